From an optimization exercise on the open Yosys and OpenROAD flow, aimed at small area; shortcuts taken in it are not production practice. At most, simulation tests tie the RTL to the original design; equivalence was not proved. The runs stand in the order in which they began. Some may have run side by side, so a run need not build on the results above it, and the first need not be the original design. Not every run is shown, and edits may drop behaviour that the tests do not exercise. The RTL of runs 2, 3 and 13 was laid out without a check of its function.

<file path="design/flow/run.sh">
#!/bin/bash
# synth_recipe.tcl (not shown) runs the flow's synth.tcl, then flattens the netlist and writes it again
# the make line also repeats each setting of config.mk as NAME=value (left out here)
make -C /OpenROAD-flow-scripts/flow DESIGN_CONFIG=/design/flow/config.mk WORK_HOME=/design/flow/orfs CLKGATE_MAP_FILE= SYNTH_SCRIPT=/design/flow/synth_recipe.tcl finish
</file>
<file path="design/flow/config.mk">
export PLATFORM = sky130hd
export DESIGN_NAME = bdot256
export DESIGN_NICKNAME = bdot256
export VERILOG_FILES = /design/flow/design.v
export SDC_FILE = /design/flow/constraint.sdc
export NUM_CORES = 4
export LEC_CHECK = 0
export CAP_MARGIN = 20
export CORE_MARGIN = 2
export CORE_UTILIZATION = 45
export PLACE_DENSITY = 0.6
export SLEW_MARGIN = 20
</file>
<file path="design/flow/constraint.sdc">
create_clock -name core_clock -period 5.0 [get_ports {clk}]
set_input_delay 1.0000 -clock core_clock [delete_from_list [all_inputs] [get_ports {clk}]]
set_output_delay 1.0000 -clock core_clock [all_outputs]
set_load 0.01 [all_outputs]
</file>
<file path="design/flow/design.v">
module shiftReg # ( 
  DATA_WIDTH = 16,
  MAX_FANOUT = 256
) (
  clk,
  rst,
  ena,
  in_data,
  out_data
);
  input   wire                       clk;
  input   wire                       rst;
  input   wire                       ena;
  input   wire   [DATA_WIDTH-1:0]    in_data;
  output         [DATA_WIDTH-1:0]    out_data;
  reg [DATA_WIDTH-1:0] out_data;
  always @(posedge clk) begin
    if(rst) begin
      out_data <= 0;
    end else if(ena) begin
      out_data <= in_data;
    end 
  end
endmodule
module nBit_mLength_shiftRegister #(
  DATA_WIDTH = 16,
  DELAY_LENGTH = 1,
  MAX_FANOUT = 256
) (
  clk,
  rst,
  ena,
  data_in,
  data_out
);
  input   wire                        clk;
  input   wire                        rst;
  input   wire                        ena;
  input   wire    [DATA_WIDTH-1:0]    data_in;
  output  wire    [DATA_WIDTH-1:0]    data_out;
  wire [DATA_WIDTH-1:0] shift_mem [0:DELAY_LENGTH+1];
  generate
    if(DELAY_LENGTH <= 0) begin
      assign data_out = data_in;
    end else begin
      assign data_out     = shift_mem[DELAY_LENGTH];
      assign shift_mem[0] = data_in;
    end
  endgenerate
  genvar i;
  generate
    for (i=0; i<DELAY_LENGTH; i=i+1) begin
      shiftReg # ( DATA_WIDTH, MAX_FANOUT ) PIPELINE_REG (
        .clk        (clk),
        .rst        (rst),
        .ena        (ena),
        .in_data    (shift_mem[i]),
        .out_data   (shift_mem[i+1])
      );
    end
  endgenerate
endmodule	
module bdot256 # ( 
		   DATA_WIDTH = 1,
		   ACCU_WIDTH = 32,
		   VECTOR_LENGTH = 256,
		   MULT_LATENCY = 3,
		   INPUT_DELAY = 1,
		   TREE_DELAY= 1,
		   OUT_DELAY = 1,
		   ROW_NUM = 1
		   )
   (
    clk,
    rst,
    ena,
    acc_reg,
    a_in,
    b_in,
    result
    );
   localparam TOTAL_DELAY = (MULT_LATENCY + 1) + TREE_DELAY*2 + INPUT_DELAY;
   input wire clk;
   input wire rst;
   input wire ena;
   input wire [31:0] acc_reg;
   input wire [DATA_WIDTH*VECTOR_LENGTH-1:0] a_in;
   input wire [DATA_WIDTH*VECTOR_LENGTH-1:0] b_in;
   output wire [31:0] 			     result;
   wire [DATA_WIDTH*VECTOR_LENGTH-1:0] 	     a_w;
   wire [DATA_WIDTH*VECTOR_LENGTH-1:0] 	     b_w;
   nBit_mLength_shiftRegister # (DATA_WIDTH*VECTOR_LENGTH, INPUT_DELAY) A_W_Q (clk, rst, ena, a_in, a_w);
   nBit_mLength_shiftRegister # (DATA_WIDTH*VECTOR_LENGTH, INPUT_DELAY) B_W_Q (clk, rst, ena, b_in, b_w);
   wire [31:0] 				     dot_res;
   wire [31:0] 				     acc_reg_q;
   wire [31:0] 				     res_q;
   nBit_mLength_shiftRegister #(32, TOTAL_DELAY + OUT_DELAY) acc_reg1 (clk, rst, ena, acc_reg, acc_reg_q);
   wire [(16*6)-1:0] 			     bdot16_dout; 
   genvar 				     i;
   generate 
      for(i=0; i<16; i=i+1) begin : bdot16_cluster
	 bdot16 bdot16_inst (
			     .clk  (clk),
			     .rst  (rst),
			     .ena  (ena),
			     .din0 (a_w[(i*16)+15 : (i*16)]),
			     .din1 (b_w[(i*16)+15 : (i*16)]),
			     .dout (bdot16_dout[(i*6)+5 : (i*6)])
			     );
      end
   endgenerate
   wire [(8*7)-1:0] res8;  
   wire [(8*7)-1:0] res8_q; 
   genvar 	    j;
   generate
      for(j=0; j<8; j=j+1) begin : reduce16to8
	 assign res8[(j*7)+6 : (j*7)] = 
					{ bdot16_dout [(j*6)+5],  
					  bdot16_dout [(j*6)+5: (j*6)] } + 
					{ bdot16_dout [(j*6)+(8*6)+5],  
					  bdot16_dout [(j*6)+(8*6)+5: (j*6)+(8*6)] }; 
      end
   endgenerate
   nBit_mLength_shiftRegister #(8*7, 1) RES8_PIPE (clk, rst, ena, res8, res8_q);
   wire [(4*8)-1:0] res4;  
   wire [(4*8)-1:0] res4_q; 
   genvar 	    k;
   generate
      for(k=0; k<4; k=k+1) begin : reduce8to4
	 assign res4[(k*8)+7 : (k*8)] = 
					{ res8_q [(k*7)+6],  
					  res8_q [(k*7)+6: (k*7)] } + 
					{ res8_q [(k*7)+(4*7)+6],  
					  res8_q [(k*7)+(4*7)+6: (k*7)+(4*7)] };  
      end
   endgenerate
   nBit_mLength_shiftRegister # (4*8, 1)    RES4_PIPE (clk, rst, ena, res4, res4_q);
   wire [(2*9)-1:0] res2;  
   wire [(2*9)-1:0] res2_q; 
   assign res2[8:0]  = { res4_q[7] ,res4_q[7:0]   } +
                       { res4_q[15],res4_q[15:8]  } ;
   assign res2[17:9] = { res4_q[23],res4_q[23:16] } +
                       { res4_q[31],res4_q[31:24] } ;
   nBit_mLength_shiftRegister # (2*9, 1)   RES2_PIPE (clk, rst, ena, res2, res2_q);
   wire [9:0] 	    dot256_res;
   assign dot256_res =  { res2_q[8] , res2_q[8:0]  } +
			{ res2_q[17], res2_q[17:9] } ;
   nBit_mLength_shiftRegister # (32, 3 - INPUT_DELAY)   DOT_PIPE (clk, rst, ena, {{22{dot256_res[9]}}, dot256_res}, dot_res);
   nBit_mLength_shiftRegister # ( 32, OUT_DELAY ) RES_Q (clk, rst, ena, dot_res, res_q);
   assign result = res_q + acc_reg_q;
endmodule
module bdot16 (
	       clk,
	       rst,
	       ena,
	       din0,
	       din1,
	       dout
	       );
   input wire          clk;
   input wire          rst;
   input wire          ena;
   input wire [15:0]   din0;
   input wire [15:0]   din1;
   output wire [5:0]   dout;  
   wire [15:0] 	       xnor_res;
   wire [3:0] 	       lt0_out, lt1_out, lt2_out, lt3_out;
   wire [3:0] 	       lt0_out_q, lt1_out_q, lt2_out_q, lt3_out_q;
   nBit_mLength_shiftRegister #(16, 1) XNOR_RES_Q  (clk, rst, ena, din0 ~^ din1, xnor_res);
   bcnt4 bcnt4_0 (xnor_res[3:0],   lt0_out);
   bcnt4 bcnt4_1 (xnor_res[7:4],   lt1_out);
   bcnt4 bcnt4_2 (xnor_res[11:8],  lt2_out);
   bcnt4 bcnt4_3 (xnor_res[15:12], lt3_out);
   nBit_mLength_shiftRegister #(4, 1) BCNT4_0 (clk, rst, ena, lt0_out, lt0_out_q);
   nBit_mLength_shiftRegister #(4, 1) BCNT4_1 (clk, rst, ena, lt1_out, lt1_out_q);
   nBit_mLength_shiftRegister #(4, 1) BCNT4_2 (clk, rst, ena, lt2_out, lt2_out_q);
   nBit_mLength_shiftRegister #(4, 1) BCNT4_3 (clk, rst, ena, lt3_out, lt3_out_q);
   assign dout =   { {2{lt0_out_q[3]}}, lt0_out_q } + 
                   { {2{lt1_out_q[3]}}, lt1_out_q } + 
                   { {2{lt2_out_q[3]}}, lt2_out_q } + 
                   { {2{lt3_out_q[3]}}, lt3_out_q } ; 
endmodule
module bcnt4 (
	      input [3:0]  din,
	      output [3:0] dout  
	      );
   assign dout = 
		 (din[3:0]==4'b0000) ? 4'b1100 :  
		 (din[3:0]==4'b0001) ? 4'b1110 :  
		 (din[3:0]==4'b0010) ? 4'b1110 :  
		 (din[3:0]==4'b0011) ? 4'b0000 :  
		 (din[3:0]==4'b0100) ? 4'b1110 :  
		 (din[3:0]==4'b0101) ? 4'b0000 :  
		 (din[3:0]==4'b0110) ? 4'b0000 :  
		 (din[3:0]==4'b0111) ? 4'b0010 :  
		 (din[3:0]==4'b1000) ? 4'b1110 :  
		 (din[3:0]==4'b1001) ? 4'b0000 :  
		 (din[3:0]==4'b1010) ? 4'b0000 :  
		 (din[3:0]==4'b1011) ? 4'b0010 :  
		 (din[3:0]==4'b1100) ? 4'b0000 :  
		 (din[3:0]==4'b1101) ? 4'b0010 :  
		 (din[3:0]==4'b1110) ? 4'b0010 :  
                 4'b0100 ;  
endmodule
</file>
==> metrics.md, run 1 <==
| Metric | Value |
|---|---|
| Status | no timing/DRC/antenna violations |
| Cell row count | between 100 and 150 |
| Top cells by area, synth | dfxtp_1 44%, mux2i_1 18%, nor2_1 9.0% |
| Top cell by count, worst path | inv_1 |
| Starting Density | 45.3% |
| DP Wirelength | 98.7 mm |
| Clock latency (worst-skew pair) | ~0.76 ns |
| Num CTS Buffers | roughly 150 |
| Non-filler cells, final | 8585 |
| Number of max-cap violations | 0 |
| WL met2 | 64.6 mm |
| Ys flop type | dfxtp_1 |
| Overflow after GRT | 0 |
| Syn Area/Cell | 9.84 µm² |
| Die Span X | 373 µm |
| Hold Crit Class | reg2reg |
| Cell variety after synth | 66 |
| Core area | 135000 µm² |
| Synthesis-to-layout area growth | 20.5% |
| CTS root buf | clkbuf_16 |
| Share of layout cells above drive strength 1 | 4.81% |
| FMAX | 214 MHz |
| Drt first-iter violations | 1928 |
| Nets | 7553 |
| Number of global-route vias before repair | 41700 |
| Synth top cells by count | 1473 x nor2_1, 1335 x dfxtp_1, 1106 x mux2i_1 |
| Synthesis-stage register bit count | approximately 1300 |
| DRC viols | 0 |
| RSZ-0062 raised after global routing | false |
| Sequential element share of the synthesized area | 43.7% |
| Actual slew at the worst max-slew pin | 0.947 ns |
| Total die area | 139000 µm² |
| Synthesis Warnings | 14 |
| Slowest stage delay, CP | 0.55 ns |
| Clk sinks | 1335 |
| EDFF count, synth | 0 |
| Final Hold Fails | 0 |
| WL/cell | 16.0 µm |
| Synth area leader | dfxtp_1 |
| Async SR Flop Fraction | 0% |
| Skew final | about 0.031 ns |
| GRT Total Usage | 19.5% |
| Setup TNS | 0 ns |
| Routed length on met1 | 62.6 mm |
| Initial antenna violation count | 9 |
| DR vias/cell | about 4.9 |
| Syn nets | between 7000 and 8000 |
| Hold_buf cts | 0 |
| Max Root-Sink Buffers | 3 |
| Most frequent cell after synthesis | nor2_1 |
| CP arrival | ~3.7 ns |
| Crit path launch type | register |
| Final WL | 138 mm |
| First-pass GRT wire length | 220 mm |
| Die height | 373 µm |
| Pre-Repair DR Iteration Count | 5 |
| Buf+Inv Stages, Crit Path | 3 |
| Crit path max fanout | 5 |
| Part of the cycle the worst path needs | slightly above 90% |
| Detail Route Antenna Nets | 0 |
| Crit end category | output pin |
| Met3 Routed Length | 6.45 mm |
| Mapped Area | 61200 µm² |
| # fillers | roughly 12000 |
| Slew margin rel. | a little under two fifths |
| H-tree depth | 4 |
| CP Data Required Time | 4.00 ns |
| Shortest period the worst path allows | 4.68 ns |
| Slew Viols, Final | 0 |
| Port bufs | 578 |
| Setup Viol. Count Final | 0 |
| Yosys top cell area share | 43.7% |
| Gate Count Post-Synth | a little over 6000 |
| Slowest CP cell | clkdlybuf4s50_1 |
| Finished Cell Area | 73700 µm² |
| TritonCTS clock tree | yes |
| Largest net degree at the start of global routing | between 100 and 150 |
| Placed Cells | 8312 |
| DR top layer | met5 |
| Clock transition at path regs | 0.06 ns |
| Crit path cell chain | ha_1 -> inv_1 -> fa_1 -> inv_1 -> a21oi_1 -> o221ai_2 -> o2111ai_1 -> a22o_1 -> o21ai_0 -> xor2_1 -> clkdlybuf4s50_1 |
| CP Class | reg2out |
| GP Congestion | approximately 0.86 |
| Area after DPL | 68600 µm² |
| Crit path max-delay family | compound AO/OA/AOI/OAI gates |
| Top Ports | 579 |
| Vias after detailed routing | 42300 |
## cell type report
type                            count  area [µm²]  share of cell area, %
Antenna cell                        3        7.51                 0.0102
Clock buffer                      218        4430                   6.01
Clock inverter                     52         672                  0.911
Inverter                          213         800                   1.08
Multi-Input combinational cell   4346       32300                   43.8
Sequential cell                  1335       26700                   36.2
Tap cell                         1781        2230                   3.02
Timing Repair Buffer              637        6590                   8.94
## logic make-up after synthesis
group	Yosys count	share of synthesized area (%)
xor gates and xnor gates	593	8.49
buffers and inverters	538	3.53
muxes	1106	18.1
adders and majority gates	388	9.05
DFF	1335	43.7
and+or+nand+nor	1832	12.1
AOI/OAI and AO/OA	427	5.00
## per-stage QoR
stage          setup slack (ns)  utilization [%]  hold slack [ns]
2_1_floorplan              1.45                -            0.452
3_3_place_gp              0.852             50.8            0.468
3_5_place_dp              0.827             50.8            0.467
4_1_cts                  0.0194             54.6            0.479
5_1_grt                  0.0687             54.6            0.494
6_report                  0.323             54.6            0.476
## worst reg2reg max path, stage by stage (launching register included)
cell      delay, ns
dfxtp_1        0.32
ha_1           0.22
fa_1           0.51
fa_1           0.43
ha_1           0.23
fa_1           0.44
xor2_1         0.50
ha_1           0.37
nor2b_1        0.15
nor3_1         0.17
mux2i_1        0.10
a211oi_1       0.23
## worst paths after layout
path | start | endpoint | slack (ns) | cells after the start
worst max register to register | register | RES8_PIPE.genblk2[0].PIPELINE_REG.out_data[41] | 1.25 | 11
worst min-delay path | register | register | 0.48 | 2
worst max-delay path | RES_Q.genblk2[0].PIPELINE_REG.out_data[1] | result[19] | 0.32 | 11
worst min register to register | register | register | 0.48 | 2
## per-layer routing
metal / up-vias / track usage [%]
met4: 8 / 6.16
met5: - / 0
met3: 216 / 4.54
met1: 19500 / 24.7
met2: 622 / 32.6
li1: 21900 / -
## cell usage in the layout (no fill, tap or decap), types with 5 or more instances in the layout
master,instances
a21oi_1,88
fa_1,112
o21bai_1,10
nor3_1,159
nand2b_1,21
buf_12,27
a2111oi_0,18
nor2_1,1473
xnor2_1,533
o211ai_1,5
a211oi_1,150
clkbuf_16,151
buf_4,32
inv_1,213
ha_1,212
a311oi_1,22
clkdlybuf4s50_1,576
nand4_1,66
maj3_1,64
clkbuf_8,40
dfxtp_1,1334
nand2_1,67
o21a_1,8
xor2_1,60
a21o_1,60
o21ai_0,18
o31ai_1,6
nor2b_1,11
inv_6,6
clkbuf_1,27
a31oi_1,5
clkinv_2,24
bufinv_16,10
o22ai_1,9
nand3_1,12
mux2i_1,1106
## repair_timing
| action | CTS | global route |
|---|---|---|
| setup buffers | 0 | 0 |
| hold endpoints to repair | 0 | 0 |
| gates resized for setup | 0 | 2 |
| setup endpoints to repair | 0 | 7 |
Power of run 1 is not shown: the default activity estimate is doubtful for this run.
==> inputs of run 2 (changes only) <==
==> design/flow/design.v (replaced) <==
module shiftReg # ( 
  parameter DATA_WIDTH = 16,
  parameter MAX_FANOUT = 256
) (
  clk,
  rst,
  ena,
  in_data,
  out_data
);
  input   wire                       clk;
  input   wire                       rst;
  input   wire                       ena;
  input   wire   [DATA_WIDTH-1:0]    in_data;
  output         [DATA_WIDTH-1:0]    out_data;
  reg [DATA_WIDTH-1:0] out_data;
  always @(posedge clk) begin
    if(rst) begin
      out_data <= 0;
    end else if(ena) begin
      out_data <= in_data;
    end 
  end
endmodule
module nBit_mLength_shiftRegister #(
  parameter DATA_WIDTH = 16,
  parameter DELAY_LENGTH = 1,
  parameter MAX_FANOUT = 256
) (
  clk,
  rst,
  ena,
  data_in,
  data_out
);
  input   wire                        clk;
  input   wire                        rst;
  input   wire                        ena;
  input   wire    [DATA_WIDTH-1:0]    data_in;
  output  wire    [DATA_WIDTH-1:0]    data_out;
  wire [DATA_WIDTH-1:0] shift_mem [0:DELAY_LENGTH+1];
  generate
    if(DELAY_LENGTH <= 0) begin
      assign data_out = data_in;
    end else begin
      assign data_out     = shift_mem[DELAY_LENGTH];
      assign shift_mem[0] = data_in;
    end
  endgenerate
  genvar i;
  generate
    for (i=0; i<DELAY_LENGTH; i=i+1) begin
      shiftReg # ( DATA_WIDTH, MAX_FANOUT ) PIPELINE_REG (
        .clk        (clk),
        .rst        (rst),
        .ena        (ena),
        .in_data    (shift_mem[i]),
        .out_data   (shift_mem[i+1])
      );
    end
  endgenerate
endmodule	
module bdot256 #(
  parameter DATA_WIDTH = 1,
  parameter ACCU_WIDTH = 32,
  parameter VECTOR_LENGTH = 256,
  parameter MULT_LATENCY = 3,
  parameter INPUT_DELAY = 1,
  parameter TREE_DELAY = 1,
  parameter OUT_DELAY = 1,
  parameter ROW_NUM = 1
) (
  input  wire         clk,
  input  wire         rst,
  input  wire         ena,
  input  wire [31:0]  acc_reg,
  input  wire [255:0] a_in,
  input  wire [255:0] b_in,
  output wire [31:0]  result
);
  wire en = ena & ~rst;
  wire [255:0] x = a_in ~^ b_in;
  wire fs0 = x[0] ^ x[100] ^ x[101];
  wire fc0 = (x[0] & x[100]) | (x[0] & x[101]) | (x[100] & x[101]);
  wire fs1 = x[102] ^ x[103] ^ x[104];
  wire fc1 = (x[102] & x[103]) | (x[102] & x[104]) | (x[103] & x[104]);
  wire fs2 = x[105] ^ x[106] ^ x[107];
  wire fc2 = (x[105] & x[106]) | (x[105] & x[107]) | (x[106] & x[107]);
  wire fs3 = x[108] ^ x[109] ^ x[10];
  wire fc3 = (x[108] & x[109]) | (x[108] & x[10]) | (x[109] & x[10]);
  wire fs4 = x[110] ^ x[111] ^ x[112];
  wire fc4 = (x[110] & x[111]) | (x[110] & x[112]) | (x[111] & x[112]);
  wire fs5 = x[113] ^ x[114] ^ x[115];
  wire fc5 = (x[113] & x[114]) | (x[113] & x[115]) | (x[114] & x[115]);
  wire fs6 = x[116] ^ x[117] ^ x[118];
  wire fc6 = (x[116] & x[117]) | (x[116] & x[118]) | (x[117] & x[118]);
  wire fs7 = x[119] ^ x[11] ^ x[120];
  wire fc7 = (x[119] & x[11]) | (x[119] & x[120]) | (x[11] & x[120]);
  wire fs8 = x[121] ^ x[122] ^ x[123];
  wire fc8 = (x[121] & x[122]) | (x[121] & x[123]) | (x[122] & x[123]);
  wire fs9 = x[124] ^ x[125] ^ x[126];
  wire fc9 = (x[124] & x[125]) | (x[124] & x[126]) | (x[125] & x[126]);
  wire fs10 = x[127] ^ x[128] ^ x[129];
  wire fc10 = (x[127] & x[128]) | (x[127] & x[129]) | (x[128] & x[129]);
  wire fs11 = x[12] ^ x[130] ^ x[131];
  wire fc11 = (x[12] & x[130]) | (x[12] & x[131]) | (x[130] & x[131]);
  wire fs12 = x[132] ^ x[133] ^ x[134];
  wire fc12 = (x[132] & x[133]) | (x[132] & x[134]) | (x[133] & x[134]);
  wire fs13 = x[135] ^ x[136] ^ x[137];
  wire fc13 = (x[135] & x[136]) | (x[135] & x[137]) | (x[136] & x[137]);
  wire fs14 = x[138] ^ x[139] ^ x[13];
  wire fc14 = (x[138] & x[139]) | (x[138] & x[13]) | (x[139] & x[13]);
  wire fs15 = x[140] ^ x[141] ^ x[142];
  wire fc15 = (x[140] & x[141]) | (x[140] & x[142]) | (x[141] & x[142]);
  wire fs16 = x[143] ^ x[144] ^ x[145];
  wire fc16 = (x[143] & x[144]) | (x[143] & x[145]) | (x[144] & x[145]);
  wire fs17 = x[146] ^ x[147] ^ x[148];
  wire fc17 = (x[146] & x[147]) | (x[146] & x[148]) | (x[147] & x[148]);
  wire fs18 = x[149] ^ x[14] ^ x[150];
  wire fc18 = (x[149] & x[14]) | (x[149] & x[150]) | (x[14] & x[150]);
  wire fs19 = x[151] ^ x[152] ^ x[153];
  wire fc19 = (x[151] & x[152]) | (x[151] & x[153]) | (x[152] & x[153]);
  wire fs20 = x[154] ^ x[155] ^ x[156];
  wire fc20 = (x[154] & x[155]) | (x[154] & x[156]) | (x[155] & x[156]);
  wire fs21 = x[157] ^ x[158] ^ x[159];
  wire fc21 = (x[157] & x[158]) | (x[157] & x[159]) | (x[158] & x[159]);
  wire fs22 = x[15] ^ x[160] ^ x[161];
  wire fc22 = (x[15] & x[160]) | (x[15] & x[161]) | (x[160] & x[161]);
  wire fs23 = x[162] ^ x[163] ^ x[164];
  wire fc23 = (x[162] & x[163]) | (x[162] & x[164]) | (x[163] & x[164]);
  wire fs24 = x[165] ^ x[166] ^ x[167];
  wire fc24 = (x[165] & x[166]) | (x[165] & x[167]) | (x[166] & x[167]);
  wire fs25 = x[168] ^ x[169] ^ x[16];
  wire fc25 = (x[168] & x[169]) | (x[168] & x[16]) | (x[169] & x[16]);
  wire fs26 = x[170] ^ x[171] ^ x[172];
  wire fc26 = (x[170] & x[171]) | (x[170] & x[172]) | (x[171] & x[172]);
  wire fs27 = x[173] ^ x[174] ^ x[175];
  wire fc27 = (x[173] & x[174]) | (x[173] & x[175]) | (x[174] & x[175]);
  wire fs28 = x[176] ^ x[177] ^ x[178];
  wire fc28 = (x[176] & x[177]) | (x[176] & x[178]) | (x[177] & x[178]);
  wire fs29 = x[179] ^ x[17] ^ x[180];
  wire fc29 = (x[179] & x[17]) | (x[179] & x[180]) | (x[17] & x[180]);
  wire fs30 = x[181] ^ x[182] ^ x[183];
  wire fc30 = (x[181] & x[182]) | (x[181] & x[183]) | (x[182] & x[183]);
  wire fs31 = x[184] ^ x[185] ^ x[186];
  wire fc31 = (x[184] & x[185]) | (x[184] & x[186]) | (x[185] & x[186]);
  wire fs32 = x[187] ^ x[188] ^ x[189];
  wire fc32 = (x[187] & x[188]) | (x[187] & x[189]) | (x[188] & x[189]);
  wire fs33 = x[18] ^ x[190] ^ x[191];
  wire fc33 = (x[18] & x[190]) | (x[18] & x[191]) | (x[190] & x[191]);
  wire fs34 = x[192] ^ x[193] ^ x[194];
  wire fc34 = (x[192] & x[193]) | (x[192] & x[194]) | (x[193] & x[194]);
  wire fs35 = x[195] ^ x[196] ^ x[197];
  wire fc35 = (x[195] & x[196]) | (x[195] & x[197]) | (x[196] & x[197]);
  wire fs36 = x[198] ^ x[199] ^ x[19];
  wire fc36 = (x[198] & x[199]) | (x[198] & x[19]) | (x[199] & x[19]);
  wire fs37 = x[1] ^ x[200] ^ x[201];
  wire fc37 = (x[1] & x[200]) | (x[1] & x[201]) | (x[200] & x[201]);
  wire fs38 = x[202] ^ x[203] ^ x[204];
  wire fc38 = (x[202] & x[203]) | (x[202] & x[204]) | (x[203] & x[204]);
  wire fs39 = x[205] ^ x[206] ^ x[207];
  wire fc39 = (x[205] & x[206]) | (x[205] & x[207]) | (x[206] & x[207]);
  wire fs40 = x[208] ^ x[209] ^ x[20];
  wire fc40 = (x[208] & x[209]) | (x[208] & x[20]) | (x[209] & x[20]);
  wire fs41 = x[210] ^ x[211] ^ x[212];
  wire fc41 = (x[210] & x[211]) | (x[210] & x[212]) | (x[211] & x[212]);
  wire fs42 = x[213] ^ x[214] ^ x[215];
  wire fc42 = (x[213] & x[214]) | (x[213] & x[215]) | (x[214] & x[215]);
  wire fs43 = x[216] ^ x[217] ^ x[218];
  wire fc43 = (x[216] & x[217]) | (x[216] & x[218]) | (x[217] & x[218]);
  wire fs44 = x[219] ^ x[21] ^ x[220];
  wire fc44 = (x[219] & x[21]) | (x[219] & x[220]) | (x[21] & x[220]);
  wire fs45 = x[221] ^ x[222] ^ x[223];
  wire fc45 = (x[221] & x[222]) | (x[221] & x[223]) | (x[222] & x[223]);
  wire fs46 = x[224] ^ x[225] ^ x[226];
  wire fc46 = (x[224] & x[225]) | (x[224] & x[226]) | (x[225] & x[226]);
  wire fs47 = x[227] ^ x[228] ^ x[229];
  wire fc47 = (x[227] & x[228]) | (x[227] & x[229]) | (x[228] & x[229]);
  wire fs48 = x[22] ^ x[230] ^ x[231];
  wire fc48 = (x[22] & x[230]) | (x[22] & x[231]) | (x[230] & x[231]);
  wire fs49 = x[232] ^ x[233] ^ x[234];
  wire fc49 = (x[232] & x[233]) | (x[232] & x[234]) | (x[233] & x[234]);
  wire fs50 = x[235] ^ x[236] ^ x[237];
  wire fc50 = (x[235] & x[236]) | (x[235] & x[237]) | (x[236] & x[237]);
  wire fs51 = x[238] ^ x[239] ^ x[23];
  wire fc51 = (x[238] & x[239]) | (x[238] & x[23]) | (x[239] & x[23]);
  wire fs52 = x[240] ^ x[241] ^ x[242];
  wire fc52 = (x[240] & x[241]) | (x[240] & x[242]) | (x[241] & x[242]);
  wire fs53 = x[243] ^ x[244] ^ x[245];
  wire fc53 = (x[243] & x[244]) | (x[243] & x[245]) | (x[244] & x[245]);
  wire fs54 = x[246] ^ x[247] ^ x[248];
  wire fc54 = (x[246] & x[247]) | (x[246] & x[248]) | (x[247] & x[248]);
  wire fs55 = x[249] ^ x[24] ^ x[250];
  wire fc55 = (x[249] & x[24]) | (x[249] & x[250]) | (x[24] & x[250]);
  wire fs56 = x[251] ^ x[252] ^ x[253];
  wire fc56 = (x[251] & x[252]) | (x[251] & x[253]) | (x[252] & x[253]);
  wire fs57 = x[254] ^ x[255] ^ x[25];
  wire fc57 = (x[254] & x[255]) | (x[254] & x[25]) | (x[255] & x[25]);
  wire fs58 = x[26] ^ x[27] ^ x[28];
  wire fc58 = (x[26] & x[27]) | (x[26] & x[28]) | (x[27] & x[28]);
  wire fs59 = x[29] ^ x[2] ^ x[30];
  wire fc59 = (x[29] & x[2]) | (x[29] & x[30]) | (x[2] & x[30]);
  wire fs60 = x[31] ^ x[32] ^ x[33];
  wire fc60 = (x[31] & x[32]) | (x[31] & x[33]) | (x[32] & x[33]);
  wire fs61 = x[34] ^ x[35] ^ x[36];
  wire fc61 = (x[34] & x[35]) | (x[34] & x[36]) | (x[35] & x[36]);
  wire fs62 = x[37] ^ x[38] ^ x[39];
  wire fc62 = (x[37] & x[38]) | (x[37] & x[39]) | (x[38] & x[39]);
  wire fs63 = x[3] ^ x[40] ^ x[41];
  wire fc63 = (x[3] & x[40]) | (x[3] & x[41]) | (x[40] & x[41]);
  wire fs64 = x[42] ^ x[43] ^ x[44];
  wire fc64 = (x[42] & x[43]) | (x[42] & x[44]) | (x[43] & x[44]);
  wire fs65 = x[45] ^ x[46] ^ x[47];
  wire fc65 = (x[45] & x[46]) | (x[45] & x[47]) | (x[46] & x[47]);
  wire fs66 = x[48] ^ x[49] ^ x[4];
  wire fc66 = (x[48] & x[49]) | (x[48] & x[4]) | (x[49] & x[4]);
  wire fs67 = x[50] ^ x[51] ^ x[52];
  wire fc67 = (x[50] & x[51]) | (x[50] & x[52]) | (x[51] & x[52]);
  wire fs68 = x[53] ^ x[54] ^ x[55];
  wire fc68 = (x[53] & x[54]) | (x[53] & x[55]) | (x[54] & x[55]);
  wire fs69 = x[56] ^ x[57] ^ x[58];
  wire fc69 = (x[56] & x[57]) | (x[56] & x[58]) | (x[57] & x[58]);
  wire fs70 = x[59] ^ x[5] ^ x[60];
  wire fc70 = (x[59] & x[5]) | (x[59] & x[60]) | (x[5] & x[60]);
  wire fs71 = x[61] ^ x[62] ^ x[63];
  wire fc71 = (x[61] & x[62]) | (x[61] & x[63]) | (x[62] & x[63]);
  wire fs72 = x[64] ^ x[65] ^ x[66];
  wire fc72 = (x[64] & x[65]) | (x[64] & x[66]) | (x[65] & x[66]);
  wire fs73 = x[67] ^ x[68] ^ x[69];
  wire fc73 = (x[67] & x[68]) | (x[67] & x[69]) | (x[68] & x[69]);
  wire fs74 = x[6] ^ x[70] ^ x[71];
  wire fc74 = (x[6] & x[70]) | (x[6] & x[71]) | (x[70] & x[71]);
  wire fs75 = x[72] ^ x[73] ^ x[74];
  wire fc75 = (x[72] & x[73]) | (x[72] & x[74]) | (x[73] & x[74]);
  wire fs76 = x[75] ^ x[76] ^ x[77];
  wire fc76 = (x[75] & x[76]) | (x[75] & x[77]) | (x[76] & x[77]);
  wire fs77 = x[78] ^ x[79] ^ x[7];
  wire fc77 = (x[78] & x[79]) | (x[78] & x[7]) | (x[79] & x[7]);
  wire fs78 = x[80] ^ x[81] ^ x[82];
  wire fc78 = (x[80] & x[81]) | (x[80] & x[82]) | (x[81] & x[82]);
  wire fs79 = x[83] ^ x[84] ^ x[85];
  wire fc79 = (x[83] & x[84]) | (x[83] & x[85]) | (x[84] & x[85]);
  wire fs80 = x[86] ^ x[87] ^ x[88];
  wire fc80 = (x[86] & x[87]) | (x[86] & x[88]) | (x[87] & x[88]);
  wire fs81 = x[89] ^ x[8] ^ x[90];
  wire fc81 = (x[89] & x[8]) | (x[89] & x[90]) | (x[8] & x[90]);
  wire fs82 = x[91] ^ x[92] ^ x[93];
  wire fc82 = (x[91] & x[92]) | (x[91] & x[93]) | (x[92] & x[93]);
  wire fs83 = x[94] ^ x[95] ^ x[96];
  wire fc83 = (x[94] & x[95]) | (x[94] & x[96]) | (x[95] & x[96]);
  wire fs84 = x[97] ^ x[98] ^ x[99];
  wire fc84 = (x[97] & x[98]) | (x[97] & x[99]) | (x[98] & x[99]);
  wire fs85 = x[9] ^ fs0 ^ fs1;
  wire fc85 = (x[9] & fs0) | (x[9] & fs1) | (fs0 & fs1);
  wire fs86 = fs10 ^ fs11 ^ fs12;
  wire fc86 = (fs10 & fs11) | (fs10 & fs12) | (fs11 & fs12);
  wire fs87 = fs13 ^ fs14 ^ fs15;
  wire fc87 = (fs13 & fs14) | (fs13 & fs15) | (fs14 & fs15);
  wire fs88 = fs16 ^ fs17 ^ fs18;
  wire fc88 = (fs16 & fs17) | (fs16 & fs18) | (fs17 & fs18);
  wire fs89 = fs19 ^ fs2 ^ fs20;
  wire fc89 = (fs19 & fs2) | (fs19 & fs20) | (fs2 & fs20);
  wire fs90 = fs21 ^ fs22 ^ fs23;
  wire fc90 = (fs21 & fs22) | (fs21 & fs23) | (fs22 & fs23);
  wire fs91 = fs24 ^ fs25 ^ fs26;
  wire fc91 = (fs24 & fs25) | (fs24 & fs26) | (fs25 & fs26);
  wire fs92 = fs27 ^ fs28 ^ fs29;
  wire fc92 = (fs27 & fs28) | (fs27 & fs29) | (fs28 & fs29);
  wire fs93 = fs3 ^ fs30 ^ fs31;
  wire fc93 = (fs3 & fs30) | (fs3 & fs31) | (fs30 & fs31);
  wire fs94 = fs32 ^ fs33 ^ fs34;
  wire fc94 = (fs32 & fs33) | (fs32 & fs34) | (fs33 & fs34);
  wire fs95 = fs35 ^ fs36 ^ fs37;
  wire fc95 = (fs35 & fs36) | (fs35 & fs37) | (fs36 & fs37);
  wire fs96 = fs38 ^ fs39 ^ fs4;
  wire fc96 = (fs38 & fs39) | (fs38 & fs4) | (fs39 & fs4);
  wire fs97 = fs40 ^ fs41 ^ fs42;
  wire fc97 = (fs40 & fs41) | (fs40 & fs42) | (fs41 & fs42);
  wire fs98 = fs43 ^ fs44 ^ fs45;
  wire fc98 = (fs43 & fs44) | (fs43 & fs45) | (fs44 & fs45);
  wire fs99 = fs46 ^ fs47 ^ fs48;
  wire fc99 = (fs46 & fs47) | (fs46 & fs48) | (fs47 & fs48);
  wire fs100 = fs49 ^ fs5 ^ fs50;
  wire fc100 = (fs49 & fs5) | (fs49 & fs50) | (fs5 & fs50);
  wire fs101 = fs51 ^ fs52 ^ fs53;
  wire fc101 = (fs51 & fs52) | (fs51 & fs53) | (fs52 & fs53);
  wire fs102 = fs54 ^ fs55 ^ fs56;
  wire fc102 = (fs54 & fs55) | (fs54 & fs56) | (fs55 & fs56);
  wire fs103 = fs57 ^ fs58 ^ fs59;
  wire fc103 = (fs57 & fs58) | (fs57 & fs59) | (fs58 & fs59);
  wire fs104 = fs6 ^ fs60 ^ fs61;
  wire fc104 = (fs6 & fs60) | (fs6 & fs61) | (fs60 & fs61);
  wire fs105 = fs62 ^ fs63 ^ fs64;
  wire fc105 = (fs62 & fs63) | (fs62 & fs64) | (fs63 & fs64);
  wire fs106 = fs65 ^ fs66 ^ fs67;
  wire fc106 = (fs65 & fs66) | (fs65 & fs67) | (fs66 & fs67);
  wire fs107 = fs68 ^ fs69 ^ fs7;
  wire fc107 = (fs68 & fs69) | (fs68 & fs7) | (fs69 & fs7);
  wire fs108 = fs70 ^ fs71 ^ fs72;
  wire fc108 = (fs70 & fs71) | (fs70 & fs72) | (fs71 & fs72);
  wire fs109 = fs73 ^ fs74 ^ fs75;
  wire fc109 = (fs73 & fs74) | (fs73 & fs75) | (fs74 & fs75);
  wire fs110 = fs76 ^ fs77 ^ fs78;
  wire fc110 = (fs76 & fs77) | (fs76 & fs78) | (fs77 & fs78);
  wire fs111 = fs79 ^ fs8 ^ fs80;
  wire fc111 = (fs79 & fs8) | (fs79 & fs80) | (fs8 & fs80);
  wire fs112 = fs81 ^ fs82 ^ fs83;
  wire fc112 = (fs81 & fs82) | (fs81 & fs83) | (fs82 & fs83);
  wire fs113 = fs84 ^ fs9 ^ fs100;
  wire fc113 = (fs84 & fs9) | (fs84 & fs100) | (fs9 & fs100);
  wire fs114 = fs101 ^ fs102 ^ fs103;
  wire fc114 = (fs101 & fs102) | (fs101 & fs103) | (fs102 & fs103);
  wire fs115 = fs104 ^ fs105 ^ fs106;
  wire fc115 = (fs104 & fs105) | (fs104 & fs106) | (fs105 & fs106);
  wire fs116 = fs107 ^ fs108 ^ fs109;
  wire fc116 = (fs107 & fs108) | (fs107 & fs109) | (fs108 & fs109);
  wire fs117 = fs110 ^ fs111 ^ fs112;
  wire fc117 = (fs110 & fs111) | (fs110 & fs112) | (fs111 & fs112);
  wire fs118 = fs85 ^ fs86 ^ fs87;
  wire fc118 = (fs85 & fs86) | (fs85 & fs87) | (fs86 & fs87);
  wire fs119 = fs88 ^ fs89 ^ fs90;
  wire fc119 = (fs88 & fs89) | (fs88 & fs90) | (fs89 & fs90);
  wire fs120 = fs91 ^ fs92 ^ fs93;
  wire fc120 = (fs91 & fs92) | (fs91 & fs93) | (fs92 & fs93);
  wire fs121 = fs94 ^ fs95 ^ fs96;
  wire fc121 = (fs94 & fs95) | (fs94 & fs96) | (fs95 & fs96);
  wire fs122 = fs97 ^ fs98 ^ fs99;
  wire fc122 = (fs97 & fs98) | (fs97 & fs99) | (fs98 & fs99);
  wire fs123 = fs113 ^ fs114 ^ fs115;
  wire fc123 = (fs113 & fs114) | (fs113 & fs115) | (fs114 & fs115);
  wire fs124 = fs116 ^ fs117 ^ fs118;
  wire fc124 = (fs116 & fs117) | (fs116 & fs118) | (fs117 & fs118);
  wire fs125 = fs119 ^ fs120 ^ fs121;
  wire fc125 = (fs119 & fs120) | (fs119 & fs121) | (fs120 & fs121);
  wire fs126 = fs122 ^ fs123 ^ fs124;
  wire fc126 = (fs122 & fs123) | (fs122 & fs124) | (fs123 & fs124);
  wire fs127 = fc0 ^ fc1 ^ fc10;
  wire fc127 = (fc0 & fc1) | (fc0 & fc10) | (fc1 & fc10);
  wire fs128 = fc11 ^ fc12 ^ fc13;
  wire fc128 = (fc11 & fc12) | (fc11 & fc13) | (fc12 & fc13);
  wire fs129 = fc14 ^ fc15 ^ fc16;
  wire fc129 = (fc14 & fc15) | (fc14 & fc16) | (fc15 & fc16);
  wire fs130 = fc17 ^ fc18 ^ fc19;
  wire fc130 = (fc17 & fc18) | (fc17 & fc19) | (fc18 & fc19);
  wire fs131 = fc2 ^ fc20 ^ fc21;
  wire fc131 = (fc2 & fc20) | (fc2 & fc21) | (fc20 & fc21);
  wire fs132 = fc22 ^ fc23 ^ fc24;
  wire fc132 = (fc22 & fc23) | (fc22 & fc24) | (fc23 & fc24);
  wire fs133 = fc25 ^ fc26 ^ fc27;
  wire fc133 = (fc25 & fc26) | (fc25 & fc27) | (fc26 & fc27);
  wire fs134 = fc28 ^ fc29 ^ fc3;
  wire fc134 = (fc28 & fc29) | (fc28 & fc3) | (fc29 & fc3);
  wire fs135 = fc30 ^ fc31 ^ fc32;
  wire fc135 = (fc30 & fc31) | (fc30 & fc32) | (fc31 & fc32);
  wire fs136 = fc33 ^ fc34 ^ fc35;
  wire fc136 = (fc33 & fc34) | (fc33 & fc35) | (fc34 & fc35);
  wire fs137 = fc36 ^ fc37 ^ fc38;
  wire fc137 = (fc36 & fc37) | (fc36 & fc38) | (fc37 & fc38);
  wire fs138 = fc39 ^ fc4 ^ fc40;
  wire fc138 = (fc39 & fc4) | (fc39 & fc40) | (fc4 & fc40);
  wire fs139 = fc41 ^ fc42 ^ fc43;
  wire fc139 = (fc41 & fc42) | (fc41 & fc43) | (fc42 & fc43);
  wire fs140 = fc44 ^ fc45 ^ fc46;
  wire fc140 = (fc44 & fc45) | (fc44 & fc46) | (fc45 & fc46);
  wire fs141 = fc47 ^ fc48 ^ fc49;
  wire fc141 = (fc47 & fc48) | (fc47 & fc49) | (fc48 & fc49);
  wire fs142 = fc5 ^ fc50 ^ fc51;
  wire fc142 = (fc5 & fc50) | (fc5 & fc51) | (fc50 & fc51);
  wire fs143 = fc52 ^ fc53 ^ fc54;
  wire fc143 = (fc52 & fc53) | (fc52 & fc54) | (fc53 & fc54);
  wire fs144 = fc55 ^ fc56 ^ fc57;
  wire fc144 = (fc55 & fc56) | (fc55 & fc57) | (fc56 & fc57);
  wire fs145 = fc58 ^ fc59 ^ fc6;
  wire fc145 = (fc58 & fc59) | (fc58 & fc6) | (fc59 & fc6);
  wire fs146 = fc60 ^ fc61 ^ fc62;
  wire fc146 = (fc60 & fc61) | (fc60 & fc62) | (fc61 & fc62);
  wire fs147 = fc63 ^ fc64 ^ fc65;
  wire fc147 = (fc63 & fc64) | (fc63 & fc65) | (fc64 & fc65);
  wire fs148 = fc66 ^ fc67 ^ fc68;
  wire fc148 = (fc66 & fc67) | (fc66 & fc68) | (fc67 & fc68);
  wire fs149 = fc69 ^ fc7 ^ fc70;
  wire fc149 = (fc69 & fc7) | (fc69 & fc70) | (fc7 & fc70);
  wire fs150 = fc71 ^ fc72 ^ fc73;
  wire fc150 = (fc71 & fc72) | (fc71 & fc73) | (fc72 & fc73);
  wire fs151 = fc74 ^ fc75 ^ fc76;
  wire fc151 = (fc74 & fc75) | (fc74 & fc76) | (fc75 & fc76);
  wire fs152 = fc77 ^ fc78 ^ fc79;
  wire fc152 = (fc77 & fc78) | (fc77 & fc79) | (fc78 & fc79);
  wire fs153 = fc8 ^ fc80 ^ fc81;
  wire fc153 = (fc8 & fc80) | (fc8 & fc81) | (fc80 & fc81);
  wire fs154 = fc82 ^ fc83 ^ fc84;
  wire fc154 = (fc82 & fc83) | (fc82 & fc84) | (fc83 & fc84);
  wire fs155 = fc9 ^ fc100 ^ fc101;
  wire fc155 = (fc9 & fc100) | (fc9 & fc101) | (fc100 & fc101);
  wire fs156 = fc102 ^ fc103 ^ fc104;
  wire fc156 = (fc102 & fc103) | (fc102 & fc104) | (fc103 & fc104);
  wire fs157 = fc105 ^ fc106 ^ fc107;
  wire fc157 = (fc105 & fc106) | (fc105 & fc107) | (fc106 & fc107);
  wire fs158 = fc108 ^ fc109 ^ fc110;
  wire fc158 = (fc108 & fc109) | (fc108 & fc110) | (fc109 & fc110);
  wire fs159 = fc111 ^ fc112 ^ fc85;
  wire fc159 = (fc111 & fc112) | (fc111 & fc85) | (fc112 & fc85);
  wire fs160 = fc86 ^ fc87 ^ fc88;
  wire fc160 = (fc86 & fc87) | (fc86 & fc88) | (fc87 & fc88);
  wire fs161 = fc89 ^ fc90 ^ fc91;
  wire fc161 = (fc89 & fc90) | (fc89 & fc91) | (fc90 & fc91);
  wire fs162 = fc92 ^ fc93 ^ fc94;
  wire fc162 = (fc92 & fc93) | (fc92 & fc94) | (fc93 & fc94);
  wire fs163 = fc95 ^ fc96 ^ fc97;
  wire fc163 = (fc95 & fc96) | (fc95 & fc97) | (fc96 & fc97);
  wire fs164 = fc98 ^ fc99 ^ fs127;
  wire fc164 = (fc98 & fc99) | (fc98 & fs127) | (fc99 & fs127);
  wire fs165 = fs128 ^ fs129 ^ fs130;
  wire fc165 = (fs128 & fs129) | (fs128 & fs130) | (fs129 & fs130);
  wire fs166 = fs131 ^ fs132 ^ fs133;
  wire fc166 = (fs131 & fs132) | (fs131 & fs133) | (fs132 & fs133);
  wire fs167 = fs134 ^ fs135 ^ fs136;
  wire fc167 = (fs134 & fs135) | (fs134 & fs136) | (fs135 & fs136);
  wire fs168 = fs137 ^ fs138 ^ fs139;
  wire fc168 = (fs137 & fs138) | (fs137 & fs139) | (fs138 & fs139);
  wire fs169 = fs140 ^ fs141 ^ fs142;
  wire fc169 = (fs140 & fs141) | (fs140 & fs142) | (fs141 & fs142);
  wire fs170 = fs143 ^ fs144 ^ fs145;
  wire fc170 = (fs143 & fs144) | (fs143 & fs145) | (fs144 & fs145);
  wire fs171 = fs146 ^ fs147 ^ fs148;
  wire fc171 = (fs146 & fs147) | (fs146 & fs148) | (fs147 & fs148);
  wire fs172 = fs149 ^ fs150 ^ fs151;
  wire fc172 = (fs149 & fs150) | (fs149 & fs151) | (fs150 & fs151);
  wire fs173 = fs152 ^ fs153 ^ fs154;
  wire fc173 = (fs152 & fs153) | (fs152 & fs154) | (fs153 & fs154);
  wire fs174 = fc113 ^ fc114 ^ fc115;
  wire fc174 = (fc113 & fc114) | (fc113 & fc115) | (fc114 & fc115);
  wire fs175 = fc116 ^ fc117 ^ fc118;
  wire fc175 = (fc116 & fc117) | (fc116 & fc118) | (fc117 & fc118);
  wire fs176 = fc119 ^ fc120 ^ fc121;
  wire fc176 = (fc119 & fc120) | (fc119 & fc121) | (fc120 & fc121);
  wire fs177 = fc122 ^ fs155 ^ fs156;
  wire fc177 = (fc122 & fs155) | (fc122 & fs156) | (fs155 & fs156);
  wire fs178 = fs157 ^ fs158 ^ fs159;
  wire fc178 = (fs157 & fs158) | (fs157 & fs159) | (fs158 & fs159);
  wire fs179 = fs160 ^ fs161 ^ fs162;
  wire fc179 = (fs160 & fs161) | (fs160 & fs162) | (fs161 & fs162);
  wire fs180 = fs163 ^ fs164 ^ fs165;
  wire fc180 = (fs163 & fs164) | (fs163 & fs165) | (fs164 & fs165);
  wire fs181 = fs166 ^ fs167 ^ fs168;
  wire fc181 = (fs166 & fs167) | (fs166 & fs168) | (fs167 & fs168);
  wire fs182 = fs169 ^ fs170 ^ fs171;
  wire fc182 = (fs169 & fs170) | (fs169 & fs171) | (fs170 & fs171);
  wire fs183 = fs172 ^ fs173 ^ fc123;
  wire fc183 = (fs172 & fs173) | (fs172 & fc123) | (fs173 & fc123);
  wire fs184 = fc124 ^ fc125 ^ fs174;
  wire fc184 = (fc124 & fc125) | (fc124 & fs174) | (fc125 & fs174);
  wire fs185 = fs175 ^ fs176 ^ fs177;
  wire fc185 = (fs175 & fs176) | (fs175 & fs177) | (fs176 & fs177);
  wire fs186 = fs178 ^ fs179 ^ fs180;
  wire fc186 = (fs178 & fs179) | (fs178 & fs180) | (fs179 & fs180);
  wire fs187 = fc127 ^ fc128 ^ fc129;
  wire fc187 = (fc127 & fc128) | (fc127 & fc129) | (fc128 & fc129);
  wire fs188 = fc130 ^ fc131 ^ fc132;
  wire fc188 = (fc130 & fc131) | (fc130 & fc132) | (fc131 & fc132);
  wire fs189 = fc133 ^ fc134 ^ fc135;
  wire fc189 = (fc133 & fc134) | (fc133 & fc135) | (fc134 & fc135);
  wire fs190 = fc136 ^ fc137 ^ fc138;
  wire fc190 = (fc136 & fc137) | (fc136 & fc138) | (fc137 & fc138);
  wire fs191 = fc139 ^ fc140 ^ fc141;
  wire fc191 = (fc139 & fc140) | (fc139 & fc141) | (fc140 & fc141);
  wire fs192 = fc142 ^ fc143 ^ fc144;
  wire fc192 = (fc142 & fc143) | (fc142 & fc144) | (fc143 & fc144);
  wire fs193 = fc145 ^ fc146 ^ fc147;
  wire fc193 = (fc145 & fc146) | (fc145 & fc147) | (fc146 & fc147);
  wire fs194 = fc148 ^ fc149 ^ fc150;
  wire fc194 = (fc148 & fc149) | (fc148 & fc150) | (fc149 & fc150);
  wire fs195 = fc151 ^ fc152 ^ fc153;
  wire fc195 = (fc151 & fc152) | (fc151 & fc153) | (fc152 & fc153);
  wire fs196 = fc154 ^ fc155 ^ fc156;
  wire fc196 = (fc154 & fc155) | (fc154 & fc156) | (fc155 & fc156);
  wire fs197 = fc157 ^ fc158 ^ fc159;
  wire fc197 = (fc157 & fc158) | (fc157 & fc159) | (fc158 & fc159);
  wire fs198 = fc160 ^ fc161 ^ fc162;
  wire fc198 = (fc160 & fc161) | (fc160 & fc162) | (fc161 & fc162);
  wire fs199 = fc163 ^ fc164 ^ fc165;
  wire fc199 = (fc163 & fc164) | (fc163 & fc165) | (fc164 & fc165);
  wire fs200 = fc166 ^ fc167 ^ fc168;
  wire fc200 = (fc166 & fc167) | (fc166 & fc168) | (fc167 & fc168);
  wire fs201 = fc169 ^ fc170 ^ fc171;
  wire fc201 = (fc169 & fc170) | (fc169 & fc171) | (fc170 & fc171);
  wire fs202 = fc172 ^ fc173 ^ fs187;
  wire fc202 = (fc172 & fc173) | (fc172 & fs187) | (fc173 & fs187);
  wire fs203 = fs188 ^ fs189 ^ fs190;
  wire fc203 = (fs188 & fs189) | (fs188 & fs190) | (fs189 & fs190);
  wire fs204 = fs191 ^ fs192 ^ fs193;
  wire fc204 = (fs191 & fs192) | (fs191 & fs193) | (fs192 & fs193);
  wire fs205 = fs194 ^ fs195 ^ fc174;
  wire fc205 = (fs194 & fs195) | (fs194 & fc174) | (fs195 & fc174);
  wire fs206 = fc175 ^ fc176 ^ fc177;
  wire fc206 = (fc175 & fc176) | (fc175 & fc177) | (fc176 & fc177);
  wire fs207 = fc178 ^ fc179 ^ fc180;
  wire fc207 = (fc178 & fc179) | (fc178 & fc180) | (fc179 & fc180);
  wire fs208 = fc181 ^ fc182 ^ fs196;
  wire fc208 = (fc181 & fc182) | (fc181 & fs196) | (fc182 & fs196);
  wire fs209 = fs197 ^ fs198 ^ fs199;
  wire fc209 = (fs197 & fs198) | (fs197 & fs199) | (fs198 & fs199);
  wire fs210 = fs200 ^ fs201 ^ fs202;
  wire fc210 = (fs200 & fs201) | (fs200 & fs202) | (fs201 & fs202);
  wire fs211 = fc187 ^ fc188 ^ fc189;
  wire fc211 = (fc187 & fc188) | (fc187 & fc189) | (fc188 & fc189);
  wire fs212 = fc190 ^ fc191 ^ fc192;
  wire fc212 = (fc190 & fc191) | (fc190 & fc192) | (fc191 & fc192);
  wire fs213 = fc193 ^ fc194 ^ fc195;
  wire fc213 = (fc193 & fc194) | (fc193 & fc195) | (fc194 & fc195);
  wire fs214 = fc196 ^ fc197 ^ fc198;
  wire fc214 = (fc196 & fc197) | (fc196 & fc198) | (fc197 & fc198);
  wire fs215 = fc199 ^ fc200 ^ fc201;
  wire fc215 = (fc199 & fc200) | (fc199 & fc201) | (fc200 & fc201);
  wire fs216 = fc202 ^ fc203 ^ fc204;
  wire fc216 = (fc202 & fc203) | (fc202 & fc204) | (fc203 & fc204);
  wire fs217 = fs211 ^ fs212 ^ fs213;
  wire fc217 = (fs211 & fs212) | (fs211 & fs213) | (fs212 & fs213);
  wire fs218 = fc205 ^ fc206 ^ fc207;
  wire fc218 = (fc205 & fc206) | (fc205 & fc207) | (fc206 & fc207);
  wire fs219 = fc208 ^ fc209 ^ fc210;
  wire fc219 = (fc208 & fc209) | (fc208 & fc210) | (fc209 & fc210);
  wire fs220 = fs214 ^ fs215 ^ fs216;
  wire fc220 = (fs214 & fs215) | (fs214 & fs216) | (fs215 & fs216);
  wire fs221 = fc211 ^ fc212 ^ fc213;
  wire fc221 = (fc211 & fc212) | (fc211 & fc213) | (fc212 & fc213);
  wire fs222 = fc214 ^ fc215 ^ fc216;
  wire fc222 = (fc214 & fc215) | (fc214 & fc216) | (fc215 & fc216);
  reg [32:0] pa;
  always @(posedge clk) if (en) pa <= {fc222, fc221, fs222, fc220, fc219, fc218, fs221, fc217, fs220, fs219, fs218, fs217, fs210, fs209, fs208, fs207, fs206, fs205, fc186, fc185, fc184, fc183, fs204, fs203, fs186, fs185, fs184, fs183, fc126, fs182, fs181, fs126, fs125};
  wire [31:0] r1 = acc_reg - 32'd256 + ({31'd0, pa[0]} << 1) + ({31'd0, pa[1]} << 1) + ({31'd0, pa[2]} << 2) + ({31'd0, pa[3]} << 2) + ({31'd0, pa[4]} << 2) + ({31'd0, pa[5]} << 2) + ({31'd0, pa[6]} << 2) + ({31'd0, pa[7]} << 2) + ({31'd0, pa[8]} << 2) + ({31'd0, pa[9]} << 3) + ({31'd0, pa[10]} << 3) + ({31'd0, pa[11]} << 3) + ({31'd0, pa[12]} << 3) + ({31'd0, pa[13]} << 3) + ({31'd0, pa[14]} << 3) + ({31'd0, pa[15]} << 3) + ({31'd0, pa[16]} << 3) + ({31'd0, pa[17]} << 3) + ({31'd0, pa[18]} << 3) + ({31'd0, pa[19]} << 3) + ({31'd0, pa[20]} << 3) + ({31'd0, pa[21]} << 4) + ({31'd0, pa[22]} << 4) + ({31'd0, pa[23]} << 4) + ({31'd0, pa[24]} << 4) + ({31'd0, pa[25]} << 5) + ({31'd0, pa[26]} << 5) + ({31'd0, pa[27]} << 5) + ({31'd0, pa[28]} << 5) + ({31'd0, pa[29]} << 5) + ({31'd0, pa[30]} << 5) + ({31'd0, pa[31]} << 6) + ({31'd0, pa[32]} << 6);
  reg [31:0] d1, d2, d3, d4, d5, d6, d7, d8;
  always @(posedge clk) if (en) begin
    d1 <= r1; d2 <= d1; d3 <= d2; d4 <= d3;
    d5 <= d4; d6 <= d5; d7 <= d6; d8 <= d7;
  end
  assign result = d8;
endmodule
==> run 2 against run 1 <==
Compared with the run above:
- still clean
- wire length fell by 58%
- worst setup slack got worse by 0.25 ns
- critical path depth rose by 5
- global-route usage rose by 6.2 points
- area after synthesis fell by 67%
==> metrics.md, run 2 <==
| Metric | Value |
|---|---|
| Worst hold start | d4[12] |
| Non-filler cells, final | 2676 |
| Slew Viols, Final | 0 |
| Die Span X | 215 µm |
| CP Data Required Time | ~5.3 ns |
| Hold path cells | 0 |
| CP arrival | 5.18 ns |
| Slowest stage delay, CP | 0.53 ns |
| Final Util | 63.3% |
| Skew final | 0.0255 ns |
| Top Ports | between 500 and 600 |
| Hold Crit Class | reg2reg |
| Cell row count | 77 |
| Detail Route Antenna Nets | 0 |
| Finished Cell Area | 27900 µm² |
| Overflow after GRT | 0 |
| H-tree depth | 1 |
| Most frequent cell after synthesis | edfxtp_1 |
| R2R depth | 15 |
| Part of the cycle the worst path needs | 98.5% |
| First-pass GRT wire length | 85.9 mm |
| Yosys top cell area share | a little over two fifths |
| Met3 usage | under 10% |
| Drt first-iter violations | between 500 and 600 |
| Area after DPL | about 27000 µm² |
| R2R setup slack | between 0.1 and 0.15 ns |
| DP Wirelength | 51.9 mm |
| GP Congestion | 0.941 |
| Starting Density | 45.4% |
| Actual slew at the worst max-slew pin | 0.561 ns |
| Setup Viol. Count Final | 0 |
| Vias after detailed routing | 12400 |
| Slowest CP cell | fa_1 |
| Clock latency (worst-skew pair) | 0.53 ns |
| Pre-Repair DR Iteration Count | 4 |
| Reg2reg start | pa[29] |
| Final Hold Fails | 0 |
| Placed Cells | 2619 |
| Clk sinks | slightly below 300 |
| EDFF count, synth | 289 |
| Top cells by area, synth | edfxtp_1 43%, fa_1 25%, ha_1 8.6% |
| Most common cell after layout, fill and taps aside | clkdlybuf4s50_1 |
| Num CTS Buffers | 27 |
| Number of global-route vias before repair | 13800 |
| RSZ-0062 raised after global routing | true |
| Async SR Flop Fraction | 0% |
| Largest net degree at the start of global routing | 60 |
| Port bufs | 578 |
| Initial antenna violation count | 17 |
| Nets | 2992 |
| Sequential element share of the synthesized area | between 40% and 50% |
| Synthesis-stage register bit count | 289 |
| Met2 Use GR | 43.9% |
| Core area | 44100 µm² |
| Top cell by count, worst path | fa_1 |
| GRT Total Usage | approximately a quarter |
| Max Root-Sink Buffers | 3 |
| Status | no timing/DRC/antenna violations |
| Crit path cell chain | buf_8 -> inv_8 -> fa_1 -> fa_1 -> fa_1 -> inv_1 -> fa_1 -> fa_1 -> ha_4 -> a21o_1 -> a21oi_2 -> a31oi_4 -> o2111a_1 -> nor3_4 -> o21bai_1 -> xor2_1 |
| Crit path launch type | input port |
| R2r endpoint | d1[25] |
| Synth area leader | edfxtp_1 |
| Total die area | 46200 µm² |
| Shortest period the worst path allows | slightly below 5 ns |
| Clock transition at path regs | approximately 0.06 ns |
| TritonCTS clock tree | yes |
| CP Class | in2reg |
| Hold EP | d5[12] |
| Commonest cells after routing, fill and taps aside | 574 x clkdlybuf4s50_1, 289 x edfxtp_1, 263 x inv_1 |
| Cell variety after synth | 54 |
| Synth top cells by count | 289 x edfxtp_1, 272 x inv_1, 250 x fa_1 |
| DRC viols | 0 |
| Share of layout cells above drive strength 1 | 6.56% |
| Die height | around 220 µm |
| Gate Count Post-Synth | 1411 |
| Ys flop type | edfxtp_1 |
| Mapped Area | 20000 µm² |
| WL/cell | between 20 and 25 µm |
| Crit path max fanout | 3 |
| Largest register FFs | 33 |
| Slew margin rel. | between 60% and 70% |
| CTS root buf | clkbuf_16 |
| Synthesis Warnings | 1 |
| Crit end category | register |
| Synthesis-to-layout area growth | 39.3% |
| Syn Area/Cell | 14.2 µm² |
| Reg with most FFs | pa |
| Met1 layer usage reported by global route | approximately a third |
| FMAX | 203 MHz |
| DR vias/cell | about 4.7 |
| Number of max-cap violations | 0 |
| Final WL | 58.4 mm |
| GRT busiest layer | met2 |
| Setup TNS | 0 ns |
| Syn nets | roughly 2300 |
run 2: metal layers:
| layer | vias up | routed length (µm) |
|---|---|---|
| met2 | 381 | 29100 |
| met1 | 6135 | 25200 |
| met4 | 12 | 573 |
| met3 | 46 | 3500 |
| li1 | 5873 | - |
| met5 | - | 66 |
run 2: per-stage QoR:
stage,setup WS (ns),hold slack (ns)
3_3_place_gp,-0.870,0.400
6_report,0.0753,0.407
3_5_place_dp,-0.884,0.405
4_1_cts,0.000394,0.404
2_1_floorplan,-0.755,0.400
5_1_grt,-0.0562,0.413
run 2: kinds of logic (layout without fill, tap and decap cells):
group                      after synthesis  after routing  synth area share, %
DFF                                    289            289                 43.3
xor gates and xnor gates               289            289                 12.6
other                                    0             12                    0
and+or+nand+nor                         80             80                 2.20
adders and majority gates              387            387                 33.5
muxes                                    2              2                0.106
AOI/OAI and AO/OA                       84             84                 2.86
buffers and inverters                  280            941                 5.39
run 2: how the worst max path moves through the flow:
stage / from / cells past startpoint / end
after global placement: acc_reg[5] / 16 / d1[28]
after global routing: acc_reg[5] / 16 / d1[25]
final: acc_reg[5] / 16 / d1[25]
after CTS: acc_reg[5] / 16 / d1[28]
after floorplan: ena / 1 / d1[0]
after detailed placement: acc_reg[5] / 16 / d1[28]
run 2: final cells by class:
cell class / count / area [µm²]
Inverter: 272 / 1030
Antenna cell: 12 / 30.0
Multi-Input combinational cell: 842 / 10500
Fill cell: 3405 / 16200
Sequential cell: 289 / 8680
Clock inverter: 10 / 47.5
Clock buffer: 33 / 698
Timing Repair Buffer: 626 / 6210
Tap cell: 592 / 741
run 2: critical path, delay by kind of cell:
family	cells	cell delay, ns
compound gates	5	0.96
fa+ha+maj	6	2.63
xor+xnor	1	0.15
simple gates	1	0.26
buf+inv	3	0.16
run 2: repair_timing:
action	CTS	global route
gates resized for setup	28	23
pin swaps	19	26
setup endpoints to repair	21	13
hold buffers	0	0
buffers inserted	0	1
Power of run 2 is not shown: the default activity estimate is doubtful for this run.
==> inputs of run 3 (changes only) <==
--- a/design/flow/design.v
+++ b/design/flow/design.v
@@ -81,3 +81,3 @@
   wire en = ena & ~rst;
-  wire [255:0] x = a_in ~^ b_in;
+  wire [255:0] x = a_in ^ b_in;
   wire fs0 = x[0] ^ x[100] ^ x[101];
@@ -530,3 +530,53 @@
   always @(posedge clk) if (en) pa <= {fc222, fc221, fs222, fc220, fc219, fc218, fs221, fc217, fs220, fs219, fs218, fs217, fs210, fs209, fs208, fs207, fs206, fs205, fc186, fc185, fc184, fc183, fs204, fs203, fs186, fs185, fs184, fs183, fc126, fs182, fs181, fs126, fs125};
-  wire [31:0] r1 = acc_reg - 32'd256 + ({31'd0, pa[0]} << 1) + ({31'd0, pa[1]} << 1) + ({31'd0, pa[2]} << 2) + ({31'd0, pa[3]} << 2) + ({31'd0, pa[4]} << 2) + ({31'd0, pa[5]} << 2) + ({31'd0, pa[6]} << 2) + ({31'd0, pa[7]} << 2) + ({31'd0, pa[8]} << 2) + ({31'd0, pa[9]} << 3) + ({31'd0, pa[10]} << 3) + ({31'd0, pa[11]} << 3) + ({31'd0, pa[12]} << 3) + ({31'd0, pa[13]} << 3) + ({31'd0, pa[14]} << 3) + ({31'd0, pa[15]} << 3) + ({31'd0, pa[16]} << 3) + ({31'd0, pa[17]} << 3) + ({31'd0, pa[18]} << 3) + ({31'd0, pa[19]} << 3) + ({31'd0, pa[20]} << 3) + ({31'd0, pa[21]} << 4) + ({31'd0, pa[22]} << 4) + ({31'd0, pa[23]} << 4) + ({31'd0, pa[24]} << 4) + ({31'd0, pa[25]} << 5) + ({31'd0, pa[26]} << 5) + ({31'd0, pa[27]} << 5) + ({31'd0, pa[28]} << 5) + ({31'd0, pa[29]} << 5) + ({31'd0, pa[30]} << 5) + ({31'd0, pa[31]} << 6) + ({31'd0, pa[32]} << 6);
+  wire fs223 = pa[2] ^ pa[3] ^ pa[4];
+  wire fc223 = (pa[2] & pa[3]) | (pa[2] & pa[4]) | (pa[3] & pa[4]);
+  wire fs224 = pa[5] ^ pa[6] ^ pa[7];
+  wire fc224 = (pa[5] & pa[6]) | (pa[5] & pa[7]) | (pa[6] & pa[7]);
+  wire fs225 = pa[9] ^ pa[10] ^ pa[11];
+  wire fc225 = (pa[9] & pa[10]) | (pa[9] & pa[11]) | (pa[10] & pa[11]);
+  wire fs226 = pa[12] ^ pa[13] ^ pa[14];
+  wire fc226 = (pa[12] & pa[13]) | (pa[12] & pa[14]) | (pa[13] & pa[14]);
+  wire fs227 = pa[15] ^ pa[16] ^ pa[17];
+  wire fc227 = (pa[15] & pa[16]) | (pa[15] & pa[17]) | (pa[16] & pa[17]);
+  wire fs228 = pa[18] ^ pa[19] ^ pa[20];
+  wire fc228 = (pa[18] & pa[19]) | (pa[18] & pa[20]) | (pa[19] & pa[20]);
+  wire fs229 = pa[21] ^ pa[22] ^ pa[23];
+  wire fc229 = (pa[21] & pa[22]) | (pa[21] & pa[23]) | (pa[22] & pa[23]);
+  wire fs230 = pa[25] ^ pa[26] ^ pa[27];
+  wire fc230 = (pa[25] & pa[26]) | (pa[25] & pa[27]) | (pa[26] & pa[27]);
+  wire fs231 = pa[28] ^ pa[29] ^ pa[30];
+  wire fc231 = (pa[28] & pa[29]) | (pa[28] & pa[30]) | (pa[29] & pa[30]);
+  wire fs232 = fs223 ^ fs224 ^ pa[8];
+  wire fc232 = (fs223 & fs224) | (fs223 & pa[8]) | (fs224 & pa[8]);
+  wire fs233 = fc223 ^ fc224 ^ fs225;
+  wire fc233 = (fc223 & fc224) | (fc223 & fs225) | (fc224 & fs225);
+  wire fs234 = fs226 ^ fs227 ^ fs228;
+  wire fc234 = (fs226 & fs227) | (fs226 & fs228) | (fs227 & fs228);
+  wire fs235 = fc225 ^ fc226 ^ fc227;
+  wire fc235 = (fc225 & fc226) | (fc225 & fc227) | (fc226 & fc227);
+  wire fs236 = fc228 ^ fs229 ^ pa[24];
+  wire fc236 = (fc228 & fs229) | (fc228 & pa[24]) | (fs229 & pa[24]);
+  wire fs237 = fc229 ^ fs230 ^ fs231;
+  wire fc237 = (fc229 & fs230) | (fc229 & fs231) | (fs230 & fs231);
+  wire fs238 = fc230 ^ fc231 ^ pa[31];
+  wire fc238 = (fc230 & fc231) | (fc230 & pa[31]) | (fc231 & pa[31]);
+  wire fs239 = fc232 ^ fs233 ^ fs234;
+  wire fc239 = (fc232 & fs233) | (fc232 & fs234) | (fs233 & fs234);
+  wire fs240 = fc233 ^ fc234 ^ fs235;
+  wire fc240 = (fc233 & fc234) | (fc233 & fs235) | (fc234 & fs235);
+  wire fs241 = fc235 ^ fc236 ^ fs237;
+  wire fc241 = (fc235 & fc236) | (fc235 & fs237) | (fc236 & fs237);
+  wire fs242 = fc237 ^ fs238 ^ pa[32];
+  wire fc242 = (fc237 & fs238) | (fc237 & pa[32]) | (fs238 & pa[32]);
+  wire fs243 = fc239 ^ fs240 ^ fs236;
+  wire fc243 = (fc239 & fs240) | (fc239 & fs236) | (fs240 & fs236);
+  wire fs244 = fc243 ^ fc240 ^ fs241;
+  wire fc244 = (fc243 & fc240) | (fc243 & fs241) | (fc240 & fs241);
+  wire fs245 = fc244 ^ fc241 ^ fs242;
+  wire fc245 = (fc244 & fc241) | (fc244 & fs242) | (fc241 & fs242);
+  wire fs246 = fc245 ^ fc242 ^ fc238;
+  wire fc246 = (fc245 & fc242) | (fc245 & fc238) | (fc242 & fc238);
+  wire [7:0] qa = {fc246, fs246, fs245, fs244, fs243, fs239, fs232, pa[0]};
+  wire [7:0] qb = {1'b0, 1'b0, 1'b0, 1'b0, 1'b0, 1'b0, 1'b0, pa[1]};
+  wire [31:0] r1 = acc_reg + 32'd256 - {qa, 1'b0} - {qb, 1'b0};
   reg [31:0] d1, d2, d3, d4, d5, d6, d7, d8;
==> design/flow/flow/run.sh (new file) <==
#!/bin/bash
# Standard ORFS layout (standard.sh) with two changes:
#  - Yosys's generic `synth` pass runs with -noabc, so its internal ABC pre-mapping does not
#    scramble the polarity of the full-adder logic before extract_fa (fewer inverters);
#  - the port buffers that buffer_ports inserts on every input and output are buf_1.
set -euo pipefail
bash standard.sh "SYNTH_ARGS=-noabc" "BUFFER_PORTS_ARGS=-buffer_cell sky130_fd_sc_hd__buf_1" finish > standard.log 2>&1
==> design/flow/standard.sh (new file) <==
#!/bin/bash
# synth_recipe.tcl (not shown) runs the flow's synth.tcl, then flattens the netlist and writes it again
# the make line also repeats each setting of config.mk as NAME=value (left out here)
make -C /OpenROAD-flow-scripts/flow DESIGN_CONFIG=/design/flow/config.mk WORK_HOME=/design/flow/orfs CLKGATE_MAP_FILE= SYNTH_SCRIPT=/design/flow/synth_recipe.tcl "${@:-finish}"
removed: design/flow/run.sh
==> run 3 against run 2 <==
Compared with the run above:
- the layout now fails its checks (negative setup slack)
- first-iteration DRC count is 28% higher
- global-route usage is 1.9 points higher
- wire length is 1.9% lower
- worst hold slack worse by 0.0011 ns
- synthesized cell count is 23% lower
- cell area is 20% lower
- utilization is 5.7 points lower
- critical path depth is 5 higher
- register-to-register slack worse by 1.1 ns
- clock-buffer cell count is 2 higher
- maximum frequency is 17% lower
- die area is 11% lower
==> metrics.md, run 3 <==
| Metric | Value |
|---|---|
| Status | complete, but fails checks |
| Total die area | around 41000 µm² |
| Slowest CP cell | fa_1 |
| Reg2reg start | pa[11] |
| DRC viols | 0 |
| Initial antenna violation count | between 50 and 60 |
| Ys flop type | edfxtp_1 |
| Crit path max fanout | 5 |
| Commonest cells after routing, fill and taps aside | 578 x buf_1, 289 x edfxtp_1, 269 x xor2_1 |
| CP arrival | 6.19 ns |
| Final WL | 57.3 mm |
| Crit path launch type | register |
| # fillers | 3185 |
| WL/cell | between 20 and 30 µm |
| Crit path capture | d1[30] |
| Yosys top cell area share | around half |
| RSZ-0062 raised after global routing | true |
| Port bufs | 578 |
| Detail Route Antenna Nets | 0 |
| Cell variety after synth | between 40 and 50 |
| GRT Total Usage | between 20 and 30% |
| Crit path max-delay family | adder cells |
| Critical Path Source | pa[11] |
| R2R setup slack | -0.92 ns |
| Overflow after GRT | 0 |
| CTS root buf | clkbuf_16 |
| Worst setup margin | -0.921 ns |
| Clk sinks | 289 |
| CP Data Required Time | 5.27 ns |
| Hold_buf cts | 0 |
| DP Wirelength | 50.6 mm |
| Skew final | 0.0273 ns |
| FMAX | 169 MHz |
| Synthesis-stage register bit count | 289 |
| Most common cell after layout, fill and taps aside | buf_1 |
| Top cells by area, synth | edfxtp_1 49%, fa_1 28%, xor2_1 13% |
| GP Congestion | 1.03 |
| Die Span X | 203 µm |
| Multi-input gate area | 9220 µm² |
| Largest register FFs | 33 |
| Part of the cycle the worst path needs | 118% |
| Die height | 203 µm |
| Cell row count | 72 |
| Share of layout cells above drive strength 1 | 8.17% |
| Routed length on met1 | approximately 22 mm |
| Vias after detailed routing | 11300 |
| Gate Count Post-Synth | 1084 |
| Crit path cell chain | fa_2 -> fa_1 -> fa_1 -> fa_2 -> fa_2 -> fa_2 -> fa_1 -> ha_2 -> fa_1 -> inv_2 -> ha_4 -> buf_6 -> buf_6 -> nand3_4 -> a21oi_4 -> buf_6 -> a21oi_4 -> a21oi_4 -> a311oi_2 -> o21ai_1 -> xor2_1 |
| TritonCTS clock tree | yes |
| Pre-Repair DR Iteration Count | 4 |
| Layout check failures | negative setup slack |
| First-pass GRT wire length | 78.5 mm |
| R2r endpoint | d1[30] |
| Reg area | 8680 µm² |
| H-tree depth | 1 |
| R2R depth | 21 |
| Number of global-route vias before repair | 11800 |
| Slowest stage delay, CP | 0.58 ns |
| Syn Area/Cell | 16.4 µm² |
| Top Ports | between 500 and 600 |
| Buf+Inv Stages, Crit Path | 4 |
| Setup TNS | -16.29 ns |
| Syn nets | 1924 |
| Drt first-iter violations | about 740 |
| Finished Cell Area | 22300 µm² |
| DR top layer | met5 |
| Shortest period the worst path allows | 5.92 ns |
| Setup Viol. Count Final | 24 |
| Nets | 2569 |
| Final Hold Fails | 0 |
| Sequential element share of the synthesized area | around half |
| Async SR Flop Fraction | 0% |
| Most frequent cell after synthesis | edfxtp_1 |
| Hold Crit Class | reg2reg |
| Hold path cells | 0 |
| Core area | slightly below 40000 µm² |
| Synth top cells by count | 289 x edfxtp_1, 269 x xor2_1, 249 x fa_1 |
| Clock latency (worst-skew pair) | around 0.54 ns |
| Crit end category | register |
| Place WS | -1.23 ns |
| Synthesis-to-layout area growth | 25.4% |
| EDFF count, synth | 289 |
| Synth area leader | edfxtp_1 |
| Area after DPL | 21000 µm² |
| CP Class | reg2reg |
| Num CTS Buffers | 29 |
| Slew Viols, Final | 0 |
| Max Root-Sink Buffers | 3 |
| Number of max-cap violations | 0 |
| WL met2 | 27.2 mm |
| Clock transition at path regs | 0.06 ns |
| Largest net degree at the start of global routing | 85 |
| Slew margin rel. | 54.8% |
| Starting Density | 45.9% |
| Actual slew at the worst max-slew pin | 0.676 ns |
| Mapped Area | 17800 µm² |
| Crit path depth | 21 |
| DR vias/cell | roughly 4.9 |
| Met3 Routed Length | about 5.4 mm |
| Reg with most FFs | pa |
| Synthesis Warnings | 1 |
==> run 3: worst reg2reg max path: stages (launching register included) <==
cell      delay [ns]
edfxtp_1        0.41
fa_2            0.41
fa_1            0.58
fa_1            0.44
fa_2            0.35
fa_2            0.35
fa_2            0.34
fa_1            0.44
ha_2            0.19
fa_1            0.49
inv_2           0.05
ha_4            0.23
buf_6           0.13
buf_6           0.13
nand3_4         0.09
a21oi_4         0.07
buf_6           0.13
a21oi_4         0.16
a21oi_4         0.09
a311oi_2        0.29
o21ai_1         0.13
xor2_1          0.15
==> run 3: cell families (layout without fill, tap and decap cells) <==
| logic type | after synthesis | count (layout) | synth area share [%] |
|---|---|---|---|
| flip-flops | 289 | 289 | 48.7 |
| buffers and inverters | 62 | 728 | 1.38 |
| XOR/XNOR | 283 | 283 | 13.9 |
| multiplexers | 1 | 1 | 0.0632 |
| other | 0 | 18 | 0 |
| AND/OR/NAND/NOR | 66 | 66 | 1.66 |
| adder cells (fa/ha/maj) | 293 | 293 | 31.1 |
| AO/OA/AOI/OAI | 90 | 90 | 3.24 |
==> run 3: repair_timing <==
| item | in CTS | in global routing |
|---|---|---|
| resized for setup | 39 | 23 |
| setup endpoints to repair | 24 | 25 |
| pin swaps | 24 | 13 |
| buffers inserted | 11 | 3 |
==> run 3: worst min path at each step <==
stage	startpoint	endpoint	slack (ns)
6_report	d5[15]	d6[15]	0.41
4_1_cts	d3[3]	d4[3]	0.42
5_1_grt	d6[21]	d7[21]	0.42
2_1_floorplan	d1[0]	d2[0]	0.40
3_3_place_gp	d5[8]	d6[8]	0.40
3_5_place_dp	d1[11]	d2[11]	0.40
==> run 3: routing by layer <==
layer  vias to the layer above  GRT usage [%]
li1                       5034              -
met1                      5579           35.6
met2                       499           42.7
met3                       114           9.60
met4                        38           11.5
met5                         -              0
==> run 3: layout make-up <==
| type | instances | share of cell area, % |
|---|---|---|
| multi-input cells | 733 | 41.3 |
| flip-flops and latches | 289 | 38.8 |
| repair buffers | 623 | 11.7 |
| clock buffers | 35 | 3.35 |
| well taps | 518 | 2.90 |
| inverters | 53 | 0.902 |
| clock inverters | 17 | 0.829 |
| diodes | 18 | 0.202 |
==> run 3: stage by stage <==
stage / instances / hold slack, ns / util (%)
2_1_floorplan: 1084 / 0.400 / -
3_3_place_gp: 2208 / 0.400 / 54.1
3_5_place_dp: 2208 / 0.405 / 54.1
4_1_cts: 2267 / 0.416 / 57.1
5_1_grt: 2281 / 0.421 / 57.5
6_report: 2286 / 0.406 / 57.5
Power of run 3 is left out: the tool's default activity adds up to more than one toggle a clock period on the data nets, which glitch-free logic cannot reach.
==> inputs of run 4 (changes only) <==
--- a/design/flow/design.v
+++ b/design/flow/design.v
@@ -81,3 +81,3 @@
   wire en = ena & ~rst;
-  wire [255:0] x = a_in ^ b_in;
+  wire [255:0] x = a_in ~^ b_in;
   wire fs0 = x[0] ^ x[100] ^ x[101];
@@ -456,127 +456,163 @@
   wire fc186 = (fs178 & fs179) | (fs178 & fs180) | (fs179 & fs180);
-  wire fs187 = fc127 ^ fc128 ^ fc129;
-  wire fc187 = (fc127 & fc128) | (fc127 & fc129) | (fc128 & fc129);
-  wire fs188 = fc130 ^ fc131 ^ fc132;
-  wire fc188 = (fc130 & fc131) | (fc130 & fc132) | (fc131 & fc132);
-  wire fs189 = fc133 ^ fc134 ^ fc135;
-  wire fc189 = (fc133 & fc134) | (fc133 & fc135) | (fc134 & fc135);
-  wire fs190 = fc136 ^ fc137 ^ fc138;
-  wire fc190 = (fc136 & fc137) | (fc136 & fc138) | (fc137 & fc138);
-  wire fs191 = fc139 ^ fc140 ^ fc141;
-  wire fc191 = (fc139 & fc140) | (fc139 & fc141) | (fc140 & fc141);
-  wire fs192 = fc142 ^ fc143 ^ fc144;
-  wire fc192 = (fc142 & fc143) | (fc142 & fc144) | (fc143 & fc144);
-  wire fs193 = fc145 ^ fc146 ^ fc147;
-  wire fc193 = (fc145 & fc146) | (fc145 & fc147) | (fc146 & fc147);
-  wire fs194 = fc148 ^ fc149 ^ fc150;
-  wire fc194 = (fc148 & fc149) | (fc148 & fc150) | (fc149 & fc150);
-  wire fs195 = fc151 ^ fc152 ^ fc153;
-  wire fc195 = (fc151 & fc152) | (fc151 & fc153) | (fc152 & fc153);
-  wire fs196 = fc154 ^ fc155 ^ fc156;
-  wire fc196 = (fc154 & fc155) | (fc154 & fc156) | (fc155 & fc156);
-  wire fs197 = fc157 ^ fc158 ^ fc159;
-  wire fc197 = (fc157 & fc158) | (fc157 & fc159) | (fc158 & fc159);
-  wire fs198 = fc160 ^ fc161 ^ fc162;
-  wire fc198 = (fc160 & fc161) | (fc160 & fc162) | (fc161 & fc162);
-  wire fs199 = fc163 ^ fc164 ^ fc165;
-  wire fc199 = (fc163 & fc164) | (fc163 & fc165) | (fc164 & fc165);
-  wire fs200 = fc166 ^ fc167 ^ fc168;
-  wire fc200 = (fc166 & fc167) | (fc166 & fc168) | (fc167 & fc168);
-  wire fs201 = fc169 ^ fc170 ^ fc171;
-  wire fc201 = (fc169 & fc170) | (fc169 & fc171) | (fc170 & fc171);
-  wire fs202 = fc172 ^ fc173 ^ fs187;
-  wire fc202 = (fc172 & fc173) | (fc172 & fs187) | (fc173 & fs187);
-  wire fs203 = fs188 ^ fs189 ^ fs190;
-  wire fc203 = (fs188 & fs189) | (fs188 & fs190) | (fs189 & fs190);
-  wire fs204 = fs191 ^ fs192 ^ fs193;
-  wire fc204 = (fs191 & fs192) | (fs191 & fs193) | (fs192 & fs193);
-  wire fs205 = fs194 ^ fs195 ^ fc174;
-  wire fc205 = (fs194 & fs195) | (fs194 & fc174) | (fs195 & fc174);
-  wire fs206 = fc175 ^ fc176 ^ fc177;
-  wire fc206 = (fc175 & fc176) | (fc175 & fc177) | (fc176 & fc177);
-  wire fs207 = fc178 ^ fc179 ^ fc180;
-  wire fc207 = (fc178 & fc179) | (fc178 & fc180) | (fc179 & fc180);
-  wire fs208 = fc181 ^ fc182 ^ fs196;
-  wire fc208 = (fc181 & fc182) | (fc181 & fs196) | (fc182 & fs196);
-  wire fs209 = fs197 ^ fs198 ^ fs199;
-  wire fc209 = (fs197 & fs198) | (fs197 & fs199) | (fs198 & fs199);
-  wire fs210 = fs200 ^ fs201 ^ fs202;
-  wire fc210 = (fs200 & fs201) | (fs200 & fs202) | (fs201 & fs202);
-  wire fs211 = fc187 ^ fc188 ^ fc189;
-  wire fc211 = (fc187 & fc188) | (fc187 & fc189) | (fc188 & fc189);
-  wire fs212 = fc190 ^ fc191 ^ fc192;
-  wire fc212 = (fc190 & fc191) | (fc190 & fc192) | (fc191 & fc192);
-  wire fs213 = fc193 ^ fc194 ^ fc195;
-  wire fc213 = (fc193 & fc194) | (fc193 & fc195) | (fc194 & fc195);
-  wire fs214 = fc196 ^ fc197 ^ fc198;
-  wire fc214 = (fc196 & fc197) | (fc196 & fc198) | (fc197 & fc198);
-  wire fs215 = fc199 ^ fc200 ^ fc201;
-  wire fc215 = (fc199 & fc200) | (fc199 & fc201) | (fc200 & fc201);
-  wire fs216 = fc202 ^ fc203 ^ fc204;
-  wire fc216 = (fc202 & fc203) | (fc202 & fc204) | (fc203 & fc204);
+  wire fs187 = fs181 ^ fs182 ^ fc126;
+  wire fc187 = (fs181 & fs182) | (fs181 & fc126) | (fs182 & fc126);
+  wire fs188 = fs183 ^ fs184 ^ fs185;
+  wire fc188 = (fs183 & fs184) | (fs183 & fs185) | (fs184 & fs185);
+  wire fs189 = fs186 ^ fs187 ^ fs188;
+  wire fc189 = (fs186 & fs187) | (fs186 & fs188) | (fs187 & fs188);
+  wire fs190 = fc127 ^ fc128 ^ fc129;
+  wire fc190 = (fc127 & fc128) | (fc127 & fc129) | (fc128 & fc129);
+  wire fs191 = fc130 ^ fc131 ^ fc132;
+  wire fc191 = (fc130 & fc131) | (fc130 & fc132) | (fc131 & fc132);
+  wire fs192 = fc133 ^ fc134 ^ fc135;
+  wire fc192 = (fc133 & fc134) | (fc133 & fc135) | (fc134 & fc135);
+  wire fs193 = fc136 ^ fc137 ^ fc138;
+  wire fc193 = (fc136 & fc137) | (fc136 & fc138) | (fc137 & fc138);
+  wire fs194 = fc139 ^ fc140 ^ fc141;
+  wire fc194 = (fc139 & fc140) | (fc139 & fc141) | (fc140 & fc141);
+  wire fs195 = fc142 ^ fc143 ^ fc144;
+  wire fc195 = (fc142 & fc143) | (fc142 & fc144) | (fc143 & fc144);
+  wire fs196 = fc145 ^ fc146 ^ fc147;
+  wire fc196 = (fc145 & fc146) | (fc145 & fc147) | (fc146 & fc147);
+  wire fs197 = fc148 ^ fc149 ^ fc150;
+  wire fc197 = (fc148 & fc149) | (fc148 & fc150) | (fc149 & fc150);
+  wire fs198 = fc151 ^ fc152 ^ fc153;
+  wire fc198 = (fc151 & fc152) | (fc151 & fc153) | (fc152 & fc153);
+  wire fs199 = fc154 ^ fc155 ^ fc156;
+  wire fc199 = (fc154 & fc155) | (fc154 & fc156) | (fc155 & fc156);
+  wire fs200 = fc157 ^ fc158 ^ fc159;
+  wire fc200 = (fc157 & fc158) | (fc157 & fc159) | (fc158 & fc159);
+  wire fs201 = fc160 ^ fc161 ^ fc162;
+  wire fc201 = (fc160 & fc161) | (fc160 & fc162) | (fc161 & fc162);
+  wire fs202 = fc163 ^ fc164 ^ fc165;
+  wire fc202 = (fc163 & fc164) | (fc163 & fc165) | (fc164 & fc165);
+  wire fs203 = fc166 ^ fc167 ^ fc168;
+  wire fc203 = (fc166 & fc167) | (fc166 & fc168) | (fc167 & fc168);
+  wire fs204 = fc169 ^ fc170 ^ fc171;
+  wire fc204 = (fc169 & fc170) | (fc169 & fc171) | (fc170 & fc171);
+  wire fs205 = fc172 ^ fc173 ^ fs190;
+  wire fc205 = (fc172 & fc173) | (fc172 & fs190) | (fc173 & fs190);
+  wire fs206 = fs191 ^ fs192 ^ fs193;
+  wire fc206 = (fs191 & fs192) | (fs191 & fs193) | (fs192 & fs193);
+  wire fs207 = fs194 ^ fs195 ^ fs196;
+  wire fc207 = (fs194 & fs195) | (fs194 & fs196) | (fs195 & fs196);
+  wire fs208 = fs197 ^ fs198 ^ fc174;
+  wire fc208 = (fs197 & fs198) | (fs197 & fc174) | (fs198 & fc174);
+  wire fs209 = fc175 ^ fc176 ^ fc177;
+  wire fc209 = (fc175 & fc176) | (fc175 & fc177) | (fc176 & fc177);
+  wire fs210 = fc178 ^ fc179 ^ fc180;
+  wire fc210 = (fc178 & fc179) | (fc178 & fc180) | (fc179 & fc180);
+  wire fs211 = fc181 ^ fc182 ^ fs199;
+  wire fc211 = (fc181 & fc182) | (fc181 & fs199) | (fc182 & fs199);
+  wire fs212 = fs200 ^ fs201 ^ fs202;
+  wire fc212 = (fs200 & fs201) | (fs200 & fs202) | (fs201 & fs202);
+  wire fs213 = fs203 ^ fs204 ^ fs205;
+  wire fc213 = (fs203 & fs204) | (fs203 & fs205) | (fs204 & fs205);
+  wire fs214 = fs206 ^ fs207 ^ fc183;
+  wire fc214 = (fs206 & fs207) | (fs206 & fc183) | (fs207 & fc183);
+  wire fs215 = fc184 ^ fc185 ^ fc186;
+  wire fc215 = (fc184 & fc185) | (fc184 & fc186) | (fc185 & fc186);
+  wire fs216 = fs208 ^ fs209 ^ fs210;
+  wire fc216 = (fs208 & fs209) | (fs208 & fs210) | (fs209 & fs210);
   wire fs217 = fs211 ^ fs212 ^ fs213;
   wire fc217 = (fs211 & fs212) | (fs211 & fs213) | (fs212 & fs213);
-  wire fs218 = fc205 ^ fc206 ^ fc207;
-  wire fc218 = (fc205 & fc206) | (fc205 & fc207) | (fc206 & fc207);
-  wire fs219 = fc208 ^ fc209 ^ fc210;
-  wire fc219 = (fc208 & fc209) | (fc208 & fc210) | (fc209 & fc210);
-  wire fs220 = fs214 ^ fs215 ^ fs216;
-  wire fc220 = (fs214 & fs215) | (fs214 & fs216) | (fs215 & fs216);
-  wire fs221 = fc211 ^ fc212 ^ fc213;
-  wire fc221 = (fc211 & fc212) | (fc211 & fc213) | (fc212 & fc213);
-  wire fs222 = fc214 ^ fc215 ^ fc216;
-  wire fc222 = (fc214 & fc215) | (fc214 & fc216) | (fc215 & fc216);
-  reg [32:0] pa;
-  always @(posedge clk) if (en) pa <= {fc222, fc221, fs222, fc220, fc219, fc218, fs221, fc217, fs220, fs219, fs218, fs217, fs210, fs209, fs208, fs207, fs206, fs205, fc186, fc185, fc184, fc183, fs204, fs203, fs186, fs185, fs184, fs183, fc126, fs182, fs181, fs126, fs125};
-  wire fs223 = pa[2] ^ pa[3] ^ pa[4];
-  wire fc223 = (pa[2] & pa[3]) | (pa[2] & pa[4]) | (pa[3] & pa[4]);
-  wire fs224 = pa[5] ^ pa[6] ^ pa[7];
-  wire fc224 = (pa[5] & pa[6]) | (pa[5] & pa[7]) | (pa[6] & pa[7]);
-  wire fs225 = pa[9] ^ pa[10] ^ pa[11];
-  wire fc225 = (pa[9] & pa[10]) | (pa[9] & pa[11]) | (pa[10] & pa[11]);
-  wire fs226 = pa[12] ^ pa[13] ^ pa[14];
-  wire fc226 = (pa[12] & pa[13]) | (pa[12] & pa[14]) | (pa[13] & pa[14]);
-  wire fs227 = pa[15] ^ pa[16] ^ pa[17];
-  wire fc227 = (pa[15] & pa[16]) | (pa[15] & pa[17]) | (pa[16] & pa[17]);
-  wire fs228 = pa[18] ^ pa[19] ^ pa[20];
-  wire fc228 = (pa[18] & pa[19]) | (pa[18] & pa[20]) | (pa[19] & pa[20]);
-  wire fs229 = pa[21] ^ pa[22] ^ pa[23];
-  wire fc229 = (pa[21] & pa[22]) | (pa[21] & pa[23]) | (pa[22] & pa[23]);
-  wire fs230 = pa[25] ^ pa[26] ^ pa[27];
-  wire fc230 = (pa[25] & pa[26]) | (pa[25] & pa[27]) | (pa[26] & pa[27]);
-  wire fs231 = pa[28] ^ pa[29] ^ pa[30];
-  wire fc231 = (pa[28] & pa[29]) | (pa[28] & pa[30]) | (pa[29] & pa[30]);
-  wire fs232 = fs223 ^ fs224 ^ pa[8];
-  wire fc232 = (fs223 & fs224) | (fs223 & pa[8]) | (fs224 & pa[8]);
-  wire fs233 = fc223 ^ fc224 ^ fs225;
-  wire fc233 = (fc223 & fc224) | (fc223 & fs225) | (fc224 & fs225);
-  wire fs234 = fs226 ^ fs227 ^ fs228;
-  wire fc234 = (fs226 & fs227) | (fs226 & fs228) | (fs227 & fs228);
-  wire fs235 = fc225 ^ fc226 ^ fc227;
-  wire fc235 = (fc225 & fc226) | (fc225 & fc227) | (fc226 & fc227);
-  wire fs236 = fc228 ^ fs229 ^ pa[24];
-  wire fc236 = (fc228 & fs229) | (fc228 & pa[24]) | (fs229 & pa[24]);
-  wire fs237 = fc229 ^ fs230 ^ fs231;
-  wire fc237 = (fc229 & fs230) | (fc229 & fs231) | (fs230 & fs231);
-  wire fs238 = fc230 ^ fc231 ^ pa[31];
-  wire fc238 = (fc230 & fc231) | (fc230 & pa[31]) | (fc231 & pa[31]);
-  wire fs239 = fc232 ^ fs233 ^ fs234;
-  wire fc239 = (fc232 & fs233) | (fc232 & fs234) | (fs233 & fs234);
-  wire fs240 = fc233 ^ fc234 ^ fs235;
-  wire fc240 = (fc233 & fc234) | (fc233 & fs235) | (fc234 & fs235);
-  wire fs241 = fc235 ^ fc236 ^ fs237;
-  wire fc241 = (fc235 & fc236) | (fc235 & fs237) | (fc236 & fs237);
-  wire fs242 = fc237 ^ fs238 ^ pa[32];
-  wire fc242 = (fc237 & fs238) | (fc237 & pa[32]) | (fs238 & pa[32]);
-  wire fs243 = fc239 ^ fs240 ^ fs236;
-  wire fc243 = (fc239 & fs240) | (fc239 & fs236) | (fs240 & fs236);
-  wire fs244 = fc243 ^ fc240 ^ fs241;
-  wire fc244 = (fc243 & fc240) | (fc243 & fs241) | (fc240 & fs241);
-  wire fs245 = fc244 ^ fc241 ^ fs242;
-  wire fc245 = (fc244 & fc241) | (fc244 & fs242) | (fc241 & fs242);
-  wire fs246 = fc245 ^ fc242 ^ fc238;
-  wire fc246 = (fc245 & fc242) | (fc245 & fc238) | (fc242 & fc238);
-  wire [7:0] qa = {fc246, fs246, fs245, fs244, fs243, fs239, fs232, pa[0]};
-  wire [7:0] qb = {1'b0, 1'b0, 1'b0, 1'b0, 1'b0, 1'b0, 1'b0, pa[1]};
-  wire [31:0] r1 = acc_reg + 32'd256 - {qa, 1'b0} - {qb, 1'b0};
+  wire fs218 = fs214 ^ fs215 ^ fs216;
+  wire fc218 = (fs214 & fs215) | (fs214 & fs216) | (fs215 & fs216);
+  wire fs219 = fs217 ^ fc187 ^ fc188;
+  wire fc219 = (fs217 & fc187) | (fs217 & fc188) | (fc187 & fc188);
+  wire fs220 = fc190 ^ fc191 ^ fc192;
+  wire fc220 = (fc190 & fc191) | (fc190 & fc192) | (fc191 & fc192);
+  wire fs221 = fc193 ^ fc194 ^ fc195;
+  wire fc221 = (fc193 & fc194) | (fc193 & fc195) | (fc194 & fc195);
+  wire fs222 = fc196 ^ fc197 ^ fc198;
+  wire fc222 = (fc196 & fc197) | (fc196 & fc198) | (fc197 & fc198);
+  wire fs223 = fc199 ^ fc200 ^ fc201;
+  wire fc223 = (fc199 & fc200) | (fc199 & fc201) | (fc200 & fc201);
+  wire fs224 = fc202 ^ fc203 ^ fc204;
+  wire fc224 = (fc202 & fc203) | (fc202 & fc204) | (fc203 & fc204);
+  wire fs225 = fc205 ^ fc206 ^ fc207;
+  wire fc225 = (fc205 & fc206) | (fc205 & fc207) | (fc206 & fc207);
+  wire fs226 = fs220 ^ fs221 ^ fs222;
+  wire fc226 = (fs220 & fs221) | (fs220 & fs222) | (fs221 & fs222);
+  wire fs227 = fc208 ^ fc209 ^ fc210;
+  wire fc227 = (fc208 & fc209) | (fc208 & fc210) | (fc209 & fc210);
+  wire fs228 = fc211 ^ fc212 ^ fc213;
+  wire fc228 = (fc211 & fc212) | (fc211 & fc213) | (fc212 & fc213);
+  wire fs229 = fs223 ^ fs224 ^ fs225;
+  wire fc229 = (fs223 & fs224) | (fs223 & fs225) | (fs224 & fs225);
+  wire fs230 = fs226 ^ fc214 ^ fc215;
+  wire fc230 = (fs226 & fc214) | (fs226 & fc215) | (fc214 & fc215);
+  wire fs231 = fc216 ^ fc217 ^ fs227;
+  wire fc231 = (fc216 & fc217) | (fc216 & fs227) | (fc217 & fs227);
+  wire fs232 = fc220 ^ fc221 ^ fc222;
+  wire fc232 = (fc220 & fc221) | (fc220 & fc222) | (fc221 & fc222);
+  wire fs233 = fc223 ^ fc224 ^ fc225;
+  wire fc233 = (fc223 & fc224) | (fc223 & fc225) | (fc224 & fc225);
+  wire fs234 = fc226 ^ fs232 ^ fc227;
+  wire fc234 = (fc226 & fs232) | (fc226 & fc227) | (fs232 & fc227);
+  wire fs235 = fc228 ^ fc229 ^ fs233;
+  wire fc235 = (fc228 & fc229) | (fc228 & fs233) | (fc229 & fs233);
+  reg [19:0] pa;
+  always @(posedge clk) if (en) pa <= {fc235, fc234, fc233, fc232, fs235, fs234, fc231, fc230, fs231, fs230, fc219, fc218, fs229, fs228, fs219, fc189, fs218, fs189, fs126, fs125};
+  wire fs236 = pa[10] ^ pa[11];
+  wire fc236 = pa[10] & pa[11];
+  wire fs237 = pa[6] ^ pa[7] ^ pa[8];
+  wire fc237 = (pa[6] & pa[7]) | (pa[6] & pa[8]) | (pa[7] & pa[8]);
+  wire fs238 = pa[12] ^ pa[13] ^ pa[14];
+  wire fc238 = (pa[12] & pa[13]) | (pa[12] & pa[14]) | (pa[13] & pa[14]);
+  wire fs239 = pa[15] ^ fc236;
+  wire fc239 = pa[15] & fc236;
+  wire fs240 = pa[16] ^ pa[17] ^ pa[18];
+  wire fc240 = (pa[16] & pa[17]) | (pa[16] & pa[18]) | (pa[17] & pa[18]);
+  wire fs241 = pa[19] ^ acc_reg[6];
+  wire fc241 = pa[19] & acc_reg[6];
+  wire fs242 = pa[3] ^ pa[4];
+  wire fc242 = pa[3] & pa[4];
+  wire fs243 = pa[9] ^ fs236 ^ fs237;
+  wire fc243 = (pa[9] & fs236) | (pa[9] & fs237) | (fs236 & fs237);
+  wire fs244 = fc237 ^ fs238 ^ fs239;
+  wire fc244 = (fc237 & fs238) | (fc237 & fs239) | (fs238 & fs239);
+  wire fs245 = fc238 ^ fc239 ^ fs240;
+  wire fc245 = (fc238 & fc239) | (fc238 & fs240) | (fc239 & fs240);
+  wire fs246 = fc240 ^ acc_reg[7];
+  wire fc246 = fc240 & acc_reg[7];
+  wire fs247 = pa[0] ^ pa[1];
+  wire fc247 = pa[0] & pa[1];
+  wire fs248 = pa[2] ^ acc_reg[2];
+  wire fc248 = pa[2] & acc_reg[2];
+  wire fs249 = pa[5] ^ fs242 ^ acc_reg[3];
+  wire fc249 = (pa[5] & fs242) | (pa[5] & acc_reg[3]) | (fs242 & acc_reg[3]);
+  wire fs250 = fc242 ^ acc_reg[4] ^ fs243;
+  wire fc250 = (fc242 & acc_reg[4]) | (fc242 & fs243) | (acc_reg[4] & fs243);
+  wire fs251 = acc_reg[5] ^ fc243 ^ fs244;
+  wire fc251 = (acc_reg[5] & fc243) | (acc_reg[5] & fs244) | (fc243 & fs244);
+  wire fs252 = fc244 ^ fs245 ^ fs241;
+  wire fc252 = (fc244 & fs245) | (fc244 & fs241) | (fs245 & fs241);
+  wire fs253 = fc245 ^ fc241 ^ fs246;
+  wire fc253 = (fc245 & fc241) | (fc245 & fs246) | (fc241 & fs246);
+  wire fs254 = ~(acc_reg[8] ^ fc246);
+  wire fc254 = acc_reg[8] | fc246;
+  wire fs255 = acc_reg[9] ^ 1'b1;
+  wire fc255 = acc_reg[9] & 1'b1;
+  wire fs256 = acc_reg[10] ^ 1'b1;
+  wire fc256 = acc_reg[10] & 1'b1;
+  wire [11:0] sx = {1'b0, fc256, fc255, fs255, fc253, fc252, fc251, fc250, fc249, fc248, fc247, fs247};
+  wire [11:0] sy = {1'b0, 1'b0, fs256, fc254, fs254, fs253, fs252, fs251, fs250, fs249, fs248, acc_reg[1]};
+  wire [11:0] s = sx + sy;               
+  wire [20:0] hi = acc_reg[31:11];
+  wire inc = s[11];
+  wire dec = ~s[11] & ~s[10];
+  wire [20:0] hi_ones, hi_zeros;
+  genvar j;
+  generate for (j = 0; j <= 20; j = j + 1) begin : g_hi
+    if (j == 0) begin : g0
+      assign hi_ones[j] = 1'b1;
+      assign hi_zeros[j] = 1'b1;
+    end else begin : gj
+      assign hi_ones[j] = &hi[j-1:0];
+      assign hi_zeros[j] = ~|hi[j-1:0];
+    end
+  end endgenerate
+  wire [20:0] hi_new = hi ^ (({21{inc}} & hi_ones) | ({21{dec}} & hi_zeros));
+  wire [31:0] r1 = {hi_new, s[9:0], acc_reg[0]};
   reg [31:0] d1, d2, d3, d4, d5, d6, d7, d8;
==> run 4 against run 3 <==
Compared with the run above:
- the run now finishes clean
- wire length fell by 16%
- critical path depth fell by 12
- worst setup slack improved by 1.1 ns
- non-clock buffer count fell by 21
- sequential share of layout area rose by 1.5 points
- worst hold slack improved by 0.0012 ns
- global-route usage fell by 2.3 points
- maximum frequency rose by 22%
- highest routed layer unchanged
==> metrics.md, run 4 <==
| Metric | Value |
|---|---|
| Drt first-iter violations | 603 |
| Clock transition at path regs | 0.06 ns |
| Place WS | -0.378 ns |
| Reg2reg start | pa[12] |
| Starting Density | 45.7% |
| R2r endpoint | d1[21] |
| Vias after detailed routing | 9977 |
| Actual slew at the worst max-slew pin | 0.588 ns |
| DR vias/cell | a little under 5 |
| Cell variety after synth | 45 |
| GRT Total Usage | 25.2% |
| Critical Path Source | a_in[122] |
| Met3 Routed Length | 3.78 mm |
| Most frequent cell after synthesis | edfxtp_1 |
| FMAX | 205 MHz |
| Max Root-Sink Buffers | 3 |
| # fillers | 3080 |
| Synthesis Warnings | 1 |
| Status | no timing/DRC/antenna violations |
| Gate Count Post-Synth | 950 |
| GP Congestion | 0.940 |
| Synth top cells by count | 276 x edfxtp_1, 274 x xnor2_1, 248 x fa_1 |
| Reg area | 8290 µm² |
| Slew Viols, Final | 0 |
| R2R setup slack | a little under 0.7 ns |
| Number of global-route vias before repair | between 10000 and 15000 |
| Crit path max fanout | 1 |
| Syn Area/Cell | 17.6 µm² |
| Core area | 36600 µm² |
| Share of layout cells above drive strength 1 | 4.71% |
| Yosys top cell area share | 49.6% |
| Crit path capture | pa[2] |
| Synthesis-stage register bit count | 276 |
| Mapped Area | 16700 µm² |
| Shortest period the worst path allows | 4.87 ns |
| Port bufs | around 580 |
| CP Data Required Time | approximately 5.3 ns |
| Num CTS Buffers | 26 |
| R2R depth | 11 |
| Hold Crit Class | reg2reg |
| Total die area | 38700 µm² |
| DRC viols | 0 |
| EDFF count, synth | 276 |
| Final WL | 48.2 mm |
| Initial antenna violation count | 17 |
| Worst setup margin | 0.130 ns |
| Overflow after GRT | 0 |
| Number of max-cap violations | 0 |
| Multi-input gate area | ~8400 µm² |
| CTS root buf | clkbuf_16 |
| H-tree depth | 1 |
| Most common cell after layout, fill and taps aside | buf_1 |
| DP Wirelength | 43.3 mm |
| Syn nets | 1764 |
| Top Ports | 579 |
| Ys flop type | edfxtp_1 |
| Crit path launch type | input port |
| Clock latency (worst-skew pair) | roughly 0.54 ns |
| Sequential element share of the synthesized area | between 40% and 50% |
| WL/cell | 23.3 µm |
| Commonest cells after routing, fill and taps aside | 578 x buf_1, 276 x edfxtp_1, 274 x xnor2_1 |
| Routed length on met1 | 19.0 mm |
| Die Span X | 197 µm |
| Clk sinks | 276 |
| CP arrival | 5.15 ns |
| Die height | 197 µm |
| RSZ-0062 raised after global routing | false |
| Nets | 2388 |
| Pre-Repair DR Iteration Count | 5 |
| Largest net degree at the start of global routing | 73 |
| Slew margin rel. | around 61% |
| First-pass GRT wire length | 68.2 mm |
| Hold_buf cts | 0 |
| Postcts setup bufs | 0 |
| PostCTS Resize Cnt | 0 |
| Crit end category | register |
| CP Class | in2reg |
| WL met2 | between 20 and 25 mm |
| Skew final | ~0.024 ns |
| Part of the cycle the worst path needs | 97.4% |
| Synth area leader | edfxtp_1 |
| Detail Route Antenna Nets | 0 |
| Async SR Flop Fraction | 0% |
| Final Hold Fails | 0 |
| Top cells by area, synth | edfxtp_1 50%, fa_1 30%, xnor2_1 14% |
| Setup Viol. Count Final | 0 |
| Cell row count | 70 |
| DR top layer | met5 |
| TritonCTS clock tree | yes |
| Synthesis-to-layout area growth | 23.0% |
## run 4: changes by cell type after synthesis, sizes merged, moves of 13 or more
cell    before  now
a21oi       33    9
xnor2       14  275
nand2       24    9
xor2       269   10
inv         53    8
ha          44   19
edfxtp     289  276
## run 4: kinds of logic after synthesis
group	share of synthesized area, %
xor+xnor	15.0
mux	0.0599
fa+ha+maj	31.1
buf+inv	0.389
compound gates	1.66
flops	49.6
simple gates	2.22
## run 4: worst min-delay path by stage
stage                     startpoint      to  slack, ns  cells past startpoint
final                         d5[29]  d6[29]       0.41                      0
after global routing          d5[29]  d6[29]       0.41                      0
after CTS                     d4[28]  d5[28]       0.40                      0
after detailed placement      d1[20]  d2[20]       0.40                      0
after global placement        d2[14]  d3[14]       0.40                      0
after floorplan                d1[0]   d2[0]       0.40                      0
## run 4: area by class of cell
class                           instances  area share (%)
Multi-Input combinational cell        660            40.7
Clock inverter                         15           0.834
Timing Repair Buffer                  602            11.7
Sequential cell                       276            40.3
Inverter                                8           0.146
Clock buffer                           32            3.27
Tap cell                              468            2.85
Antenna cell                           10           0.122
## run 4: per-stage QoR
stage,TNS [ns],hold slack (ns),cells,util (%),area (µm²)
finish,0,0.408,2071,56.2,20600
global route,0,0.409,2063,56.1,20500
CTS,0,0.398,2060,56.0,20500
detailed placement,-3.48,0.405,2013,53.7,19700
global placement,-3.45,0.400,2013,53.7,19700
floorplan,-154.85,0.400,950,-,16700
## run 4: worst max-delay path, cell delays in order
cell and delay [ns]:
buf_1 0.08, xnor2_1 0.49, fa_1 0.55, fa_1 0.60, fa_1 0.47, fa_1 0.46
fa_1 0.53, fa_1 0.55, fa_1 0.41
## run 4: routing by layer
metal	up-vias	track usage (%)
met1	5032	34.6
met5	-	0
li1	4534	-
met2	353	42.5
met3	52	4.72
met4	6	5.40
Power of run 4 is not shown: the default activity estimate is doubtful for this run.
==> inputs of run 5 (changes only) <==
--- a/design/flow/config.mk
+++ b/design/flow/config.mk
@@ -10,2 +10,3 @@
 export CORE_UTILIZATION = 45
+export CTS_BUF_LIST = sky130_fd_sc_hd__clkbuf_4
 export PLACE_DENSITY = 0.6
==> run 5 against run 4 <==
Compared with the run above:
- die area unchanged
- first-iteration DRC count decreased by 9.0%
- worst setup slack improved by 0.094 ns
- maximum frequency increased by 2.0%
- register-to-register slack got worse by 0.02 ns
- sequential share of layout area increased by 0.096 points
- still clean
- critical endpoint unchanged
- cell area decreased by 0.24%
- non-clock buffer count unchanged
- wire length increased by 1.1%
- utilization decreased by 0.13 points
- via count increased by 2.0%
- critical path type unchanged
==> metrics.md, run 5 <==
| Metric | Value |
|---|---|
| RSZ-0062 raised after global routing | false |
| Number of max-cap violations | 0 |
| H-tree depth | 3 |
| Postcts setup bufs | 0 |
| Cell row count | 70 |
| Critical Path Source | a_in[122] |
| DP Wirelength | 43.3 mm |
| Final Hold Fails | 0 |
| Setup TNS | 0 ns |
| Final WL | 48.7 mm |
| Gate Count Post-Synth | 950 |
| CP Data Required Time | 5.39 ns |
| Shortest period the worst path allows | about 4.8 ns |
| Crit path max fanout | 1 |
| Most frequent cell after synthesis | edfxtp_1 |
| Top cells by area, synth | edfxtp_1 50%, fa_1 30%, xnor2_1 14% |
| Slew Viols, Final | 0 |
| Yosys top cell area share | 49.6% |
| Synthesis Warnings | 1 |
| FMAX | about 210 MHz |
| Slew margin rel. | 59.9% |
| Die Span X | 197 µm |
| Pre-Repair DR Iteration Count | 4 |
| Setup Viol. Count Final | 0 |
| Async SR Flop Fraction | 0% |
| Synth area leader | edfxtp_1 |
| Clock transition at path regs | about 0.06 ns |
| Max Root-Sink Buffers | 3 |
| Top cell by count, worst path | fa_1 |
| Overflow after GRT | 0 |
| Total die area | roughly 39000 µm² |
| PostCTS Resize Cnt | 0 |
| Worst hold start | d1[20] |
| Reg2reg start | pa[12] |
| Nets | 2431 |
| Sequential element share of the synthesized area | 49.6% |
| Syn nets | 1764 |
| Part of the cycle the worst path needs | between 90 and 100% |
| GRT Total Usage | 25.7% |
| Crit end category | register |
| DRC viols | 0 |
| Port bufs | between 500 and 600 |
| Slowest stage delay, CP | 0.60 ns |
| Cell variety after synth | between 40 and 50 |
| Detail Route Antenna Nets | 0 |
| Placed Cells | 2013 |
| Vias after detailed routing | 10200 |
| Synthesis-to-layout area growth | 22.7% |
| First-pass GRT wire length | approximately 70 mm |
| Die height | 197 µm |
| Clk sinks | about 280 |
| Crit path launch type | input port |
| Mapped Area | 16700 µm² |
| # fillers | 3102 |
| Hold slack | 0.373 ns |
| Synthesis-stage register bit count | 276 |
| GP Congestion | 0.940 |
| Syn Area/Cell | 17.6 µm² |
| CP arrival | 5.16 ns |
| Commonest cells after routing, fill and taps aside | 578 x buf_1, 276 x edfxtp_1, 274 x xnor2_1 |
| Most common cell after layout, fill and taps aside | buf_1 |
| Final Util | 56.0% |
| EDFF count, synth | 276 |
| Num CTS Buffers | 69 |
| Crit path cell chain | buf_1 -> xnor2_1 -> fa_1 -> fa_1 -> fa_1 -> fa_1 -> fa_1 -> fa_1 -> fa_1 |
| Core area | about 37000 µm² |
| Hold_buf cts | 0 |
| CP Class | in2reg |
| Drt first-iter violations | 549 |
| Non-filler cells, final | 2129 |
| Synth top cells by count | 276 x edfxtp_1, 274 x xnor2_1, 248 x fa_1 |
| Initial antenna violation count | 16 |
| CTS root buf | clkbuf_4 |
| Ys flop type | edfxtp_1 |
| Clock latency (worst-skew pair) | 0.65 ns |
| Skew final | 0.0486 ns |
| Starting Density | between 40% and 50% |
| Status | no timing/DRC/antenna violations |
| Crit path max-delay family | adder cells |
| Actual slew at the worst max-slew pin | ~0.6 ns |
| Largest net degree at the start of global routing | 73 |
| Number of global-route vias before repair | 11100 |
| TritonCTS clock tree | yes |
| Top Ports | 579 |
| WL/cell | 22.9 µm |
| Buf+Inv Stages, Crit Path | 1 |
| Hold Crit Class | reg2reg |
| Slowest CP cell | fa_1 |
| Share of layout cells above drive strength 1 | 8.17% |
| DR vias/cell | 4.78 |
==> run 5: changes by cell type in the layout (fill, tap and decap cells not counted), sizes merged <==
cell      change
clkinvlp      -3
inv           +3
bufinv        -2
diode         -2
clkinv        +3
clkbuf       +59
==> run 5: final timing paths <==
| kind | depth (start not counted) | to | slack, ns |
|---|---|---|---|
| max | 9 | pa[2] | 0.22 |
| min | 0 | d2[20] | 0.37 |
| max reg2reg | 11 | d1[25] | 0.66 |
| min reg2reg | 0 | d2[20] | 0.37 |
==> run 5: through the flow <==
step / cell area (µm²) / worst slack, ns
CTS: 20500 / 0.323
finish: 20500 / 0.225
floorplan: 16700 / -0.561
global route: 20500 / 0.259
global placement: 19700 / -0.348
detailed placement: 19700 / -0.378
==> run 5: routing by layer <==
layer | share of wire [%] | vias up | global-route usage (%)
li1 | - | 4651 | -
met5 | 0.084 | - | 0
met2 | 51 | 365 | 43.1
met4 | 1.6 | 6 | 5.65
met1 | 41 | 5105 | 34.2
met3 | 6.8 | 46 | 6.16
==> run 5: cell type report <==
type	instances	area [µm²]	area share, %
multi-input combinational	660	8370	40.8
clock buffer	91	683	3.33
sequential	276	8290	40.4
clock inverter	16	118	0.573
tap	468	586	2.86
timing repair buffer	602	2410	11.8
antenna	8	20.0	0.0976
inverter	8	30.0	0.146
==> run 5: cells by family (layout without fill, tap and decap cells) <==
| family | after synthesis | in the layout | synth area share [%] |
|---|---|---|---|
| xor+xnor | 285 | 285 | 15.0 |
| flops | 276 | 276 | 49.6 |
| fa+ha+maj | 267 | 267 | 31.1 |
| simple gates | 66 | 66 | 2.22 |
| compound gates | 41 | 41 | 1.66 |
| buf+inv | 14 | 717 | 0.389 |
| mux | 1 | 1 | 0.0599 |
| other cells | 0 | 8 | 0 |
==> run 5: worst reg2reg max path: cells and delay by family (launching register included) <==
| family | cells | cell delay [ns] |
|---|---|---|
| compound gates | 4 | 1.02 |
| xor+xnor | 1 | 0.15 |
| fa+ha+maj | 4 | 1.86 |
| buf+inv | 1 | 0.24 |
| flops | 1 | 0.40 |
| simple gates | 1 | 0.38 |
Power of run 5 is not shown: the default activity estimate is doubtful for this run.
==> inputs of run 6 (changes only) <==
==> design/flow/flow/run.sh (replaced) <==
#!/bin/bash
# Standard ORFS layout (standard.sh) with these changes:
#  - Yosys's generic synth pass runs with -noabc, so its internal ABC pre-mapping does not
#    scramble the polarity of the full-adder logic before extract_fa (fewer inverters);
#  - the port buffers that buffer_ports inserts on every input and output are buf_1;
#  - clock tree: clkbuf_8 buffers, sink clusters of up to 16 flip-flops, no dummy loads.
set -euo pipefail
bash standard.sh "SYNTH_ARGS=-noabc" \
  "BUFFER_PORTS_ARGS=-buffer_cell sky130_fd_sc_hd__buf_1" \
  "CTS_ARGS=-sink_clustering_enable -repair_clock_nets -dont_use_dummy_load -buf_list sky130_fd_sc_hd__clkbuf_8 -sink_clustering_size 16 -sink_clustering_max_diameter 100" \
  finish > standard.log 2>&1
--- a/design/flow/config.mk
+++ b/design/flow/config.mk
@@ -10,3 +10,2 @@
 export CORE_UTILIZATION = 45
-export CTS_BUF_LIST = sky130_fd_sc_hd__clkbuf_4
 export PLACE_DENSITY = 0.6
==> run 6 against run 5 <==
Compared with the run above:
- still clean
- global-route usage fell by 0.56 points
- non-clock buffer count unchanged
- sequential share of layout area increased by 1.0 points
- register-to-register slack hardly changed
- final cell count down 4.0%
- critical path depth stayed put
- synthesized cell count unchanged
- wire length shrank 1.5%
- critical path type unchanged
- highest routed layer unchanged
==> metrics.md, run 6 <==
| Metric | Value |
|---|---|
| Starting Density | a little under half |
| GRT Total Usage | 25.1% |
| Syn nets | ~1800 |
| Max Root-Sink Buffers | 3 |
| Clock transition at path regs | approximately 0.1 ns |
| R2r endpoint | d1[25] |
| Slew Viols, Final | 0 |
| CP Data Required Time | approximately 5.3 ns |
| Die height | 197 µm |
| Clock latency (worst-skew pair) | 0.53 ns |
| Synthesis-to-layout area growth | 19.6% |
| First-pass GRT wire length | 67.8 mm |
| Number of global-route vias before repair | 10700 |
| Clk sinks | 276 |
| H-tree depth | 1 |
| Die Span X | around 200 µm |
| Cell row count | 70 |
| DRC viols | 0 |
| R2R setup slack | around 0.65 ns |
| DP Wirelength | roughly 43 mm |
| Post-synthesis mux area share | less than 1% |
| Most frequent cell after synthesis | edfxtp_1 |
| Overflow after GRT | 0 |
| Synthesis Warnings | 1 |
| FMAX | 205 MHz |
| Largest net degree at the start of global routing | 73 |
| Largest family of logic cells by synthesized area | adder cells |
| Crit path launch type | input port |
| Crit path cell chain | buf_1 -> xnor2_1 -> fa_1 -> fa_1 -> fa_1 -> fa_1 -> fa_1 -> fa_1 -> fa_1 |
| Detail Route Antenna Nets | 0 |
| Commonest cells after routing, fill and taps aside | 578 x buf_1, 276 x edfxtp_1, 274 x xnor2_1 |
| Cell variety after synth | between 40 and 50 |
| Share of layout cells above drive strength 1 | 3.64% |
| Nets | about 2400 |
| Hold Crit Class | reg2reg |
| Slowest stage delay, CP | around 0.60 ns |
| Simple-Gate Fraction of Synth Area | 2.22% |
| CP Class | in2reg |
| EDFF count, synth | 276 |
| Shortest period the worst path allows | 4.87 ns |
| Synth area leader | edfxtp_1 |
| Top Ports | 579 |
| Part of the cycle the worst path needs | roughly 97% |
| CTS root buf | clkbuf_8 |
| Adder-Cell Fraction of Synth Area | 31.1% |
| Async SR Flop Fraction | 0% |
| Number of max-cap violations | 0 |
| Pre-Repair DR Iteration Count | 5 |
| Top cell by count, worst path | fa_1 |
| Synthesis-stage register bit count | 276 |
| Ys flop type | edfxtp_1 |
| # fillers | 3126 |
| Skew final | 0.0508 ns |
| Status | no timing/DRC/antenna violations |
| RSZ-0062 raised after global routing | false |
| Vias after detailed routing | just under 10000 |
| Synth top cells by count | 276 x edfxtp_1, 274 x xnor2_1, 248 x fa_1 |
| Reg2reg start | pa[12] |
| Crit path max fanout | 1 |
| Drt first-iter violations | 629 |
| Most common cell after layout, fill and taps aside | buf_1 |
| Worst setup margin | 0.130 ns |
| Top cells by area, synth | edfxtp_1 50%, fa_1 30%, xnor2_1 14% |
| Actual slew at the worst max-slew pin | 0.590 ns |
| Postcts setup bufs | 0 |
| Total die area | 38700 µm² |
| Syn Area/Cell | 17.6 µm² |
| Post-synthesis compound-gate area fraction | 1.66% |
| Crit path capture | pa[2] |
| PostCTS Resize Cnt | 0 |
| DR vias/cell | 4.83 |
| CP arrival | approximately 5.2 ns |
| Final WL | 48.0 mm |
| Slew margin rel. | between 60% and 70% |
| Setup Viol. Count Final | 0 |
| GP Congestion | 0.940 |
| Slowest CP cell | fa_1 |
| Num CTS Buffers | 21 |
| Post-Synth XOR/XNOR Area | 15.0% |
| Place WS | -0.378 ns |
| Core area | 36600 µm² |
| Crit end category | register |
| Critical Path Source | a_in[122] |
| Port bufs | about 580 |
| TritonCTS clock tree | yes |
| R2R depth | 11 |
| Initial antenna violation count | 16 |
| Mapped Area | 16700 µm² |
| Yosys top cell area share | 49.6% |
| Sequential element share of the synthesized area | between 40% and 50% |
| Final Hold Fails | 0 |
| WL/cell | around 23 µm |
| Gate Count Post-Synth | 950 |
| Hold_buf cts | 0 |
[run 6: per-layer routing]
layer	part of all wire, %	GRT usage [%]	vias up
met1	40	34.4	5014
met4	1.6	4.34	6
met3	6.8	4.60	42
met5	0.085	0	-
li1	-	-	4494
met2	51	42.7	319
[run 6: final cells by class]
class | instances | area [µm²] | area share [%]
Tap cell | 468 | 586 | 2.93
Clock buffer | 21 | 289 | 1.45
Sequential cell | 276 | 8290 | 41.4
Inverter | 8 | 30.0 | 0.150
Timing Repair Buffer | 602 | 2410 | 12.1
Antenna cell | 9 | 22.5 | 0.113
Multi-Input combinational cell | 660 | 8370 | 41.9
[run 6: worst max-delay path, delay by kind of cell]
| kind | cells | cell delay (ns) |
|---|---|---|
| XOR/XNOR | 1 | 0.49 |
| adder cells (fa/ha/maj) | 7 | 3.58 |
| buffers and inverters | 1 | 0.08 |
[run 6: per-stage QoR]
step / hold slack [ns] / util [%] / instance area [µm²] / instances / TNS (ns)
after global routing: 0.406 / 54.6 / 20000 / 2037 / 0
after global placement: 0.400 / 53.7 / 19700 / 2013 / -3.45
final: 0.389 / 54.6 / 20000 / 2044 / 0
after CTS: 0.399 / 54.5 / 20000 / 2034 / 0
after floorplan: 0.400 / - / 16700 / 950 / -154.85
after detailed placement: 0.405 / 53.7 / 19700 / 2013 / -3.48
[run 6: cell families after synthesis]
logic type,after synthesis
compound gates,41
xor+xnor,285
fa+ha+maj,267
buf+inv,14
flops,276
mux,1
simple gates,66
[run 6: worst min-delay path by stage]
stage / startpoint / slack [ns] / to / depth (start not counted)
after floorplan: d1[0] / 0.40 / d2[0] / 0
after global placement: d2[14] / 0.40 / d3[14] / 0
after detailed placement: d1[20] / 0.40 / d2[20] / 0
after CTS: d4[28] / 0.40 / d5[28] / 0
after global routing: d1[27] / 0.41 / d2[27] / 0
final: d5[29] / 0.39 / d6[29] / 0
Power of run 6 is not shown: the default activity estimate is doubtful for this run.
==> inputs of run 7 (changes only) <==
--- a/design/flow/config.mk
+++ b/design/flow/config.mk
@@ -10,2 +10,3 @@
 export CORE_UTILIZATION = 45
+export GPL_TIMING_DRIVEN = 0
 export PLACE_DENSITY = 0.6
==> run 7 against run 6 <==
Compared with the run above:
- register-to-register slack improved by 0.04 ns
- still clean on timing, DRC and antenna
- global-route usage fell by 0.97 points
- die area unchanged
- via count is 1.4% lower
- wire length shrank 3.0%
- clock-buffer cell count did not move
- synthesized cell count stayed put
- non-clock buffer count down 11
- maximum frequency is essentially flat
- cell area rose by 0.21%
- first-iteration DRC count is 21% lower
==> metrics.md, run 7 <==
| Metric | Value |
|---|---|
| GRT Total Usage | about a quarter |
| Clock latency (worst-skew pair) | 0.54 ns |
| Syn Area/Cell | 17.6 µm² |
| Actual slew at the worst max-slew pin | around 0.83 ns |
| Yosys top cell area share | 49.6% |
| DP Wirelength | ~42 mm |
| Ys flop type | edfxtp_1 |
| DR vias/cell | 4.77 |
| Hold slack | ~0.37 ns |
| CTS root buf | clkbuf_8 |
| Status | no timing/DRC/antenna violations |
| Top Ports | 579 |
| Gate Count Post-Synth | 950 |
| Initial antenna violation count | 31 |
| Drt first-iter violations | 496 |
| Final WL | 46.6 mm |
| Synthesis-stage register bit count | roughly 280 |
| RSZ-0062 raised after global routing | false |
| GP Congestion | 0.946 |
| First-pass GRT wire length | 64.8 mm |
| Synthesis-to-layout area growth | 19.9% |
| Slowest CP cell | fa_1 |
| Mapped Area | 16700 µm² |
| Area after DPL | 19700 µm² |
| Part of the cycle the worst path needs | 97.4% |
| Commonest cells after routing, fill and taps aside | 575 x buf_1, 276 x edfxtp_1, 274 x xnor2_1 |
| Syn nets | ~1800 |
| Crit path cell chain | buf_1 -> xnor2_1 -> fa_1 -> fa_1 -> fa_1 -> fa_1 -> fa_1 -> fa_1 -> fa_1 |
| Hold Crit Class | reg2reg |
| Total die area | about 39000 µm² |
| DR top layer | met5 |
| Top cells by area, synth | edfxtp_1 50%, fa_1 30%, xnor2_1 14% |
| Slew margin rel. | ~45% |
| EDFF count, synth | approximately 280 |
| Met3 Routed Length | about 3.8 mm |
| Non-filler cells, final | 2042 |
| Cell row count | 70 |
| Placed Cells | roughly 2000 |
| Number of max-cap violations | 0 |
| Max Root-Sink Buffers | 3 |
| Crit path max fanout | 1 |
| Number of global-route vias before repair | 10300 |
| Starting Density | 45.7% |
| PostCTS Resize Cnt | 0 |
| Slowest stage delay, CP | about 0.63 ns |
| Port bufs | 575 |
| Crit end category | register |
| Final Hold Fails | 0 |
| TritonCTS clock tree | yes |
| CP Data Required Time | 5.28 ns |
| CP arrival | around 5.2 ns |
| Nets | ~2400 |
| Clock transition at path regs | 0.10 ns |
| Synth top cells by count | 276 x edfxtp_1, 274 x xnor2_1, 248 x fa_1 |
| Most common cell after layout, fill and taps aside | buf_1 |
| Sequential element share of the synthesized area | 49.6% |
| Finished Cell Area | 20000 µm² |
| Synthesis Warnings | 1 |
| Core area | roughly 37000 µm² |
| Top cell by count, worst path | fa_1 |
| DRC viols | 0 |
| Most frequent cell after synthesis | edfxtp_1 |
| WL met2 | 23.4 mm |
| Shortest period the worst path allows | ~5 ns |
| FMAX | just over 200 MHz |
| Setup Viol. Count Final | 0 |
| Slew Viols, Final | 0 |
| Die Span X | 197 µm |
| CP Class | in2reg |
| Postcts setup bufs | 0 |
| Num CTS Buffers | 21 |
| Crit path launch type | input port |
| Hold_buf cts | 0 |
| Async SR Flop Fraction | 0% |
| Detail Route Antenna Nets | 0 |
| WL/cell | ~23 µm |
| Synth area leader | edfxtp_1 |
| Largest net degree at the start of global routing | 31 |
| Cell variety after synth | 45 |
| Routed length on met1 | ~18 mm |
| Overflow after GRT | 0 |
| Share of layout cells above drive strength 1 | ~3.1% |
| Clk sinks | 276 |
| Vias after detailed routing | 9735 |
| H-tree depth | 1 |
| Skew final | 0.100 ns |
| Pre-Repair DR Iteration Count | 5 |
| Die height | approximately 200 µm |
-- run 7: cell types whose count changed in the layout (fill, tap and decap cells not counted), sizes merged --
cell	previous run	this run
buf	602	590
clkbuf	21	22
diode	9	18
-- run 7: layer usage --
| layer | track usage (%) | vias to the layer above |
|---|---|---|
| met5 | 1.79 | - |
| met4 | 6.52 | 8 |
| met3 | 6.35 | 48 |
| met2 | 39.8 | 332 |
| met1 | 31.7 | 4869 |
| li1 | - | 4478 |
-- run 7: cell families after synthesis --
kind of cell / Yosys count / synth area share (%)
muxes: 1 / 0.0599
buffers and inverters: 14 / 0.389
adders and majority gates: 267 / 31.1
and+or+nand+nor: 66 / 2.22
xor gates and xnor gates: 285 / 15.0
AOI/OAI and AO/OA: 41 / 1.66
DFF: 276 / 49.6
-- run 7: metrics by stage --
stage	setup TNS (ns)	util [%]	setup WS (ns)
after detailed placement	-3.83	53.8	-0.422
after global routing	0	54.7	0.0550
final	0	54.7	0.131
after CTS	0	54.6	0.139
after global placement	-528.26	53.2	-1.92
after floorplan	-154.85	-	-0.561
-- run 7: final cells by class --
class | instances | area (µm²)
fill | 3100 | 16600
multi-input combinational | 660 | 8370
sequential | 276 | 8290
timing repair buffer | 585 | 2400
tap | 468 | 586
clock buffer | 21 | 289
antenna | 18 | 45.0
buffer | 6 | 35.0
inverter | 8 | 30.0
-- run 7: worst paths after layout --
kind	start	endpoint	slack (ns)	depth (start not counted)
setup / recovery	a_in[75]	pa[2]	0.13	9
hold / removal	d2[25]	d3[25]	0.37	0
setup reg to reg	pa[12]	d1[22]	0.69	12
hold reg to reg	d2[25]	d3[25]	0.37	0
-- run 7: critical path, delay by kind of cell --
family | cells | cell delay, ns
xor gates and xnor gates | 1 | 0.48
adders and majority gates | 7 | 3.58
buffers and inverters | 1 | 0.08
Power of run 7 is not shown: the default activity estimate is doubtful for this run.
==> inputs of run 8 (changes only) <==
==> design/flow/flow/run.sh (replaced) <==
#!/bin/bash
# Standard ORFS layout (standard.sh) with these changes:
#  - Yosys's generic synth pass runs with -noabc, so its internal ABC pre-mapping does not
#    scramble the polarity of the full-adder logic before extract_fa (fewer inverters);
#  - the port buffers that buffer_ports inserts on every input and output are buf_1;
#  - clock tree: clkbuf_8 buffers, sink clusters of up to 18 flip-flops, no dummy loads.
set -euo pipefail
bash standard.sh "SYNTH_ARGS=-noabc" \
  "BUFFER_PORTS_ARGS=-buffer_cell sky130_fd_sc_hd__buf_1" \
  "CTS_ARGS=-sink_clustering_enable -repair_clock_nets -dont_use_dummy_load -buf_list sky130_fd_sc_hd__clkbuf_8 -sink_clustering_size 18 -sink_clustering_max_diameter 100" \
  finish > standard.log 2>&1
==> run 8 against run 7 <==
Compared with the run above:
- register-to-register slack improved by 0.02 ns
- final cell count shrank 0.20%
- non-clock buffer count unchanged
- largest cell class unchanged
- highest routed layer unchanged
==> metrics.md, run 8 <==
| Metric | Value |
|---|---|
| CTS root buf | clkbuf_8 |
| Drt first-iter violations | 531 |
| CP arrival | ~5 ns |
| Syn nets | 1764 |
| Simple-Gate Fraction of Synth Area | under 10% |
| Detail Route Antenna Nets | 0 |
| Clock transition at path regs | about 0.1 ns |
| Core area | 36600 µm² |
| Nets | approximately 2400 |
| Top Ports | 579 |
| Cell variety after synth | 45 |
| Die height | 197 µm |
| DRC viols | 0 |
| Crit path launch type | input port |
| Overflow after GRT | 0 |
| GRT Total Usage | 24.2% |
| Area after DPL | 19700 µm² |
| Syn Area/Cell | 17.6 µm² |
| Final WL | between 40 and 50 mm |
| Largest family of logic cells by synthesized area | adder cells |
| Most frequent cell after synthesis | edfxtp_1 |
| Max Root-Sink Buffers | 3 |
| Initial antenna violation count | 31 |
| H-tree depth | 1 |
| DR vias/cell | 4.77 |
| Pre-Repair DR Iteration Count | 4 |
| Cell row count | 70 |
| Share of layout cells above drive strength 1 | 2.96% |
| Adder-Cell Fraction of Synth Area | 31.1% |
| Clk sinks | 276 |
| Top cells by area, synth | edfxtp_1 50%, fa_1 30%, xnor2_1 14% |
| Yosys top cell area share | 49.6% |
| Hold_buf cts | 0 |
| Port bufs | 575 |
| Crit end category | register |
| Crit path max fanout | 1 |
| Clock latency (worst-skew pair) | 0.53 ns |
| Num CTS Buffers | 19 |
| FMAX | 206 MHz |
| WL/cell | about 23 µm |
| Shortest period the worst path allows | between 4 and 5 ns |
| Slew Viols, Final | 0 |
| Slew margin rel. | 44.5% |
| CP Class | in2reg |
| GP Congestion | 0.946 |
| Synthesis-to-layout area growth | 19.7% |
| Commonest cells after routing, fill and taps aside | 575 x buf_1, 276 x edfxtp_1, 274 x xnor2_1 |
| Starting Density | 45.7% |
| Synth top cells by count | 276 x edfxtp_1, 274 x xnor2_1, 248 x fa_1 |
| Setup Viol. Count Final | 0 |
| Place WS | -0.422 ns |
| Worst setup margin | 0.154 ns |
| Synth area leader | edfxtp_1 |
| EDFF count, synth | 276 |
| Status | no timing/DRC/antenna violations |
| RSZ-0062 raised after global routing | false |
| Actual slew at the worst max-slew pin | 0.831 ns |
| Gate Count Post-Synth | 950 |
| Largest net degree at the start of global routing | 31 |
| First-pass GRT wire length | 64.9 mm |
| Part of the cycle the worst path needs | 96.9% |
| Synthesis-stage register bit count | 276 |
| CP Data Required Time | 5.27 ns |
| DP Wirelength | ~42 mm |
| Post-Synth XOR/XNOR Area | 15.0% |
| Postcts setup bufs | 0 |
| Final Hold Fails | 0 |
| Finished Cell Area | 20000 µm² |
| Total die area | 38700 µm² |
| Synthesis Warnings | 1 |
| Number of global-route vias before repair | 10300 |
| Vias after detailed routing | about 9700 |
| Post-synthesis compound-gate area fraction | approximately 1.7% |
| Mapped Area | 16700 µm² |
| Post-synthesis mux area share | less than 1% |
| Die Span X | approximately 200 µm |
| Async SR Flop Fraction | 0% |
| TritonCTS clock tree | yes |
| Hold Crit Class | reg2reg |
| Skew final | 0.0786 ns |
| Number of max-cap violations | 0 |
| Ys flop type | edfxtp_1 |
| Sequential element share of the synthesized area | 49.6% |
| Most common cell after layout, fill and taps aside | buf_1 |
| PostCTS Resize Cnt | 0 |
==> run 8: logic make-up (layout without fill, tap and decap cells) <==
group           after synthesis  after routing
buf+inv                      14            618
fa+ha+maj                   267            267
mux                           1              1
other cells                   0             16
xor+xnor                    285            285
flops                       276            276
compound gates               41             41
simple gates                 66             66
==> run 8: per-stage QoR <==
step	setup TNS, ns	hold WS, ns	instances	util [%]
CTS	0	0.382	2022	54.5
global route	0	0.386	2034	54.6
detailed placement	-3.83	0.405	2003	53.8
global placement	-528.26	0.400	1993	53.2
floorplan	-154.85	0.400	950	-
finish	0	0.377	2038	54.7
==> run 8: final timing paths <==
kind                               start      to  slack, ns  cells past startpoint
worst max-delay path            a_in[75]   pa[2]       0.15                      9
worst min-delay path              d3[13]  d4[13]       0.38                      0
worst max register to register    pa[12]  d1[22]       0.71                     12
worst min register to register    d3[13]  d4[13]       0.38                      0
==> run 8: layer usage <==
layer,part of all wire [%],up-vias,global-route usage (%)
li1,-,4470,-
met1,40,4852,31.9
met2,50,342,39.9
met3,7.8,56,6.19
met4,2.2,8,6.88
met5,0.081,-,1.79
==> run 8: layout make-up <==
class                      instances  area (µm²)
fill                            3108       16600
multi-input combinational        660        8370
sequential                       276        8290
timing repair buffer             585        2400
tap                              468         586
clock buffer                      19         262
antenna                           16        40.0
buffer                             6        35.0
inverter                           8        30.0
==> run 8: critical path, cell delays in order <==
cell and delay, ns:
buf_1 0.08, xnor2_1 0.46, fa_1 0.52, fa_1 0.53, fa_1 0.63, fa_1 0.48
fa_1 0.41, fa_1 0.59, fa_1 0.42
Power of run 8 is not shown: the default activity estimate is doubtful for this run.
==> inputs of run 9 (changes only) <==
--- a/design/flow/flow/run.sh
+++ b/design/flow/flow/run.sh
@@ -5,4 +5,8 @@
 #  - the port buffers that buffer_ports inserts on every input and output are buf_1;
-#  - clock tree: clkbuf_8 buffers, sink clusters of up to 18 flip-flops, no dummy loads.
+#  - clock tree: clkbuf_8 buffers, sink clusters of up to 18 flip-flops, no dummy loads;
+#  - the largest buffers and inverters are added to the platform's don't-use list, so the
+#    enable net's buffer tree is built from smaller buffers.
 set -euo pipefail
+DU="sky130_fd_sc_hd__probe_p_8 sky130_fd_sc_hd__probec_p_8 sky130_fd_sc_hd__lpflow_bleeder_1 sky130_fd_sc_hd__lpflow_clkbufkapwr_1 sky130_fd_sc_hd__lpflow_clkbufkapwr_16 sky130_fd_sc_hd__lpflow_clkbufkapwr_2 sky130_fd_sc_hd__lpflow_clkbufkapwr_4 sky130_fd_sc_hd__lpflow_clkbufkapwr_8 sky130_fd_sc_hd__lpflow_clkinvkapwr_1 sky130_fd_sc_hd__lpflow_clkinvkapwr_16 sky130_fd_sc_hd__lpflow_clkinvkapwr_2 sky130_fd_sc_hd__lpflow_clkinvkapwr_4 sky130_fd_sc_hd__lpflow_clkinvkapwr_8 sky130_fd_sc_hd__lpflow_decapkapwr_12 sky130_fd_sc_hd__lpflow_decapkapwr_3 sky130_fd_sc_hd__lpflow_decapkapwr_4 sky130_fd_sc_hd__lpflow_decapkapwr_6 sky130_fd_sc_hd__lpflow_decapkapwr_8 sky130_fd_sc_hd__lpflow_inputiso0n_1 sky130_fd_sc_hd__lpflow_inputiso0p_1 sky130_fd_sc_hd__lpflow_inputiso1n_1 sky130_fd_sc_hd__lpflow_inputiso1p_1 sky130_fd_sc_hd__lpflow_inputisolatch_1 sky130_fd_sc_hd__lpflow_isobufsrc_1 sky130_fd_sc_hd__lpflow_isobufsrc_16 sky130_fd_sc_hd__lpflow_isobufsrc_2 sky130_fd_sc_hd__lpflow_isobufsrc_4 sky130_fd_sc_hd__lpflow_isobufsrc_8 sky130_fd_sc_hd__lpflow_isobufsrckapwr_16 sky130_fd_sc_hd__lpflow_lsbuf_lh_hl_isowell_tap_1 sky130_fd_sc_hd__lpflow_lsbuf_lh_hl_isowell_tap_2 sky130_fd_sc_hd__lpflow_lsbuf_lh_hl_isowell_tap_4 sky130_fd_sc_hd__lpflow_lsbuf_lh_isowell_4 sky130_fd_sc_hd__lpflow_lsbuf_lh_isowell_tap_1 sky130_fd_sc_hd__lpflow_lsbuf_lh_isowell_tap_2 sky130_fd_sc_hd__lpflow_lsbuf_lh_isowell_tap_4"
+DU="$DU sky130_fd_sc_hd__buf_12 sky130_fd_sc_hd__buf_16 sky130_fd_sc_hd__bufbuf_8 sky130_fd_sc_hd__bufbuf_16 sky130_fd_sc_hd__bufinv_8 sky130_fd_sc_hd__bufinv_16 sky130_fd_sc_hd__inv_12 sky130_fd_sc_hd__inv_16"
 bash standard.sh "SYNTH_ARGS=-noabc" \
@@ -10,2 +14,3 @@
   "CTS_ARGS=-sink_clustering_enable -repair_clock_nets -dont_use_dummy_load -buf_list sky130_fd_sc_hd__clkbuf_8 -sink_clustering_size 18 -sink_clustering_max_diameter 100" \
+  "DONT_USE_CELLS=$DU" \
   finish > standard.log 2>&1
==> run 9 against run 8 <==
Compared with the run above:
- via count up 0.58%
- cell area down 0.37%
- first-iteration DRC count up 3.2%
- critical path depth unchanged
- utilization down 0.21 points
- synthesized cell count unchanged
==> metrics.md, run 9 <==
| Metric | Value |
|---|---|
| EDFF count, synth | 276 |
| Slew Viols, Final | 0 |
| Syn Area/Cell | ~18 µm² |
| Die height | around 200 µm |
| Most frequent cell after synthesis | edfxtp_1 |
| Commonest cells after routing, fill and taps aside | 575 x buf_1, 276 x edfxtp_1, 274 x xnor2_1 |
| Cell variety after synth | 45 |
| Gate Count Post-Synth | 950 |
| CP arrival | ~5.2 ns |
| Clk sinks | approximately 280 |
| Port bufs | about 580 |
| Synthesis-stage register bit count | 276 |
| # fillers | 3163 |
| Setup Viol. Count Final | 0 |
| Nets | 2370 |
| R2R setup slack | 0.72 ns |
| Core area | 36600 µm² |
| PostCTS Resize Cnt | 0 |
| Final Hold Fails | 0 |
| Number of max-cap violations | 0 |
| RSZ-0062 raised after global routing | false |
| Status | no timing/DRC/antenna violations |
| CP Data Required Time | 5.27 ns |
| Top Ports | 579 |
| DP Wirelength | 42.4 mm |
| Sequential element share of the synthesized area | 49.6% |
| Mapped Area | 16700 µm² |
| GP Congestion | 0.946 |
| Overflow after GRT | 0 |
| Starting Density | a little under half |
| Postcts setup bufs | 0 |
| Max Root-Sink Buffers | 3 |
| TritonCTS clock tree | yes |
| Vias after detailed routing | ~9800 |
| Num CTS Buffers | 19 |
| Synthesis Warnings | 1 |
| Clock latency (worst-skew pair) | 0.52 ns |
| Ys flop type | edfxtp_1 |
| Total die area | slightly below 40000 µm² |
| Synth top cells by count | 276 x edfxtp_1, 274 x xnor2_1, 248 x fa_1 |
| Most common cell after layout, fill and taps aside | buf_1 |
| Detail Route Antenna Nets | 0 |
| Crit end category | register |
| Slew margin rel. | 51.9% |
| GRT Total Usage | 24.3% |
| Part of the cycle the worst path needs | roughly 100% |
| Skew final | 0.0793 ns |
| Number of global-route vias before repair | around 10000 |
| CTS root buf | clkbuf_8 |
| Yosys top cell area share | approximately 50% |
| Worst hold start | d3[13] |
| WL/cell | 22.9 µm |
| Cell row count | 70 |
| CP Class | in2reg |
| Syn nets | 1764 |
| Crit path max fanout | 1 |
| R2r endpoint | d1[22] |
| Reg2reg start | pa[12] |
| Synth area leader | edfxtp_1 |
| Clock transition at path regs | 0.10 ns |
| Top cells by area, synth | edfxtp_1 50%, fa_1 30%, xnor2_1 14% |
| First-pass GRT wire length | 65.3 mm |
| Die Span X | approximately 200 µm |
| Shortest period the worst path allows | ~5 ns |
| Share of layout cells above drive strength 1 | under 10% |
| Drt first-iter violations | 548 |
| Actual slew at the worst max-slew pin | around 0.72 ns |
| Final WL | about 47 mm |
| H-tree depth | 1 |
| Hold_buf cts | 0 |
| Hold Crit Class | reg2reg |
| Critical Path Source | a_in[75] |
| Hold path cells | 0 |
| DRC viols | 0 |
| DR vias/cell | 4.79 |
| Pre-Repair DR Iteration Count | 5 |
| R2R depth | 12 |
| Hold EP | d4[13] |
| Synthesis-to-layout area growth | 19.2% |
| Initial antenna violation count | 32 |
| Setup TNS | 0 ns |
| Async SR Flop Fraction | 0% |
| FMAX | 205 MHz |
| Crit path launch type | input port |
| Largest net degree at the start of global routing | 31 |
## run 9: cell counts after synthesis
Identical to the previous run, type by type.
## run 9: cell families after synthesis
group | Yosys count | synth area share (%)
xor gates and xnor gates | 285 | 15.0
buffers and inverters | 14 | 0.389
and+or+nand+nor | 66 | 2.22
DFF | 276 | 49.6
muxes | 1 | 0.0599
adders and majority gates | 267 | 31.1
AOI/OAI and AO/OA | 41 | 1.66
## run 9: how the worst max path moves through the flow
stage	end	slack, ns
final	pa[2]	0.12
after global routing	pa[2]	0.06
after CTS	pa[2]	0.13
after detailed placement	pa[2]	-0.42
after global placement	d1[25]	-1.92
after floorplan	d1[0]	-0.56
## run 9: routing by layer
| metal | global-route usage, % | share of wire (%) | up-vias |
|---|---|---|---|
| li1 | - | - | 4478 |
| met1 | 32.4 | 40 | 4889 |
| met2 | 39.8 | 50 | 354 |
| met3 | 6.11 | 7.9 | 51 |
| met4 | 6.88 | 1.9 | 12 |
| met5 | 1.15 | 0.16 | - |
## run 9: worst max-delay path, cell delays in order
cell and delay, ns:
buf_1 0.08, xnor2_1 0.48, fa_1 0.53, fa_1 0.53, fa_1 0.63, fa_1 0.48, fa_1 0.41, fa_1 0.59
fa_1 0.42
## run 9: layout make-up
type / count / area, µm² / share of cell area (%)
well taps: 468 / 586 / 2.94
diodes: 21 / 52.6 / 0.264
clock buffers: 19 / 262 / 1.31
inverters: 8 / 30.0 / 0.151
repair buffers: 585 / 2310 / 11.6
flip-flops and latches: 276 / 8290 / 41.6
multi-input cells: 660 / 8370 / 42.0
plain buffers: 6 / 35.0 / 0.176
## run 9: metrics by stage
| stage | hold WS (ns) | utilization (%) | instance area [µm²] | cells | worst slack [ns] |
|---|---|---|---|---|---|
| 2_1_floorplan | 0.400 | - | 16700 | 950 | -0.561 |
| 3_3_place_gp | 0.400 | 53.2 | 19500 | 1993 | -1.92 |
| 3_5_place_dp | 0.405 | 53.6 | 19600 | 2003 | -0.419 |
| 4_1_cts | 0.377 | 54.3 | 19900 | 2022 | 0.131 |
| 5_1_grt | 0.387 | 54.4 | 19900 | 2036 | 0.0559 |
| 6_report | 0.378 | 54.4 | 19900 | 2043 | 0.117 |
Power of run 9 is not shown: the default activity estimate is doubtful for this run.
==> inputs of run 10 (changes only) <==
--- a/design/flow/flow/run.sh
+++ b/design/flow/flow/run.sh
@@ -10,3 +10,3 @@
 DU="sky130_fd_sc_hd__probe_p_8 sky130_fd_sc_hd__probec_p_8 sky130_fd_sc_hd__lpflow_bleeder_1 sky130_fd_sc_hd__lpflow_clkbufkapwr_1 sky130_fd_sc_hd__lpflow_clkbufkapwr_16 sky130_fd_sc_hd__lpflow_clkbufkapwr_2 sky130_fd_sc_hd__lpflow_clkbufkapwr_4 sky130_fd_sc_hd__lpflow_clkbufkapwr_8 sky130_fd_sc_hd__lpflow_clkinvkapwr_1 sky130_fd_sc_hd__lpflow_clkinvkapwr_16 sky130_fd_sc_hd__lpflow_clkinvkapwr_2 sky130_fd_sc_hd__lpflow_clkinvkapwr_4 sky130_fd_sc_hd__lpflow_clkinvkapwr_8 sky130_fd_sc_hd__lpflow_decapkapwr_12 sky130_fd_sc_hd__lpflow_decapkapwr_3 sky130_fd_sc_hd__lpflow_decapkapwr_4 sky130_fd_sc_hd__lpflow_decapkapwr_6 sky130_fd_sc_hd__lpflow_decapkapwr_8 sky130_fd_sc_hd__lpflow_inputiso0n_1 sky130_fd_sc_hd__lpflow_inputiso0p_1 sky130_fd_sc_hd__lpflow_inputiso1n_1 sky130_fd_sc_hd__lpflow_inputiso1p_1 sky130_fd_sc_hd__lpflow_inputisolatch_1 sky130_fd_sc_hd__lpflow_isobufsrc_1 sky130_fd_sc_hd__lpflow_isobufsrc_16 sky130_fd_sc_hd__lpflow_isobufsrc_2 sky130_fd_sc_hd__lpflow_isobufsrc_4 sky130_fd_sc_hd__lpflow_isobufsrc_8 sky130_fd_sc_hd__lpflow_isobufsrckapwr_16 sky130_fd_sc_hd__lpflow_lsbuf_lh_hl_isowell_tap_1 sky130_fd_sc_hd__lpflow_lsbuf_lh_hl_isowell_tap_2 sky130_fd_sc_hd__lpflow_lsbuf_lh_hl_isowell_tap_4 sky130_fd_sc_hd__lpflow_lsbuf_lh_isowell_4 sky130_fd_sc_hd__lpflow_lsbuf_lh_isowell_tap_1 sky130_fd_sc_hd__lpflow_lsbuf_lh_isowell_tap_2 sky130_fd_sc_hd__lpflow_lsbuf_lh_isowell_tap_4"
-DU="$DU sky130_fd_sc_hd__buf_12 sky130_fd_sc_hd__buf_16 sky130_fd_sc_hd__bufbuf_8 sky130_fd_sc_hd__bufbuf_16 sky130_fd_sc_hd__bufinv_8 sky130_fd_sc_hd__bufinv_16 sky130_fd_sc_hd__inv_12 sky130_fd_sc_hd__inv_16"
+DU="$DU sky130_fd_sc_hd__buf_6 sky130_fd_sc_hd__buf_8 sky130_fd_sc_hd__buf_12 sky130_fd_sc_hd__buf_16 sky130_fd_sc_hd__bufbuf_8 sky130_fd_sc_hd__bufbuf_16 sky130_fd_sc_hd__bufinv_8 sky130_fd_sc_hd__bufinv_16 sky130_fd_sc_hd__inv_12 sky130_fd_sc_hd__inv_16"
 bash standard.sh "SYNTH_ARGS=-noabc" \
==> run 10 against run 9 <==
Compared with the run above:
- critical path depth is the same
- clock skew grew 0.013 ns
- final cell count shrank 0.59%
- critical endpoint unchanged
- worst setup slack gained 0.095 ns
- area after synthesis is essentially flat
- cell area shrank 0.50%
- register-to-register slack lost 0.03 ns
- global-route usage grew 1.0 points
- still clean on timing, DRC and antenna
- wire length grew 3.7%
- largest cell class unchanged
==> metrics.md, run 10 <==
| Metric | Value |
|---|---|
| Part of the cycle the worst path needs | 95.8% |
| Hold_buf cts | 0 |
| GRT Total Usage | 25.3% |
| Synth top cells by count | 276 x edfxtp_1, 274 x xnor2_1, 248 x fa_1 |
| Max Root-Sink Buffers | 3 |
| Vias after detailed routing | 9870 |
| Detail Route Antenna Nets | 0 |
| Largest net degree at the start of global routing | 33 |
| Cell variety after synth | 45 |
| Top Ports | 579 |
| WL/cell | about 24 µm |
| TritonCTS clock tree | yes |
| RSZ-0062 raised after global routing | false |
| Worst hold start | d2[28] |
| Clock latency (worst-skew pair) | 0.54 ns |
| CP arrival | 5.08 ns |
| Postcts setup bufs | 0 |
| Synthesis Warnings | 1 |
| CP Class | in2reg |
| Post-Synth XOR/XNOR Area | 15.0% |
| Mapped Area | 16700 µm² |
| Port bufs | ~580 |
| # fillers | 3166 |
| Final Hold Fails | 0 |
| Synth area leader | edfxtp_1 |
| Actual slew at the worst max-slew pin | 0.529 ns |
| DRC viols | 0 |
| Synthesis-stage register bit count | 276 |
| Share of layout cells above drive strength 1 | 2.96% |
| Reg2reg start | pa[12] |
| Async SR Flop Fraction | 0% |
| Slew margin rel. | 64.4% |
| Core area | about 37000 µm² |
| Commonest cells after routing, fill and taps aside | 575 x buf_1, 276 x edfxtp_1, 274 x xnor2_1 |
| Most frequent cell after synthesis | edfxtp_1 |
| Die Span X | 197 µm |
| Drt first-iter violations | 595 |
| Gate Count Post-Synth | 950 |
| PostCTS Resize Cnt | 0 |
| Adder-Cell Fraction of Synth Area | a little under a third |
| Crit path launch type | input port |
| Die height | 197 µm |
| Slowest stage delay, CP | 0.58 ns |
| Slowest CP cell | fa_1 |
| Nets | 2371 |
| Num CTS Buffers | 20 |
| CP Data Required Time | 5.29 ns |
| Syn Area/Cell | 17.6 µm² |
| FMAX | 209 MHz |
| DR vias/cell | 4.86 |
| Top cell by count, worst path | fa_1 |
| Top cells by area, synth | edfxtp_1 50%, fa_1 30%, xnor2_1 14% |
| Status | no timing/DRC/antenna violations |
| Non-filler cells, final | 2031 |
| Sequential element share of the synthesized area | about half |
| Post-synthesis mux area share | 0.0599% |
| Pre-Repair DR Iteration Count | 5 |
| Overflow after GRT | 0 |
| Final WL | 48.5 mm |
| Crit path max fanout | 1 |
| First-pass GRT wire length | approximately 68 mm |
| Number of max-cap violations | 0 |
| Largest family of logic cells by synthesized area | adder cells |
| Initial antenna violation count | 16 |
| CTS root buf | clkbuf_8 |
| Placed Cells | roughly 2000 |
| Yosys top cell area share | 49.6% |
| Simple-Gate Fraction of Synth Area | 2.22% |
| Critical Path Source | a_in[5] |
| Ys flop type | edfxtp_1 |
| Starting Density | 45.6% |
| Slew Viols, Final | 0 |
| Syn nets | 1764 |
| EDFF count, synth | 276 |
| Clk sinks | about 280 |
| Post-synthesis compound-gate area fraction | 1.66% |
| H-tree depth | 1 |
| Crit path cell chain | buf_1 -> xnor2_1 -> fa_1 -> fa_1 -> fa_1 -> fa_1 -> fa_1 -> fa_1 -> fa_1 |
| Synthesis-to-layout area growth | 18.7% |
| Crit path max-delay family | adder cells |
| Setup Viol. Count Final | 0 |
| DP Wirelength | 43.8 mm |
| Buf+Inv Stages, Crit Path | 1 |
| Cell row count | 70 |
| Hold Crit Class | reg2reg |
| Number of global-route vias before repair | approximately 10000 |
| Crit end category | register |
| Shortest period the worst path allows | between 4 and 5 ns |
| Most common cell after layout, fill and taps aside | buf_1 |
| Skew final | 0.0919 ns |
| GP Congestion | 0.967 |
| Clock transition at path regs | 0.11 ns |
| Total die area | slightly below 40000 µm² |
-- run 10: changes by cell type after synthesis, sizes merged --
cell,before,now
buf,5,4
clkbuf,1,2
-- run 10: per-layer routing --
metal	wire [µm]	track usage [%]	vias to the layer above
met2	24800	43.3	321
met3	3180	3.94	41
met1	19900	35.6	5038
met4	504	3.17	10
met5	54	0	-
li1	-	-	4460
-- run 10: through the flow --
step / area [µm²] / setup slack (ns) / utilization [%] / hold WS, ns / TNS, ns
6_report: 19800 / 0.212 / 54.2 / 0.326 / 0
5_1_grt: 19800 / 0.131 / 54.1 / 0.346 / 0
4_1_cts: 19800 / 0.221 / 54.1 / 0.329 / 0
3_5_place_dp: 19500 / -0.366 / 53.4 / 0.405 / -2.82
3_3_place_gp: 19500 / -1.96 / 53.2 / 0.400 / -538.80
2_1_floorplan: 16700 / -0.561 / - / 0.400 / -154.85
-- run 10: cell type report --
cell class	instances	area (µm²)	share of cell area, %
Multi-Input combinational cell	660	8370	42.2
Sequential cell	276	8290	41.8
Timing Repair Buffer	585	2230	11.3
Tap cell	468	586	2.95
Clock buffer	20	275	1.39
Buffer	6	30.0	0.151
Inverter	8	30.0	0.151
Antenna cell	8	20.0	0.101
-- run 10: logic make-up after synthesis --
family,after synthesis
adder cells (fa/ha/maj),267
multiplexers,1
AND/OR/NAND/NOR,66
buffers and inverters,14
AO/OA/AOI/OAI,41
flip-flops,276
XOR/XNOR,285
-- run 10: path summary, 6_finish.rpt --
path / to / slack (ns) / cells past startpoint
max: pa[2] / 0.21 / 9
min: d3[28] / 0.33 / 0
max reg2reg: d1[16] / 0.69 / 12
min reg2reg: d3[28] / 0.33 / 0
Power of run 10 is not shown: the default activity estimate is doubtful for this run.
==> inputs of run 11 (changes only) <==
--- a/design/flow/flow/run.sh
+++ b/design/flow/flow/run.sh
@@ -5,3 +5,3 @@
 #  - the port buffers that buffer_ports inserts on every input and output are buf_1;
-#  - clock tree: clkbuf_8 buffers, sink clusters of up to 18 flip-flops, no dummy loads;
+#  - clock tree: clkbuf_8 buffers, sink clusters of up to 20 flip-flops, no dummy loads;
 #  - the largest buffers and inverters are added to the platform's don't-use list, so the
@@ -13,3 +13,3 @@
   "BUFFER_PORTS_ARGS=-buffer_cell sky130_fd_sc_hd__buf_1" \
-  "CTS_ARGS=-sink_clustering_enable -repair_clock_nets -dont_use_dummy_load -buf_list sky130_fd_sc_hd__clkbuf_8 -sink_clustering_size 18 -sink_clustering_max_diameter 100" \
+  "CTS_ARGS=-sink_clustering_enable -repair_clock_nets -dont_use_dummy_load -buf_list sky130_fd_sc_hd__clkbuf_8 -sink_clustering_size 20 -sink_clustering_max_diameter 100" \
   "DONT_USE_CELLS=$DU" \
--- a/design/flow/config.mk
+++ b/design/flow/config.mk
@@ -9,5 +9,5 @@
 export CORE_MARGIN = 2
-export CORE_UTILIZATION = 45
+export CORE_UTILIZATION = 55
 export GPL_TIMING_DRIVEN = 0
-export PLACE_DENSITY = 0.6
+export PLACE_DENSITY = 0.7
 export SLEW_MARGIN = 20
==> run 11 against run 10 <==
Compared with the run above:
- synthesized cell count stayed put
- cell area is 0.46% lower
- clock-buffer cell count is 3 lower
- via count is 6.2% higher
- non-clock buffer count stayed put
- critical endpoint is now pa[3]
- final cell count is 3.2% lower
- highest routed layer unchanged
==> metrics.md, run 11 <==
| Metric | Value |
|---|---|
| DP Wirelength | 48.2 mm |
| Cell variety after synth | 45 |
| Final Hold Fails | 0 |
| Worst setup margin | 0.0674 ns |
| GP Congestion | 1.09 |
| Number of global-route vias before repair | roughly 11000 |
| Starting Density | 56.1% |
| DR vias/cell | 5.33 |
| Nets | 2368 |
| Place WS | -0.466 ns |
| Largest family of logic cells by synthesized area | adder cells |
| Total die area | 31800 µm² |
| Syn nets | roughly 1800 |
| GRT Total Usage | approximately 34% |
| Num CTS Buffers | 17 |
| Largest net degree at the start of global routing | 33 |
| Crit path launch type | input port |
| FMAX | 203 MHz |
| Die height | 178 µm |
| Synth top cells by count | 276 x edfxtp_1, 274 x xnor2_1, 248 x fa_1 |
| Post-Synth XOR/XNOR Area | 15.0% |
| Die Span X | 178 µm |
| Initial antenna violation count | 41 |
| Actual slew at the worst max-slew pin | 0.604 ns |
| Share of layout cells above drive strength 1 | 2.84% |
| Clock transition at path regs | 0.11 ns |
| Detail Route Antenna Nets | 0 |
| Pre-Repair DR Iteration Count | 5 |
| Synthesis Warnings | 1 |
| Crit path max fanout | 1 |
| EDFF count, synth | about 280 |
| Drt first-iter violations | 937 |
| Shortest period the worst path allows | 4.93 ns |
| Slew Viols, Final | 0 |
| Core area | 29800 µm² |
| Clock latency (worst-skew pair) | 0.52 ns |
| H-tree depth | 1 |
| Status | no timing/DRC/antenna violations |
| DRC viols | 0 |
| Sequential element share of the synthesized area | 49.6% |
| CP arrival | about 5.2 ns |
| Part of the cycle the worst path needs | 98.7% |
| Post-synthesis compound-gate area fraction | 1.66% |
| CP Class | in2reg |
| Hold Crit Class | reg2reg |
| Gate Count Post-Synth | between 900 and 1000 |
| Synth area leader | edfxtp_1 |
| Clk sinks | 276 |
| Postcts setup bufs | 0 |
| Cell row count | 63 |
| Yosys top cell area share | 49.6% |
| Skew final | around 0.044 ns |
| Final WL | approximately 53 mm |
| Post-synthesis mux area share | 0.0599% |
| Most common cell after layout, fill and taps aside | buf_1 |
| Crit end category | register |
| Mapped Area | 16700 µm² |
| WL/cell | 27.1 µm |
| TritonCTS clock tree | yes |
| Commonest cells after routing, fill and taps aside | 575 x buf_1, 276 x edfxtp_1, 273 x xnor2_1 |
| Simple-Gate Fraction of Synth Area | 2.22% |
| Synthesis-stage register bit count | 276 |
| Max Root-Sink Buffers | 3 |
| Ys flop type | edfxtp_1 |
| Hold slack | 0.399 ns |
| CP Data Required Time | 5.26 ns |
| Top cells by area, synth | edfxtp_1 50%, fa_1 30%, xnor2_1 14% |
| RSZ-0062 raised after global routing | false |
| Adder-Cell Fraction of Synth Area | about 31% |
| Setup Viol. Count Final | 0 |
| Vias after detailed routing | 10500 |
| Synthesis-to-layout area growth | 18.1% |
| Port bufs | roughly 580 |
| Number of max-cap violations | 0 |
| Async SR Flop Fraction | 0% |
| Overflow after GRT | 0 |
| CTS root buf | clkbuf_8 |
| First-pass GRT wire length | 72.4 mm |
| Most frequent cell after synthesis | edfxtp_1 |
| Slew margin rel. | between 50 and 60% |
| Syn Area/Cell | 17.6 µm² |
| Top Ports | 579 |
run 11: cell counts after synthesis:
No cell type changed its count.
run 11: final timing paths:
check | start | to | slack [ns] | cells after the start
worst min-delay path | d2[12] | d3[12] | 0.40 | 0
worst max register to register | pa[12] | d1[21] | 0.79 | 12
worst max-delay path | b_in[62] | pa[3] | 0.07 | 9
worst min register to register | d2[12] | d3[12] | 0.40 | 0
run 11: cell families (layout without fill, tap and decap cells):
kind of cell             count (synthesis)  after routing
adder cells (fa/ha/maj)                267            267
other                                    0             24
buffers and inverters                   14            616
AO/OA/AOI/OAI                           41             41
AND/OR/NAND/NOR                         66             66
flip-flops                             276            276
multiplexers                             1              1
XOR/XNOR                               285            285
run 11: cell type report:
type / count / area [µm²]
tap: 390 / 488
antenna: 24 / 60.1
timing repair buffer: 585 / 2230
multi-input combinational: 660 / 8380
buffer: 6 / 30.0
inverter: 8 / 30.0
clock buffer: 17 / 234
sequential: 276 / 8290
fill: 2213 / 10100
run 11: worst max-delay path, stage by stage:
cell and delay, ns:
buf_1 0.09, xnor2_1 0.47, fa_1 0.55, fa_1 0.45, fa_1 0.59, fa_1 0.52, fa_1 0.51, fa_1 0.47
fa_1 0.53
run 11: stage by stage:
stage / setup TNS [ns] / area, µm² / instances / utilization [%]
after floorplan: -154.85 / 16700 / 950 / -
after detailed placement: -4.28 / 19400 / 1925 / 65.2
after CTS: 0 / 19700 / 1942 / 66.0
after global routing: 0 / 19700 / 1954 / 66.2
final: 0 / 19700 / 1966 / 66.3
after global placement: -525.32 / 19400 / 1915 / 65.0
run 11: per-layer routing:
layer | GRT usage [%] | share of wire [%] | up-vias | wire length (µm)
met2 | 52.2 | 47 | 628 | 25100
met1 | 46.7 | 38 | 5226 | 20200
li1 | - | - | 4489 | -
met4 | 11.0 | 3.4 | 22 | 1790
met3 | 10.7 | 12 | 119 | 6200
met5 | 0 | 0.20 | - | 108
run 11: timing repair:
| action | in CTS | in global routing |
|---|---|---|
| hold buffers | 0 | 0 |
| setup endpoints to repair | 0 | 1 |
| gates resized for setup | 0 | 1 |
| hold endpoints to repair | 0 | 0 |
Power of run 11 is not shown: the default activity estimate is doubtful for this run.
==> inputs of run 12 (changes only) <==
--- a/design/flow/flow/run.sh
+++ b/design/flow/flow/run.sh
@@ -13,3 +13,3 @@
   "BUFFER_PORTS_ARGS=-buffer_cell sky130_fd_sc_hd__buf_1" \
-  "CTS_ARGS=-sink_clustering_enable -repair_clock_nets -dont_use_dummy_load -buf_list sky130_fd_sc_hd__clkbuf_8 -sink_clustering_size 20 -sink_clustering_max_diameter 100" \
+  "CTS_ARGS=-sink_clustering_enable -repair_clock_nets -dont_use_dummy_load -buf_list sky130_fd_sc_hd__clkbuf_8 -sink_clustering_size 20 -sink_clustering_max_diameter 60" \
   "DONT_USE_CELLS=$DU" \
--- a/design/flow/config.mk
+++ b/design/flow/config.mk
@@ -9,5 +9,5 @@
 export CORE_MARGIN = 2
-export CORE_UTILIZATION = 55
+export CORE_UTILIZATION = 45
 export GPL_TIMING_DRIVEN = 0
-export PLACE_DENSITY = 0.7
+export PLACE_DENSITY = 0.6
 export SLEW_MARGIN = 20
==> run 12 against run 11 <==
Compared with the run above:
- global-route usage shrank 8.7 points
- sequential share of layout area decreased by 0.22 points
- first-iteration DRC count is 34% lower
- register-to-register slack about the same
- synthesized cell count is the same
- clock-buffer cell count grew 3
- critical path depth stayed put
- largest cell class unchanged
==> metrics.md, run 12 <==
| Metric | Value |
|---|---|
| Ys flop type | edfxtp_1 |
| Postcts setup bufs | 0 |
| Shortest period the worst path allows | 4.88 ns |
| Top cells by area, synth | edfxtp_1 50%, fa_1 30%, xnor2_1 14% |
| DP Wirelength | ~44 mm |
| Syn nets | 1764 |
| EDFF count, synth | 276 |
| Nets | 2371 |
| Final Hold Fails | 0 |
| Synthesis-stage register bit count | 276 |
| Actual slew at the worst max-slew pin | 0.582 ns |
| Synth area leader | edfxtp_1 |
| Initial antenna violation count | 27 |
| Total die area | 38700 µm² |
| Number of max-cap violations | 0 |
| Port bufs | ~580 |
| CP Class | in2reg |
| CP Data Required Time | 5.24 ns |
| CTS root buf | clkbuf_8 |
| GRT Total Usage | between 20% and 30% |
| Clock latency (worst-skew pair) | 0.54 ns |
| PostCTS Resize Cnt | 0 |
| Crit path launch type | input port |
| R2R setup slack | 0.78 ns |
| DRC viols | 0 |
| Number of global-route vias before repair | around 10000 |
| Final WL | 48.4 mm |
| Clk sinks | 276 |
| WL/cell | 23.8 µm |
| # fillers | ~3200 |
| Cell variety after synth | 45 |
| Pre-Repair DR Iteration Count | 5 |
| Crit path max fanout | 1 |
| Yosys top cell area share | 49.6% |
| GRT busiest layer | met2 |
| Mapped Area | 16700 µm² |
| Num CTS Buffers | 20 |
| DR vias/cell | 4.83 |
| H-tree depth | 1 |
| Hold Crit Class | reg2reg |
| Slew Viols, Final | 0 |
| GP Congestion | 0.967 |
| Detail Route Antenna Nets | 0 |
| Most frequent cell after synthesis | edfxtp_1 |
| Share of layout cells above drive strength 1 | 2.96% |
| Vias after detailed routing | 9843 |
| Crit end category | register |
| Final Util | between 50% and 60% |
| CP arrival | 5.12 ns |
| Max Root-Sink Buffers | 3 |
| Most common cell after layout, fill and taps aside | buf_1 |
| Largest net degree at the start of global routing | 33 |
| Die Span X | 197 µm |
| Skew final | a little over 0.09 ns |
| Met1 layer usage reported by global route | between 30 and 40% |
| Cell row count | 70 |
| Core area | 36600 µm² |
| Drt first-iter violations | 616 |
| Top Ports | roughly 580 |
| Syn Area/Cell | between 15 and 20 µm² |
| Part of the cycle the worst path needs | 97.5% |
| Synthesis Warnings | 1 |
| Met2 Use GR | between 40% and 50% |
| Slew margin rel. | 60.9% |
| Synthesis-to-layout area growth | 18.8% |
| Met3 usage | 5.82% |
| RSZ-0062 raised after global routing | false |
| Setup Viol. Count Final | 0 |
| Overflow after GRT | 0 |
| FMAX | about 210 MHz |
| Hold_buf cts | 0 |
| Die height | 197 µm |
| TritonCTS clock tree | yes |
| First-pass GRT wire length | 67.5 mm |
| Starting Density | 45.6% |
| Gate Count Post-Synth | 950 |
| Synth top cells by count | 276 x edfxtp_1, 274 x xnor2_1, 248 x fa_1 |
| Async SR Flop Fraction | 0% |
| Sequential element share of the synthesized area | 49.6% |
| Status | no timing/DRC/antenna violations |
| Clock transition at path regs | between 0.1 and 0.15 ns |
| Commonest cells after routing, fill and taps aside | 575 x buf_1, 276 x edfxtp_1, 274 x xnor2_1 |
run 12: cell counts after synthesis:
Identical to the previous run, type by type.
run 12: final timing paths:
kind / startpoint / endpoint / cells after the start
max: a_in[73] / pa[2] / 9
max reg2reg: pa[12] / d1[25] / 11
min reg2reg: d5[14] / d6[14] / 0
min: d5[14] / d6[14] / 0
run 12: through the flow:
step / hold WS (ns) / setup TNS (ns) / area [µm²] / cells / worst slack (ns)
2_1_floorplan: 0.400 / -154.85 / 16700 / 950 / -0.561
3_3_place_gp: 0.400 / -538.80 / 19500 / 1993 / -1.96
3_5_place_dp: 0.405 / -2.82 / 19500 / 2003 / -0.366
4_1_cts: 0.401 / 0 / 19800 / 2023 / 0.171
5_1_grt: 0.400 / 0 / 19800 / 2030 / 0.0806
6_report: 0.396 / 0 / 19800 / 2036 / 0.123
run 12: area by class of cell:
class	instances	area, µm²	share of cell area (%)
sequential	276	8290	41.8
buffer	6	30.0	0.151
multi-input combinational	660	8370	42.2
antenna	13	32.5	0.164
tap	468	586	2.95
clock buffer	20	275	1.39
timing repair buffer	585	2230	11.3
inverter	8	30.0	0.151
run 12: cell families (layout without fill, tap and decap cells):
group / count (synthesis) / count (layout) / share of synthesized area [%]
compound gates: 41 / 41 / 1.66
xor+xnor: 285 / 285 / 15.0
fa+ha+maj: 267 / 267 / 31.1
buf+inv: 14 / 619 / 0.359
flops: 276 / 276 / 49.6
mux: 1 / 1 / 0.0599
other cells: 0 / 13 / 0
simple gates: 66 / 66 / 2.22
run 12: critical path: stages:
cell and delay (ns):
buf_1 0.08, xnor2_1 0.49, fa_1 0.53, fa_1 0.52
fa_1 0.47, fa_1 0.47, fa_1 0.52, fa_1 0.59
fa_1 0.44
run 12: per-layer routing:
| metal | wire length (µm) | vias up |
|---|---|---|
| li1 | - | 4472 |
| met1 | 19000 | 4962 |
| met2 | 24400 | 333 |
| met3 | 4030 | 60 |
| met4 | 874 | 16 |
| met5 | 93 | - |
Power of run 12 is not shown: the default activity estimate is doubtful for this run.
==> inputs of run 13 (changes only) <==
==> design/flow/design.v (replaced) <==
module shiftReg # ( 
  parameter DATA_WIDTH = 16,
  parameter MAX_FANOUT = 256
) (
  clk,
  rst,
  ena,
  in_data,
  out_data
);
  input   wire                       clk;
  input   wire                       rst;
  input   wire                       ena;
  input   wire   [DATA_WIDTH-1:0]    in_data;
  output         [DATA_WIDTH-1:0]    out_data;
  reg [DATA_WIDTH-1:0] out_data;
  always @(posedge clk) begin
    if(rst) begin
      out_data <= 0;
    end else if(ena) begin
      out_data <= in_data;
    end 
  end
endmodule
module nBit_mLength_shiftRegister #(
  parameter DATA_WIDTH = 16,
  parameter DELAY_LENGTH = 1,
  parameter MAX_FANOUT = 256
) (
  clk,
  rst,
  ena,
  data_in,
  data_out
);
  input   wire                        clk;
  input   wire                        rst;
  input   wire                        ena;
  input   wire    [DATA_WIDTH-1:0]    data_in;
  output  wire    [DATA_WIDTH-1:0]    data_out;
  wire [DATA_WIDTH-1:0] shift_mem [0:DELAY_LENGTH+1];
  generate
    if(DELAY_LENGTH <= 0) begin
      assign data_out = data_in;
    end else begin
      assign data_out     = shift_mem[DELAY_LENGTH];
      assign shift_mem[0] = data_in;
    end
  endgenerate
  genvar i;
  generate
    for (i=0; i<DELAY_LENGTH; i=i+1) begin
      shiftReg # ( DATA_WIDTH, MAX_FANOUT ) PIPELINE_REG (
        .clk        (clk),
        .rst        (rst),
        .ena        (ena),
        .in_data    (shift_mem[i]),
        .out_data   (shift_mem[i+1])
      );
    end
  endgenerate
endmodule	
module bdot256 #(
  parameter DATA_WIDTH = 1,
  parameter ACCU_WIDTH = 32,
  parameter VECTOR_LENGTH = 256,
  parameter MULT_LATENCY = 3,
  parameter INPUT_DELAY = 1,
  parameter TREE_DELAY = 1,
  parameter OUT_DELAY = 1,
  parameter ROW_NUM = 1
) (
  input  wire         clk,
  input  wire         rst,
  input  wire         ena,
  input  wire [31:0]  acc_reg,
  input  wire [255:0] a_in,
  input  wire [255:0] b_in,
  output wire [31:0]  result
);
  wire en = ena & ~rst;
  wire [255:0] x = a_in ~^ b_in;
  wire fc237, fc241, fc242, fc247, fs237, fs241, fs242, fs247, fc238, fc239, fc240, fc246;
  wire fs240, fs246, fs238, fs239, fc245, fc243, fs243, fc244, fs245, fc248, fs244, fs248;
  wire fc249, fs249, fc253, fs253, fc250, fs250, fc252, fc251, fs251, fs252, fc0, fc1;
  wire fc2, fc3, fc4, fc5, fc6, fc7, fc8, fc9, fc10, fc11, fc12, fc13;
  wire fc14, fc15, fc16, fc17, fc18, fc19, fc20, fc21, fc22, fc23, fc24, fc25;
  wire fc26, fc27, fc28, fc29, fc30, fc31, fc32, fc33, fc34, fc35, fc36, fc37;
  wire fc38, fc39, fc40, fc41, fc42, fc43, fc44, fc45, fc46, fc47, fc48, fc49;
  wire fc50, fc51, fc52, fc53, fc54, fc55, fc56, fc57, fc58, fc59, fc60, fc61;
  wire fc62, fc63, fc64, fc65, fc66, fc67, fc68, fc69, fc70, fc71, fc72, fc73;
  wire fc74, fc75, fc76, fc77, fc78, fc79, fc80, fc81, fc82, fc83, fc84, fs0;
  wire fs1, fs2, fs3, fs4, fs5, fs6, fs7, fs8, fs9, fs10, fs11, fs12;
  wire fs13, fs14, fs15, fs16, fs17, fs18, fs19, fs20, fs21, fs22, fs23, fs24;
  wire fs25, fs26, fs27, fs28, fs29, fs30, fs31, fs32, fs33, fs34, fs35, fs36;
  wire fs37, fs38, fs39, fs40, fs41, fs42, fs43, fs44, fs45, fs46, fs47, fs48;
  wire fs49, fs50, fs51, fs52, fs53, fs54, fs55, fs56, fs57, fs58, fs59, fs60;
  wire fs61, fs62, fs63, fs64, fs65, fs66, fs67, fs68, fs69, fs70, fs71, fs72;
  wire fs73, fs74, fs75, fs76, fs77, fs78, fs79, fs80, fs81, fs82, fs83, fs84;
  wire fc127, fc128, fc129, fc130, fc131, fc132, fc133, fc134, fc135, fc136, fc137, fc138;
  wire fc139, fc140, fc141, fc142, fc143, fc144, fc145, fc146, fc147, fc148, fc149, fc150;
  wire fc151, fc152, fc153, fc154, fc85, fc86, fc87, fc88, fc89, fc90, fc91, fc92;
  wire fc93, fc94, fc95, fc96, fc97, fc98, fc99, fc100, fc101, fc102, fc103, fc104;
  wire fc105, fc106, fc107, fc108, fc109, fc110, fc111, fc112, fs127, fs128, fs129, fs130;
  wire fs131, fs132, fs133, fs134, fs135, fs136, fs137, fs138, fs139, fs140, fs141, fs142;
  wire fs143, fs144, fs145, fs146, fs147, fs148, fs149, fs150, fs151, fs152, fs153, fs154;
  wire fs85, fs86, fs87, fs88, fs89, fs90, fs91, fs92, fs93, fs94, fs95, fs96;
  wire fs97, fs98, fs99, fs100, fs101, fs102, fs103, fs104, fs105, fs106, fs107, fs108;
  wire fs109, fs110, fs111, fs112, fc190, fc191, fc192, fc193, fc194, fc195, fc196, fc197;
  wire fc198, fc155, fc156, fc157, fc158, fc159, fc160, fc161, fc162, fc163, fc164, fc165;
  wire fc166, fc167, fc168, fc169, fc170, fc171, fc172, fc173, fs190, fs191, fs192, fs193;
  wire fs194, fs195, fs196, fs197, fs198, fc113, fs113, fc114, fc115, fc116, fc117, fc118;
  wire fc119, fc120, fc121, fc122, fs155, fs156, fs157, fs158, fs159, fs160, fs161, fs162;
  wire fs163, fs164, fs165, fs166, fs167, fs168, fs169, fs170, fs171, fs172, fs173, fs114;
  wire fs115, fs116, fs117, fs118, fs119, fs120, fs121, fs122, fc220, fc221, fc222, fc199;
  wire fc200, fc201, fc202, fc203, fc204, fc205, fc206, fc207, fs220, fs221, fs222, fc174;
  wire fc175, fc176, fc177, fc178, fc179, fc180, fc181, fc182, fs199, fs200, fs201, fs202;
  wire fs203, fs204, fs205, fs206, fs207, fc123, fc124, fc125, fs174, fs175, fs176, fs177;
  wire fs178, fs179, fs180, fs181, fs182, fs123, fs124, fs125, fc232, fc223, fc224, fc225;
  wire fc226, fs232, fc208, fs208, fc209, fc210, fc211, fc212, fc213, fs223, fs224, fs225;
  wire fs226, fc183, fs183, fc184, fc185, fc186, fs209, fs210, fs211, fs212, fs213, fc126;
  wire fs184, fs185, fs186, fs126, fc214, fc233, fs214, fc187, fc227, fc228, fc229, fs233;
  wire fs187, fc215, fc216, fc217, fs227, fs228, fs229, fc188, fs215, fs216, fs217, fs188;
  wire fc234, fs234, fc235, fc230, fs230, fc231, fs235, fc218, fs218, fc219, fs231, fc189;
  wire fs189, fs219, fc236, fs236, fc255, fc256, fs255, fs256, fc254, fs254;
  assign fs0 = x[0] ^ x[100] ^ x[101];
  assign fc0 = (x[0] & x[100]) | (x[0] & x[101]) | (x[100] & x[101]);
  assign fs1 = x[102] ^ x[103] ^ x[104];
  assign fc1 = (x[102] & x[103]) | (x[102] & x[104]) | (x[103] & x[104]);
  assign fs2 = x[105] ^ x[106] ^ x[107];
  assign fc2 = (x[105] & x[106]) | (x[105] & x[107]) | (x[106] & x[107]);
  assign fs3 = x[108] ^ x[109] ^ x[10];
  assign fc3 = (x[108] & x[109]) | (x[108] & x[10]) | (x[109] & x[10]);
  assign fs4 = x[110] ^ x[111] ^ x[112];
  assign fc4 = (x[110] & x[111]) | (x[110] & x[112]) | (x[111] & x[112]);
  assign fs5 = x[113] ^ x[114] ^ x[115];
  assign fc5 = (x[113] & x[114]) | (x[113] & x[115]) | (x[114] & x[115]);
  assign fs6 = x[116] ^ x[117] ^ x[118];
  assign fc6 = (x[116] & x[117]) | (x[116] & x[118]) | (x[117] & x[118]);
  assign fs7 = x[119] ^ x[11] ^ x[120];
  assign fc7 = (x[119] & x[11]) | (x[119] & x[120]) | (x[11] & x[120]);
  assign fs8 = x[121] ^ x[122] ^ x[123];
  assign fc8 = (x[121] & x[122]) | (x[121] & x[123]) | (x[122] & x[123]);
  assign fs9 = x[124] ^ x[125] ^ x[126];
  assign fc9 = (x[124] & x[125]) | (x[124] & x[126]) | (x[125] & x[126]);
  assign fs10 = x[127] ^ x[128] ^ x[129];
  assign fc10 = (x[127] & x[128]) | (x[127] & x[129]) | (x[128] & x[129]);
  assign fs11 = x[12] ^ x[130] ^ x[131];
  assign fc11 = (x[12] & x[130]) | (x[12] & x[131]) | (x[130] & x[131]);
  assign fs12 = x[132] ^ x[133] ^ x[134];
  assign fc12 = (x[132] & x[133]) | (x[132] & x[134]) | (x[133] & x[134]);
  assign fs13 = x[135] ^ x[136] ^ x[137];
  assign fc13 = (x[135] & x[136]) | (x[135] & x[137]) | (x[136] & x[137]);
  assign fs14 = x[138] ^ x[139] ^ x[13];
  assign fc14 = (x[138] & x[139]) | (x[138] & x[13]) | (x[139] & x[13]);
  assign fs15 = x[140] ^ x[141] ^ x[142];
  assign fc15 = (x[140] & x[141]) | (x[140] & x[142]) | (x[141] & x[142]);
  assign fs16 = x[143] ^ x[144] ^ x[145];
  assign fc16 = (x[143] & x[144]) | (x[143] & x[145]) | (x[144] & x[145]);
  assign fs17 = x[146] ^ x[147] ^ x[148];
  assign fc17 = (x[146] & x[147]) | (x[146] & x[148]) | (x[147] & x[148]);
  assign fs18 = x[149] ^ x[14] ^ x[150];
  assign fc18 = (x[149] & x[14]) | (x[149] & x[150]) | (x[14] & x[150]);
  assign fs19 = x[151] ^ x[152] ^ x[153];
  assign fc19 = (x[151] & x[152]) | (x[151] & x[153]) | (x[152] & x[153]);
  assign fs20 = x[154] ^ x[155] ^ x[156];
  assign fc20 = (x[154] & x[155]) | (x[154] & x[156]) | (x[155] & x[156]);
  assign fs21 = x[157] ^ x[158] ^ x[159];
  assign fc21 = (x[157] & x[158]) | (x[157] & x[159]) | (x[158] & x[159]);
  assign fs22 = x[15] ^ x[160] ^ x[161];
  assign fc22 = (x[15] & x[160]) | (x[15] & x[161]) | (x[160] & x[161]);
  assign fs23 = x[162] ^ x[163] ^ x[164];
  assign fc23 = (x[162] & x[163]) | (x[162] & x[164]) | (x[163] & x[164]);
  assign fs24 = x[165] ^ x[166] ^ x[167];
  assign fc24 = (x[165] & x[166]) | (x[165] & x[167]) | (x[166] & x[167]);
  assign fs25 = x[168] ^ x[169] ^ x[16];
  assign fc25 = (x[168] & x[169]) | (x[168] & x[16]) | (x[169] & x[16]);
  assign fs26 = x[170] ^ x[171] ^ x[172];
  assign fc26 = (x[170] & x[171]) | (x[170] & x[172]) | (x[171] & x[172]);
  assign fs27 = x[173] ^ x[174] ^ x[175];
  assign fc27 = (x[173] & x[174]) | (x[173] & x[175]) | (x[174] & x[175]);
  assign fs28 = x[176] ^ x[177] ^ x[178];
  assign fc28 = (x[176] & x[177]) | (x[176] & x[178]) | (x[177] & x[178]);
  assign fs29 = x[179] ^ x[17] ^ x[180];
  assign fc29 = (x[179] & x[17]) | (x[179] & x[180]) | (x[17] & x[180]);
  assign fs30 = x[181] ^ x[182] ^ x[183];
  assign fc30 = (x[181] & x[182]) | (x[181] & x[183]) | (x[182] & x[183]);
  assign fs31 = x[184] ^ x[185] ^ x[186];
  assign fc31 = (x[184] & x[185]) | (x[184] & x[186]) | (x[185] & x[186]);
  assign fs32 = x[187] ^ x[188] ^ x[189];
  assign fc32 = (x[187] & x[188]) | (x[187] & x[189]) | (x[188] & x[189]);
  assign fs33 = x[18] ^ x[190] ^ x[191];
  assign fc33 = (x[18] & x[190]) | (x[18] & x[191]) | (x[190] & x[191]);
  assign fs34 = x[192] ^ x[193] ^ x[194];
  assign fc34 = (x[192] & x[193]) | (x[192] & x[194]) | (x[193] & x[194]);
  assign fs35 = x[195] ^ x[196] ^ x[197];
  assign fc35 = (x[195] & x[196]) | (x[195] & x[197]) | (x[196] & x[197]);
  assign fs36 = x[198] ^ x[199] ^ x[19];
  assign fc36 = (x[198] & x[199]) | (x[198] & x[19]) | (x[199] & x[19]);
  assign fs37 = x[1] ^ x[200] ^ x[201];
  assign fc37 = (x[1] & x[200]) | (x[1] & x[201]) | (x[200] & x[201]);
  assign fs38 = x[202] ^ x[203] ^ x[204];
  assign fc38 = (x[202] & x[203]) | (x[202] & x[204]) | (x[203] & x[204]);
  assign fs39 = x[205] ^ x[206] ^ x[207];
  assign fc39 = (x[205] & x[206]) | (x[205] & x[207]) | (x[206] & x[207]);
  assign fs40 = x[208] ^ x[209] ^ x[20];
  assign fc40 = (x[208] & x[209]) | (x[208] & x[20]) | (x[209] & x[20]);
  assign fs41 = x[210] ^ x[211] ^ x[212];
  assign fc41 = (x[210] & x[211]) | (x[210] & x[212]) | (x[211] & x[212]);
  assign fs42 = x[213] ^ x[214] ^ x[215];
  assign fc42 = (x[213] & x[214]) | (x[213] & x[215]) | (x[214] & x[215]);
  assign fs43 = x[216] ^ x[217] ^ x[218];
  assign fc43 = (x[216] & x[217]) | (x[216] & x[218]) | (x[217] & x[218]);
  assign fs44 = x[219] ^ x[21] ^ x[220];
  assign fc44 = (x[219] & x[21]) | (x[219] & x[220]) | (x[21] & x[220]);
  assign fs45 = x[221] ^ x[222] ^ x[223];
  assign fc45 = (x[221] & x[222]) | (x[221] & x[223]) | (x[222] & x[223]);
  assign fs46 = x[224] ^ x[225] ^ x[226];
  assign fc46 = (x[224] & x[225]) | (x[224] & x[226]) | (x[225] & x[226]);
  assign fs47 = x[227] ^ x[228] ^ x[229];
  assign fc47 = (x[227] & x[228]) | (x[227] & x[229]) | (x[228] & x[229]);
  assign fs48 = x[22] ^ x[230] ^ x[231];
  assign fc48 = (x[22] & x[230]) | (x[22] & x[231]) | (x[230] & x[231]);
  assign fs49 = x[232] ^ x[233] ^ x[234];
  assign fc49 = (x[232] & x[233]) | (x[232] & x[234]) | (x[233] & x[234]);
  assign fs50 = x[235] ^ x[236] ^ x[237];
  assign fc50 = (x[235] & x[236]) | (x[235] & x[237]) | (x[236] & x[237]);
  assign fs51 = x[238] ^ x[239] ^ x[23];
  assign fc51 = (x[238] & x[239]) | (x[238] & x[23]) | (x[239] & x[23]);
  assign fs52 = x[240] ^ x[241] ^ x[242];
  assign fc52 = (x[240] & x[241]) | (x[240] & x[242]) | (x[241] & x[242]);
  assign fs53 = x[243] ^ x[244] ^ x[245];
  assign fc53 = (x[243] & x[244]) | (x[243] & x[245]) | (x[244] & x[245]);
  assign fs54 = x[246] ^ x[247] ^ x[248];
  assign fc54 = (x[246] & x[247]) | (x[246] & x[248]) | (x[247] & x[248]);
  assign fs55 = x[249] ^ x[24] ^ x[250];
  assign fc55 = (x[249] & x[24]) | (x[249] & x[250]) | (x[24] & x[250]);
  assign fs56 = x[251] ^ x[252] ^ x[253];
  assign fc56 = (x[251] & x[252]) | (x[251] & x[253]) | (x[252] & x[253]);
  assign fs57 = x[254] ^ x[255] ^ x[25];
  assign fc57 = (x[254] & x[255]) | (x[254] & x[25]) | (x[255] & x[25]);
  assign fs58 = x[26] ^ x[27] ^ x[28];
  assign fc58 = (x[26] & x[27]) | (x[26] & x[28]) | (x[27] & x[28]);
  assign fs59 = x[29] ^ x[2] ^ x[30];
  assign fc59 = (x[29] & x[2]) | (x[29] & x[30]) | (x[2] & x[30]);
  assign fs60 = x[31] ^ x[32] ^ x[33];
  assign fc60 = (x[31] & x[32]) | (x[31] & x[33]) | (x[32] & x[33]);
  assign fs61 = x[34] ^ x[35] ^ x[36];
  assign fc61 = (x[34] & x[35]) | (x[34] & x[36]) | (x[35] & x[36]);
  assign fs62 = x[37] ^ x[38] ^ x[39];
  assign fc62 = (x[37] & x[38]) | (x[37] & x[39]) | (x[38] & x[39]);
  assign fs63 = x[3] ^ x[40] ^ x[41];
  assign fc63 = (x[3] & x[40]) | (x[3] & x[41]) | (x[40] & x[41]);
  assign fs64 = x[42] ^ x[43] ^ x[44];
  assign fc64 = (x[42] & x[43]) | (x[42] & x[44]) | (x[43] & x[44]);
  assign fs65 = x[45] ^ x[46] ^ x[47];
  assign fc65 = (x[45] & x[46]) | (x[45] & x[47]) | (x[46] & x[47]);
  assign fs66 = x[48] ^ x[49] ^ x[4];
  assign fc66 = (x[48] & x[49]) | (x[48] & x[4]) | (x[49] & x[4]);
  assign fs67 = x[50] ^ x[51] ^ x[52];
  assign fc67 = (x[50] & x[51]) | (x[50] & x[52]) | (x[51] & x[52]);
  assign fs68 = x[53] ^ x[54] ^ x[55];
  assign fc68 = (x[53] & x[54]) | (x[53] & x[55]) | (x[54] & x[55]);
  assign fs69 = x[56] ^ x[57] ^ x[58];
  assign fc69 = (x[56] & x[57]) | (x[56] & x[58]) | (x[57] & x[58]);
  assign fs70 = x[59] ^ x[5] ^ x[60];
  assign fc70 = (x[59] & x[5]) | (x[59] & x[60]) | (x[5] & x[60]);
  assign fs71 = x[61] ^ x[62] ^ x[63];
  assign fc71 = (x[61] & x[62]) | (x[61] & x[63]) | (x[62] & x[63]);
  assign fs72 = x[64] ^ x[65] ^ x[66];
  assign fc72 = (x[64] & x[65]) | (x[64] & x[66]) | (x[65] & x[66]);
  assign fs73 = x[67] ^ x[68] ^ x[69];
  assign fc73 = (x[67] & x[68]) | (x[67] & x[69]) | (x[68] & x[69]);
  assign fs74 = x[6] ^ x[70] ^ x[71];
  assign fc74 = (x[6] & x[70]) | (x[6] & x[71]) | (x[70] & x[71]);
  assign fs75 = x[72] ^ x[73] ^ x[74];
  assign fc75 = (x[72] & x[73]) | (x[72] & x[74]) | (x[73] & x[74]);
  assign fs76 = x[75] ^ x[76] ^ x[77];
  assign fc76 = (x[75] & x[76]) | (x[75] & x[77]) | (x[76] & x[77]);
  assign fs77 = x[78] ^ x[79] ^ x[7];
  assign fc77 = (x[78] & x[79]) | (x[78] & x[7]) | (x[79] & x[7]);
  assign fs78 = x[80] ^ x[81] ^ x[82];
  assign fc78 = (x[80] & x[81]) | (x[80] & x[82]) | (x[81] & x[82]);
  assign fs79 = x[83] ^ x[84] ^ x[85];
  assign fc79 = (x[83] & x[84]) | (x[83] & x[85]) | (x[84] & x[85]);
  assign fs80 = x[86] ^ x[87] ^ x[88];
  assign fc80 = (x[86] & x[87]) | (x[86] & x[88]) | (x[87] & x[88]);
  assign fs81 = x[89] ^ x[8] ^ x[90];
  assign fc81 = (x[89] & x[8]) | (x[89] & x[90]) | (x[8] & x[90]);
  assign fs82 = x[91] ^ x[92] ^ x[93];
  assign fc82 = (x[91] & x[92]) | (x[91] & x[93]) | (x[92] & x[93]);
  assign fs83 = x[94] ^ x[95] ^ x[96];
  assign fc83 = (x[94] & x[95]) | (x[94] & x[96]) | (x[95] & x[96]);
  assign fs84 = x[97] ^ x[98] ^ x[99];
  assign fc84 = (x[97] & x[98]) | (x[97] & x[99]) | (x[98] & x[99]);
  assign fs85 = x[9] ^ fs0 ^ fs1;
  assign fc85 = (x[9] & fs0) | (x[9] & fs1) | (fs0 & fs1);
  assign fs86 = fs10 ^ fs11 ^ fs12;
  assign fc86 = (fs10 & fs11) | (fs10 & fs12) | (fs11 & fs12);
  assign fs87 = fs13 ^ fs14 ^ fs15;
  assign fc87 = (fs13 & fs14) | (fs13 & fs15) | (fs14 & fs15);
  assign fs88 = fs16 ^ fs17 ^ fs18;
  assign fc88 = (fs16 & fs17) | (fs16 & fs18) | (fs17 & fs18);
  assign fs89 = fs19 ^ fs2 ^ fs20;
  assign fc89 = (fs19 & fs2) | (fs19 & fs20) | (fs2 & fs20);
  assign fs90 = fs21 ^ fs22 ^ fs23;
  assign fc90 = (fs21 & fs22) | (fs21 & fs23) | (fs22 & fs23);
  assign fs91 = fs24 ^ fs25 ^ fs26;
  assign fc91 = (fs24 & fs25) | (fs24 & fs26) | (fs25 & fs26);
  assign fs92 = fs27 ^ fs28 ^ fs29;
  assign fc92 = (fs27 & fs28) | (fs27 & fs29) | (fs28 & fs29);
  assign fs93 = fs3 ^ fs30 ^ fs31;
  assign fc93 = (fs3 & fs30) | (fs3 & fs31) | (fs30 & fs31);
  assign fs94 = fs32 ^ fs33 ^ fs34;
  assign fc94 = (fs32 & fs33) | (fs32 & fs34) | (fs33 & fs34);
  assign fs95 = fs35 ^ fs36 ^ fs37;
  assign fc95 = (fs35 & fs36) | (fs35 & fs37) | (fs36 & fs37);
  assign fs96 = fs38 ^ fs39 ^ fs4;
  assign fc96 = (fs38 & fs39) | (fs38 & fs4) | (fs39 & fs4);
  assign fs97 = fs40 ^ fs41 ^ fs42;
  assign fc97 = (fs40 & fs41) | (fs40 & fs42) | (fs41 & fs42);
  assign fs98 = fs43 ^ fs44 ^ fs45;
  assign fc98 = (fs43 & fs44) | (fs43 & fs45) | (fs44 & fs45);
  assign fs99 = fs46 ^ fs47 ^ fs48;
  assign fc99 = (fs46 & fs47) | (fs46 & fs48) | (fs47 & fs48);
  assign fs100 = fs49 ^ fs5 ^ fs50;
  assign fc100 = (fs49 & fs5) | (fs49 & fs50) | (fs5 & fs50);
  assign fs101 = fs51 ^ fs52 ^ fs53;
  assign fc101 = (fs51 & fs52) | (fs51 & fs53) | (fs52 & fs53);
  assign fs102 = fs54 ^ fs55 ^ fs56;
  assign fc102 = (fs54 & fs55) | (fs54 & fs56) | (fs55 & fs56);
  assign fs103 = fs57 ^ fs58 ^ fs59;
  assign fc103 = (fs57 & fs58) | (fs57 & fs59) | (fs58 & fs59);
  assign fs104 = fs6 ^ fs60 ^ fs61;
  assign fc104 = (fs6 & fs60) | (fs6 & fs61) | (fs60 & fs61);
  assign fs105 = fs62 ^ fs63 ^ fs64;
  assign fc105 = (fs62 & fs63) | (fs62 & fs64) | (fs63 & fs64);
  assign fs106 = fs65 ^ fs66 ^ fs67;
  assign fc106 = (fs65 & fs66) | (fs65 & fs67) | (fs66 & fs67);
  assign fs107 = fs68 ^ fs69 ^ fs7;
  assign fc107 = (fs68 & fs69) | (fs68 & fs7) | (fs69 & fs7);
  assign fs108 = fs70 ^ fs71 ^ fs72;
  assign fc108 = (fs70 & fs71) | (fs70 & fs72) | (fs71 & fs72);
  assign fs109 = fs73 ^ fs74 ^ fs75;
  assign fc109 = (fs73 & fs74) | (fs73 & fs75) | (fs74 & fs75);
  assign fs110 = fs76 ^ fs77 ^ fs78;
  assign fc110 = (fs76 & fs77) | (fs76 & fs78) | (fs77 & fs78);
  assign fs111 = fs79 ^ fs8 ^ fs80;
  assign fc111 = (fs79 & fs8) | (fs79 & fs80) | (fs8 & fs80);
  assign fs112 = fs81 ^ fs82 ^ fs83;
  assign fc112 = (fs81 & fs82) | (fs81 & fs83) | (fs82 & fs83);
  assign fs113 = fs84 ^ fs9 ^ fs100;
  assign fc113 = (fs84 & fs9) | (fs84 & fs100) | (fs9 & fs100);
  assign fs114 = fs101 ^ fs102 ^ fs103;
  assign fc114 = (fs101 & fs102) | (fs101 & fs103) | (fs102 & fs103);
  assign fs115 = fs104 ^ fs105 ^ fs106;
  assign fc115 = (fs104 & fs105) | (fs104 & fs106) | (fs105 & fs106);
  assign fs116 = fs107 ^ fs108 ^ fs109;
  assign fc116 = (fs107 & fs108) | (fs107 & fs109) | (fs108 & fs109);
  assign fs117 = fs110 ^ fs111 ^ fs112;
  assign fc117 = (fs110 & fs111) | (fs110 & fs112) | (fs111 & fs112);
  assign fs118 = fs85 ^ fs86 ^ fs87;
  assign fc118 = (fs85 & fs86) | (fs85 & fs87) | (fs86 & fs87);
  assign fs119 = fs88 ^ fs89 ^ fs90;
  assign fc119 = (fs88 & fs89) | (fs88 & fs90) | (fs89 & fs90);
  assign fs120 = fs91 ^ fs92 ^ fs93;
  assign fc120 = (fs91 & fs92) | (fs91 & fs93) | (fs92 & fs93);
  assign fs121 = fs94 ^ fs95 ^ fs96;
  assign fc121 = (fs94 & fs95) | (fs94 & fs96) | (fs95 & fs96);
  assign fs122 = fs97 ^ fs98 ^ fs99;
  assign fc122 = (fs97 & fs98) | (fs97 & fs99) | (fs98 & fs99);
  assign fs123 = fs113 ^ fs114 ^ fs115;
  assign fc123 = (fs113 & fs114) | (fs113 & fs115) | (fs114 & fs115);
  assign fs124 = fs116 ^ fs117 ^ fs118;
  assign fc124 = (fs116 & fs117) | (fs116 & fs118) | (fs117 & fs118);
  assign fs125 = fs119 ^ fs120 ^ fs121;
  assign fc125 = (fs119 & fs120) | (fs119 & fs121) | (fs120 & fs121);
  assign fs126 = fs122 ^ fs123 ^ fs124;
  assign fc126 = (fs122 & fs123) | (fs122 & fs124) | (fs123 & fs124);
  assign fs127 = fc0 ^ fc1 ^ fc10;
  assign fc127 = (fc0 & fc1) | (fc0 & fc10) | (fc1 & fc10);
  assign fs128 = fc11 ^ fc12 ^ fc13;
  assign fc128 = (fc11 & fc12) | (fc11 & fc13) | (fc12 & fc13);
  assign fs129 = fc14 ^ fc15 ^ fc16;
  assign fc129 = (fc14 & fc15) | (fc14 & fc16) | (fc15 & fc16);
  assign fs130 = fc17 ^ fc18 ^ fc19;
  assign fc130 = (fc17 & fc18) | (fc17 & fc19) | (fc18 & fc19);
  assign fs131 = fc2 ^ fc20 ^ fc21;
  assign fc131 = (fc2 & fc20) | (fc2 & fc21) | (fc20 & fc21);
  assign fs132 = fc22 ^ fc23 ^ fc24;
  assign fc132 = (fc22 & fc23) | (fc22 & fc24) | (fc23 & fc24);
  assign fs133 = fc25 ^ fc26 ^ fc27;
  assign fc133 = (fc25 & fc26) | (fc25 & fc27) | (fc26 & fc27);
  assign fs134 = fc28 ^ fc29 ^ fc3;
  assign fc134 = (fc28 & fc29) | (fc28 & fc3) | (fc29 & fc3);
  assign fs135 = fc30 ^ fc31 ^ fc32;
  assign fc135 = (fc30 & fc31) | (fc30 & fc32) | (fc31 & fc32);
  assign fs136 = fc33 ^ fc34 ^ fc35;
  assign fc136 = (fc33 & fc34) | (fc33 & fc35) | (fc34 & fc35);
  assign fs137 = fc36 ^ fc37 ^ fc38;
  assign fc137 = (fc36 & fc37) | (fc36 & fc38) | (fc37 & fc38);
  assign fs138 = fc39 ^ fc4 ^ fc40;
  assign fc138 = (fc39 & fc4) | (fc39 & fc40) | (fc4 & fc40);
  assign fs139 = fc41 ^ fc42 ^ fc43;
  assign fc139 = (fc41 & fc42) | (fc41 & fc43) | (fc42 & fc43);
  assign fs140 = fc44 ^ fc45 ^ fc46;
  assign fc140 = (fc44 & fc45) | (fc44 & fc46) | (fc45 & fc46);
  assign fs141 = fc47 ^ fc48 ^ fc49;
  assign fc141 = (fc47 & fc48) | (fc47 & fc49) | (fc48 & fc49);
  assign fs142 = fc5 ^ fc50 ^ fc51;
  assign fc142 = (fc5 & fc50) | (fc5 & fc51) | (fc50 & fc51);
  assign fs143 = fc52 ^ fc53 ^ fc54;
  assign fc143 = (fc52 & fc53) | (fc52 & fc54) | (fc53 & fc54);
  assign fs144 = fc55 ^ fc56 ^ fc57;
  assign fc144 = (fc55 & fc56) | (fc55 & fc57) | (fc56 & fc57);
  assign fs145 = fc58 ^ fc59 ^ fc6;
  assign fc145 = (fc58 & fc59) | (fc58 & fc6) | (fc59 & fc6);
  assign fs146 = fc60 ^ fc61 ^ fc62;
  assign fc146 = (fc60 & fc61) | (fc60 & fc62) | (fc61 & fc62);
  assign fs147 = fc63 ^ fc64 ^ fc65;
  assign fc147 = (fc63 & fc64) | (fc63 & fc65) | (fc64 & fc65);
  assign fs148 = fc66 ^ fc67 ^ fc68;
  assign fc148 = (fc66 & fc67) | (fc66 & fc68) | (fc67 & fc68);
  assign fs149 = fc69 ^ fc7 ^ fc70;
  assign fc149 = (fc69 & fc7) | (fc69 & fc70) | (fc7 & fc70);
  assign fs150 = fc71 ^ fc72 ^ fc73;
  assign fc150 = (fc71 & fc72) | (fc71 & fc73) | (fc72 & fc73);
  assign fs151 = fc74 ^ fc75 ^ fc76;
  assign fc151 = (fc74 & fc75) | (fc74 & fc76) | (fc75 & fc76);
  assign fs152 = fc77 ^ fc78 ^ fc79;
  assign fc152 = (fc77 & fc78) | (fc77 & fc79) | (fc78 & fc79);
  assign fs153 = fc8 ^ fc80 ^ fc81;
  assign fc153 = (fc8 & fc80) | (fc8 & fc81) | (fc80 & fc81);
  assign fs154 = fc82 ^ fc83 ^ fc84;
  assign fc154 = (fc82 & fc83) | (fc82 & fc84) | (fc83 & fc84);
  assign fs155 = fc9 ^ fc100 ^ fc101;
  assign fc155 = (fc9 & fc100) | (fc9 & fc101) | (fc100 & fc101);
  assign fs156 = fc102 ^ fc103 ^ fc104;
  assign fc156 = (fc102 & fc103) | (fc102 & fc104) | (fc103 & fc104);
  assign fs157 = fc105 ^ fc106 ^ fc107;
  assign fc157 = (fc105 & fc106) | (fc105 & fc107) | (fc106 & fc107);
  assign fs158 = fc108 ^ fc109 ^ fc110;
  assign fc158 = (fc108 & fc109) | (fc108 & fc110) | (fc109 & fc110);
  assign fs159 = fc111 ^ fc112 ^ fc85;
  assign fc159 = (fc111 & fc112) | (fc111 & fc85) | (fc112 & fc85);
  assign fs160 = fc86 ^ fc87 ^ fc88;
  assign fc160 = (fc86 & fc87) | (fc86 & fc88) | (fc87 & fc88);
  assign fs161 = fc89 ^ fc90 ^ fc91;
  assign fc161 = (fc89 & fc90) | (fc89 & fc91) | (fc90 & fc91);
  assign fs162 = fc92 ^ fc93 ^ fc94;
  assign fc162 = (fc92 & fc93) | (fc92 & fc94) | (fc93 & fc94);
  assign fs163 = fc95 ^ fc96 ^ fc97;
  assign fc163 = (fc95 & fc96) | (fc95 & fc97) | (fc96 & fc97);
  assign fs164 = fc98 ^ fc99 ^ fs127;
  assign fc164 = (fc98 & fc99) | (fc98 & fs127) | (fc99 & fs127);
  assign fs165 = fs128 ^ fs129 ^ fs130;
  assign fc165 = (fs128 & fs129) | (fs128 & fs130) | (fs129 & fs130);
  assign fs166 = fs131 ^ fs132 ^ fs133;
  assign fc166 = (fs131 & fs132) | (fs131 & fs133) | (fs132 & fs133);
  assign fs167 = fs134 ^ fs135 ^ fs136;
  assign fc167 = (fs134 & fs135) | (fs134 & fs136) | (fs135 & fs136);
  assign fs168 = fs137 ^ fs138 ^ fs139;
  assign fc168 = (fs137 & fs138) | (fs137 & fs139) | (fs138 & fs139);
  assign fs169 = fs140 ^ fs141 ^ fs142;
  assign fc169 = (fs140 & fs141) | (fs140 & fs142) | (fs141 & fs142);
  assign fs170 = fs143 ^ fs144 ^ fs145;
  assign fc170 = (fs143 & fs144) | (fs143 & fs145) | (fs144 & fs145);
  assign fs171 = fs146 ^ fs147 ^ fs148;
  assign fc171 = (fs146 & fs147) | (fs146 & fs148) | (fs147 & fs148);
  assign fs172 = fs149 ^ fs150 ^ fs151;
  assign fc172 = (fs149 & fs150) | (fs149 & fs151) | (fs150 & fs151);
  assign fs173 = fs152 ^ fs153 ^ fs154;
  assign fc173 = (fs152 & fs153) | (fs152 & fs154) | (fs153 & fs154);
  assign fs174 = fc113 ^ fc114 ^ fc115;
  assign fc174 = (fc113 & fc114) | (fc113 & fc115) | (fc114 & fc115);
  assign fs175 = fc116 ^ fc117 ^ fc118;
  assign fc175 = (fc116 & fc117) | (fc116 & fc118) | (fc117 & fc118);
  assign fs176 = fc119 ^ fc120 ^ fc121;
  assign fc176 = (fc119 & fc120) | (fc119 & fc121) | (fc120 & fc121);
  assign fs177 = fc122 ^ fs155 ^ fs156;
  assign fc177 = (fc122 & fs155) | (fc122 & fs156) | (fs155 & fs156);
  assign fs178 = fs157 ^ fs158 ^ fs159;
  assign fc178 = (fs157 & fs158) | (fs157 & fs159) | (fs158 & fs159);
  assign fs179 = fs160 ^ fs161 ^ fs162;
  assign fc179 = (fs160 & fs161) | (fs160 & fs162) | (fs161 & fs162);
  assign fs180 = fs163 ^ fs164 ^ fs165;
  assign fc180 = (fs163 & fs164) | (fs163 & fs165) | (fs164 & fs165);
  assign fs181 = fs166 ^ fs167 ^ fs168;
  assign fc181 = (fs166 & fs167) | (fs166 & fs168) | (fs167 & fs168);
  assign fs182 = fs169 ^ fs170 ^ fs171;
  assign fc182 = (fs169 & fs170) | (fs169 & fs171) | (fs170 & fs171);
  assign fs183 = fs172 ^ fs173 ^ fc123;
  assign fc183 = (fs172 & fs173) | (fs172 & fc123) | (fs173 & fc123);
  assign fs184 = fc124 ^ fc125 ^ fs174;
  assign fc184 = (fc124 & fc125) | (fc124 & fs174) | (fc125 & fs174);
  assign fs185 = fs175 ^ fs176 ^ fs177;
  assign fc185 = (fs175 & fs176) | (fs175 & fs177) | (fs176 & fs177);
  assign fs186 = fs178 ^ fs179 ^ fs180;
  assign fc186 = (fs178 & fs179) | (fs178 & fs180) | (fs179 & fs180);
  assign fs187 = fs181 ^ fs182 ^ fs183;
  assign fc187 = (fs181 & fs182) | (fs181 & fs183) | (fs182 & fs183);
  assign fs188 = fc126 ^ fs184 ^ fs185;
  assign fc188 = (fc126 & fs184) | (fc126 & fs185) | (fs184 & fs185);
  assign fs189 = fs186 ^ fs187 ^ fs188;
  assign fc189 = (fs186 & fs187) | (fs186 & fs188) | (fs187 & fs188);
  assign fs190 = fc127 ^ fc128 ^ fc129;
  assign fc190 = (fc127 & fc128) | (fc127 & fc129) | (fc128 & fc129);
  assign fs191 = fc130 ^ fc131 ^ fc132;
  assign fc191 = (fc130 & fc131) | (fc130 & fc132) | (fc131 & fc132);
  assign fs192 = fc133 ^ fc134 ^ fc135;
  assign fc192 = (fc133 & fc134) | (fc133 & fc135) | (fc134 & fc135);
  assign fs193 = fc136 ^ fc137 ^ fc138;
  assign fc193 = (fc136 & fc137) | (fc136 & fc138) | (fc137 & fc138);
  assign fs194 = fc139 ^ fc140 ^ fc141;
  assign fc194 = (fc139 & fc140) | (fc139 & fc141) | (fc140 & fc141);
  assign fs195 = fc142 ^ fc143 ^ fc144;
  assign fc195 = (fc142 & fc143) | (fc142 & fc144) | (fc143 & fc144);
  assign fs196 = fc145 ^ fc146 ^ fc147;
  assign fc196 = (fc145 & fc146) | (fc145 & fc147) | (fc146 & fc147);
  assign fs197 = fc148 ^ fc149 ^ fc150;
  assign fc197 = (fc148 & fc149) | (fc148 & fc150) | (fc149 & fc150);
  assign fs198 = fc151 ^ fc152 ^ fc153;
  assign fc198 = (fc151 & fc152) | (fc151 & fc153) | (fc152 & fc153);
  assign fs199 = fc154 ^ fc155 ^ fc156;
  assign fc199 = (fc154 & fc155) | (fc154 & fc156) | (fc155 & fc156);
  assign fs200 = fc157 ^ fc158 ^ fc159;
  assign fc200 = (fc157 & fc158) | (fc157 & fc159) | (fc158 & fc159);
  assign fs201 = fc160 ^ fc161 ^ fc162;
  assign fc201 = (fc160 & fc161) | (fc160 & fc162) | (fc161 & fc162);
  assign fs202 = fc163 ^ fc164 ^ fc165;
  assign fc202 = (fc163 & fc164) | (fc163 & fc165) | (fc164 & fc165);
  assign fs203 = fc166 ^ fc167 ^ fc168;
  assign fc203 = (fc166 & fc167) | (fc166 & fc168) | (fc167 & fc168);
  assign fs204 = fc169 ^ fc170 ^ fc171;
  assign fc204 = (fc169 & fc170) | (fc169 & fc171) | (fc170 & fc171);
  assign fs205 = fc172 ^ fc173 ^ fs190;
  assign fc205 = (fc172 & fc173) | (fc172 & fs190) | (fc173 & fs190);
  assign fs206 = fs191 ^ fs192 ^ fs193;
  assign fc206 = (fs191 & fs192) | (fs191 & fs193) | (fs192 & fs193);
  assign fs207 = fs194 ^ fs195 ^ fs196;
  assign fc207 = (fs194 & fs195) | (fs194 & fs196) | (fs195 & fs196);
  assign fs208 = fs197 ^ fs198 ^ fc174;
  assign fc208 = (fs197 & fs198) | (fs197 & fc174) | (fs198 & fc174);
  assign fs209 = fc175 ^ fc176 ^ fc177;
  assign fc209 = (fc175 & fc176) | (fc175 & fc177) | (fc176 & fc177);
  assign fs210 = fc178 ^ fc179 ^ fc180;
  assign fc210 = (fc178 & fc179) | (fc178 & fc180) | (fc179 & fc180);
  assign fs211 = fc181 ^ fc182 ^ fs199;
  assign fc211 = (fc181 & fc182) | (fc181 & fs199) | (fc182 & fs199);
  assign fs212 = fs200 ^ fs201 ^ fs202;
  assign fc212 = (fs200 & fs201) | (fs200 & fs202) | (fs201 & fs202);
  assign fs213 = fs203 ^ fs204 ^ fs205;
  assign fc213 = (fs203 & fs204) | (fs203 & fs205) | (fs204 & fs205);
  assign fs214 = fs206 ^ fs207 ^ fs208;
  assign fc214 = (fs206 & fs207) | (fs206 & fs208) | (fs207 & fs208);
  assign fs215 = fc183 ^ fc184 ^ fc185;
  assign fc215 = (fc183 & fc184) | (fc183 & fc185) | (fc184 & fc185);
  assign fs216 = fc186 ^ fs209 ^ fs210;
  assign fc216 = (fc186 & fs209) | (fc186 & fs210) | (fs209 & fs210);
  assign fs217 = fs211 ^ fs212 ^ fs213;
  assign fc217 = (fs211 & fs212) | (fs211 & fs213) | (fs212 & fs213);
  assign fs218 = fs214 ^ fc187 ^ fc188;
  assign fc218 = (fs214 & fc187) | (fs214 & fc188) | (fc187 & fc188);
  assign fs219 = fs215 ^ fs216 ^ fs217;
  assign fc219 = (fs215 & fs216) | (fs215 & fs217) | (fs216 & fs217);
  assign fs220 = fc190 ^ fc191 ^ fc192;
  assign fc220 = (fc190 & fc191) | (fc190 & fc192) | (fc191 & fc192);
  assign fs221 = fc193 ^ fc194 ^ fc195;
  assign fc221 = (fc193 & fc194) | (fc193 & fc195) | (fc194 & fc195);
  assign fs222 = fc196 ^ fc197 ^ fc198;
  assign fc222 = (fc196 & fc197) | (fc196 & fc198) | (fc197 & fc198);
  assign fs223 = fc199 ^ fc200 ^ fc201;
  assign fc223 = (fc199 & fc200) | (fc199 & fc201) | (fc200 & fc201);
  assign fs224 = fc202 ^ fc203 ^ fc204;
  assign fc224 = (fc202 & fc203) | (fc202 & fc204) | (fc203 & fc204);
  assign fs225 = fc205 ^ fc206 ^ fc207;
  assign fc225 = (fc205 & fc206) | (fc205 & fc207) | (fc206 & fc207);
  assign fs226 = fs220 ^ fs221 ^ fs222;
  assign fc226 = (fs220 & fs221) | (fs220 & fs222) | (fs221 & fs222);
  assign fs227 = fc208 ^ fc209 ^ fc210;
  assign fc227 = (fc208 & fc209) | (fc208 & fc210) | (fc209 & fc210);
  assign fs228 = fc211 ^ fc212 ^ fc213;
  assign fc228 = (fc211 & fc212) | (fc211 & fc213) | (fc212 & fc213);
  assign fs229 = fs223 ^ fs224 ^ fs225;
  assign fc229 = (fs223 & fs224) | (fs223 & fs225) | (fs224 & fs225);
  assign fs230 = fs226 ^ fc214 ^ fc215;
  assign fc230 = (fs226 & fc214) | (fs226 & fc215) | (fc214 & fc215);
  assign fs231 = fc216 ^ fc217 ^ fs227;
  assign fc231 = (fc216 & fc217) | (fc216 & fs227) | (fc217 & fs227);
  assign fs232 = fc220 ^ fc221 ^ fc222;
  assign fc232 = (fc220 & fc221) | (fc220 & fc222) | (fc221 & fc222);
  assign fs233 = fc223 ^ fc224 ^ fc225;
  assign fc233 = (fc223 & fc224) | (fc223 & fc225) | (fc224 & fc225);
  assign fs234 = fc226 ^ fs232 ^ fc227;
  assign fc234 = (fc226 & fs232) | (fc226 & fc227) | (fs232 & fc227);
  assign fs235 = fc228 ^ fc229 ^ fs233;
  assign fc235 = (fc228 & fc229) | (fc228 & fs233) | (fc229 & fs233);
  assign fs236 = fc232 ^ fc233 ^ fc234;
  assign fc236 = (fc232 & fc233) | (fc232 & fc234) | (fc233 & fc234);
  reg [18:0] pa;
  always @(posedge clk) if (en) pa <= {fc236, fs236, fc235, fs235, fc231, fc230, fs234, fs231, fc219, fc218, fs230, fs229, fs228, fs219, fc189, fs218, fs189, fs126, fs125};
  assign fs237 = pa[10] ^ pa[11];
  assign fc237 = pa[10] & pa[11];
  assign fs238 = pa[6] ^ pa[7] ^ pa[8];
  assign fc238 = (pa[6] & pa[7]) | (pa[6] & pa[8]) | (pa[7] & pa[8]);
  assign fs239 = pa[12] ^ pa[13] ^ pa[14];
  assign fc239 = (pa[12] & pa[13]) | (pa[12] & pa[14]) | (pa[13] & pa[14]);
  assign fs240 = pa[15] ^ fc237;
  assign fc240 = pa[15] & fc237;
  assign fs241 = pa[16] ^ pa[17];
  assign fc241 = pa[16] & pa[17];
  assign fs242 = pa[3] ^ pa[4];
  assign fc242 = pa[3] & pa[4];
  assign fs243 = pa[9] ^ fs237 ^ fs238;
  assign fc243 = (pa[9] & fs237) | (pa[9] & fs238) | (fs237 & fs238);
  assign fs244 = fc238 ^ fs240 ^ fs239;
  assign fc244 = (fc238 & fs240) | (fc238 & fs239) | (fs240 & fs239);
  assign fs245 = fs241 ^ fc239 ^ fc240;
  assign fc245 = (fs241 & fc239) | (fs241 & fc240) | (fc239 & fc240);
  assign fs246 = pa[18] ^ fc241;
  assign fc246 = pa[18] & fc241;
  assign fs247 = pa[0] ^ pa[1];
  assign fc247 = pa[0] & pa[1];
  assign fs248 = pa[2] ^ acc_reg[2];
  assign fc248 = pa[2] & acc_reg[2];
  assign fs249 = pa[5] ^ fs242 ^ acc_reg[3];
  assign fc249 = (pa[5] & fs242) | (pa[5] & acc_reg[3]) | (fs242 & acc_reg[3]);
  assign fs250 = fc242 ^ acc_reg[4] ^ fs243;
  assign fc250 = (fc242 & acc_reg[4]) | (fc242 & fs243) | (acc_reg[4] & fs243);
  assign fs251 = acc_reg[5] ^ fc243 ^ fs244;
  assign fc251 = (acc_reg[5] & fc243) | (acc_reg[5] & fs244) | (fc243 & fs244);
  assign fs252 = acc_reg[6] ^ fc244 ^ fs245;
  assign fc252 = (acc_reg[6] & fc244) | (acc_reg[6] & fs245) | (fc244 & fs245);
  assign fs253 = fs246 ^ acc_reg[7] ^ fc245;
  assign fc253 = (fs246 & acc_reg[7]) | (fs246 & fc245) | (acc_reg[7] & fc245);
  assign fs254 = ~(fc246 ^ acc_reg[8]);
  assign fc254 = fc246 | acc_reg[8];
  assign fs255 = acc_reg[9] ^ 1'b1;
  assign fc255 = acc_reg[9] & 1'b1;
  assign fs256 = acc_reg[10] ^ 1'b1;
  assign fc256 = acc_reg[10] & 1'b1;
  wire [11:0] sx = {1'b0, fc256, fc255, fs255, fc253, fs253, fc251, fc250, fc249, fc248, fc247, fs247};
  wire [11:0] sy = {1'b0, 1'b0, fs256, fc254, fs254, fc252, fs252, fs251, fs250, fs249, fs248, acc_reg[1]};
  wire [11:0] s = sx + sy;               
  wire [20:0] hi = acc_reg[31:11];
  wire inc = s[11];
  wire dec = ~s[11] & ~s[10];
  wire [20:0] hi_ones, hi_zeros;
  genvar j;
  generate for (j = 0; j <= 20; j = j + 1) begin : g_hi
    if (j == 0) begin : g0
      assign hi_ones[j] = 1'b1;
      assign hi_zeros[j] = 1'b1;
    end else begin : gj
      assign hi_ones[j] = &hi[j-1:0];
      assign hi_zeros[j] = ~|hi[j-1:0];
    end
  end endgenerate
  wire [20:0] hi_new = hi ^ (({21{inc}} & hi_ones) | ({21{dec}} & hi_zeros));
  wire [31:0] r1 = {hi_new, s[9:0], acc_reg[0]};
  reg [31:0] d1, d2, d3, d4, d5, d6, d7, d8;
  always @(posedge clk) if (en) begin
    d1 <= r1; d2 <= d1; d3 <= d2; d4 <= d3;
    d5 <= d4; d6 <= d5; d7 <= d6; d8 <= d7;
  end
  assign result = d8;
endmodule
--- a/design/flow/flow/run.sh
+++ b/design/flow/flow/run.sh
@@ -5,3 +5,3 @@
 #  - the port buffers that buffer_ports inserts on every input and output are buf_1;
-#  - clock tree: clkbuf_8 buffers, sink clusters of up to 20 flip-flops, no dummy loads;
+#  - clock tree: clkbuf_8 buffers, sink clusters of up to 18 flip-flops, no dummy loads;
 #  - the largest buffers and inverters are added to the platform's don't-use list, so the
@@ -13,3 +13,3 @@
   "BUFFER_PORTS_ARGS=-buffer_cell sky130_fd_sc_hd__buf_1" \
-  "CTS_ARGS=-sink_clustering_enable -repair_clock_nets -dont_use_dummy_load -buf_list sky130_fd_sc_hd__clkbuf_8 -sink_clustering_size 20 -sink_clustering_max_diameter 60" \
+  "CTS_ARGS=-sink_clustering_enable -repair_clock_nets -dont_use_dummy_load -buf_list sky130_fd_sc_hd__clkbuf_8 -sink_clustering_size 18 -sink_clustering_max_diameter 100" \
   "DONT_USE_CELLS=$DU" \
==> run 13 against run 12 <==
Compared with the run above:
- maximum frequency shrank 1.1%
- cell area is essentially flat
- sequential share of layout area fell by 0.17 points
- clock-buffer cell count down 1
- highest routed layer unchanged
- register-to-register slack lost 0.10 ns
- flip-flop and latch count fell by 1
- synthesized cell count fell by 0.11%
- worst setup slack worse by 0.056 ns
==> metrics.md, run 13 <==
| Metric | Value |
|---|---|
| Status | no timing/DRC/antenna violations |
| Finished Cell Area | 19900 µm² |
| Die Span X | 196 µm |
| Clock latency (worst-skew pair) | 0.53 ns |
| Largest family of logic cells by synthesized area | adder cells |
| Final Util | 54.4% |
| Vias after detailed routing | 9958 |
| GRT Total Usage | 27.2% |
| Hold_buf cts | 0 |
| Synth area leader | edfxtp_1 |
| Top cells by area, synth | edfxtp_1 50%, fa_1 30%, xnor2_1 14% |
| Most common cell after layout, fill and taps aside | buf_1 |
| Setup Viol. Count Final | 0 |
| Num CTS Buffers | 19 |
| Sequential element share of the synthesized area | between 40% and 50% |
| Synthesis Warnings | 1 |
| Initial antenna violation count | 32 |
| Largest net degree at the start of global routing | 32 |
| EDFF count, synth | around 280 |
| Postcts setup bufs | 0 |
| H-tree depth | 1 |
| Final Hold Fails | 0 |
| Clk sinks | 275 |
| Multi-input gate area | 8400 µm² |
| Slew margin rel. | 46.4% |
| Port bufs | 574 |
| Drt first-iter violations | 651 |
| Synthesis-to-layout area growth | 19.1% |
| Total die area | 38600 µm² |
| First-pass GRT wire length | 72.1 mm |
| Post-synthesis compound-gate area fraction | 1.47% |
| Gate Count Post-Synth | 949 |
| Top Ports | 579 |
| Slowest CP cell | fa_1 |
| Die height | 196 µm |
| DRC viols | 0 |
| Number of max-cap violations | 0 |
| CP Data Required Time | 5.25 ns |
| Post-Synth XOR/XNOR Area | about 15% |
| Syn nets | ~1800 |
| Pre-Repair DR Iteration Count | 5 |
| Setup TNS | 0 ns |
| Crit path cell chain | buf_1 -> xnor2_2 -> fa_1 -> fa_1 -> fa_1 -> fa_1 -> fa_1 -> fa_1 -> fa_1 -> fa_1 |
| Part of the cycle the worst path needs | 98.7% |
| CTS root buf | clkbuf_8 |
| Adder-Cell Fraction of Synth Area | between 30% and 40% |
| Post-synthesis mux area share | 0.240% |
| WL/cell | 25.6 µm |
| Commonest cells after routing, fill and taps aside | 574 x buf_1, 275 x edfxtp_1, 263 x xnor2_1 |
| Cell row count | 70 |
| CP arrival | 5.18 ns |
| Starting Density | ~46% |
| Overflow after GRT | 0 |
| Share of layout cells above drive strength 1 | 3.09% |
| Crit path launch type | input port |
| GP Congestion | 0.983 |
| Ys flop type | edfxtp_1 |
| Async SR Flop Fraction | 0% |
| FMAX | 203 MHz |
| Synthesis-stage register bit count | 275 |
| Synth top cells by count | 275 x edfxtp_1, 271 x xnor2_1, 248 x fa_1 |
| Top cell by count, worst path | fa_1 |
| Reg area | 8260 µm² |
| Slowest stage delay, CP | roughly 0.52 ns |
| DR vias/cell | a little under 5 |
| # fillers | 3078 |
| Syn Area/Cell | between 15 and 20 µm² |
| Crit end category | register |
| Detail Route Antenna Nets | 0 |
| RSZ-0062 raised after global routing | false |
| Final WL | 52.1 mm |
| Simple-Gate Fraction of Synth Area | 2.07% |
| Slew Viols, Final | 0 |
| Most frequent cell after synthesis | edfxtp_1 |
| Yosys top cell area share | 49.5% |
| Mapped Area | between 15000 and 20000 µm² |
| CP Class | in2reg |
| Max Root-Sink Buffers | 3 |
| TritonCTS clock tree | yes |
| Crit path max fanout | 1 |
| Clock transition at path regs | 0.12 ns |
| Nets | 2367 |
| Shortest period the worst path allows | 4.93 ns |
| Actual slew at the worst max-slew pin | approximately 0.8 ns |
| DP Wirelength | 47.2 mm |
| Area after DPL | a little under 20000 µm² |
| Number of global-route vias before repair | approximately 11000 |
| Cell variety after synth | 41 |
| Core area | roughly 37000 µm² |
| Skew final | ~0.07 ns |
| Hold Crit Class | reg2reg |
-- run 13: cell count changes after synthesis, sizes merged, moves of 4 or more --
cell   previous run  this run
and3              5         1
nor2             16        10
xnor2           275       271
xor2             10        14
inv               8        12
nor3              9         4
-- run 13: logic make-up after synthesis --
| logic type | count (synthesis) |
|---|---|
| fa+ha+maj | 267 |
| flops | 275 |
| buf+inv | 20 |
| xor+xnor | 285 |
| simple gates | 60 |
| mux | 4 |
| compound gates | 38 |
-- run 13: final cells by class --
class                           instances  area share [%]
Tap cell                              468            2.95
Antenna cell                           18           0.227
Timing Repair Buffer                  583            11.2
Inverter                               12           0.227
Clock buffer                           19            1.32
Buffer                                  8           0.202
Sequential cell                       275            41.6
Multi-Input combinational cell        654            42.3
-- run 13: metrics by stage --
| step | hold slack (ns) | instances | setup WS, ns |
|---|---|---|---|
| finish | 0.351 | 2037 | 0.0672 |
| global route | 0.340 | 2031 | 0.00274 |
| CTS | 0.350 | 2019 | 0.0217 |
| detailed placement | 0.405 | 2000 | -0.627 |
| global placement | 0.400 | 1991 | -1.93 |
| floorplan | 0.400 | 949 | -0.546 |
-- run 13: worst paths after layout --
path	depth (start not counted)	start	end	slack [ns]
worst max-delay path	10	a_in[147]	pa[17]	0.07
worst min-delay path	0	d1[13]	d2[13]	0.35
worst min register to register	0	d1[13]	d2[13]	0.35
worst max register to register	13	pa[6]	d1[16]	0.68
-- run 13: repair_timing --
action	CTS	global route
endpoints found under the setup margin	1	2
resized for setup	2	6
cloned	0	0
-- run 13: layer usage --
| layer | track usage [%] | share of wire (%) | wire length (µm) |
|---|---|---|---|
| met1 | 39.7 | 43 | 22600 |
| met2 | 44.2 | 49 | 25600 |
| met3 | 2.81 | 5.4 | 2820 |
| met4 | 7.32 | 2.1 | 1080 |
| met5 | 0 | 0.035 | 18 |
-- run 13: worst max-delay path: cells and delay by family --
kind / cells / cell delay [ns]
adders and majority gates: 8 / 3.75
xor gates and xnor gates: 1 / 0.33
buffers and inverters: 1 / 0.10
Power of run 13 is not shown: the default activity estimate is doubtful for this run.
==> inputs of run 14 (changes only) <==
==> design/flow/design.v: back to that of run 4 <==
--- a/design/flow/flow/run.sh
+++ b/design/flow/flow/run.sh
@@ -7,3 +7,4 @@
 #  - the largest buffers and inverters are added to the platform's don't-use list, so the
-#    enable net's buffer tree is built from smaller buffers.
+#    enable net's buffer tree is built from smaller buffers;
+#  - synthesis runs flow/synth.tcl: synth_recipe.tcl with a delay-relaxed ABC mapping script.
 set -euo pipefail
@@ -11,3 +12,4 @@
 DU="$DU sky130_fd_sc_hd__buf_6 sky130_fd_sc_hd__buf_8 sky130_fd_sc_hd__buf_12 sky130_fd_sc_hd__buf_16 sky130_fd_sc_hd__bufbuf_8 sky130_fd_sc_hd__bufbuf_16 sky130_fd_sc_hd__bufinv_8 sky130_fd_sc_hd__bufinv_16 sky130_fd_sc_hd__inv_12 sky130_fd_sc_hd__inv_16"
-bash standard.sh "SYNTH_ARGS=-noabc" \
+export FLOW_ABC_SCRIPT="$PWD/flow/abc_speed_relaxed.script"
+bash standard.sh "SYNTH_ARGS=-noabc" "SYNTH_SCRIPT=$PWD/flow/synth.tcl" \
   "BUFFER_PORTS_ARGS=-buffer_cell sky130_fd_sc_hd__buf_1" \
==> design/flow/flow/abc_speed_relaxed.script (new file) <==
&get -n
&st
&dch
&nf -R 50
&st
&syn2
&if -g -K 6
&synch2
&nf -R 50
&st
&syn2
&if -g -K 6
&synch2
&nf -R 50
&st
&syn2
&if -g -K 6
&synch2
&nf -R 50
&st
&syn2
&if -g -K 6
&synch2
&nf -R 50
&st
&syn2
&if -g -K 6
&synch2
&nf -R 50
&put
buffer -c
topo
stime -c
upsize -c
dnsize -c
==> design/flow/flow/synth.tcl (new file) <==
# The standard flow's synth_recipe.tcl, with ORFS's ABC mapping script swapped for
# flow/abc_speed_relaxed.script (ORFS's abc_speed.script with "&nf -R 50": the
# mapper may trade up to 50% of the best delay for area).
proc synth {args} { yosys synth -nofsm -noshare {*}$args }
proc abc {args} {
  set i [lsearch -exact $args -script]
  if {$i >= 0} { lset args [expr {$i + 1}] $::env(FLOW_ABC_SCRIPT) }
  yosys abc {*}$args
}
source $::env(SCRIPTS_DIR)/synth.tcl
# left out here: clear keep_hierarchy, flatten, clean up, hide names made inside functions, write 1_2_yosys.v
--- a/design/flow/config.mk
+++ b/design/flow/config.mk
@@ -9,5 +9,5 @@
 export CORE_MARGIN = 2
-export CORE_UTILIZATION = 45
+export CORE_UTILIZATION = 55
 export GPL_TIMING_DRIVEN = 0
-export PLACE_DENSITY = 0.6
+export PLACE_DENSITY = 0.7
 export SLEW_MARGIN = 20
==> run 14 against run 13 <==
Compared with the run above:
- via count increased by 3.2%
- critical path type unchanged
- first-iteration DRC count increased by 59%
- largest cell class unchanged
- final cell count decreased by 3.4%
- global-route usage increased by 5.9 points
- die area decreased by 18%
- critical path depth decreased by 1
- critical endpoint is now pa[5]
- worst setup slack improved by 0.022 ns
==> metrics.md, run 14 <==
| Metric | Value |
|---|---|
| Placed Cells | between 1500 and 2000 |
| Drt first-iter violations | 1033 |
| Non-filler cells, final | 1968 |
| Sequential element share of the synthesized area | 49.8% |
| Ys flop type | edfxtp_1 |
| CP Data Required Time | 5.25 ns |
| CTS root buf | clkbuf_8 |
| Die height | 178 µm |
| Core area | between 20000 and 30000 µm² |
| Syn nets | 1756 |
| H-tree depth | 1 |
| Crit path depth | 9 |
| Synthesis-stage register bit count | 276 |
| Skew final | 0.0186 ns |
| Crit path max-delay family | adder cells |
| Crit path launch type | input port |
| Buf+Inv Stages, Crit Path | 1 |
| Commonest cells after routing, fill and taps aside | 574 x buf_1, 276 x edfxtp_1, 271 x xnor2_1 |
| Reg2reg start | pa[6] |
| Max Root-Sink Buffers | 3 |
| Die Span X | 178 µm |
| Crit path max fanout | 1 |
| RSZ-0062 raised after global routing | false |
| Initial antenna violation count | 41 |
| Top cell by count, worst path | fa_1 |
| # fillers | 2227 |
| GP Congestion | 1.04 |
| DP Wirelength | 46.1 mm |
| Clock latency (worst-skew pair) | between 0.5 and 0.6 ns |
| Synth area leader | edfxtp_1 |
| Synth top cells by count | 276 x edfxtp_1, 272 x xnor2_1, 248 x fa_1 |
| Largest net degree at the start of global routing | 33 |
| Slew margin rel. | 52.4% |
| Pre-Repair DR Iteration Count | 5 |
| Starting Density | between 50% and 60% |
| DR vias/cell | 5.22 |
| EDFF count, synth | 276 |
| Worst hold start | d2[23] |
| Num CTS Buffers | 19 |
| Hold Crit Class | reg2reg |
| Shortest period the worst path allows | 4.91 ns |
| Critical Path Source | a_in[12] |
| Top Ports | 579 |
| Crit path cell chain | buf_1 -> xnor2_1 -> fa_1 -> fa_1 -> fa_1 -> fa_1 -> fa_1 -> fa_1 -> fa_1 |
| R2R depth | 14 |
| Share of layout cells above drive strength 1 | under 10% |
| TritonCTS clock tree | yes |
| Most common cell after layout, fill and taps aside | buf_1 |
| Actual slew at the worst max-slew pin | slightly above 0.7 ns |
| Synthesis Warnings | 1 |
| Slowest stage delay, CP | 0.61 ns |
| Reg area | between 8000 and 9000 µm² |
| Syn Area/Cell | between 15 and 20 µm² |
| Final Util | between 60 and 70% |
| Crit end category | register |
| Slew Viols, Final | 0 |
| CP Class | in2reg |
| Mapped Area | 16600 µm² |
| FMAX | 204 MHz |
| Final WL | 51.2 mm |
| Detail Route Antenna Nets | 0 |
| Number of global-route vias before repair | 10500 |
| WL/cell | 26.0 µm |
| Port bufs | 574 |
| Top cells by area, synth | edfxtp_1 50%, fa_1 30%, xnor2_1 14% |
| Setup Viol. Count Final | 0 |
| DRC viols | 0 |
| GRT Total Usage | about 33% |
| Most frequent cell after synthesis | edfxtp_1 |
| Postcts setup bufs | 0 |
| Number of max-cap violations | 0 |
| Final Hold Fails | 0 |
| Overflow after GRT | 0 |
| Async SR Flop Fraction | 0% |
| Part of the cycle the worst path needs | ~100% |
| Clk sinks | 276 |
| Gate Count Post-Synth | 942 |
| Cell row count | 63 |
| Total die area | 31700 µm² |
| First-pass GRT wire length | 70.5 mm |
| Vias after detailed routing | around 10000 |
| Hold slack | 0.414 ns |
| Clock transition at path regs | 0.11 ns |
| CP arrival | 5.16 ns |
| Cell variety after synth | 40 |
| Multi-input gate area | 8310 µm² |
| Synthesis-to-layout area growth | 18.5% |
| Yosys top cell area share | 49.8% |
| Hold path cells | 0 |
| Status | no timing/DRC/antenna violations |
| Nets | 2361 |
| Slowest CP cell | fa_1 |
==> run 14: worst reg2reg max path, cell delays in order, from the launching register on <==
cell	delay, ns
edfxtp_1	0.41
fa_1	0.57
fa_1	0.43
fa_1	0.44
ha_1	0.35
o21ai_0	0.10
nor2_1	0.20
a41oi_1	0.28
o21ai_1	0.42
nand2b_1	0.13
nor3_1	0.42
nand4_1	0.18
inv_1	0.10
a31oi_1	0.10
xnor2_1	0.16
==> run 14: final cells by class <==
type                    count  share of cell area [%]
clock buffers              19                    1.33
diodes                     33                   0.419
plain buffers               5                   0.121
flip-flops and latches    276                    42.0
well taps                 390                    2.47
inverters                   9                   0.171
repair buffers            584                    11.3
multi-input cells         652                    42.1
==> run 14: path summary, 6_finish.rpt <==
| check | endpoint | slack [ns] |
|---|---|---|
| setup / recovery | pa[5] | 0.09 |
| hold / removal | d3[23] | 0.41 |
| setup reg to reg | d1[31] | 0.48 |
| hold reg to reg | d3[23] | 0.41 |
==> run 14: timing repair <==
| action | 4_1_cts | 5_1_grt |
|---|---|---|
| setup endpoints to repair | 0 | 2 |
| gates resized for setup | 0 | 1 |
| hold buffers | 0 | 0 |
==> run 14: kinds of logic (layout without fill, tap and decap cells) <==
| family | Yosys count | in the layout | share of synthesized area, % |
|---|---|---|---|
| flops | 276 | 276 | 49.8 |
| other cells | 0 | 33 | 0 |
| simple gates | 61 | 61 | 2.08 |
| mux | 1 | 1 | 0.0602 |
| fa+ha+maj | 267 | 267 | 31.3 |
| compound gates | 38 | 38 | 1.45 |
| buf+inv | 14 | 617 | 0.346 |
| xor+xnor | 285 | 285 | 15.0 |
==> run 14: through the flow <==
| step | area [µm²] | setup slack (ns) | setup TNS [ns] |
|---|---|---|---|
| after floorplan | 16600 | -0.561 | -154.85 |
| after global placement | 19300 | -1.88 | -518.59 |
| after detailed placement | 19400 | -0.429 | -4.54 |
| after CTS | 19600 | 0.114 | 0 |
| after global routing | 19700 | 0.0327 | 0 |
| final | 19700 | 0.0891 | 0 |
==> run 14: layer usage <==
layer  part of all wire [%]  track usage, %  vias up  routed length [µm]
met4                    3.0            10.7       20                1540
li1                       -               -     4463                   -
met5                   0.24               0        -                 122
met2                     47            49.7      578               24000
met3                     12            10.9       94                6040
met1                     38            46.4     5120               19600
Power of run 14 is not shown: the default activity estimate is doubtful for this run.
==> inputs of run 15 (changes only) <==
==> design/flow/flow/abc_speed_relaxed.script (replaced) <==
&get -n
&st
&dch
&nf -R 100
&st
&syn2
&if -g -K 6
&synch2
&nf -R 100
&st
&syn2
&if -g -K 6
&synch2
&nf -R 100
&st
&syn2
&if -g -K 6
&synch2
&nf -R 100
&st
&syn2
&if -g -K 6
&synch2
&nf -R 100
&st
&syn2
&if -g -K 6
&synch2
&nf -R 100
&put
dnsize -c
--- a/design/flow/flow/synth.tcl
+++ b/design/flow/flow/synth.tcl
@@ -1,4 +1,4 @@
 # The standard flow's synth_recipe.tcl, with ORFS's ABC mapping script swapped for
-# flow/abc_speed_relaxed.script (ORFS's abc_speed.script with "&nf -R 50": the
-# mapper may trade up to 50% of the best delay for area).
+# flow/abc_speed_relaxed.script (ORFS's abc_speed.script with "&nf -R 100" and without its final
+# buffer and upsize steps: the mapper may trade up to 100% of the best delay for area).
 proc synth {args} { yosys synth -nofsm -noshare {*}$args }
==> run 15 against run 14 <==
Compared with the run above:
- still clean on timing, DRC and antenna
- area after synthesis decreased by 0.54%
- die area decreased by 0.53%
- via count decreased by 0.32%
- largest cell class is now flip-flops and latches
==> metrics.md, run 15 <==
| Metric | Value |
|---|---|
| Status | no timing/DRC/antenna violations |
| Most frequent cell after synthesis | edfxtp_1 |
| Slowest CP cell | fa_1 |
| Top Ports | 579 |
| Crit path max-delay family | adder cells |
| Core area | 29600 µm² |
| RSZ-0062 raised after global routing | false |
| Top cells by area, synth | edfxtp_1 50%, fa_1 30%, xnor2_1 14% |
| Syn Area/Cell | 17.7 µm² |
| Setup Viol. Count Final | 0 |
| Final Hold Fails | 0 |
| CP arrival | 5.13 ns |
| Crit path cell chain | buf_1 -> xnor2_1 -> fa_1 -> fa_1 -> fa_1 -> fa_1 -> fa_1 -> fa_1 -> fa_1 |
| # fillers | 2309 |
| Cell variety after synth | 29 |
| Detail Route Antenna Nets | 0 |
| TritonCTS clock tree | yes |
| CP Class | in2reg |
| Commonest cells after routing, fill and taps aside | 578 x buf_1, 276 x edfxtp_1, 271 x xnor2_1 |
| Clock transition at path regs | between 0.1 and 0.15 ns |
| Clk sinks | 276 |
| Synth area leader | edfxtp_1 |
| Die Span X | 177 µm |
| Most common cell after layout, fill and taps aside | buf_1 |
| DRC viols | 0 |
| Synthesis-to-layout area growth | 18.5% |
| Vias after detailed routing | about 10000 |
| Sequential element share of the synthesized area | 50.1% |
| Cell row count | 63 |
| Ys flop type | edfxtp_1 |
| Nets | 2358 |
| Total die area | 31500 µm² |
| Port bufs | 578 |
| First-pass GRT wire length | 69.2 mm |
| Share of layout cells above drive strength 1 | ~2% |
| DR vias/cell | 5.24 |
| Number of global-route vias before repair | 10600 |
| Met1 layer usage reported by global route | between 40 and 50% |
| Met2 Use GR | 49.7% |
| Synthesis Warnings | 1 |
| Max Root-Sink Buffers | 3 |
| Slew margin rel. | 54.7% |
| Number of max-cap violations | 0 |
| Overflow after GRT | 0 |
| Synth top cells by count | 276 x edfxtp_1, 272 x xnor2_1, 248 x fa_1 |
| Placed Cells | about 1900 |
| Part of the cycle the worst path needs | between 90% and 100% |
| Non-filler cells, final | 1955 |
| Mapped Area | ~17000 µm² |
| Actual slew at the worst max-slew pin | approximately 0.67 ns |
| Slew Viols, Final | 0 |
| GRT busiest layer | met2 |
| Gate Count Post-Synth | 935 |
| Buf+Inv Stages, Crit Path | 1 |
| Setup TNS | 0 ns |
| Crit end category | register |
| Met3 usage | approximately a tenth |
| Drt first-iter violations | roughly 900 |
| Skew final | 0.0645 ns |
| Final WL | 50.4 mm |
| Clock latency (worst-skew pair) | roughly 0.55 ns |
| CTS root buf | clkbuf_8 |
| DP Wirelength | 45.5 mm |
| Die height | 177 µm |
| Starting Density | between 50% and 60% |
| Shortest period the worst path allows | 4.87 ns |
| Pre-Repair DR Iteration Count | 5 |
| FMAX | 205 MHz |
| Top cell by count, worst path | fa_1 |
| EDFF count, synth | 276 |
| WL/cell | 25.8 µm |
| Crit path launch type | input port |
| Multi-input gate area | 8240 µm² |
| Hold Crit Class | reg2reg |
| Syn nets | approximately 1700 |
| Largest net degree at the start of global routing | 32 |
| Hold_buf cts | 0 |
| Synthesis-stage register bit count | around 280 |
| Yosys top cell area share | 50.1% |
| Async SR Flop Fraction | 0% |
| Slowest stage delay, CP | between 0.5 and 0.6 ns |
| Initial antenna violation count | 38 |
| Num CTS Buffers | 19 |
| GP Congestion | 1.05 |
| GRT Total Usage | 32.5% |
| Reg area | 8290 µm² |
| Crit path max fanout | 1 |
| CP Data Required Time | 5.26 ns |
| H-tree depth | 1 |
-- run 15: changes by cell type in the layout (fill, tap and decap cells not counted), moves of 3 or more --
cell      change
nand3_1       -3
o21ai_1       -5
diode_2      -10
clkinv_1      +9
o21ai_0       +5
inv_1         -9
nor3_1        +3
clkbuf_1      -3
buf_1         +4
nand2_1       +4
-- run 15: logic make-up after synthesis --
group,count (synthesis),share of synthesized area [%]
muxes,2,0.121
adders and majority gates,267,31.4
xor gates and xnor gates,286,15.1
DFF,276,50.1
buffers and inverters,9,0.204
and+or+nand+nor,61,1.79
AOI/OAI and AO/OA,34,1.24
-- run 15: layer usage --
layer | up-vias | part of all wire (%)
met5 | - | 0.18
met3 | 76 | 11
met4 | 14 | 2.6
li1 | 4422 | -
met1 | 5173 | 38
met2 | 557 | 48
-- run 15: through the flow --
| stage | util, % | worst slack, ns | cell area, µm² | hold WS, ns |
|---|---|---|---|---|
| finish | 66.2 | 0.132 | 19600 | 0.382 |
| global route | 66.1 | 0.0774 | 19600 | 0.382 |
| CTS | 66.0 | 0.101 | 19600 | 0.376 |
| detailed placement | 65.1 | -0.445 | 19300 | 0.405 |
| global placement | 64.8 | -1.88 | 19200 | 0.400 |
| floorplan | - | -0.561 | 16600 | 0.400 |
-- run 15: path summary, 6_finish.rpt --
| kind | startpoint | endpoint | slack [ns] | cells after the start |
|---|---|---|---|---|
| max | a_in[49] | pa[2] | 0.13 | 9 |
| min | d1[28] | d2[28] | 0.38 | 0 |
| max reg2reg | pa[12] | d1[31] | 0.31 | 15 |
| min reg2reg | d1[28] | d2[28] | 0.38 | 0 |
-- run 15: final cells by class --
| class | count | area share (%) |
|---|---|---|
| inverters | 9 | 0.172 |
| well taps | 390 | 2.49 |
| clock buffers | 19 | 1.33 |
| diodes | 23 | 0.293 |
| multi-input cells | 650 | 42.0 |
| repair buffers | 588 | 11.4 |
| flip-flops and latches | 276 | 42.2 |
-- run 15: timing repair --
action | 4_1_cts | 5_1_grt
setup endpoints to repair | 0 | 2
resized for setup | 0 | 1
setup buffers | 0 | 0
Power of run 15 is not shown: the default activity estimate is doubtful for this run.
==> inputs of run 16 (changes only) <==
--- a/design/flow/flow/run.sh
+++ b/design/flow/flow/run.sh
@@ -5,3 +5,3 @@
 #  - the port buffers that buffer_ports inserts on every input and output are buf_1;
-#  - clock tree: clkbuf_8 buffers, sink clusters of up to 18 flip-flops, no dummy loads;
+#  - clock tree: clkbuf_16 buffers, sink clusters of up to 30 flip-flops, no dummy loads;
 #  - the largest buffers and inverters are added to the platform's don't-use list, so the
@@ -15,3 +15,3 @@
   "BUFFER_PORTS_ARGS=-buffer_cell sky130_fd_sc_hd__buf_1" \
-  "CTS_ARGS=-sink_clustering_enable -repair_clock_nets -dont_use_dummy_load -buf_list sky130_fd_sc_hd__clkbuf_8 -sink_clustering_size 18 -sink_clustering_max_diameter 100" \
+  "CTS_ARGS=-sink_clustering_enable -repair_clock_nets -dont_use_dummy_load -buf_list sky130_fd_sc_hd__clkbuf_16 -sink_clustering_size 30 -sink_clustering_max_diameter 100" \
   "DONT_USE_CELLS=$DU" \
==> run 16 against run 15 <==
Compared with the run above:
- critical path depth unchanged
- non-clock buffer count unchanged
- sequential share of layout area decreased by 0.12 points
- global-route usage about the same
- highest routed layer unchanged
- critical endpoint unchanged
- flip-flop and latch count did not move
- area after synthesis did not move
- final cell count decreased by 0.51%
- register-to-register slack got worse by 0.04 ns
==> metrics.md, run 16 <==
| Metric | Value |
|---|---|
| Clock latency (worst-skew pair) | approximately 0.48 ns |
| Crit path launch type | input port |
| Vias after detailed routing | between 10000 and 15000 |
| Placed Cells | 1913 |
| Setup Viol. Count Final | 0 |
| Num CTS Buffers | 13 |
| Gate Count Post-Synth | 935 |
| Slew Viols, Final | 0 |
| Non-filler cells, final | 1945 |
| Largest net degree at the start of global routing | 32 |
| Crit path capture | pa[2] |
| Async SR Flop Fraction | 0% |
| Final WL | between 50 and 60 mm |
| DR vias/cell | 5.24 |
| Nets | 2352 |
| Crit end category | register |
| Max Root-Sink Buffers | 3 |
| Overflow after GRT | 0 |
| Crit path max-delay family | adder cells |
| Crit path cell chain | buf_1 -> xnor2_1 -> fa_1 -> fa_1 -> fa_1 -> fa_1 -> fa_1 -> fa_1 -> fa_1 |
| Die Span X | 177 µm |
| Synth area leader | edfxtp_1 |
| DP Wirelength | 45.5 mm |
| Yosys top cell area share | between 50% and 60% |
| Crit path depth | 9 |
| Cell row count | 63 |
| R2R setup slack | 0.27 ns |
| Starting Density | 55.8% |
| Number of global-route vias before repair | about 11000 |
| Reg2reg start | pa[12] |
| Pre-Repair DR Iteration Count | 5 |
| Most common cell after layout, fill and taps aside | buf_1 |
| Commonest cells after routing, fill and taps aside | 578 x buf_1, 276 x edfxtp_1, 271 x xnor2_1 |
| Syn nets | 1749 |
| DRC viols | 0 |
| Skew final | roughly 0.064 ns |
| Initial antenna violation count | 35 |
| WL/cell | 25.9 µm |
| Die height | 177 µm |
| R2R depth | 15 |
| CTS root buf | clkbuf_16 |
| Number of max-cap violations | 0 |
| Mapped Area | between 15000 and 20000 µm² |
| Synthesis-stage register bit count | about 280 |
| Most frequent cell after synthesis | edfxtp_1 |
| Postcts setup bufs | 0 |
| First-pass GRT wire length | about 69 mm |
| CP Data Required Time | approximately 5.2 ns |
| Cell variety after synth | 29 |
| CP arrival | 5.16 ns |
| Total die area | ~31000 µm² |
| H-tree depth | 1 |
| # fillers | 2301 |
| Buf+Inv Stages, Crit Path | 1 |
| Ys flop type | edfxtp_1 |
| Clk sinks | around 280 |
| Top cell by count, worst path | fa_1 |
| Share of layout cells above drive strength 1 | 1.63% |
| R2r endpoint | d1[31] |
| Synthesis Warnings | 1 |
| CP Class | in2reg |
| FMAX | 202 MHz |
| Crit path max fanout | 1 |
| Sequential element share of the synthesized area | 50.1% |
| Final Hold Fails | 0 |
| Clock transition at path regs | 0.10 ns |
| RSZ-0062 raised after global routing | false |
| Top Ports | 579 |
| EDFF count, synth | 276 |
| Core area | between 20000 and 30000 µm² |
| Drt first-iter violations | 853 |
| Detail Route Antenna Nets | 0 |
| Actual slew at the worst max-slew pin | 0.682 ns |
| Shortest period the worst path allows | 4.94 ns |
| Port bufs | about 580 |
| Synth top cells by count | 276 x edfxtp_1, 272 x xnor2_1, 248 x fa_1 |
| Slew margin rel. | a little over half |
| Syn Area/Cell | approximately 18 µm² |
| Status | no timing/DRC/antenna violations |
| Part of the cycle the worst path needs | 98.8% |
| TritonCTS clock tree | yes |
| Top cells by area, synth | edfxtp_1 50%, fa_1 30%, xnor2_1 14% |
| GP Congestion | 1.05 |
| Critical Path Source | a_in[49] |
| Slowest CP cell | fa_1 |
| Hold Crit Class | reg2reg |
| Synthesis-to-layout area growth | 18.9% |
| Slowest stage delay, CP | 0.58 ns |
| GRT Total Usage | between 30 and 40% |
==> run 16: cell counts after synthesis <==
Identical to the previous run, type by type.
==> run 16: kinds of logic after synthesis <==
logic type / count (synthesis) / synth area share [%]
adders and majority gates: 267 / 31.4
DFF: 276 / 50.1
buffers and inverters: 9 / 0.204
muxes: 2 / 0.121
and+or+nand+nor: 61 / 1.79
xor gates and xnor gates: 286 / 15.1
AOI/OAI and AO/OA: 34 / 1.24
==> run 16: layout make-up <==
cell class	instances	area, µm²	share of cell area (%)
diodes	19	47.5	0.242
inverters	9	33.8	0.172
repair buffers	588	2240	11.4
flip-flops and latches	276	8290	42.1
multi-input cells	650	8240	41.9
clock buffers	13	325	1.65
well taps	390	488	2.48
==> run 16: per-layer routing <==
layer / part of all wire, % / up-vias / routed length, µm / global-route usage [%]
met5: 0.24 / - / 123 / 0
met4: 2.8 / 18 / 1410 / 11.3
met3: 9.4 / 82 / 4740 / 8.80
met2: 48 / 517 / 24400 / 50.2
met1: 39 / 5158 / 19700 / 45.0
li1: - / 4413 / - / -
==> run 16: worst min path at each step <==
stage | startpoint | endpoint | slack (ns) | cells past startpoint
after floorplan | d1[0] | d2[0] | 0.40 | 0
after global placement | d5[1] | d6[1] | 0.40 | 0
after detailed placement | d1[15] | d2[15] | 0.40 | 0
after CTS | d1[23] | d2[23] | 0.36 | 0
after global routing | d1[23] | d2[23] | 0.36 | 0
final | d1[23] | d2[23] | 0.37 | 0
==> run 16: what timing repair did <==
item | 4_1_cts | 5_1_grt
setup endpoints to repair | 0 | 2
resized for setup | 0 | 1
hold buffers | 0 | 0
==> run 16: metrics by stage <==
stage | TNS [ns] | hold slack (ns) | setup WS [ns] | util, % | cell area, µm²
floorplan | -154.85 | 0.400 | -0.561 | - | 16600
global placement | -515.51 | 0.400 | -1.88 | 64.8 | 19200
detailed placement | -4.36 | 0.405 | -0.445 | 65.1 | 19300
CTS | 0 | 0.360 | 0.0619 | 66.2 | 19600
global route | 0 | 0.365 | 0.0387 | 66.3 | 19700
finish | 0 | 0.365 | 0.0616 | 66.4 | 19700
Power of run 16 is not shown: the default activity estimate is doubtful for this run.

-- what the ideal ports hide --
In the flow no input, the clock included, has a driving cell. The finished layouts below were timed again as built, in two steps. Step 1 sets driving cells, clkbuf_16 on the clock port and buf_2 on the other inputs (assumed; they add their load-dependent delay and slew). Step 2 adds t to the input delays and takes it off the output delays; t is the mean of the earliest and latest rising clock arrival at the registers after step 1. Input paths then give back, and output paths get back, about the clock's delay inside the block. Three values: ideal, step 1, step 2; two values: the first two.
run | shift t [ns] | slack for setup (ns) | worst setup path after step 2 | worst data-port slew with drivers (ns) | pins driven straight from the clock port
run 1 | 0.825 | 0.323 / 0.245 / 1.070 | register to output | 0.14 | 1
run 2 | 0.562 | 0.075 / 0.067 / -0.495 | input to register | 0.18 | 1
run 3 | 0.564 | -0.921 / -0.921 / -0.921 | register to register | 0.24 | 1
run 4 | 0.571 | 0.130 / 0.148 / -0.422 | input to register | 0.23 | 1
run 5 | 0.675 | 0.225 / 0.237 / -0.438 | input to register | 0.21 | 1
run 6 | 0.547 | 0.130 / 0.143 / -0.405 | input to register | 0.21 | 1
run 7 | 0.528 | 0.131 / 0.153 / -0.375 | input to register | 0.21 | 1
run 8 | 0.529 | 0.154 / 0.176 / -0.353 | input to register | 0.22 | 1
run 9 | 0.523 | 0.117 / 0.138 / -0.385 | input to register | 0.23 | 1
run 10 | 0.537 | 0.212 / 0.225 / -0.312 | input to register | 0.22 | 1
run 11 | 0.550 | 0.067 / 0.093 / -0.458 | input to register | 0.24 | 1
run 12 | 0.548 | 0.123 / 0.142 / -0.406 | input to register | 0.24 | 1
run 13 | 0.541 | 0.067 / 0.095 / -0.446 | input to register | 0.22 | 1
run 14 | 0.544 | 0.089 / 0.109 / -0.435 | input to register | 0.27 | 1
run 15 | 0.560 | 0.132 / 0.155 / -0.405 | input to register | 0.23 | 1
run 16 | 0.498 | 0.062 / 0.092 / -0.406 | input to register | 0.21 | 1
Met with ideal ports but missed after step 2: setup timing in 14 of these runs. For run 5, which loses most, drivers alone change the setup slack by +0.012 ns; drivers and shift together by -0.663 ns.
